This design comes from an exercise in tuning for a short achievable clock period and few clock cycles on the open sky130 flow, not from production work.
RTL that was checked went through simulation tests only; none was proved equivalent to the original.
The runs stand in the order in which they began. Some may have run side by side, so a run need not build on the results above it, and the first need not be the original design.
Some runs may be left out. An edit can pass the tests and still lose a function that they never use.
The RTL of run 2 was laid out without a check of its function.
Power figures rest on the tool's default switching activity, not on a simulated workload.

<file path="flow/config.mk">
export PLATFORM = sky130hd
export DESIGN_NAME = SynCPU
export DESIGN_NICKNAME = SynCPU
export VERILOG_FILES = /design/flow/design.v
export SDC_FILE = /design/flow/constraint.sdc
export NUM_CORES = 4
export LEC_CHECK = 0
export CAP_MARGIN = 20
export CORE_MARGIN = 2
export CORE_UTILIZATION = 30
export SLEW_MARGIN = 20
</file>
<file path="flow/constraint.sdc">
create_clock -name core_clock -period 11.0 [get_ports {clk}]
set_input_delay 2.2000 -clock core_clock [delete_from_list [all_inputs] [get_ports {clk}]]
set_output_delay 2.2000 -clock core_clock [all_outputs]
set_load 0.01 [all_outputs]
</file>
<file path="flow/design.v">
`timescale 1ns / 1ps
module pp_register(clk, hold, q, d, rst, flush, set_data);
input clk, hold, rst, flush;
input [31:0]set_data;
input [31:0] d;
output reg [31:0] q;
always @(posedge clk or negedge rst) begin
    if (rst == 0) begin
        q <= 0;
    end else if (hold) begin
        q <= q;
    end else if (flush == 0) begin
        q <= set_data;
    end else begin
        q <= d;
    end
end 
endmodule
`timescale 1ns / 1ps
module pp_register_bit(
    input  wire clk,
    input  wire rst,
    input  wire hold,
    input  wire flush,
    input  wire d,
    input  wire set_data,
    output reg  q
);
always @(posedge clk or negedge rst) begin
    if (!rst) begin
        q <= 1'b0;
    end else if (hold) begin
        q <= q;
    end else if (!flush) begin
        q <= set_data;
    end else begin
        q <= d;
    end
end
endmodule
`timescale 1ns / 1ps
module pp_register_inst(
    input        clk,
    input        hold,
    input        rst,
    input        flush,
    input [31:0] d,
    input [31:0] rst_set_data,
    input [31:0] flush_set_data,
    output reg [31:0] q
);
always @(posedge clk or negedge rst) begin
    if (!rst) begin
        q <= rst_set_data;
    end else if (hold) begin
        q <= q;
    end else if (!flush) begin
        q <= flush_set_data;
    end else begin
        q <= d;
    end
end
endmodule
`timescale 1ns / 1ps
module reg_file (
    input wire clk_regs,     
    input wire rst,
    input wire[4:0] rs1,    
    input wire[4:0] rs2,
    input wire[31:0] din,
    input wire [4:0] rd,
    input wire reg_wrt,
    output wire[31:0] d1_temp,
    output wire[31:0] d2_temp
);
    reg[31:0] regs[0:31];
    wire raw_rs1 = reg_wrt && (rd != 5'b0) && (rd == rs1);
    wire raw_rs2 = reg_wrt && (rd != 5'b0) && (rd == rs2);
    assign d1_temp = (rs1 == 0) ? 32'b0 : (raw_rs1 ? din : regs[rs1]);
    assign d2_temp = (rs2 == 0) ? 32'b0 : (raw_rs2 ? din : regs[rs2]);
    always @(negedge rst or posedge clk_regs)begin
        if(rst==0) begin
                     regs[0]<=0;          regs[1]<=0;          regs[2]<=0;          regs[3]<=0; 
                     regs[4]<=0;          regs[5]<=0;          regs[6]<=0;          regs[7]<=0; 
                     regs[8]<=0;          regs[9]<=0;          regs[10]<=0;         regs[11]<=0; 
                     regs[12]<=0;         regs[13]<=0;         regs[14]<=0;         regs[15]<=0; 
                     regs[16]<=0;         regs[17]<=0;         regs[18]<=0;         regs[19]<=0; 
                     regs[20]<=0;         regs[21]<=0;         regs[22]<=0;         regs[23]<=0; 
                     regs[24]<=0;         regs[25]<=0;         regs[26]<=0;         regs[27]<=0; 
                     regs[28]<=0;         regs[29]<=0;         regs[30]<=0;         regs[31]<=0;  
        end
        else if(reg_wrt & (rd != 5'b0)) begin
            regs[rd] <= din;
        end
        else begin
        end
    end   
endmodule
`timescale 1ns / 1ps
module pc_reg (clk, rst, pc_br, alu_out, pc_sel, pc, hold, flush);
    input clk;  
    input rst;
    input hold;
    input flush;
    input [31:0] pc_br;   
    input [31:0] alu_out;   
    input [1:0] pc_sel;       
    reg [31:0] pc_MUX;
    output [31:0] pc;
    pp_register pc_pp(.d(pc_MUX), .q(pc), .rst(rst), .hold(hold), .flush(1'b1), .clk(clk));
    always@(*)
    begin
    case(pc_sel)
        0 : pc_MUX = pc + 4;
        1 : pc_MUX = pc_br;
        2 : pc_MUX = alu_out;
        default pc_MUX = 0;
        endcase
    end
endmodule
`timescale 1ns / 1ps
module imm_gen (input [31:0]inst,
                input [3:0]imm_sel,
                output reg[31:0]imm);
always @(*)
begin
    if (imm_sel[2:0] == 3'b000 || imm_sel[2:0] == 3'b111)
        imm = {32{1'b0}};
    else
    begin
        if (imm_sel[2:0] == 3'b101)
            imm[31:20] = inst[31:20];
        else if (imm_sel[3])
            imm[31:20] = {12{1'b0}};
        else
            imm[31:20] = {12{inst[31]}};
        if (imm_sel[2:0] == 3'b101 || imm_sel[2:0] == 3'b110)
            imm[19:12] = inst[19:12];
        else if (imm_sel[3])
        begin
            if (imm_sel[2:0] == 3'b100)
                imm[19:12] = {{7{1'b0}},inst[31]};
            else
                imm[19:12] = {8{1'b0}};
        end
        else
            imm[19:12] = {8{inst[31]}};
        if (imm_sel[2:0] == 3'b100)
            imm[11] = inst[7];
        else if (imm_sel[2:0] == 3'b101)
            imm[11] = 1'b0;
        else if (imm_sel[2:0] == 3'b110)
            imm[11] = inst[20];
        else
            imm[11] = inst[31];
        if (imm_sel[2:0] == 3'b010 || imm_sel[2:0] == 3'b101)
            imm[10:5] = {6{1'b0}};
        else
            imm[10:5] = inst[30:25];
        if (imm_sel[2:0] == 3'b101)
            imm[4:1] = {4{1'b0}};
        else if (imm_sel[2:0] == 3'b011 || imm_sel[2:0] == 3'b100)
            imm[4:1] = inst[11:8];
        else
            imm[4:1] = inst[24:21];
        if (imm_sel[2:0] == 3'b011)
            imm[0] = inst[7];
        else if (imm_sel[2:0] == 3'b001 || imm_sel[2:0] == 3'b010)
            imm[0] = inst[20];
        else
            imm[0] = 1'b0;
    end
end
endmodule
`timescale 1ns / 1ps
module alu(alu_a,
           alu_b,
           alu_ctl,
           alu_out);
    input [31:0] alu_a, alu_b;
    input [4:0] alu_ctl;
    output reg[31:0] alu_out;
    parameter
    ADD = 5'b0000_1,
    SLT = 5'b0001_0,
    SLTU = 5'b0001_1,
    AND = 5'b0010_0,
    OR = 5'b0010_1,
    XOR = 5'b0011_0,
    SLL = 5'b0011_1,
    SRL = 5'b0100_0,
    SUB = 5'b0100_1,
    SRA = 5'b0101_0,
    BEQ = 5'b0101_1,
    BNE = 5'b0110_0,
    BLT = 5'b0110_1,
    BLTU = 5'b0111_0,
    BGE = 5'b0111_1,
    BGEU = 5'b1000_0,
    LUI = 5'b1000_1,
    ADDU = 5'b1001_0;
    always@(*)
    begin
        case(alu_ctl)
            ADD: alu_out = $signed(alu_a) + $signed(alu_b);
            SLT: begin
                if ($signed(alu_a) < $signed(alu_b))
                    alu_out = 1;
                else
                    alu_out = 0;
            end
            SLTU: begin
                if ($unsigned(alu_a)<$unsigned(alu_b))
                    alu_out = 1;
                else
                    alu_out = 0;
            end
            AND: alu_out = alu_a & alu_b;
            OR: alu_out  = alu_a | alu_b;
            XOR: alu_out = alu_a ^ alu_b;
            SLL: alu_out = $unsigned(alu_a) << alu_b[4:0];
            SRL: alu_out = $unsigned(alu_a) >> alu_b[4:0];
            SUB: alu_out = $signed($signed(alu_a) - $signed(alu_b));
            SRA: alu_out = $signed(alu_a) >>> alu_b[4:0];
            BEQ: begin
                if (alu_a == alu_b)
                    alu_out = 1;
                else
                    alu_out = 0;
            end
            BNE: begin
                if (alu_a != alu_b)
                    alu_out = 1;
                else
                    alu_out = 0;
            end
            BLT: begin
                if ($signed(alu_a) < $signed(alu_b))
                    alu_out = 1;
                else
                    alu_out = 0;
            end
            BLTU: begin
                if ($unsigned(alu_a) < $unsigned(alu_b))
                    alu_out = 1;
                else
                    alu_out = 0;
            end
            BGE: begin
                if ($signed(alu_a) >= $signed(alu_b))
                    alu_out = 1;
                else
                    alu_out = 0;
            end
            BGEU: begin
                if ($unsigned(alu_a) >= $unsigned(alu_b))
                    alu_out = 1;
                else
                    alu_out = 0;
            end
            LUI: alu_out      = $signed(alu_b);
            ADDU:alu_out      = $unsigned($unsigned(alu_a) + $signed(alu_b));
            default : alu_out = 32'bxxxx_xxxx_xxxx_xxxx_xxxx_xxxx_xxxx_xxxx;
        endcase
    end
endmodule
`timescale 1ns / 1ps
module alu_mux( pc,
                d1,
                d2,
                imm,
                alu_forward,
                din,
                trim_forward,
                A_sel,
                B_sel,
                A_out,
                B_out
                );
    input  [31:0] d1, d2, imm, pc, alu_forward, din, trim_forward;
    input  [2:0] A_sel; 
    input  [2:0] B_sel;
    output reg [31:0] A_out, B_out;
    always @(*) begin
        casex(A_sel)
            3'b000: A_out = $unsigned(pc);
            3'b001: A_out = d1;
            3'b010: A_out = alu_forward;
            3'b011: A_out = din;
            3'b1xx: A_out = trim_forward;
            default: A_out = d1;
        endcase
        casex(B_sel)
            3'b000: B_out = d2;
            3'b001: B_out = imm;
            3'b010: B_out = alu_forward;
            3'b011: B_out = din;
            3'b1xx: B_out = trim_forward;
            default: B_out = d2;
        endcase
    end
endmodule
`timescale 1ns / 1ps
module top_alu(pc,
               d1,
               d2,
               imm,
               alu_forward,
               din,
               A_sel,
               B_sel,
               alu_ctl,
               alu_out,
               trim_forward);
    input [31:0] pc, d1, d2, imm, alu_forward, din, trim_forward;
    input [2:0]A_sel, B_sel;
    input [4:0] alu_ctl;
    output [31:0] alu_out;
    wire [31:0] alu_a, alu_b;
    alu_mux alu_mux(.pc(pc),.d1(d1), .d2(d2),.imm(imm), .alu_forward(alu_forward),.din(din),.A_sel(A_sel),.B_sel(B_sel),.A_out(alu_a),.B_out(alu_b), .trim_forward(trim_forward));
    alu alu(.alu_a(alu_a),.alu_b(alu_b),.alu_out(alu_out),.alu_ctl(alu_ctl));
endmodule
`timescale 1ns / 1ps
module b_adder (input [31:0]pc,
                input [31:0]imm,
                output reg[31:0]pc_br);
always @(*)
begin
    pc_br = $unsigned($unsigned(pc) + $signed(imm));
end
endmodule
`timescale 1ns / 1ps
module din_MUX(alu_out, din_sel, pc_ma, trim_out, din);
input [31:0] alu_out, pc_ma, trim_out;
input [1:0] din_sel;
output reg [31:0] din;
always@(*)
begin
    case(din_sel)
    1 : din = pc_ma + 4;
    2 : din = alu_out;
    3 : din = trim_out;
    default din = 32'bxxxx_xxxx_xxxx_xxxx_xxxx_xxxx_xxxx_xxxx;
    endcase
    end
endmodule
`timescale 1ns / 1ps
module trim_extender(trim_ctl, trim_out,trim_in);
input [2:0] trim_ctl;
input [31:0] trim_in;
output reg[31:0] trim_out;
parameter 
LW = 3'b000,
LH = 3'b001,
LB = 3'b010,
LBU = 3'b011,
LHU = 3'b100;
always@(*) begin
    case(trim_ctl)
        LW:  trim_out = trim_in;
        LH:  trim_out = {{16{trim_in[15]}}, trim_in[15:0]};
        LB:  trim_out = {{24{trim_in[7]}},  trim_in[7:0]};
        LBU: trim_out = {{24{1'b0}},        trim_in[7:0]};
        LHU: trim_out = {{16{1'b0}},        trim_in[15:0]};
        default: trim_out = 32'hxxxx_xxxx;
    endcase
end
endmodule
`timescale 1ns / 1ps
module ID_CU(op_id,imm_sel);
input [8:0] op_id;
output [3:0] imm_sel;
ControlUnit id_cu(.inst_9(op_id) , .pc_sel(), .reg_wrt(), .imm_sel(imm_sel), .A_sel(), .B_sel(), .alu_ctl(), .b_cmp(1'b0), .dm_ctl(), .trim_ctl(), .din_sel());
endmodule
module EX_CU(op_ex,A_sel,B_sel,alu_ctl, pc_sel, b_cmp);
input [8:0] op_ex;
output A_sel,B_sel;
input b_cmp;
output [4:0] alu_ctl;
output [1:0] pc_sel;
ControlUnit id_cu(.inst_9(op_ex) , .pc_sel(pc_sel), .reg_wrt(), .imm_sel(), .A_sel(A_sel), .B_sel(B_sel), .alu_ctl(alu_ctl), .b_cmp(b_cmp), .dm_ctl(), .trim_ctl(), .din_sel());
endmodule
module MA_CU(
    op_ma,
    trim_ctl,
    din_sel,
    dm_ctl,
    mem_req,
    mem_we,
    mem_re
);
input  [8:0] op_ma;
output [2:0] trim_ctl;
output [1:0] din_sel;
output [3:0] dm_ctl;
output       mem_req;
output       mem_we;
output       mem_re;
ControlUnit id_cu(
    .inst_9   (op_ma),
    .pc_sel   (),
    .reg_wrt  (),
    .imm_sel  (),
    .A_sel    (),
    .B_sel    (),
    .alu_ctl  (),
    .b_cmp    (1'b0),
    .dm_ctl   (dm_ctl),
    .trim_ctl (trim_ctl),
    .din_sel  (din_sel)
);
wire [4:0] opcode_5 = op_ma[4:0];
assign mem_re  = (opcode_5 == 5'b00000);  
assign mem_we  = (opcode_5 == 5'b01000);  
assign mem_req = mem_re | mem_we;
endmodule
module WB_CU(op_wb,reg_wrt);
input [8:0] op_wb;
output reg_wrt;
ControlUnit id_cu(.inst_9(op_wb) , .pc_sel(), .reg_wrt(reg_wrt), .imm_sel(), .A_sel(), .B_sel(), .alu_ctl(), .b_cmp(1'b0), .dm_ctl(), .trim_ctl(), .din_sel());
endmodule
module ControlUnit(inst_9 ,pc_sel,reg_wrt,imm_sel,A_sel,B_sel,alu_ctl,b_cmp,dm_ctl,trim_ctl,din_sel);
input [8:0] inst_9;
input b_cmp;
output [2:0] trim_ctl;
output [3:0] dm_ctl;
output [1:0] din_sel;
output [1:0] pc_sel;
output reg_wrt;
output [3:0] imm_sel;
output A_sel,B_sel;
output [4:0] alu_ctl;
reg [2:0] trim_ctl;
reg [3:0] dm_ctl;
reg [1:0] din_sel;
reg [1:0] pc_sel;
reg reg_wrt;
reg [3:0] imm_sel;
reg  A_sel,B_sel;
reg [4:0] alu_ctl;
parameter I_imm= 4'b0001,
IS_imm=4'b0010,
S_imm=4'b0011,
B_imm=4'b0100,
U_imm=4'b0101,
J_imm=4'b0110,
IU_imm=4'b1001;
parameter LW = 3'b000,
LH = 3'b001,
LB = 3'b010,
LBU = 3'b011,
LHU = 3'b100;
parameter ADD  = 5'b0000_1, 
SLT = 5'b0001_0, 
SLTU = 5'b0001_1,
AND = 5'b0010_0,
OR = 5'b0010_1,
XOR = 5'b0011_0,
SLL = 5'b0011_1,
SRL = 5'b0100_0,
SUB = 5'b0100_1,
SRA = 5'b0101_0,
BEQ = 5'b0101_1,
BNE = 5'b0110_0,
BLT = 5'b0110_1,
BLTU = 5'b0111_0,
BGE = 5'b0111_1,
BGEU = 5'b1000_0,
LUI = 5'b1000_1,
ADDU = 5'b10010;
wire [14:0] CU_out;
    always@(*)begin
        pc_sel=2'b0;
        reg_wrt=2'b00;
        imm_sel=4'b0000;
        A_sel=1'b0;
        B_sel=1'b0;     
        alu_ctl=5'b0000_0;
        dm_ctl=4'b0000;
        trim_ctl=3'b000;
        din_sel=2'b00;
    case(inst_9[4:0])
        5'b01100:begin
                reg_wrt=1'b1; 
                A_sel=1'b1;                                              
                B_sel=1'b0;
                din_sel=2'b10;
                case(inst_9[7:5])
                        3'b000:begin
                                case(inst_9[8])
                                1'b0:alu_ctl=ADD; 
                                1'b1:alu_ctl=SUB; 
                                endcase
                        end
                        3'b010:alu_ctl=SLT; 
                        3'b011:alu_ctl=SLTU; 
                        3'b111:alu_ctl=AND; 
                        3'b110:alu_ctl=OR; 
                        3'b100:alu_ctl=XOR; 
                        3'b001:alu_ctl=SLL; 
                        3'b101:begin
                                case(inst_9[8])
                                1'b0:alu_ctl=SRL; 
                                1'b1:alu_ctl=SRA; 
                                endcase
                        end
                endcase
                end
        5'b00100:begin  
                reg_wrt=1'b1;                                                
                A_sel=1'b1;
                B_sel=1'b1;
                din_sel=2'b10;
                 imm_sel=I_imm;
                case(inst_9[7:5])
                        3'b000:alu_ctl=ADD; 
                        3'b010:alu_ctl=SLT; 
                        3'b011:begin
                                imm_sel=I_imm;
                                alu_ctl=SLTU; 
                        end
                        3'b111:alu_ctl=AND; 
                        3'b110:alu_ctl=OR; 
                        3'b100:alu_ctl=XOR; 
                        3'b001:alu_ctl=SLL; 
                        3'b101:begin
                        case(inst_9[8])
                            1'b0:alu_ctl=SRL; 
                            1'b1:alu_ctl=SRA; 
                            default:alu_ctl=5'bXXXXX;
                            endcase
                           end 
                        default:alu_ctl=5'bXXXXX;
                endcase    
                end
        5'b00000:begin
                reg_wrt=1'b1;
                imm_sel = I_imm;
                A_sel=1'b1;
                B_sel=1'b1;
                alu_ctl=ADD;
                din_sel=2'b11;
                dm_ctl = 4'b1000;
                case(inst_9[7:5])
                3'b000:trim_ctl=LB; 
                3'b001:trim_ctl=LH; 
                3'b010:trim_ctl=LW; 
                3'b100:begin 
                        alu_ctl=ADD;
                        trim_ctl=LBU;
                end
                3'b101:begin 
                        alu_ctl=ADD;
                        trim_ctl=LHU;
                end
                endcase            
                end
        5'b01000:begin
                imm_sel = S_imm;
                A_sel = 1'b1;
                B_sel =  1'b1;
                din_sel=2'b00;
                alu_ctl = ADD;
                case(inst_9[7:5])
                3'b000:dm_ctl=4'b001; 
                3'b001:dm_ctl=4'b0011; 
                3'b010:dm_ctl=4'b1111; 
                endcase            
                end    
        5'b11000:begin
                imm_sel=B_imm;
                A_sel=1'b1;       
                B_sel=1'b0;       
                din_sel=2'b00;
                case(inst_9[7:5])
                3'b000:alu_ctl= BEQ; 
                3'b001:alu_ctl=BNE; 
                3'b100:alu_ctl=BLT; 
                3'b101:alu_ctl=BGE; 
                3'b110:alu_ctl=BLTU; 
                3'b111:alu_ctl=BGEU; 
                endcase
                case(b_cmp)
                1'b0:pc_sel=0;
                1'b1:pc_sel=1;
                endcase
                end
        5'b01101:begin
                reg_wrt=1'b1;
                imm_sel=U_imm;
                A_sel=1'bx;
                B_sel=1'b1;
                alu_ctl=LUI;
                din_sel=2'b10;
                end
        5'b00101:begin
                reg_wrt=1'b1;
                imm_sel=U_imm;
                A_sel=1'b0;    
                B_sel=1'b1;    
                alu_ctl=ADD;   
                din_sel=2'b10;
                end
        5'b11011:begin
                pc_sel=2'b10;
                reg_wrt=1'b1;
                imm_sel=J_imm;
                A_sel=1'b0;
                B_sel=1'b1;                
                din_sel=2'b01;
                alu_ctl=ADD;
                end
        5'b11001:begin
                pc_sel=2'b10;
                reg_wrt=1'b1;
                imm_sel=I_imm;
                A_sel=1'b1;
                B_sel=1'b1;
                alu_ctl=ADD;
                din_sel=2'b01;
                end
    endcase
    end  
endmodule
`timescale 1ns / 1ps
module hold_CU(dm_ack, im_ack, hold, inst_5);
input dm_ack, im_ack;  
output reg hold;
input [4:0] inst_5;  
reg buffer;
always @(*) begin
    case (inst_5)
        5'b00000,
        5'b01000: hold = ~(im_ack & dm_ack);
        default:  hold = ~im_ack;
    endcase
end
endmodule
`timescale 1ns / 1ps
module CU_forwarding(CU_A_sel, CU_B_sel, inst_EX, inst_MA, inst_WB, A_sel, B_sel);
    input   CU_A_sel;
    input   CU_B_sel;
    input   [14:0]inst_EX;
    input   [9:0]inst_MA;
    input   [9:0]inst_WB;
    output  reg[2:0]A_sel;
    output  reg[2:0]B_sel;
    parameter Rtype = 5'b01100;
    parameter Itype = 5'b00100;
    parameter LUI   = 5'b01101;
    parameter AUIPC = 5'b00101;
    parameter JAL   = 5'b11011;
    parameter JALR  = 5'b11001;
    parameter Ltype = 5'b00000;
    parameter Stype = 5'b01000;
    parameter Btype = 5'b11000;
    wire    [4:0] opcode_EX;
    wire    [4:0] opcode_MA;
    wire    [4:0] opcode_WB;
    wire    [4:0] rd_MA, rd_WB;
    wire    [4:0] rs1;
    wire    [4:0] rs2;
    assign opcode_EX = inst_EX[4:0];
    assign opcode_MA = inst_MA[4:0];
    assign opcode_WB = inst_WB[4:0];
    assign rd_MA = inst_MA[9:5];
    assign rd_WB = inst_WB[9:5];
    assign rs1 = inst_EX[9:5];
    assign rs2 = inst_EX[14:10];
wire reg_wrt_ma = (opcode_MA == Rtype) | (opcode_MA == Itype) | (opcode_MA == Ltype) |
                  (opcode_MA == LUI)   | (opcode_MA == AUIPC) | (opcode_MA == JAL)  | (opcode_MA == JALR);
wire reg_wrt_wb = (opcode_WB == Rtype) | (opcode_WB == Itype) | (opcode_WB == Ltype) |
                  (opcode_WB == LUI)   | (opcode_WB == AUIPC) | (opcode_WB == JAL)  | (opcode_WB == JALR);
always @(*) begin
    A_sel = {2'b00, CU_A_sel};
    B_sel = {2'b00, CU_B_sel};
    if ((opcode_EX == Rtype) | (opcode_EX == Itype) | (opcode_EX == Ltype) | (opcode_EX == Stype) | (opcode_EX == Btype) | (opcode_EX == JALR)) begin
        if (reg_wrt_ma && (rd_MA != 5'b0)) begin
            if (rd_MA == rs1 && CU_A_sel) begin
                if (opcode_MA == Ltype) A_sel = 3'b100;       
                else                    A_sel = 3'b010;       
            end
            if (rd_MA == rs2 && !CU_B_sel) begin
                if (opcode_MA == Ltype) B_sel = 3'b100;
                else                    B_sel = 3'b010;
            end
        end
        if (reg_wrt_wb && (rd_WB != 5'b0)) begin
            if (A_sel == {2'b00, CU_A_sel} && (rd_WB == rs1) && CU_A_sel)
                A_sel = 3'b011;  
            if (B_sel == {2'b00, CU_B_sel} && (rd_WB == rs2) && !CU_B_sel)
                B_sel = 3'b011;  
        end
    end
end
endmodule
`timescale 1ns / 1ps
module if_module(clk, rst, pc_br, alu_out, pc_sel, im_inst,im_addr, pc_id, inst_id, inst_valid_id, flush, hold);
    input clk;
    input rst, flush, hold;
    input [31:0] pc_br;     
    input [31:0] alu_out;         
    input [1:0] pc_sel;
    input [31:0] im_inst;
    wire [31:0] pc;
    output [31:0] im_addr;
    assign im_addr = pc;
    output [31:0] pc_id;
    output [31:0] inst_id;
    output        inst_valid_id;
pc_reg PC_module(
    .clk(clk),
    .rst(rst),
    .pc_br(pc_br),
    .alu_out(alu_out),
    .pc_sel(pc_sel),
    .pc(pc),
    .hold(hold),
    .flush(flush)
);
pp_register_inst inst_id_pp(
    .clk(clk),
    .hold(hold),
    .rst(rst),
    .flush(flush),
    .d(im_inst),
    .rst_set_data(32'b0000_0000_0000_000000_000_00000_0010011),
    .flush_set_data(32'b0000_0000_0000_000000_000_00000_0010011),
    .q(inst_id)
);
pp_register_bit inst_valid_id_pp(
    .clk      (clk),
    .rst      (rst),
    .hold     (hold),
    .flush    (flush),
    .d        (1'b1),
    .set_data (1'b0),
    .q        (inst_valid_id)
);
pp_register pc_id_pp(.q(pc_id), .d(pc), .set_data(32'b0), .flush(1'b1), .hold(hold), .rst(rst), .clk(clk));
endmodule
`timescale 1ns / 1ps
module id_module (clk, rst, inst_id, pc_id, inst_valid_id, din, rd, reg_wrt, inst_ex, inst_valid_ex, d1, d2, pc_ex, hold, flush, imm_sel, imm_ex,
                  d1_id, imm_id);
    input               clk;
    input               rst;
    input               hold;
    input               flush;
    input wire[31:0]    inst_id;
    input wire[31:0]    pc_id;
    input               inst_valid_id;
    input wire[31:0]    din;
    input wire[4:0]     rd;
    input               reg_wrt;
    input [3:0]         imm_sel;
    output [31:0] inst_ex;
    output        inst_valid_ex;
    output [31:0] imm_ex;
    output [31:0] d1_id;
    output [31:0] imm_id;
    wire[4:0] rs1;
    wire[4:0] rs2;
    wire[31:0] d1_temp, d2_temp;
    output [31:0] d1;
    output [31:0] d2;
    output [31:0] pc_ex;
    assign rs1 = inst_id[19:15];
    assign rs2 = inst_id[24:20];
    wire[31:0] imm;
pp_register d1_pp(.rst(rst), .clk(clk),.set_data(32'b0), .hold(hold), .flush(flush), .d(d1_temp), .q(d1));
pp_register d2_pp(.rst(rst), .clk(clk), .set_data(32'b0),.hold(hold), .flush(flush), .d(d2_temp), .q(d2));
pp_register pc_ex_pp(.rst(rst), .clk(clk), .set_data(32'b0), .hold(hold), .flush(1'b1), .d(pc_id), .q(pc_ex));
pp_register_inst inst_ex_pp(
    .clk(clk),
    .hold(hold),
    .rst(rst),
    .flush(flush),
    .d(inst_id),
    .rst_set_data(32'b0000_0000_0000_000000_000_00000_0010011),
    .flush_set_data(32'b0000_0000_0000_000000_000_00000_0010011),
    .q(inst_ex)
);
pp_register_bit inst_valid_ex_pp(
    .clk      (clk),
    .rst      (rst),
    .hold     (hold),
    .flush    (flush),
    .d        (inst_valid_id),
    .set_data (1'b0),
    .q        (inst_valid_ex)
);
pp_register imm_pp(.rst(rst), .clk(clk), .set_data(32'b0),.hold(hold), .flush(flush), .d(imm), .q(imm_ex));
reg_file registers_file(
    .clk_regs(clk),
    .rst(rst),
    .rs1(rs1),
    .rs2(rs2),
    .din(din),
    .rd(rd),
    .reg_wrt(reg_wrt),
    .d1_temp(d1_temp),
    .d2_temp(d2_temp)
);
assign d1_id  = d1_temp;
assign imm_id = imm;
imm_gen imm_gen(.inst(inst_id),
                .imm_sel(imm_sel),
                .imm(imm));
endmodule
`timescale 1ns / 1ps
module ex_module (pc_ex, d1, d2,din, inst_ex, inst_valid_ex, A_sel, B_sel, alu_ctl, clk, rst, pc_br, pc_ma, alu_out, d2_ma, inst_ma, inst_valid_ma, flush, hold,
trim_forward, imm_ex, alu_pc);
                  input [31:0]imm_ex;
                  input [31:0]pc_ex;
                  input [31:0]d1;
                  input [31:0]d2;
                  input [31:0]din;
                  input [31:0]inst_ex;
                  input        inst_valid_ex;
                  input [2:0]A_sel;
                  input [2:0]B_sel;
                  input [4:0] alu_ctl;
                  input clk;
                  input rst;
                  input flush;
                  input hold;
                  output [31:0]pc_br;
                  output [31:0]pc_ma;
                  output [31:0]alu_out;
                  output [31:0]d2_ma;
                  output [31:0]inst_ma;
                  output        inst_valid_ma;
                  input [31:0] trim_forward;
                  output [31:0] alu_pc;
wire[31:0] pc_br_temp, alu_out_temp;
assign alu_pc = alu_out_temp;
b_adder b_adder(.pc(pc_ex),
                .imm(imm_ex),
                .pc_br(pc_br_temp));
top_alu top_alu(.pc(pc_ex),
               .d1(d1),
               .d2(d2),
               .imm(imm_ex),
               .alu_forward(alu_out),
               .din(din),
               .A_sel(A_sel),
               .B_sel(B_sel),
               .alu_ctl(alu_ctl),
               .alu_out(alu_out_temp),
               .trim_forward(trim_forward));
assign pc_br = pc_br_temp;
pp_register pc_ma_pp(clk, hold, pc_ma, pc_ex, rst, 1'b1, 32'b0);  
pp_register_inst inst_ma_pp(
    .clk(clk),
    .hold(hold),
    .rst(rst),
    .flush(1'b1),
    .d(inst_ex),
    .rst_set_data(32'b0000_0000_0000_000000_000_00000_0010011),
    .flush_set_data(32'b0000_0000_0000_000000_000_00000_0010011),
    .q(inst_ma)
);
pp_register_bit inst_valid_ma_pp(
    .clk      (clk),
    .rst      (rst),
    .hold     (hold),
    .flush    (1'b1),
    .d        (inst_valid_ex),
    .set_data (1'b0),
    .q        (inst_valid_ma)
);
pp_register alu_out_pp(clk, hold, alu_out, alu_out_temp, rst, 1'b1, 32'b0);
pp_register d2_ma_pp(clk, hold, d2_ma, d2, rst, 1'b1, 32'b0);
endmodule
`timescale 1ns / 1ps
module ma_module(
    alu_out,
    pc_ma,
    inst_valid_ma,
    dm_load,
    din_sel,
    trim_ctl,
    din,
    clk,
    rst,
    inst_ma,
    inst_wb,
    pc_wb,
    inst_valid_wb,
    op_ma,
    b_cmp,
    d2_ma,
    dm_store,
    dm_addr,
    hold,
    trim_forward,
    reg_wrt_wb
);
output wire[8:0] op_ma;
output wire b_cmp;
input [31:0]alu_out, dm_load, inst_ma,d2_ma;
input [31:0] pc_ma;
input        inst_valid_ma;
input [1:0] din_sel;
input [2:0] trim_ctl;
input clk, rst, hold;
output [31:0] din; 
output [31:0] inst_wb, trim_forward;
output [31:0] pc_wb;
output        inst_valid_wb;
output wire[31:0] dm_addr, dm_store;
input             reg_wrt_wb;
wire [31:0] trim_out, din_temp;
assign b_cmp = alu_out[0];
assign op_ma = {inst_ma[30], inst_ma[14:12], inst_ma[6:2]};
wire [4:0] opcode_ma = inst_ma[6:2];
wire [4:0] rs2_ma    = inst_ma[24:20];
wire [4:0] rd_wb     = inst_wb[11:7];
wire       is_store  = (opcode_ma == 5'b01000);
wire       fwd_store_from_wb = is_store && reg_wrt_wb && (rd_wb != 5'b0) && (rd_wb == rs2_ma);
wire [1:0] byte_off = alu_out[1:0];
wire [31:0] dm_load_lane = dm_load >> (byte_off * 8);
wire [31:0] store_data_raw = fwd_store_from_wb ? din : d2_ma;
wire [31:0] store_data_lane = store_data_raw << (byte_off * 8);
assign dm_store = store_data_lane;
assign dm_addr  = alu_out;
assign trim_forward = trim_out;
wire flush;
pp_register din_pp(.d(din_temp), .q(din), .set_data(32'b0), .clk(clk), .rst(rst), .flush(1'b1), .hold(hold));
pp_register_inst inst_wb_pp(
    .clk(clk),
    .hold(hold),
    .rst(rst),
    .flush(1'b1),
    .d(inst_ma),
    .rst_set_data(32'b0000_0000_0000_000000_000_00000_0010011),
    .flush_set_data(32'b0000_0000_0000_000000_000_00000_0010011),
    .q(inst_wb)
);
pp_register_bit inst_valid_wb_pp(
    .clk      (clk),
    .rst      (rst),
    .hold     (hold),
    .flush    (1'b1),
    .d        (inst_valid_ma),
    .set_data (1'b0),
    .q        (inst_valid_wb)
);
pp_register pc_wb_pp(clk, hold, pc_wb, pc_ma, rst, 1'b1, 32'b0);
trim_extender trim_extender(.trim_ctl(trim_ctl), .trim_out(trim_out), .trim_in(dm_load_lane));
din_MUX din_MUX(.alu_out(alu_out), .din_sel(din_sel), .pc_ma(pc_ma), .trim_out(trim_out), .din(din_temp));
endmodule
`timescale 1ns / 1ps
module SynCPU(
    dm_load,
    dm_addr,
    dm_store,
    im_addr,
    im_inst,
    dm_ctl,
    mem_req,
    mem_we,
    mem_re,
    trace_valid,
    trace_pc,
    trace_inst,
    trace_rd,
    trace_rd_data,
    clk,
    rst,
    dm_ack,
    im_ack
);
input               clk, rst, dm_ack, im_ack;
input  wire [31:0]  im_inst, dm_load;
output wire [31:0]  dm_addr, dm_store, im_addr;
output wire [3:0]   dm_ctl;
output wire         trace_valid;
output wire [31:0]  trace_pc;
output wire [31:0]  trace_inst;
output wire [4:0]   trace_rd;
output wire [31:0]  trace_rd_data;
output wire         mem_req;
output wire         mem_we;
output wire         mem_re;
wire [31:0] alu_out, pc_ex, d2_ma, inst_ex, pc_br, pc_id, d1, d2, inst_id, imm_ex, trim_forward;
wire [31:0] din, inst_ma, pc_ma, inst_wb, pc_wb, alu_pc;
wire [31:0] d1_id, imm_id;
wire        hold, flush_ifid, flush_idex;            
wire inst_valid_id;
wire inst_valid_ex;
wire inst_valid_ma;
wire inst_valid_wb;
wire [4:0]  rd       = inst_wb[11:7];
wire [8:0] op_id = {inst_id[30], inst_id[14:12], inst_id[6:2]}; 
wire [3:0] imm_sel;
wire [8:0] op_ex = {inst_ex[30], inst_ex[14:12], inst_ex[6:2]}; 
wire [2:0]A_sel, B_sel;
wire [4:0] alu_ctl;
wire [8:0] op_ma = {inst_ma[30], inst_ma[14:12], inst_ma[6:2]};
wire b_cmp_ma;
wire b_cmp_ex;
wire [2:0] trim_ctl;
wire [1:0] din_sel;
wire [1:0] pc_sel;
wire [3:0] dm_ctl_raw;
wire is_jalr_ex = (inst_ex[6:2] == 5'b11001);
wire [31:0] jump_target_ex = is_jalr_ex ? (alu_pc & 32'hFFFF_FFFE) : alu_pc;
wire [1:0] pc_sel_final_raw = pc_sel;
wire [31:0] alu_out_for_pc  = jump_target_ex;
wire [1:0] pc_sel_final = pc_sel_final_raw;
wire flush_redirect = (((pc_sel_final == 2'b01) | (pc_sel_final == 2'b10)) ? 1'b0 : 1'b1);
assign flush_ifid = flush_redirect;
assign flush_idex = flush_redirect;
wire flush = flush_ifid;
wire [8:0] op_wb = {inst_wb[30], inst_wb[14:12], inst_wb[6:2]};
wire reg_wrt;
wire [4:0] inst_5 = inst_ma[6:2];
wire CU_A_sel, CU_B_sel;
if_module IF(
    .clk           (clk),
    .rst           (rst),
    .pc_br         (pc_br),
    .alu_out       (alu_out_for_pc),
    .pc_sel        (pc_sel_final),
    .im_inst       (im_inst),
    .im_addr       (im_addr),
    .pc_id         (pc_id),
    .inst_id       (inst_id),
    .inst_valid_id (inst_valid_id),
    .flush         (flush_ifid),
    .hold          (hold)
);
id_module ID(
    .clk           (clk),
    .rst           (rst),
    .inst_id       (inst_id),
    .pc_id         (pc_id),
    .inst_valid_id (inst_valid_id),
    .din           (din),
    .rd            (rd),
    .reg_wrt       (reg_wrt),
    .inst_ex       (inst_ex),
    .inst_valid_ex (inst_valid_ex),
    .d1            (d1),
    .d2            (d2),
    .pc_ex         (pc_ex),
    .flush         (flush_idex),
    .hold          (hold),
    .imm_ex        (imm_ex),
    .imm_sel       (imm_sel),
    .d1_id         (d1_id),
    .imm_id        (imm_id)
);
wire [4:0] opcode_ex_5 = inst_ex[6:2];
wire [4:0] rs2_ex      = inst_ex[24:20];
wire       is_store_ex = (opcode_ex_5 == 5'b01000);
wire [4:0] opcode_ma_5 = inst_ma[6:2];
wire [4:0] rd_ma_full  = inst_ma[11:7];
wire [4:0] rd_wb_full  = inst_wb[11:7];
wire reg_wrt_ma_full = (opcode_ma_5 == 5'b01100) | (opcode_ma_5 == 5'b00100) | (opcode_ma_5 == 5'b00000) |
                       (opcode_ma_5 == 5'b01101) | (opcode_ma_5 == 5'b00101) | (opcode_ma_5 == 5'b11011) | (opcode_ma_5 == 5'b11001);
wire fwd_store_from_ma = is_store_ex && reg_wrt_ma_full && (rd_ma_full != 5'b0) && (rd_ma_full == rs2_ex);
wire fwd_store_from_wb = is_store_ex && reg_wrt && (rd_wb_full != 5'b0) && (rd_wb_full == rs2_ex);
wire [31:0] store_data_ma = (opcode_ma_5 == 5'b00000) ? trim_forward : alu_out;
wire [31:0] d2_ex_fwd = fwd_store_from_ma ? store_data_ma : (fwd_store_from_wb ? din : d2);
ex_module EX(
    .alu_out       (alu_out),
    .d1            (d1),
    .d2            (d2_ex_fwd),
    .inst_ex       (inst_ex),
    .inst_valid_ex (inst_valid_ex),
    .A_sel         (A_sel),
    .B_sel         (B_sel),
    .alu_ctl       (alu_ctl),
    .clk           (clk),
    .rst           (rst),
    .pc_br         (pc_br),
    .pc_ma         (pc_ma),
    .pc_ex         (pc_ex),
    .d2_ma         (d2_ma),
    .inst_ma       (inst_ma),
    .inst_valid_ma (inst_valid_ma),
    .flush         (flush),
    .hold          (hold),
    .imm_ex        (imm_ex),
    .din           (din),
    .trim_forward  (trim_forward),
    .alu_pc        (alu_pc)
);
ma_module MA(
    .alu_out        (alu_out),
    .pc_ma          (pc_ma),
    .inst_valid_ma  (inst_valid_ma),
    .dm_load        (dm_load),
    .trim_ctl       (trim_ctl),
    .din            (din),
    .clk            (clk),
    .rst            (rst),
    .inst_ma        (inst_ma),
    .inst_wb        (inst_wb),
    .pc_wb          (pc_wb),
    .inst_valid_wb  (inst_valid_wb),
    .b_cmp          (b_cmp_ma),
    .d2_ma          (d2_ma),
    .dm_store       (dm_store),
    .dm_addr        (dm_addr),
    .op_ma          (op_ma),
    .din_sel        (din_sel),
    .hold           (hold),
    .trim_forward   (trim_forward),
    .reg_wrt_wb     (reg_wrt)
);
ID_CU ID_CU(
    .op_id   (op_id),
    .imm_sel (imm_sel)
);
assign b_cmp_ex = alu_pc[0];
EX_CU EX_CU(
    .op_ex   (op_ex),
    .A_sel   (CU_A_sel),
    .B_sel   (CU_B_sel),
    .alu_ctl (alu_ctl),
    .b_cmp   (b_cmp_ex),
    .pc_sel  (pc_sel)
); 
MA_CU MA_CU(
    .op_ma    (op_ma),
    .trim_ctl (trim_ctl),
    .din_sel  (din_sel),
    .dm_ctl   (dm_ctl_raw),
    .mem_req  (mem_req),
    .mem_we   (mem_we),
    .mem_re   (mem_re)
);
assign dm_ctl = mem_we ? (dm_ctl_raw << dm_addr[1:0]) : dm_ctl_raw;
WB_CU WB_CU(
    .op_wb   (op_wb),
    .reg_wrt (reg_wrt)
);
hold_CU HOLD_CU(
    .dm_ack (dm_ack),
    .im_ack (im_ack),
    .hold   (hold),
    .inst_5 (inst_5)
);
CU_forwarding CU_forwarding(
    .CU_A_sel (CU_A_sel),
    .CU_B_sel (CU_B_sel),
    .inst_EX  ({inst_ex[24:20], inst_ex[19:15], inst_ex[6:2]}),
    .inst_MA  ({inst_ma[11:7], inst_ma[6:2]}),
    .A_sel    (A_sel),
    .B_sel    (B_sel),
    .inst_WB  ({inst_wb[11:7], inst_wb[6:2]})
);
assign trace_valid   = inst_valid_wb & ~hold;
assign trace_pc      = pc_wb;
assign trace_inst    = inst_wb;
assign trace_rd      = (inst_valid_wb && reg_wrt) ? rd : 5'd0;
assign trace_rd_data = (inst_valid_wb && reg_wrt) ? din : 32'd0;
endmodule
</file>
<file path="flow/run.sh">
#!/bin/bash
# synth_recipe.tcl (not shown) runs the flow's synth.tcl, then flattens the netlist and writes it again
# the make line also repeats each setting of config.mk as NAME=value (left out here)
make -C /OpenROAD-flow-scripts/flow DESIGN_CONFIG=/design/flow/config.mk WORK_HOME=/design/flow/orfs CLKGATE_MAP_FILE= SYNTH_SCRIPT=/design/flow/synth_recipe.tcl finish
</file>
==> run notes, run 1 <==
status=no timing/DRC/antenna violations; worst min-delay path class=register to register; Post-Route Setup TNS=0 ns; Core Area=282000 um^2; IO Port Bufs=272; post-synth top area cell=dfrtp_1; Yosys reg bits=between 1000 and 1500; Fill cells=approximately 28000; min Tclk post-route=~9.4 ns; slew margin rel.=0.0803; clock sinks=~1500; initial antenna violation count=30; final hold violations=0; DRC=0; total power=between 30000 and 40000 uW; Root Driver=clkbuf_16; most frequent cells in the layout=1461 x dfrtp_1, 1183 x nand2_1, 1039 x mux2_2, 574 x a22oi_1, 418 x a21oi_1; 1st-pass router iterations=13; share of cells above drive strength 1=0.209; Post-DRT Antenna Nets=0; syn nets=8946; # H-tree levels=4; Crit path top cell by count=buf_4; commonest non-fill, non-tap cell in the layout=dfrtp_1; DR WL/cell=36.7 um; share of the synthesized area in the top cell type=0.432; Setup Skew=0.0851 ns; largest net degree at the start of global routing=224; Crit path arrival time=~10 ns; CP Launch Type=register; Area contributors post-synth=dfrtp_1 43%, mux2_2 14%, nand2_1 5.3%, a22oi_1 5.1%, clkbuf_1 3.0%; Max Cap Viol=0; Leak Pwr=approximately 0.044 uW; initial core utilization=0.301; DPL Wire Length=301000 um; hold buffer count at CTS=0; GRT Util Overall=0.313; Clock Path Buffers=3; Final period util=0.852; fin. max-slew vios=0; Synth Flop Type=dfrtp_1; total grt overflow=0; Setup WS post-layout=between 1.5 and 2 ns; CTS tree=built; Critical Path End Type=register; sequential area share after synthesis=0.435; area grow syn2layout=16.5%; clock transition at the registers of the reported paths=0.06 ns; RSZ-0062 raised after global routing=false; Mapped Area=around 85000 um^2; Via density=6.50; final setup violation count=0; max incr delay on CP=between 0.8 and 0.9 ns; global-route wire length before repair=639000 um; worst-margin pin slew=between 1 and 1.5 ns; Synth Instances=about 8700; pre-CTS setup slack=about 0.95 ns; DIE WIDTH=roughly 540 um; Num CTS Buffers=between 150 and 200; drt total wl=465000 um; IR drop worst, VDD=~0.28 mV; row cnt=around 200; nets=8960; synthesis warning total=16; DRT iter0 DRCs=13987; die footprint=between 200000 and 300000 um^2; Placed Cells=12329; num ports=273; Clock Latency Late Sink=approximately 0.89 ns; Post-synth EDFFs=0; height of the die=between 500 and 600 um; Crit path required time=roughly 12 ns; Synth cell types=99; ys async rst share=1.00; crit-path max FO=13; vias in the first global route=slightly below 80000; Peak Freq=107 MHz; Setup Fix Bufs, Post-CTS=0; crit path kind=register to register; syn avg cell area=around 9.7 um^2; RePlAce Congestion=between 1 and 1.5; PostCTS Resize Cnt=0; final non-filler cell total=between 10000 and 15000; PD cells=roughly 340 nW/um^2; Via Count=82316; CP max stage cell=nor4_1
routing by layer:
layer	up-vias	wire, um	GRT usage
met5	-	719	0.00483
met4	39	44100	0.239
met3	2110	61600	0.119
met2	6698	189000	0.444
met1	41038	169000	0.381
li1	32431	-	-
metrics by stage:
step	util	hold slack [ns]	instance area (um^2)
finish	0.351	0.449	98900
global route	0.351	0.473	98800
CTS	0.350	0.447	98600
detailed placement	0.330	0.444	92900
global placement	0.330	0.442	92900
floorplan	-	0.432	84900
synth_stat cells, drive strengths merged (9+ instances only):
cell type,n
o31ai,17
mux2,1040
nand2b,37
nor3,161
o22ai,45
o21ai,388
nor2,422
nand3,189
o21bai,31
or3,23
a22o,181
a31o,9
xnor2,97
mux2i,231
nand2,1199
buf,113
o221ai,21
dfstp,12
and3,73
o211ai,36
a211o,18
a22oi,574
a211oi,71
a21oi,419
xor2,38
a222oi,75
and2,23
clkbuf,673
a32oi,9
nor2b,22
or2,17
or4,10
nand4,170
a21o,42
o2111ai,13
inv,133
ha,134
a31oi,46
nand3b,68
nor4,52
nor3b,10
a221oi,209
o21a,19
dfrtp,1464
a221o,12
flip-flops by register name (all words and copies together), names as in the netlist, 32 cells and up:
name,cells
ID.registers_file.regs,992
MA.din_pp.q,32
ID.d1_pp.q,32
EX.d2_ma_pp.q,32
EX.pc_ma_pp.q,32
EX.alu_out_pp.q,32
IF.inst_id_pp.q,32
ID.imm_pp.q,32
MA.inst_wb_pp.q,32
ID.inst_ex_pp.q,32
IF.PC_module.pc_pp.q,32
ID.d2_pp.q,32
IF.pc_id_pp.q,32
MA.pc_wb_pp.q,32
ID.pc_ex_pp.q,32
EX.inst_ma_pp.q,32
area by class of cell:
cell class              count  area [um^2]  share of cell area
repair buffers            636         5710              0.0577
flip-flops and latches   1476        37000               0.374
multi-input cells        6344        45300               0.458
clock buffers             225         4580              0.0463
diodes                     31         77.6            0.000785
well taps                3743         4680              0.0474
clock inverters            68         1090              0.0110
inverters                 135          507             0.00513
path summary, 6_finish.rpt:
| kind | start | endpoint | slack, ns | depth (start not counted) |
|---|---|---|---|---|
| worst max register to register | ID.inst_ex_pp.q[3] | ID.imm_pp.q[17] | 1.63 | 32 |
| worst min-delay path | ID.inst_ex_pp.q[0] | EX.inst_ma_pp.q[0] | 0.45 | 2 |
| worst max-delay path | ID.inst_ex_pp.q[3] | ID.imm_pp.q[17] | 1.63 | 32 |
| min in group asynchronous | rst | IF.inst_id_pp.q[3] | 1.32 | 1 |
| max in group asynchronous | rst | ID.registers_file.regs[8][14] | 7.16 | 4 |
| worst min register to register | ID.inst_ex_pp.q[0] | EX.inst_ma_pp.q[0] | 0.45 | 2 |
power by group:
part,internal (uW),leakage (uW),switching [uW]
clock,3330,0.00273,2560
sequential,7080,0.0199,2240
combinational,5770,0.0218,12800
logic make-up after synthesis:
group,count (synthesis),synth area share
DFF,1476,0.435
adders and majority gates,137,0.0205
xor gates and xnor gates,135,0.0139
AOI/OAI and AO/OA,2311,0.191
muxes,1271,0.165
and+or+nand+nor,2490,0.133
buffers and inverters,921,0.0417
worst max-delay path, delay by kind of cell, from the launching register on:
kind                       cells  cell delay (ns)
DFF                            1             0.58
adders and majority gates      2             0.62
AOI/OAI and AO/OA             12             2.92
xor gates and xnor gates       1             0.21
and+or+nand+nor               11             3.85
buffers and inverters          6             1.08
Testbench counts, summed over its fixed seeds: cycles 35,717.
==> run 2: changes to the inputs <==
==> flow/design.v (replaced) <==
`timescale 1ns / 1ps
module reg_file (
    input  wire        clk,
    input  wire        rst,
    input  wire [4:0]  rs1,
    input  wire [4:0]  rs2,
    input  wire        we,
    input  wire [4:0]  rd,
    input  wire [31:0] din,
    output wire [31:0] d1,
    output wire [31:0] d2
);
    reg [31:0] regs [1:31];
    integer i;
    always @(posedge clk or negedge rst) begin
        if (!rst) begin
            for (i = 1; i < 32; i = i + 1) regs[i] <= 32'd0;
        end else if (we && rd != 5'd0) begin
            regs[rd] <= din;
        end
    end
    wire [31:0] r1 = (rs1 == 5'd0) ? 32'd0 : regs[rs1];
    wire [31:0] r2 = (rs2 == 5'd0) ? 32'd0 : regs[rs2];
    wire byp1 = we && (rd != 5'd0) && (rd == rs1);
    wire byp2 = we && (rd != 5'd0) && (rd == rs2);
    assign d1 = byp1 ? din : r1;
    assign d2 = byp2 ? din : r2;
endmodule
`timescale 1ns / 1ps
module SynCPU(
    dm_load,
    dm_addr,
    dm_store,
    im_addr,
    im_inst,
    dm_ctl,
    mem_req,
    mem_we,
    mem_re,
    trace_valid,
    trace_pc,
    trace_inst,
    trace_rd,
    trace_rd_data,
    clk,
    rst,
    dm_ack,
    im_ack
);
input               clk, rst, dm_ack, im_ack;
input  wire [31:0]  im_inst, dm_load;
output wire [31:0]  dm_addr, dm_store, im_addr;
output wire [3:0]   dm_ctl;
output wire         trace_valid;
output wire [31:0]  trace_pc;
output wire [31:0]  trace_inst;
output wire [4:0]   trace_rd;
output wire [31:0]  trace_rd_data;
output wire         mem_req;
output wire         mem_we;
output wire         mem_re;
localparam OP_LOAD  = 5'b00000;
localparam OP_OPIMM = 5'b00100;
localparam OP_AUIPC = 5'b00101;
localparam OP_STORE = 5'b01000;
localparam OP_OP    = 5'b01100;
localparam OP_LUI   = 5'b01101;
localparam OP_BR    = 5'b11000;
localparam OP_JALR  = 5'b11001;
localparam OP_JAL   = 5'b11011;
reg  [31:0] pc_q;
reg         v_id;
reg  [31:0] inst_id, pc_id;
reg         v_ex;
reg  [31:0] inst_ex, pc_ex;
reg  [31:0] a_ex, b_ex, sd_ex, cst_ex;
reg         fa_ma, fa_wb, fb_ma, fb_wb, fs_ma, fs_wb;
reg         add_ex, sub_ex, sll_ex, srl_ex, sra_ex, slt_ex, sltu_ex, xor_ex, or_ex, and_ex, cst_sel_ex;
reg         br_ex, jalr_ex, load_ex, store_ex, rdw_ex, pred_ex;
reg         v_ma;
reg  [31:0] inst_ma, pc_ma, res_ma, sd_ma;
reg  [3:0]  be_ma;
reg         we_ma, re_ma, rdw_ma, load_ma;
reg         v_wb;
reg  [31:0] inst_wb, pc_wb, res_wb;
reg  [4:0]  rd_wb;
wire mem_stall = (we_ma | re_ma) & ~dm_ack;
wire lu_stall;
wire ex_redirect;
wire [31:0] ex_tgt;
wire [4:0] opc_id = inst_id[6:2];
wire [2:0] f3_id  = inst_id[14:12];
wire       f7_id  = inst_id[30];
wire [4:0] rd_id  = inst_id[11:7];
wire [4:0] rs1_id = inst_id[19:15];
wire [4:0] rs2_id = inst_id[24:20];
wire id_load  = (opc_id == OP_LOAD);
wire id_opimm = (opc_id == OP_OPIMM);
wire id_auipc = (opc_id == OP_AUIPC);
wire id_store = (opc_id == OP_STORE);
wire id_op    = (opc_id == OP_OP);
wire id_lui   = (opc_id == OP_LUI);
wire id_br    = (opc_id == OP_BR);
wire id_jalr  = (opc_id == OP_JALR);
wire id_jal   = (opc_id == OP_JAL);
wire id_alu   = id_op | id_opimm;
wire id_use1 = id_load | id_opimm | id_store | id_op | id_br | id_jalr;
wire id_use2 = id_store | id_op | id_br;
wire id_rdw  = id_load | id_opimm | id_auipc | id_op | id_lui | id_jalr | id_jal;
wire [31:0] imm_i = {{20{inst_id[31]}}, inst_id[31:20]};
wire [31:0] imm_s = {{20{inst_id[31]}}, inst_id[31:25], inst_id[11:7]};
wire [31:0] imm_b = {{19{inst_id[31]}}, inst_id[31], inst_id[7], inst_id[30:25], inst_id[11:8], 1'b0};
wire [31:0] imm_u = {inst_id[31:12], 12'b0};
wire [31:0] imm_j = {{11{inst_id[31]}}, inst_id[31], inst_id[19:12], inst_id[20], inst_id[30:21], 1'b0};
wire [31:0] pcimm  = id_jal ? imm_j : (id_br ? imm_b : imm_u);
wire [31:0] tsum   = pc_id + pcimm;    
wire [31:0] pc4_id = pc_id + 32'd4;
wire pred_id = v_id & (id_jal | (id_br & inst_id[31]));
wire [31:0] rf_d1, rf_d2;
wire        rf_we = v_wb & (rd_wb != 5'd0);
reg_file RF(
    .clk (clk),
    .rst (rst),
    .rs1 (rs1_id),
    .rs2 (rs2_id),
    .we  (rf_we),
    .rd  (rd_wb),
    .din (res_wb),
    .d1  (rf_d1),
    .d2  (rf_d2)
);
wire [4:0] rd_ex = inst_ex[11:7];
wire [4:0] rd_ma = inst_ma[11:7];
wire prod_ex = v_ex & rdw_ex & (rd_ex != 5'd0);
wire prod_ma = v_ma & rdw_ma & (rd_ma != 5'd0);
wire m1_ex = prod_ex & (rd_ex == rs1_id);
wire m2_ex = prod_ex & (rd_ex == rs2_id);
wire m1_ma = prod_ma & (rd_ma == rs1_id);
wire m2_ma = prod_ma & (rd_ma == rs2_id);
assign lu_stall = v_id & load_ex & ((id_use1 & m1_ex) | (id_use2 & m2_ex));
assign im_addr = pc_q;
always @(posedge clk or negedge rst) begin
    if (!rst) begin
        pc_q <= 32'd0;
        v_id <= 1'b0;
    end else if (!mem_stall) begin
        if (ex_redirect) begin
            pc_q <= ex_tgt;
            v_id <= 1'b0;
        end else if (!lu_stall) begin
            if (pred_id)
                pc_q <= tsum;
            else if (im_ack)
                pc_q <= pc_q + 32'd4;
            v_id <= im_ack & ~pred_id;
        end
    end
end
always @(posedge clk) begin
    if (!mem_stall && !lu_stall) begin
        inst_id <= im_inst;
        pc_id   <= pc_q;
    end
end
always @(posedge clk or negedge rst) begin
    if (!rst)
        v_ex <= 1'b0;
    else if (!mem_stall)
        v_ex <= v_id & ~lu_stall & ~ex_redirect;
end
always @(posedge clk) begin
    if (!mem_stall) begin
        inst_ex  <= inst_id;
        pc_ex    <= pc_id;
        a_ex     <= rf_d1;
        b_ex     <= (id_op | id_br) ? rf_d2 : (id_store ? imm_s : imm_i);
        sd_ex    <= rf_d2;
        cst_ex   <= id_lui ? imm_u : (id_auipc ? tsum : (id_br ? (pred_id ? pc4_id : tsum) : pc4_id));
        fa_ma    <= id_use1 & m1_ex;
        fa_wb    <= id_use1 & ~m1_ex & m1_ma;
        fb_ma    <= (id_op | id_br) & m2_ex;
        fb_wb    <= (id_op | id_br) & ~m2_ex & m2_ma;
        fs_ma    <= id_store & m2_ex;
        fs_wb    <= id_store & ~m2_ex & m2_ma;
        add_ex   <= (id_op & f3_id == 3'b000 & ~f7_id) | (id_opimm & f3_id == 3'b000) | id_load | id_store;
        sub_ex   <= id_op & f3_id == 3'b000 & f7_id;
        sll_ex   <= id_alu & f3_id == 3'b001;
        slt_ex   <= id_alu & f3_id == 3'b010;
        sltu_ex  <= id_alu & f3_id == 3'b011;
        xor_ex   <= id_alu & f3_id == 3'b100;
        srl_ex   <= id_alu & f3_id == 3'b101 & ~f7_id;
        sra_ex   <= id_alu & f3_id == 3'b101 & f7_id;
        or_ex    <= id_alu & f3_id == 3'b110;
        and_ex   <= id_alu & f3_id == 3'b111;
        cst_sel_ex <= id_lui | id_auipc | id_jal | id_jalr;
        br_ex    <= id_br;
        jalr_ex  <= id_jalr;
        load_ex  <= id_load;
        store_ex <= id_store;
        rdw_ex   <= id_rdw;
        pred_ex  <= pred_id;
    end
end
wire [31:0] A  = fa_ma ? res_ma : (fa_wb ? res_wb : a_ex);
wire [31:0] B  = fb_ma ? res_ma : (fb_wb ? res_wb : b_ex);
wire [31:0] SD = fs_ma ? res_ma : (fs_wb ? res_wb : sd_ex);
wire [31:0] sum = A + B;
wire [31:0] dif = A - B;
wire        lt  = $signed(A) < $signed(B);
wire        ltu = A < B;
wire        eq  = (A == B);
wire [31:0] shl = A << B[4:0];
wire [31:0] shr = A >> B[4:0];
wire [31:0] sra = $signed(A) >>> B[4:0];
wire [31:0] res =
      ({32{add_ex}}  & sum)
    | ({32{sub_ex}}  & dif)
    | ({32{sll_ex}}  & shl)
    | ({32{srl_ex}}  & shr)
    | ({32{sra_ex}}  & sra)
    | {31'd0, (slt_ex & lt) | (sltu_ex & ltu)}
    | ({32{xor_ex}}  & (A ^ B))
    | ({32{or_ex}}   & (A | B))
    | ({32{and_ex}}  & (A & B))
    | ({32{cst_sel_ex}} & cst_ex);
wire [2:0] f3_ex = inst_ex[14:12];
reg taken;
always @(*) begin
    case (f3_ex)
        3'b000:  taken = eq;
        3'b001:  taken = ~eq;
        3'b100:  taken = lt;
        3'b101:  taken = ~lt;
        3'b110:  taken = ltu;
        default: taken = ~ltu;
    endcase
end
assign ex_redirect = v_ex & (jalr_ex | (br_ex & (taken ^ pred_ex)));
assign ex_tgt      = jalr_ex ? {sum[31:1], 1'b0} : cst_ex;
wire [1:0] lane = sum[1:0];
reg  [3:0] be_raw;
always @(*) begin
    case (f3_ex[1:0])
        2'b00:   be_raw = 4'b0001;
        2'b01:   be_raw = 4'b0011;
        default: be_raw = 4'b1111;
    endcase
end
always @(posedge clk or negedge rst) begin
    if (!rst) begin
        v_ma  <= 1'b0;
        we_ma <= 1'b0;
        re_ma <= 1'b0;
    end else if (!mem_stall) begin
        v_ma  <= v_ex;
        we_ma <= v_ex & store_ex;
        re_ma <= v_ex & load_ex;
    end
end
always @(posedge clk) begin
    if (!mem_stall) begin
        inst_ma <= inst_ex;
        pc_ma   <= pc_ex;
        res_ma  <= res;
        sd_ma   <= SD << {lane, 3'b000};
        be_ma   <= store_ex ? (be_raw << lane) : (load_ex ? 4'b1000 : 4'b0000);
        rdw_ma  <= rdw_ex;
        load_ma <= load_ex;
    end
end
assign dm_addr  = res_ma;
assign dm_store = sd_ma;
assign dm_ctl   = be_ma;
assign mem_we   = we_ma;
assign mem_re   = re_ma;
assign mem_req  = we_ma | re_ma;
wire [2:0]  f3_ma = inst_ma[14:12];
wire [31:0] ld_sh = dm_load >> {res_ma[1:0], 3'b000};
reg  [31:0] ld_val;
always @(*) begin
    case (f3_ma)
        3'b000:  ld_val = {{24{ld_sh[7]}}, ld_sh[7:0]};
        3'b001:  ld_val = {{16{ld_sh[15]}}, ld_sh[15:0]};
        3'b100:  ld_val = {24'd0, ld_sh[7:0]};
        3'b101:  ld_val = {16'd0, ld_sh[15:0]};
        default: ld_val = ld_sh;
    endcase
end
always @(posedge clk or negedge rst) begin
    if (!rst)
        v_wb <= 1'b0;
    else
        v_wb <= v_ma & ~mem_stall;
end
always @(posedge clk) begin
    if (!mem_stall) begin
        inst_wb <= inst_ma;
        pc_wb   <= pc_ma;
        res_wb  <= rdw_ma ? (load_ma ? ld_val : res_ma) : 32'd0;
        rd_wb   <= rdw_ma ? rd_ma : 5'd0;
    end
end
assign trace_valid   = v_wb;
assign trace_pc      = pc_wb;
assign trace_inst    = inst_wb;
assign trace_rd      = rd_wb;
assign trace_rd_data = res_wb;
endmodule
--- a/flow/config.mk
+++ b/flow/config.mk
@@ -7,2 +7,3 @@
 export LEC_CHECK = 0
+export ABC_CLOCK_PERIOD_IN_PS = 2000
 export CAP_MARGIN = 20
@@ -10,2 +11,3 @@
 export CORE_UTILIZATION = 30
+export SETUP_SLACK_MARGIN = 5
 export SLEW_MARGIN = 20
==> run notes, run 2 <==
DRC=0; reg-to-reg setup timing slack=5.25 ns; worst-margin pin slew=1.34 ns; Clock Path Buffers=3; PD cells=298 nW/um^2; Post-Route Setup TNS=0 ns; 1st-pass router iterations=13; IR drop worst, VDD=approximately 0.17 mV; CTS tree=built; crit-path max FO=32; commonest non-fill, non-tap cell in the layout=mux2_2; Post-synth EDFFs=a little over 500; initial antenna violation count=33; Worst R2R Start=fa_wb; Critical Path End Type=register; ys async rst share=0.667; sequential area share after synthesis=0.496; slew margin rel.=0.102; largest reg by FF count=RF.regs; clock sinks=between 1500 and 2000; min-delay src=inst_ma[16]; Num CTS Buffers=168; status=no timing/DRC/antenna violations; drt total wl=410000 um; DR WL/cell=roughly 36 um; Clock Latency Late Sink=0.88 ns; reg2reg end=res_ma[29]; syn avg cell area=between 10 and 15 um^2; CP Launch Type=register; DPL Wire Length=~260000 um; Post-synth top cells=1098 x mux2_2, 1030 x dfrtp_1, 539 x clkbuf_1; Crit path required time=between 10 and 15 ns; num ports=273; min Tclk post-route=roughly 5.8 ns; Synth cell types=about 100; global-route wire length before repair=between 500000 and 600000 um; DRT iter0 DRCs=approximately 13000; fin util=0.350; RSZ-0062 raised after global routing=false; post-synth top area cell=dfrtp_1; Leak Pwr=around 0.04 uW; most frequent cells in the layout=1098 x mux2_2, 1030 x dfrtp_1, 514 x edfxtp_1, 498 x nand2_1, 486 x a22oi_1; hold path endpoint=inst_wb[16]; GRT Util Overall=0.280; die footprint=around 280000 um^2; total grt overflow=0; Root Driver=clkbuf_16; area grow syn2layout=16.2%; Synth Flop Type=dfrtp_1; fin. max-slew vios=0; Hold Crit Depth=0; height of the die=about 530 um; syn nets=7631; clock transition at the registers of the reported paths=0.07 ns; worst reg-to-reg path cell count=14; Final period util=0.523; worst min-delay path class=register to register; Mapped Area=83200 um^2; largest net degree at the start of global routing=approximately 190; Post-DRT Antenna Nets=0; top-count cell post-synth=mux2_2; max reg flops=just under 1000; nets=~7600; total power=approximately 29000 uW; # H-tree levels=4; final setup violation count=0; DIE WIDTH=around 530 um; vias in the first global route=roughly 70000; Synth Instances=roughly 7400; initial core utilization=0.301; row cnt=around 190; Setup Skew=slightly below 0.07 ns; Via density=roughly 6.4; synthesis warning total=3; Peak Freq=174 MHz; Core Area=~280000 um^2; RePlAce Congestion=1.05; Max Cap Viol=0; Setup Fix Bufs, Post-CTS=0; share of the synthesized area in the top cell type=0.310; hold buffer count at CTS=0; share of cells above drive strength 1=0.237; Area contributors post-synth=dfrtp_1 31%, edfxtp_1 19%, mux2_2 15%, a22oi_1 4.4%, mux2i_1 2.7%; Yosys reg bits=~1500; crit path kind=register to register; final hold violations=0; Crit path arrival time=6.33 ns; Via Count=between 70000 and 80000; IO Port Bufs=between 200 and 300
[run 2: worst max-delay path, cell delays in order, from the launching register on]
cell and delay, ns:
edfxtp_1 0.34, buf_4 0.50, mux2i_1 0.16, o21ai_1 0.67, inv_1 0.10, ha_1 0.58, and4_1 0.30, nand4_1 0.13
o2111ai_1 0.55, a211oi_1 0.29, o41ai_1 0.81, a31oi_1 0.28, a221oi_1 0.29, nor2_1 0.12, or3_1 0.33
[run 2: logic make-up (layout without fill, tap and decap cells)]
group / count (synthesis) / after routing / share of synthesized area
other cells: 0 / 19 / 0
xor+xnor: 145 / 145 / 0.0155
simple gates: 1440 / 1440 / 0.0798
fa+ha+maj: 132 / 132 / 0.0201
flops: 1544 / 1544 / 0.496
compound gates: 2043 / 2043 / 0.176
buf+inv: 807 / 960 / 0.0377
mux: 1320 / 1320 / 0.176
[run 2: cell type report]
class / count / area, um^2
sequential: 1544 / 41200
timing repair buffer: 526 / 4790
tap: 3705 / 4640
clock inverter: 86 / 1170
antenna: 19 / 47.5
multi-input combinational: 5080 / 39600
fill: 27165 / 179000
inverter: 127 / 480
clock buffer: 221 / 4710
[run 2: repair_timing]
action / 4_1_cts / 5_1_grt
gates resized for setup: 0 / 4
endpoints found under the hold margin: 0 / 0
endpoints found under the setup margin: 0 / 19
[run 2: stage by stage]
stage	instances	cell area (um^2)	hold slack, ns	worst slack, ns
2_1_floorplan	7431	83200	0.400	1.14
3_3_place_gp	10974	90500	0.400	5.12
3_5_place_dp	10974	90500	0.405	5.16
4_1_cts	11281	96400	0.407	5.15
5_1_grt	11292	96600	0.424	5.02
6_report	11308	96700	0.410	5.25
[run 2: worst max-delay path by stage]
stage | slack, ns | start | cells past startpoint | to
after floorplan | 1.14 | dm_ack | 8 | pc_q[10]
after global routing | 5.02 | inst_id[5] | 17 | pc_q[31]
after detailed placement | 5.16 | res_wb[10] | 15 | pc_q[30]
after global placement | 5.12 | fb_wb | 19 | pc_q[30]
final | 5.25 | fa_wb | 14 | res_ma[29]
after CTS | 5.15 | res_wb[10] | 13 | res_ma[29]
[run 2: per-layer routing]
metal,track usage,vias to the layer above,share of wire
met5,0.00171,-,0.00043
met2,0.411,5935,0.42
met3,0.101,1821,0.13
met4,0.181,20,0.081
li1,-,28341,-
met1,0.347,36270,0.37
[run 2: where the power goes]
group	leakage (uW)	switching, uW	total, uW	internal (uW)
registers	0.0200	1610	9520	7910
clock network	0.00284	2590	6080	3490
logic	0.0174	9020	13200	4170
==> run 3: changes to the inputs <==
--- a/flow/design.v
+++ b/flow/design.v
@@ -73,2 +73,5 @@
 reg  [31:0] inst_id, pc_id;
+reg         bhit_id, bpred_id;
+reg  [29:0] ptgt_id;
+reg  [1:0]  bctr_id;
 reg         v_ex;
@@ -79,2 +82,7 @@
 reg         br_ex, jalr_ex, load_ex, store_ex, rdw_ex, pred_ex;
+reg         jal_ex, other_ex, bpred_ex, jpred_ex, bhit_ex;
+reg  [29:0] ptgt_ex;
+reg         bad_ma;
+reg  [1:0]  bctr_ex;
+reg  [31:0] bt_ex, e0_ex, e1_ex;
 reg         v_ma;
@@ -86,3 +94,3 @@
 reg  [4:0]  rd_wb;
-wire mem_stall = (we_ma | re_ma) & ~dm_ack;
+wire rep = ((we_ma | re_ma) & ~dm_ack) | bad_ma;
 wire lu_stall;
@@ -117,3 +125,6 @@
 wire [31:0] pc4_id = pc_id + 32'd4;
-wire pred_id = v_id & (id_jal | (id_br & inst_id[31]));
+wire id_redirect = v_id & ((id_jal & ~bpred_id) | (id_br & inst_id[31] & ~bhit_id));
+wire pred_id = bpred_id | id_jal | (id_br & inst_id[31] & ~bhit_id);
+wire [31:0] e0_id = {ptgt_id, 2'b00} - imm_i;
+wire [31:0] e1_id = {ptgt_id, 2'b01} - imm_i;
 wire [31:0] rf_d1, rf_d2;
@@ -141,2 +152,13 @@
 assign im_addr = pc_q;
+reg         bt_v   [0:31];
+reg  [11:0] bt_tag [0:31];
+reg  [29:0] bt_tgt [0:31];
+reg  [1:0]  bt_ctr [0:31];
+reg         bt_unc [0:31];
+wire [4:0]  b_idx  = pc_q[6:2];
+wire        b_hit  = bt_v[b_idx] & (bt_tag[b_idx] == pc_q[18:7]);
+wire        b_pred = b_hit & (bt_unc[b_idx] | bt_ctr[b_idx][1]);
+wire [29:0] b_tgt  = bt_tgt[b_idx];
+wire [1:0]  b_ctr  = bt_ctr[b_idx];
+wire [31:0] if_next = b_pred ? {b_tgt, 2'b00} : pc_q + 32'd4;
 always @(posedge clk or negedge rst) begin
@@ -145,4 +167,7 @@
         v_id <= 1'b0;
-    end else if (!mem_stall) begin
-        if (ex_redirect) begin
+    end else begin
+        if (rep) begin
+            pc_q <= pc_ma;
+            v_id <= 1'b0;
+        end else if (ex_redirect) begin
             pc_q <= ex_tgt;
@@ -150,7 +175,7 @@
         end else if (!lu_stall) begin
-            if (pred_id)
+            if (id_redirect)
                 pc_q <= tsum;
             else if (im_ack)
-                pc_q <= pc_q + 32'd4;
-            v_id <= im_ack & ~pred_id;
+                pc_q <= if_next;
+            v_id <= im_ack & ~id_redirect;
         end
@@ -159,5 +184,9 @@
 always @(posedge clk) begin
-    if (!mem_stall && !lu_stall) begin
-        inst_id <= im_inst;
-        pc_id   <= pc_q;
+    if (!lu_stall) begin
+        inst_id  <= im_inst;
+        pc_id    <= pc_q;
+        bhit_id  <= b_hit;
+        bpred_id <= b_pred;
+        ptgt_id  <= b_tgt;
+        bctr_id  <= b_ctr;
     end
@@ -167,7 +196,7 @@
         v_ex <= 1'b0;
-    else if (!mem_stall)
-        v_ex <= v_id & ~lu_stall & ~ex_redirect;
+    else
+        v_ex <= v_id & ~lu_stall & ~ex_redirect & ~rep;
 end
 always @(posedge clk) begin
-    if (!mem_stall) begin
+    begin
         inst_ex  <= inst_id;
@@ -201,2 +230,12 @@
         pred_ex  <= pred_id;
+        jal_ex   <= id_jal;
+        other_ex <= ~(id_jal | id_br | id_jalr);
+        bpred_ex <= bpred_id;
+        ptgt_ex  <= ptgt_id;
+        jpred_ex <= bpred_id & id_jalr;
+        bhit_ex  <= bhit_id;
+        bctr_ex  <= bctr_id;
+        bt_ex    <= tsum;
+        e0_ex    <= e0_id;
+        e1_ex    <= e1_id;
     end
@@ -237,4 +276,50 @@
 end
-assign ex_redirect = v_ex & (jalr_ex | (br_ex & (taken ^ pred_ex)));
+wire jalr_ok = jpred_ex & ((A == e0_ex) | (A == e1_ex));
+assign ex_redirect = v_ex & ((jalr_ex & ~jalr_ok) | (br_ex & (taken ^ pred_ex)));
 assign ex_tgt      = jalr_ex ? {sum[31:1], 1'b0} : cst_ex;
+wire bad_ex = bpred_ex & (other_ex | ((jal_ex | br_ex) & ({ptgt_ex, 2'b00} != bt_ex)));
+wire [1:0]  ctr_inc = (bhit_ex & bctr_ex != 2'b11) ? bctr_ex + 2'd1 : (bhit_ex ? 2'b11 : 2'b10);
+wire [1:0]  ctr_dec = (bctr_ex != 2'b00) ? bctr_ex - 2'd1 : 2'b00;
+reg         u_inv, u_set, u_ctr_we, u_unc;
+reg  [4:0]  u_idx;
+reg  [11:0] u_tag;
+reg  [29:0] u_tgt;
+reg  [1:0]  u_ctr;
+always @(posedge clk or negedge rst) begin
+    if (!rst) begin
+        u_inv    <= 1'b0;
+        u_set    <= 1'b0;
+        u_ctr_we <= 1'b0;
+    end else begin
+        u_inv    <= v_ex & bad_ex;
+        u_set    <= v_ex & ~bad_ex & (jal_ex | jalr_ex | (br_ex & taken));
+        u_ctr_we <= v_ex & ~bad_ex & (jal_ex | jalr_ex | (br_ex & (taken | bhit_ex)));
+    end
+end
+always @(posedge clk) begin
+    u_idx <= pc_ex[6:2];
+    u_tag <= pc_ex[18:7];
+    u_tgt <= jalr_ex ? sum[31:2] : bt_ex[31:2];
+    u_unc <= ~br_ex;
+    u_ctr <= ~br_ex ? 2'b11 : (taken ? ctr_inc : ctr_dec);
+end
+integer k;
+always @(posedge clk or negedge rst) begin
+    if (!rst) begin
+        for (k = 0; k < 32; k = k + 1) bt_v[k] <= 1'b0;
+    end else if (u_inv) begin
+        bt_v[u_idx] <= 1'b0;
+    end else if (u_set) begin
+        bt_v[u_idx] <= 1'b1;
+    end
+end
+always @(posedge clk) begin
+    if (u_set) begin
+        bt_tag[u_idx] <= u_tag;
+        bt_tgt[u_idx] <= u_tgt;
+        bt_unc[u_idx] <= u_unc;
+    end
+    if (u_ctr_we)
+        bt_ctr[u_idx] <= u_ctr;
+end
 wire [1:0] lane = sum[1:0];
@@ -251,8 +336,10 @@
         v_ma  <= 1'b0;
+        bad_ma <= 1'b0;
         we_ma <= 1'b0;
         re_ma <= 1'b0;
-    end else if (!mem_stall) begin
-        v_ma  <= v_ex;
-        we_ma <= v_ex & store_ex;
-        re_ma <= v_ex & load_ex;
+    end else begin
+        v_ma  <= v_ex & ~rep;
+        we_ma <= v_ex & ~bad_ex & store_ex & ~rep;
+        re_ma <= v_ex & ~bad_ex & load_ex & ~rep;
+        bad_ma <= v_ex & bad_ex & ~rep;
     end
@@ -260,3 +347,3 @@
 always @(posedge clk) begin
-    if (!mem_stall) begin
+    begin
         inst_ma <= inst_ex;
@@ -292,6 +379,6 @@
     else
-        v_wb <= v_ma & ~mem_stall;
+        v_wb <= v_ma & ~rep;
 end
 always @(posedge clk) begin
-    if (!mem_stall) begin
+    begin
         inst_wb <= inst_ma;
--- a/flow/config.mk
+++ b/flow/config.mk
@@ -10,3 +10,3 @@
 export CORE_MARGIN = 2
-export CORE_UTILIZATION = 30
+export CORE_UTILIZATION = 45
 export SETUP_SLACK_MARGIN = 5
==> run notes, run 3 <==
largest reg by FF count=RF.regs; ys async rst share=0.331; synthesis warning total=4; commonest non-fill, non-tap cell in the layout=edfxtp_1; total grt overflow=0; slew margin rel.=0.136; net switching power=between 10000 and 15000 uW; final non-filler cell total=15447; pre-CTS setup slack=between 3 and 4 ns; top flop regs=RF.regs x992, bt_tgt x960, bt_tag x384; initial antenna violation count=44; Clk network pwr share=0.345; Critical Path End Type=register; Int Pwr=roughly 24000 uW; reg-to-reg setup timing slack=just over 5 ns; most frequent cells in the layout=1538 x edfxtp_1, 1068 x mux2_2, 1059 x dfrtp_1, 709 x nand2_1, 595 x dfxtp_1; Yosys reg bits=approximately 3200; met2 usage=0.530; CTS tree=built; Max Cap Viol=0; RSZ-0062 raised after global routing=false; Placed Cells=about 15000; global-route wire length before repair=approximately 830000 um; fin util=0.517; Post-synth EDFFs=around 1500; Synth Instances=approximately 11000; DRC=0; max reg flops=around 990; grt peak-use layer=met2; post-synth top area cell=edfxtp_1; Synth cell types=91; PD cells=around 220 nW/um^2; hold path endpoint=inst_wb[28]; status=no timing/DRC/antenna violations; Root Driver=clkbuf_16; Flop pwr share=0.436; worst-margin pin slew=~1.3 ns; Setup WS post-layout=a little over 5 ns; IR drop worst, VDD=0.195 mV; Crit path required time=roughly 12 ns; Hold Crit Depth=0; Via density=just under 7; Setup Skew=between 0.08 and 0.09 ns; final hold violations=0; Leak Pwr=roughly 0.064 uW; Post-DRT Antenna Nets=0; hold slack final=0.320 ns; Clock Path Buffers=4; syn avg cell area=roughly 13 um^2; worst min-delay path class=register to register; initial core utilization=0.453; drt total wl=607000 um; RePlAce Congestion=about 1.0; reg2reg end=pc_q[28]; Num CTS Buffers=about 350; Core Area=approximately 320000 um^2; DPL Wire Length=about 380000 um; fin. max-slew vios=0; Mapped Area=144000 um^2; row cnt=around 210; crit path kind=register to register; sequential area share after synthesis=0.591; sw frac=0.317; met1 usage=0.485; num ports=between 200 and 300; min Tclk post-route=around 5.9 ns; vias in the first global route=roughly 100k; largest net degree at the start of global routing=161; Post-synth top cells=1538 x edfxtp_1, 1068 x mux2_2, 1066 x dfrtp_1; Synth Flop Type=edfxtp_1; Logic pwr share=0.219; Via Count=roughly 110k; share of the synthesized area in the top cell type=0.321; worst reg-to-reg path cell count=18; clock sinks=3217; top-count cell post-synth=edfxtp_1; die footprint=around 320000 um^2; Area contributors post-synth=edfxtp_1 32%, dfrtp_1 19%, dfxtp_1 8.5%, mux2_2 8.3%, mux4_2 6.0%; Post-Route Setup TNS=0 ns; 1st-pass router iterations=12; min-delay src=inst_ma[28]; area grow syn2layout=14.2%; GR Util met3=0.110; clock transition at the registers of the reported paths=0.06 ns; crit-path max FO=67; Final period util=0.540; Crit path arrival time=just under 7 ns; Worst R2R Start=fb_wb; DIE WIDTH=approximately 570 um; DR WL/cell=slightly below 40 um; Clock Latency Late Sink=between 0.9 and 1 ns; nets=approximately 11000; IO Port Bufs=between 200 and 300; # H-tree levels=5; share of cells above drive strength 1=0.232; GRT Util Overall=0.366; syn nets=approximately 11000; final setup violation count=0; Peak Freq=168 MHz; DRT iter0 DRCs=18826; CP Launch Type=register; height of the die=570 um
==> run 3: cell types whose count changed in the layout (fill, tap and decap cells not counted), moves of 47 or more <==
cell,change
nand2_1,+211
dfxtp_1,+595
o21ai_0,+123
xnor2_1,+99
nor2_1,+64
inv_1,+59
xor2_1,+60
and2_1,+47
edfxtp_1,+1024
clkbuf_16,+186
mux4_2,+383
buf_4,+90
==> run 3: worst max path at each step <==
stage	from	endpoint	slack (ns)	cells after the start
final	fb_wb	pc_q[28]	5.06	18
after global routing	res_ma[0]	pc_q[6]	4.97	20
after CTS	fa_wb	pc_q[6]	4.99	18
after detailed placement	fb_ma	pc_q[6]	3.97	19
after global placement	fb_ma	pc_q[6]	3.97	19
after floorplan	inst_ex[7]	pc_q[28]	3.28	11
==> run 3: layer usage <==
metal	wire length [um]	part of all wire	vias to the layer above
li1	-	-	41958
met1	229000	0.38	54649
met2	256000	0.42	8327
met3	75200	0.12	2340
met4	46100	0.076	33
met5	345	0.00057	-
==> run 3: critical path, stage by stage (launching register included) <==
cell	delay, ns
dfxtp_2	0.33
buf_4	0.51
mux2i_1	0.19
o21a_2	0.26
buf_4	0.31
inv_1	0.12
buf_4	0.46
ha_1	0.34
o21ai_0	0.13
o21ai_0	0.48
nand4_1	0.29
a311oi_1	0.46
o32a_1	0.38
a21bo_2	0.21
a21oi_1	0.14
xnor2_1	0.50
nand2_1	0.20
a21oi_1	0.24
o32a_1	0.20
==> run 3: cells by family (layout without fill, tap and decap cells) <==
family,Yosys count,after routing,synth area share
adders and majority gates,174,174,0.0153
muxes,1727,1727,0.163
buffers and inverters,1042,1448,0.0281
and+or+nand+nor,1921,1921,0.0619
AOI/OAI and AO/OA,2451,2451,0.122
xor gates and xnor gates,304,304,0.0185
other,0,25,0
DFF,3217,3217,0.591
==> run 3: metrics by stage <==
stage / power [uW] / instance area [um^2]
2_1_floorplan: 19500 / 144000
3_3_place_gp: 23200 / 152000
3_5_place_dp: 23300 / 152000
4_1_cts: 35300 / 164000
5_1_grt: 36300 / 164000
6_report: 35400 / 164000
==> run 3: what timing repair did <==
action,in CTS,in global routing
cloned,0,0
endpoints found under the setup margin,41,38
hold buffers,0,0
pin swaps,1,2
resized for setup,10,16
buffers inserted,2,3
==> run 3: cell type report <==
cell class              count  area (um^2)
diodes                     25         62.6
clock buffers             491        10100
clock inverters           147         1730
fillers                 26596       154000
inverters                 189          717
multi-input cells        6577        55900
flip-flops and latches   3217        85200
well taps                4180         5230
repair buffers            621         5520
==> run 3: power by group through the flow <==
stage	sequential, uW	clock [uW]	combinational, uW
floorplan	15100	0	4380
global route	15500	12700	8130
detailed placement	15600	0	7640
global placement	15600	0	7580
CTS	15400	12300	7660
finish	15400	12200	7770
Testbench counts for the RTL of run 3, summed over its fixed seeds: cycles 30,304.
==> run 4: changes to the inputs <==
--- a/flow/design.v
+++ b/flow/design.v
@@ -13,12 +13,16 @@
     reg [31:0] regs [1:31];
-    integer i;
+    reg [31:1] valid;
     always @(posedge clk or negedge rst) begin
-        if (!rst) begin
-            for (i = 1; i < 32; i = i + 1) regs[i] <= 32'd0;
-        end else if (we && rd != 5'd0) begin
+        if (!rst)
+            valid <= 31'd0;
+        else if (we && rd != 5'd0)
+            valid[rd] <= 1'b1;
+    end
+    always @(posedge clk) begin
+        if (we && rd != 5'd0)
             regs[rd] <= din;
-        end
     end
-    wire [31:0] r1 = (rs1 == 5'd0) ? 32'd0 : regs[rs1];
-    wire [31:0] r2 = (rs2 == 5'd0) ? 32'd0 : regs[rs2];
+    wire [31:0] vfull = {valid, 1'b0};
+    wire [31:0] r1 = (rs1 == 5'd0) ? 32'd0 : (regs[rs1] & {32{vfull[rs1]}});
+    wire [31:0] r2 = (rs2 == 5'd0) ? 32'd0 : (regs[rs2] & {32{vfull[rs2]}});
     wire byp1 = we && (rd != 5'd0) && (rd == rs1);
@@ -83,2 +87,3 @@
 reg         jal_ex, other_ex, bpred_ex, jpred_ex, bhit_ex;
+reg         r_eq, r_ne, r_lt, r_ge, r_ltu, r_geu, r_jn, r_jp;
 reg  [29:0] ptgt_ex;
@@ -91,2 +96,4 @@
 reg         we_ma, re_ma, rdw_ma, load_ma;
+reg  [3:0]  ls0, sg;
+reg         ls1_l1, ls1_l3, ls1_ex, hi_raw, alu_sel;
 reg         v_wb;
@@ -94,5 +101,9 @@
 reg  [4:0]  rd_wb;
-wire rep = ((we_ma | re_ma) & ~dm_ack) | bad_ma;
+wire fail_ma = ((we_ma | re_ma) & ~dm_ack) | bad_ma;
+reg  rep_q;      
+reg  fr_q;       
+wire rep = rep_q;
 wire lu_stall;
 wire ex_redirect;
+wire id_go;        
 wire [31:0] ex_tgt;
@@ -151,2 +162,3 @@
 assign lu_stall = v_id & load_ex & ((id_use1 & m1_ex) | (id_use2 & m2_ex));
+assign id_go    = v_id & ~lu_stall & ~ex_redirect & ~rep;
 assign im_addr = pc_q;
@@ -168,4 +180,4 @@
     end else begin
-        if (rep) begin
-            pc_q <= pc_ma;
+        if (rep_q) begin
+            pc_q <= pc_wb;
             v_id <= 1'b0;
@@ -174,2 +186,5 @@
             v_id <= 1'b0;
+        end else if (fr_q) begin
+            pc_q <= pc_id;
+            v_id <= 1'b0;
         end else if (!lu_stall) begin
@@ -177,3 +192,3 @@
                 pc_q <= tsum;
-            else if (im_ack)
+            else
                 pc_q <= if_next;
@@ -183,2 +198,11 @@
 end
+always @(posedge clk or negedge rst) begin
+    if (!rst) begin
+        fr_q  <= 1'b0;
+        rep_q <= 1'b0;
+    end else begin
+        fr_q  <= ~im_ack & ~rep_q & ~ex_redirect & ~fr_q & ~lu_stall & ~id_redirect;
+        rep_q <= v_ma & fail_ma & ~rep_q;
+    end
+end
 always @(posedge clk) begin
@@ -197,3 +221,24 @@
     else
-        v_ex <= v_id & ~lu_stall & ~ex_redirect & ~rep;
+        v_ex <= id_go;
+end
+always @(posedge clk or negedge rst) begin
+    if (!rst) begin
+        r_eq  <= 1'b0;
+        r_ne  <= 1'b0;
+        r_lt  <= 1'b0;
+        r_ge  <= 1'b0;
+        r_ltu <= 1'b0;
+        r_geu <= 1'b0;
+        r_jn  <= 1'b0;
+        r_jp  <= 1'b0;
+    end else begin
+        r_eq  <= id_go & id_br & ((f3_id == 3'b000 & ~pred_id) | (f3_id == 3'b001 &  pred_id));
+        r_ne  <= id_go & id_br & ((f3_id == 3'b000 &  pred_id) | (f3_id == 3'b001 & ~pred_id));
+        r_lt  <= id_go & id_br & ((f3_id == 3'b100 & ~pred_id) | (f3_id == 3'b101 &  pred_id));
+        r_ge  <= id_go & id_br & ((f3_id == 3'b100 &  pred_id) | (f3_id == 3'b101 & ~pred_id));
+        r_ltu <= id_go & id_br & ((f3_id == 3'b110 & ~pred_id) | (f3_id == 3'b111 &  pred_id));
+        r_geu <= id_go & id_br & ((f3_id == 3'b110 &  pred_id) | (f3_id == 3'b111 & ~pred_id));
+        r_jn  <= id_go & id_jalr & ~bpred_id;
+        r_jp  <= id_go & id_jalr &  bpred_id;
+    end
 end
@@ -276,4 +321,4 @@
 end
-wire jalr_ok = jpred_ex & ((A == e0_ex) | (A == e1_ex));
-assign ex_redirect = v_ex & ((jalr_ex & ~jalr_ok) | (br_ex & (taken ^ pred_ex)));
+assign ex_redirect = (r_eq & eq) | (r_ne & ~eq) | (r_lt & lt) | (r_ge & ~lt) | (r_ltu & ltu) | (r_geu & ~ltu)
+                   | r_jn | (r_jp & ~((A == e0_ex) | (A == e1_ex)));
 assign ex_tgt      = jalr_ex ? {sum[31:1], 1'b0} : cst_ex;
@@ -337,2 +382,9 @@
         bad_ma <= 1'b0;
+        ls0    <= 4'b0000;
+        ls1_l1 <= 1'b0;
+        ls1_l3 <= 1'b0;
+        ls1_ex <= 1'b0;
+        hi_raw <= 1'b0;
+        sg     <= 4'b0000;
+        alu_sel <= 1'b0;
         we_ma <= 1'b0;
@@ -344,2 +396,9 @@
         bad_ma <= v_ex & bad_ex & ~rep;
+        ls0    <= {4{v_ex & load_ex & ~rep}} & (4'b0001 << lane);
+        ls1_l1 <= (f3_ex[1] | (f3_ex[0] & ~lane[1]));
+        ls1_l3 <= f3_ex[0] & lane[1];
+        ls1_ex <= ~f3_ex[1] & ~f3_ex[0];
+        hi_raw <= f3_ex[1];
+        sg     <= f3_ex[2] ? 4'b0000 : (f3_ex[1] ? 4'b0000 : (f3_ex[0] ? (4'b0010 << lane) : (4'b0001 << lane)));
+        alu_sel <= rdw_ex & ~load_ex;
     end
@@ -360,17 +419,12 @@
 assign dm_ctl   = be_ma;
-assign mem_we   = we_ma;
-assign mem_re   = re_ma;
-assign mem_req  = we_ma | re_ma;
-wire [2:0]  f3_ma = inst_ma[14:12];
-wire [31:0] ld_sh = dm_load >> {res_ma[1:0], 3'b000};
-reg  [31:0] ld_val;
-always @(*) begin
-    case (f3_ma)
-        3'b000:  ld_val = {{24{ld_sh[7]}}, ld_sh[7:0]};
-        3'b001:  ld_val = {{16{ld_sh[15]}}, ld_sh[15:0]};
-        3'b100:  ld_val = {24'd0, ld_sh[7:0]};
-        3'b101:  ld_val = {16'd0, ld_sh[15:0]};
-        default: ld_val = ld_sh;
-    endcase
-end
+assign mem_we   = we_ma & ~rep_q;
+assign mem_re   = re_ma & ~rep_q;
+assign mem_req  = (we_ma | re_ma) & ~rep_q;
+wire        ld_is = |ls0;
+wire        ld_ext = |(sg & {dm_load[31], dm_load[23], dm_load[15], dm_load[7]});
+wire [7:0]  ld_b0 = ({8{ls0[0]}} & dm_load[7:0])   | ({8{ls0[1]}} & dm_load[15:8])
+                  | ({8{ls0[2]}} & dm_load[23:16]) | ({8{ls0[3]}} & dm_load[31:24]);
+wire [7:0]  ld_b1 = ({8{ls1_l1}} & dm_load[15:8]) | ({8{ls1_l3}} & dm_load[31:24]) | ({8{ls1_ex & ld_ext}});
+wire [15:0] ld_hi = ({16{hi_raw}} & dm_load[31:16]) | {16{~hi_raw & ld_ext}};
+wire [31:0] ld_val = {ld_hi & {16{ld_is}}, ld_b1 & {8{ld_is}}, ld_b0};
 always @(posedge clk or negedge rst) begin
@@ -379,3 +433,3 @@
     else
-        v_wb <= v_ma & ~rep;
+        v_wb <= v_ma & ~fail_ma & ~rep_q;
 end
@@ -385,3 +439,3 @@
         pc_wb   <= pc_ma;
-        res_wb  <= rdw_ma ? (load_ma ? ld_val : res_ma) : 32'd0;
+        res_wb  <= ld_val | ({32{alu_sel}} & res_ma);
         rd_wb   <= rdw_ma ? rd_ma : 5'd0;
==> flow/flow/run.sh (new file) <==
#!/bin/bash
set -euo pipefail
bash standard.sh SETUP_SLACK_MARGIN=7.5 finish > flow_make.log 2>&1
==> flow/standard.sh (new file) <==
#!/bin/bash
# synth_recipe.tcl (not shown) runs the flow's synth.tcl, then flattens the netlist and writes it again
# the make line also repeats each setting of config.mk as NAME=value (left out here)
make -C /OpenROAD-flow-scripts/flow DESIGN_CONFIG=/design/flow/config.mk WORK_HOME=/design/flow/orfs CLKGATE_MAP_FILE= SYNTH_SCRIPT=/design/flow/synth_recipe.tcl "${@:-finish}"
--- a/flow/config.mk
+++ b/flow/config.mk
@@ -11,3 +11,2 @@
 export CORE_UTILIZATION = 45
-export SETUP_SLACK_MARGIN = 5
 export SLEW_MARGIN = 20
removed: flow/run.sh
==> run notes, run 4 <==
status=no timing/DRC/antenna violations; Via Count=~96000; DRT iter0 DRCs=about 14000; share of cells above drive strength 1=0.348; post-synth top area cell=edfxtp_1; sequential area share after synthesis=0.633; M1 wire length=between 200000 and 250000 um; Post-Route Setup TNS=0 ns; Core Area=approximately 320000 um^2; drt total wl=between 500000 and 600000 um; most frequent cells in the layout=2530 x edfxtp_1, 993 x mux4_2, 609 x nand2_1, 609 x buf_4, 448 x dfxtp_1; height of the die=~570 um; DPL Wire Length=342000 um; # H-tree levels=5; crit path kind=register to register; pre-CTS setup slack=between 3 and 4 ns; top flop regs=RF.regs x992, bt_tgt x960, bt_tag x384; area grow syn2layout=22.5%; crit-path max FO=11; GRT Util Overall=0.355; clock transition at the registers of the reported paths=around 0.06 ns; syn nets=roughly 9500; Num CTS Buffers=between 300 and 400; Via density=between 6 and 7; die footprint=326000 um^2; Setup WS post-layout=~6.3 ns; Clock Path Buffers=4; top-count cell post-synth=edfxtp_1; Root Driver=clkbuf_16; Critical Path End Type=register; Fill cells=25233; Max Cap Viol=0; initial antenna violation count=54; hold buffer count at CTS=0; IR drop worst, VDD=around 0.18 mV; Post-synth top cells=2530 x edfxtp_1, 993 x mux4_2, 641 x nand2_1; Synth Instances=between 9000 and 10000; ys async rst share=0.0390; max reg flops=roughly 990; 1st-pass router iterations=6; Crit path arrival time=approximately 5.6 ns; Crit path required time=11.87 ns; fin. max-slew vios=0; Met2 Wirelength=260000 um; Mapped Area=~140000 um^2; Synth cell types=about 100; RSZ-0062 raised after global routing=true; commonest non-fill, non-tap cell in the layout=edfxtp_1; DIE WIDTH=between 500 and 600 um; initial core utilization=0.451; global-route wire length before repair=roughly 790000 um; worst min-delay path class=register to register; Leak Pwr=between 0.06 and 0.07 uW; share of the synthesized area in the top cell type=0.525; IO Port Bufs=between 200 and 300; Area contributors post-synth=edfxtp_1 53%, mux4_2 15%, dfxtp_1 8.6%, mux2i_1 2.4%, dfrtp_1 2.2%; met3 wire length=about 60000 um; vias in the first global route=93532; num ports=273; Setup Skew=about 0.061 ns; CP Launch Type=register; largest reg by FF count=RF.regs; Clock Latency Late Sink=0.96 ns; min Tclk post-route=between 4 and 5 ns; Post-synth EDFFs=about 2500; nets=10425; total grt overflow=0; clock sinks=approximately 3300; Post-DRT Antenna Nets=0; final setup violation count=0; syn avg cell area=between 15 and 20 um^2; worst-margin pin slew=around 1.3 ns; DRC=0; hold slack final=approximately 0.31 ns; Top Layer Used=met5; Synth Flop Type=edfxtp_1; final hold violations=0; Yosys reg bits=around 3300; largest net degree at the start of global routing=92; PD cells=220 nW/um^2; CTS tree=built; Final period util=0.427; DR WL/cell=between 30 and 40 um; RePlAce Congestion=0.979; synthesis warning total=3; row cnt=between 200 and 250; Peak Freq=~210 MHz; slew margin rel.=0.166
## run 4: cell types whose count changed after synthesis, sizes merged, moves of 51 or more
cell,before,now
mux2,1070,69
a22o,230,22
a222oi,69,15
a221oi,248,52
dfrtp,1066,128
edfxtp,1538,2530
clkbuf,659,375
mux2i,267,359
nand4,188,48
nand2,724,642
mux4,390,993
a22oi,443,60
nand3,135,84
nor2,438,496
## run 4: area by class of cell
type | count | area (um^2) | area share
sequential | 3278 | 92100 | 0.520
multi-input combinational | 5167 | 54500 | 0.308
timing repair buffer | 1163 | 12700 | 0.0716
clock buffer | 488 | 9860 | 0.0556
tap | 4305 | 5390 | 0.0304
clock inverter | 162 | 1570 | 0.00888
inverter | 206 | 918 | 0.00518
antenna | 36 | 90.1 | 0.000508
timing repair inverter | 7 | 62.6 | 0.000353
## run 4: final timing paths
| check | depth (start not counted) | end | slack, ns | start |
|---|---|---|---|---|
| min in group asynchronous | 1 | bt_v[6] | 1.29 | rst |
| worst min-delay path | 0 | inst_ma[17] | 0.31 | inst_ex[17] |
| worst min register to register | 0 | inst_ma[17] | 0.31 | inst_ex[17] |
| worst max register to register | 17 | pc_q[8] | 6.31 | fa_wb |
| worst max-delay path | 17 | pc_q[8] | 6.31 | fa_wb |
| max in group asynchronous | 2 | v_wb | 8.15 | rst |
## run 4: worst max-delay path: stages, from the launching register on
cell	delay [ns]
dfxtp_4	0.38
buf_12	0.16
mux2_4	0.33
mux2i_4	0.38
ha_4	0.30
or3_4	0.41
nand3b_1	0.22
nor4_4	0.24
mux2_4	0.33
a311o_1	0.28
a211oi_2	0.23
o2111ai_4	0.16
buf_12	0.19
nor3_4	0.20
buf_6	0.16
nor2b_4	0.33
o211ai_1	0.17
nand2_1	0.10
## run 4: power by group
| part | internal (uW) | switching (uW) | total, uW | leakage, uW |
|---|---|---|---|---|
| logic | 4390 | 6000 | 10400 | 0.0261 |
| clock network | 6750 | 5080 | 11800 | 0.00558 |
| registers | 15000 | 1730 | 16700 | 0.0298 |
| total | 26200 | 12800 | 39000 | 0.0615 |
## run 4: metrics by stage
stage	cells	cell area [um^2]	total power, uW	util
final	14812	177000	39000	0.553
after global routing	14792	177000	39900	0.553
after CTS	14673	175000	38400	0.546
after detailed placement	13436	153000	25100	0.477
after global placement	13435	153000	25100	0.477
after floorplan	9238	146000	21000	-
## run 4: per-layer routing
metal / GRT usage / vias to the layer above
met3: 0.0866 / 1339
met4: 0.197 / 20
li1: - / 38365
met1: 0.474 / 50034
met2: 0.534 / 5918
met5: 0 / -
## run 4: cell families (layout without fill, tap and decap cells)
group,count (synthesis),after routing,share of synthesized area
DFF,3278,3278,0.633
and+or+nand+nor,1672,1675,0.0524
adders and majority gates,183,183,0.0160
muxes,1421,1421,0.185
xor gates and xnor gates,301,301,0.0182
buffers and inverters,799,2026,0.0226
AOI/OAI and AO/OA,1584,1587,0.0720
other,0,36,0
## run 4: timing repair
action / CTS / global route
buffers inserted: 535 / 101
endpoints found under the setup margin: 684 / 413
pin swaps: 158 / 97
resized for setup: 2089 / 295
gates cloned: 52 / 1
Testbench counts for the RTL of run 4, summed over its fixed seeds: cycles 30,304.
==> run 5: changes to the inputs <==
--- a/flow/design.v
+++ b/flow/design.v
@@ -33,2 +33,31 @@
 `timescale 1ns / 1ps
+module ks_add32 (
+    input  wire [31:0] a,
+    input  wire [31:0] b,
+    input  wire        cin,
+    output wire [31:0] s,
+    output wire        cout
+);
+    wire [32*6-1:0] G, P;
+    assign G[31:0] = {a[31:1] & b[31:1], (a[0] & b[0]) | ((a[0] | b[0]) & cin)};
+    assign P[31:0] = {a[31:1] | b[31:1], 1'b0};
+    genvar l, i;
+    generate
+        for (l = 1; l <= 5; l = l + 1) begin : lv
+            for (i = 0; i < 32; i = i + 1) begin : bt
+                if (i >= (1 << (l - 1))) begin : cmb
+                    assign G[32*l + i] = G[32*(l-1) + i] | (P[32*(l-1) + i] & G[32*(l-1) + i - (1 << (l - 1))]);
+                    assign P[32*l + i] = P[32*(l-1) + i] & P[32*(l-1) + i - (1 << (l - 1))];
+                end else begin : pass
+                    assign G[32*l + i] = G[32*(l-1) + i];
+                    assign P[32*l + i] = P[32*(l-1) + i];
+                end
+            end
+        end
+    endgenerate
+    wire [32:0] c = {G[32*5 +: 32], cin};
+    assign s    = a ^ (b ^ c[31:0]);
+    assign cout = c[32];
+endmodule
+`timescale 1ns / 1ps
 module SynCPU(
@@ -80,3 +109,4 @@
 reg  [1:0]  bctr_id;
-reg         v_ex;
+reg         v_ex_q;
+wire        v_ex;       
 reg  [31:0] inst_ex, pc_ex;
@@ -86,4 +116,6 @@
 reg         br_ex, jalr_ex, load_ex, store_ex, rdw_ex, pred_ex;
-reg         jal_ex, other_ex, bpred_ex, jpred_ex, bhit_ex;
-reg         r_eq, r_ne, r_lt, r_ge, r_ltu, r_geu, r_jn, r_jp;
+reg         jal_ex, other_ex, bpred_ex, jpred_ex, bhit_ex, cst_only_ex;
+reg         r_eq_q, r_ne_q, r_lt_q, r_ge_q, r_ltu_q, r_geu_q, r_jn_q, r_jp_q;
+reg         exr_q;       
+reg  [31:0] tgt_q;           
 reg  [29:0] ptgt_ex;
@@ -95,5 +127,5 @@
 reg  [3:0]  be_ma;
-reg         we_ma, re_ma, rdw_ma, load_ma;
+reg         we_ma, re_ma, rq_ma, rdw_ma, load_ma;
 reg  [3:0]  ls0, sg;
-reg         ls1_l1, ls1_l3, ls1_ex, hi_raw, alu_sel;
+reg         ls1_l1, ls1_l3, ls1_ex, hi_raw, hi_ex, alu_sel;
 reg         v_wb;
@@ -101,3 +133,3 @@
 reg  [4:0]  rd_wb;
-wire fail_ma = ((we_ma | re_ma) & ~dm_ack) | bad_ma;
+wire fail_ma = (rq_ma & ~dm_ack) | bad_ma;
 reg  rep_q;      
@@ -105,2 +137,3 @@
 wire rep = rep_q;
+wire rep_next = v_ma & fail_ma & ~rep_q;
 wire lu_stall;
@@ -136,3 +169,5 @@
 wire [31:0] pc4_id = pc_id + 32'd4;
-wire id_redirect = v_id & ((id_jal & ~bpred_id) | (id_br & inst_id[31] & ~bhit_id));
+wire br_next  = (imm_b == 32'd4);
+wire jal_next = (imm_j == 32'd4);
+wire id_redirect = v_id & ((id_jal & ~jal_next & ~bpred_id) | (id_br & inst_id[31] & ~bhit_id));
 wire pred_id = bpred_id | id_jal | (id_br & inst_id[31] & ~bhit_id);
@@ -162,4 +197,7 @@
 assign lu_stall = v_id & load_ex & ((id_use1 & m1_ex) | (id_use2 & m2_ex));
+wire jfuse   = v_id & id_jalr & ~bpred_id & v_ex & cst_only_ex & m1_ex;
+wire [31:0] jtgt = cst_ex + imm_i;
 assign id_go    = v_id & ~lu_stall & ~ex_redirect & ~rep;
-assign im_addr = pc_q;
+wire   id_go_e  = v_id & ~lu_stall & ~rep;
+assign im_addr = exr_q ? tgt_q : pc_q;
 reg         bt_v   [0:31];
@@ -170,4 +208,12 @@
 wire [4:0]  b_idx  = pc_q[6:2];
-wire        b_hit  = bt_v[b_idx] & (bt_tag[b_idx] == pc_q[18:7]);
-wire        b_pred = b_hit & (bt_unc[b_idx] | bt_ctr[b_idx][1]);
+reg  [31:0] b_hitv, b_predv;
+integer m;
+always @(*) begin
+    for (m = 0; m < 32; m = m + 1) begin
+        b_hitv[m]  = bt_v[m] & (b_idx == m) & (bt_tag[m] == pc_q[18:7]);
+        b_predv[m] = b_hitv[m] & (bt_unc[m] | bt_ctr[m][1]);
+    end
+end
+wire        b_hit  = |b_hitv;
+wire        b_pred = |b_predv;
 wire [29:0] b_tgt  = bt_tgt[b_idx];
@@ -175,2 +221,3 @@
 wire [31:0] if_next = b_pred ? {b_tgt, 2'b00} : pc_q + 32'd4;
+wire [31:0] pc_f    = exr_q ? tgt_q : pc_q;
 always @(posedge clk or negedge rst) begin
@@ -180,18 +227,16 @@
     end else begin
-        if (rep_q) begin
+        if (rep_q)
             pc_q <= pc_wb;
-            v_id <= 1'b0;
-        end else if (ex_redirect) begin
-            pc_q <= ex_tgt;
-            v_id <= 1'b0;
-        end else if (fr_q) begin
+        else if (exr_q)
+            pc_q <= tgt_q + 32'd4;    
+        else if (fr_q)
             pc_q <= pc_id;
+        else if (!lu_stall)
+            pc_q <= id_redirect ? tsum : (jfuse ? {jtgt[31:1], 1'b0} : if_next);
+        if (rep_q | ex_redirect | fr_q)
             v_id <= 1'b0;
-        end else if (!lu_stall) begin
-            if (id_redirect)
-                pc_q <= tsum;
-            else
-                pc_q <= if_next;
-            v_id <= im_ack & ~id_redirect;
-        end
+        else if (exr_q)
+            v_id <= im_ack;           
+        else if (!lu_stall)
+            v_id <= im_ack & ~id_redirect & ~jfuse;
     end
@@ -202,5 +247,7 @@
         rep_q <= 1'b0;
+        exr_q <= 1'b0;
     end else begin
-        fr_q  <= ~im_ack & ~rep_q & ~ex_redirect & ~fr_q & ~lu_stall & ~id_redirect;
-        rep_q <= v_ma & fail_ma & ~rep_q;
+        exr_q <= ex_redirect & ~rep_q;
+        fr_q  <= ~im_ack & ~rep_q & ~ex_redirect & ~fr_q & ~lu_stall & ~id_redirect & ~jfuse;
+        rep_q <= rep_next;
     end
@@ -208,7 +255,10 @@
 always @(posedge clk) begin
+    tgt_q  <= ex_tgt;
+end
+always @(posedge clk) begin
     if (!lu_stall) begin
         inst_id  <= im_inst;
-        pc_id    <= pc_q;
-        bhit_id  <= b_hit;
-        bpred_id <= b_pred;
+        pc_id    <= pc_f;
+        bhit_id  <= b_hit & ~exr_q;
+        bpred_id <= b_pred & ~exr_q;
         ptgt_id  <= b_tgt;
@@ -219,27 +269,36 @@
     if (!rst)
-        v_ex <= 1'b0;
+        v_ex_q <= 1'b0;
     else
-        v_ex <= id_go;
+        v_ex_q <= id_go_e;
 end
+assign v_ex = v_ex_q & ~exr_q;
 always @(posedge clk or negedge rst) begin
     if (!rst) begin
-        r_eq  <= 1'b0;
-        r_ne  <= 1'b0;
-        r_lt  <= 1'b0;
-        r_ge  <= 1'b0;
-        r_ltu <= 1'b0;
-        r_geu <= 1'b0;
-        r_jn  <= 1'b0;
-        r_jp  <= 1'b0;
+        r_eq_q  <= 1'b0;
+        r_ne_q  <= 1'b0;
+        r_lt_q  <= 1'b0;
+        r_ge_q  <= 1'b0;
+        r_ltu_q <= 1'b0;
+        r_geu_q <= 1'b0;
+        r_jn_q  <= 1'b0;
+        r_jp_q  <= 1'b0;
     end else begin
-        r_eq  <= id_go & id_br & ((f3_id == 3'b000 & ~pred_id) | (f3_id == 3'b001 &  pred_id));
-        r_ne  <= id_go & id_br & ((f3_id == 3'b000 &  pred_id) | (f3_id == 3'b001 & ~pred_id));
-        r_lt  <= id_go & id_br & ((f3_id == 3'b100 & ~pred_id) | (f3_id == 3'b101 &  pred_id));
-        r_ge  <= id_go & id_br & ((f3_id == 3'b100 &  pred_id) | (f3_id == 3'b101 & ~pred_id));
-        r_ltu <= id_go & id_br & ((f3_id == 3'b110 & ~pred_id) | (f3_id == 3'b111 &  pred_id));
-        r_geu <= id_go & id_br & ((f3_id == 3'b110 &  pred_id) | (f3_id == 3'b111 & ~pred_id));
-        r_jn  <= id_go & id_jalr & ~bpred_id;
-        r_jp  <= id_go & id_jalr &  bpred_id;
+        r_eq_q  <= id_go_e & id_br & ~br_next & ((f3_id == 3'b000 & ~pred_id) | (f3_id == 3'b001 &  pred_id));
+        r_ne_q  <= id_go_e & id_br & ~br_next & ((f3_id == 3'b000 &  pred_id) | (f3_id == 3'b001 & ~pred_id));
+        r_lt_q  <= id_go_e & id_br & ~br_next & ((f3_id == 3'b100 & ~pred_id) | (f3_id == 3'b101 &  pred_id));
+        r_ge_q  <= id_go_e & id_br & ~br_next & ((f3_id == 3'b100 &  pred_id) | (f3_id == 3'b101 & ~pred_id));
+        r_ltu_q <= id_go_e & id_br & ~br_next & ((f3_id == 3'b110 & ~pred_id) | (f3_id == 3'b111 &  pred_id));
+        r_geu_q <= id_go_e & id_br & ~br_next & ((f3_id == 3'b110 &  pred_id) | (f3_id == 3'b111 & ~pred_id));
+        r_jn_q  <= id_go_e & id_jalr & ~bpred_id & ~jfuse;
+        r_jp_q  <= id_go_e & id_jalr &  bpred_id;
     end
 end
+wire r_eq  = r_eq_q  & ~exr_q;
+wire r_ne  = r_ne_q  & ~exr_q;
+wire r_lt  = r_lt_q  & ~exr_q;
+wire r_ge  = r_ge_q  & ~exr_q;
+wire r_ltu = r_ltu_q & ~exr_q;
+wire r_geu = r_geu_q & ~exr_q;
+wire r_jn  = r_jn_q  & ~exr_q;
+wire r_jp  = r_jp_q  & ~exr_q;
 always @(posedge clk) begin
@@ -276,2 +335,3 @@
         jal_ex   <= id_jal;
+        cst_only_ex <= id_lui | id_auipc;
         other_ex <= ~(id_jal | id_br | id_jalr);
@@ -290,6 +350,8 @@
 wire [31:0] SD = fs_ma ? res_ma : (fs_wb ? res_wb : sd_ex);
-wire [31:0] sum = A + B;
-wire [31:0] dif = A - B;
-wire        lt  = $signed(A) < $signed(B);
-wire        ltu = A < B;
+wire [31:0] sum, dif;
+wire        c_sum, c_dif;
+ks_add32 add_u (.a(A), .b(B),  .cin(1'b0), .s(sum), .cout(c_sum));
+ks_add32 sub_u (.a(A), .b(~B), .cin(1'b1), .s(dif), .cout(c_dif));
+wire        ltu = ~c_dif;
+wire        lt  = ltu ^ A[31] ^ B[31];
 wire        eq  = (A == B);
@@ -325,18 +387,16 @@
 wire bad_ex = bpred_ex & (other_ex | ((jal_ex | br_ex) & ({ptgt_ex, 2'b00} != bt_ex)));
-wire [1:0]  ctr_inc = (bhit_ex & bctr_ex != 2'b11) ? bctr_ex + 2'd1 : (bhit_ex ? 2'b11 : 2'b10);
-wire [1:0]  ctr_dec = (bctr_ex != 2'b00) ? bctr_ex - 2'd1 : 2'b00;
-reg         u_inv, u_set, u_ctr_we, u_unc;
+reg         u_inv, u_v, u_jmp, u_br, u_taken, u_bhit, u_unc;
+reg  [1:0]  u_bctr;
 reg  [4:0]  u_idx;
 reg  [11:0] u_tag;
-reg  [29:0] u_tgt;
-reg  [1:0]  u_ctr;
+reg  [29:0] u_sum, u_bt;
+reg         u_jalr;
+wire [29:0] u_tgt = u_jalr ? u_sum : u_bt;
 always @(posedge clk or negedge rst) begin
     if (!rst) begin
-        u_inv    <= 1'b0;
-        u_set    <= 1'b0;
-        u_ctr_we <= 1'b0;
+        u_inv <= 1'b0;
+        u_v   <= 1'b0;
     end else begin
-        u_inv    <= v_ex & bad_ex;
-        u_set    <= v_ex & ~bad_ex & (jal_ex | jalr_ex | (br_ex & taken));
-        u_ctr_we <= v_ex & ~bad_ex & (jal_ex | jalr_ex | (br_ex & (taken | bhit_ex)));
+        u_inv <= v_ex & bad_ex;
+        u_v   <= v_ex & ~bad_ex & (jal_ex | jalr_ex | br_ex);
     end
@@ -344,8 +404,19 @@
 always @(posedge clk) begin
-    u_idx <= pc_ex[6:2];
-    u_tag <= pc_ex[18:7];
-    u_tgt <= jalr_ex ? sum[31:2] : bt_ex[31:2];
-    u_unc <= ~br_ex;
-    u_ctr <= ~br_ex ? 2'b11 : (taken ? ctr_inc : ctr_dec);
-end
+    u_jmp   <= jal_ex | jalr_ex;
+    u_br    <= br_ex;
+    u_taken <= taken;
+    u_bhit  <= bhit_ex;
+    u_bctr  <= bctr_ex;
+    u_idx   <= pc_ex[6:2];
+    u_tag   <= pc_ex[18:7];
+    u_sum   <= sum[31:2];
+    u_bt    <= bt_ex[31:2];
+    u_jalr  <= jalr_ex;
+    u_unc   <= ~br_ex;
+end
+wire [1:0]  ctr_inc  = (u_bhit & u_bctr != 2'b11) ? u_bctr + 2'd1 : (u_bhit ? 2'b11 : 2'b10);
+wire [1:0]  ctr_dec  = (u_bctr != 2'b00) ? u_bctr - 2'd1 : 2'b00;
+wire        u_set    = u_v & (u_jmp | u_taken);
+wire        u_ctr_we = u_v & (u_jmp | u_taken | u_bhit);
+wire [1:0]  u_ctr    = u_jmp ? 2'b11 : (u_taken ? ctr_inc : ctr_dec);
 integer k;
@@ -387,2 +458,3 @@
         hi_raw <= 1'b0;
+        hi_ex  <= 1'b0;
         sg     <= 4'b0000;
@@ -391,13 +463,16 @@
         re_ma <= 1'b0;
+        rq_ma <= 1'b0;
     end else begin
         v_ma  <= v_ex & ~rep;
-        we_ma <= v_ex & ~bad_ex & store_ex & ~rep;
-        re_ma <= v_ex & ~bad_ex & load_ex & ~rep;
+        we_ma <= v_ex & ~bad_ex & store_ex & ~rep & ~rep_next;
+        re_ma <= v_ex & ~bad_ex & load_ex & ~rep & ~rep_next;
+        rq_ma <= v_ex & ~bad_ex & (store_ex | load_ex) & ~rep & ~rep_next;
         bad_ma <= v_ex & bad_ex & ~rep;
-        ls0    <= {4{v_ex & load_ex & ~rep}} & (4'b0001 << lane);
-        ls1_l1 <= (f3_ex[1] | (f3_ex[0] & ~lane[1]));
-        ls1_l3 <= f3_ex[0] & lane[1];
-        ls1_ex <= ~f3_ex[1] & ~f3_ex[0];
-        hi_raw <= f3_ex[1];
-        sg     <= f3_ex[2] ? 4'b0000 : (f3_ex[1] ? 4'b0000 : (f3_ex[0] ? (4'b0010 << lane) : (4'b0001 << lane)));
+        ls0    <= {4{load_ex}} & (4'b0001 << lane);
+        ls1_l1 <= load_ex & (f3_ex[1] | (f3_ex[0] & ~lane[1]));
+        ls1_l3 <= load_ex & f3_ex[0] & lane[1];
+        ls1_ex <= load_ex & ~f3_ex[1] & ~f3_ex[0];
+        hi_raw <= load_ex & f3_ex[1];
+        hi_ex  <= load_ex & ~f3_ex[1];
+        sg     <= (~load_ex | f3_ex[2] | f3_ex[1]) ? 4'b0000 : (f3_ex[0] ? (4'b0010 << lane) : (4'b0001 << lane));
         alu_sel <= rdw_ex & ~load_ex;
@@ -419,6 +494,5 @@
 assign dm_ctl   = be_ma;
-assign mem_we   = we_ma & ~rep_q;
-assign mem_re   = re_ma & ~rep_q;
-assign mem_req  = (we_ma | re_ma) & ~rep_q;
-wire        ld_is = |ls0;
+assign mem_we   = we_ma;
+assign mem_re   = re_ma;
+assign mem_req  = rq_ma;
 wire        ld_ext = |(sg & {dm_load[31], dm_load[23], dm_load[15], dm_load[7]});
@@ -427,4 +501,4 @@
 wire [7:0]  ld_b1 = ({8{ls1_l1}} & dm_load[15:8]) | ({8{ls1_l3}} & dm_load[31:24]) | ({8{ls1_ex & ld_ext}});
-wire [15:0] ld_hi = ({16{hi_raw}} & dm_load[31:16]) | {16{~hi_raw & ld_ext}};
-wire [31:0] ld_val = {ld_hi & {16{ld_is}}, ld_b1 & {8{ld_is}}, ld_b0};
+wire [15:0] ld_hi = ({16{hi_raw}} & dm_load[31:16]) | {16{hi_ex & ld_ext}};
+wire [31:0] ld_val = {ld_hi, ld_b1, ld_b0};
 always @(posedge clk or negedge rst) begin
--- a/flow/config.mk
+++ b/flow/config.mk
@@ -10,3 +10,3 @@
 export CORE_MARGIN = 2
-export CORE_UTILIZATION = 45
+export CORE_UTILIZATION = 70
 export SLEW_MARGIN = 20
==> run notes, run 5 <==
status=stopped before the end; Last stage=global routing; Tool Error=[ERROR GRT-0116] Global routing finished with congestion. Check the congestion regions in the DRC Viewer.; Post-synth EDFFs=around 2500; top-count cell post-synth=edfxtp_1; num ports=around 270; row cnt=between 150 and 200; Synth Instances=roughly 10000; share of the synthesized area in the top cell type=0.505; # H-tree levels=5; largest net degree at the start of global routing=between 70 and 80; IO Port Bufs=~270; hold buffer count at CTS=0; total grt overflow=a little over 5000; vias in the first global route=140967; clock sinks=around 3300; Synth cell types=approximately 110; sequential area share after synthesis=0.618; global-route wire length before repair=1270000 um; Mapped Area=approximately 150000 um^2; GRT Util Overall=0.843; Synth Flop Type=edfxtp_1; syn avg cell area=between 15 and 20 um^2; Clock Path Buffers=4; Yosys reg bits=around 3300; ys async rst share=0.0388; DIE WIDTH=around 470 um; syn nets=~10000; height of the die=468 um; Num CTS Buffers=340; synthesis warning total=3; Area contributors post-synth=edfxtp_1 50%, mux4_2 14%, dfxtp_1 9.1%, xnor2_1 2.9%, dfrtp_1 2.2%; pre-CTS setup slack=4.76 ns; RePlAce Congestion=between 1 and 1.5; Root Driver=clkbuf_16; Post-synth top cells=2530 x edfxtp_1, 913 x mux4_2, 687 x dfxtp_1; DPL Wire Length=388000 um; initial core utilization=0.703; post-synth top area cell=edfxtp_1
## run 5: changes by cell type after synthesis, moves of 67 or more
cell	delta
xnor2_1	+287
mux4_2	-80
xor2_1	+208
nand4_1	+95
nor2_1	+159
dfxtp_1	+67
## run 5: power groups by stage
| stage | Clock [uW] | Sequential, uW | Combinational, uW |
|---|---|---|---|
| floorplan | 0 | 16000 | 5730 |
| global placement | 0 | 16600 | 8750 |
| detailed placement | 0 | 16700 | 9350 |
| CTS | 11800 | 16300 | 11600 |
## run 5: worst min path at each step
stage,start,endpoint,slack (ns),cells after the start
floorplan,inst_ex[0],inst_ma[0],0.31,0
global placement,bctr_ex[1],u_bctr[1],0.31,0
detailed placement,inst_ex[31],inst_ma[31],0.31,0
CTS,inst_ex[30],inst_ma[30],0.31,0
## run 5: what timing repair did
action,CTS
cloned,60
buffers inserted,458
gates resized for setup,2182
pin swaps,213
setup endpoints to repair,727
## run 5: kinds of logic after synthesis
| logic type | share of synthesized area |
|---|---|
| muxes | 0.169 |
| xor gates and xnor gates | 0.0463 |
| DFF | 0.618 |
| and+or+nand+nor | 0.0604 |
| adders and majority gates | 0.0209 |
| buffers and inverters | 0.0217 |
| AOI/OAI and AO/OA | 0.0644 |
## run 5: metrics by stage
stage	total power (uW)	util	std cells	hold WS, ns	instance area [um^2]
floorplan	21700	-	9987	0.310	151000
CTS	39600	0.832	13863	0.314	178000
detailed placement	26000	0.734	12752	0.312	157000
global placement	25400	0.734	12752	0.310	157000
## run 5: layer usage
layer,global-route usage,GRT overflow
met1,0.847,457
met4,0.826,1353
met5,0.483,61
met2,0.993,2870
met3,0.696,439
Testbench counts for the RTL of run 5, summed over its fixed seeds: cycles 29,737.
==> run 6: changes to the inputs <==
--- a/flow/design.v
+++ b/flow/design.v
@@ -171,4 +171,8 @@
 wire jal_next = (imm_j == 32'd4);
-wire id_redirect = v_id & ((id_jal & ~jal_next & ~bpred_id) | (id_br & inst_id[31] & ~bhit_id));
-wire pred_id = bpred_id | id_jal | (id_br & inst_id[31] & ~bhit_id);
+wire br_same = id_br & (rs1_id == rs2_id);
+wire br_alw  = br_same & (f3_id == 3'b000 | f3_id == 3'b101 | f3_id == 3'b111);
+wire br_nev  = br_same & (f3_id == 3'b001 | f3_id == 3'b100 | f3_id == 3'b110);
+wire br_st   = id_br & (br_alw | (inst_id[31] & ~br_nev)) & (~bhit_id | br_alw);
+wire id_redirect = v_id & ((id_jal & ~jal_next & ~bpred_id) | (br_st & ~br_next & ~bpred_id));
+wire pred_id = bpred_id | id_jal | br_st;
 wire [31:0] e0_id = {ptgt_id, 2'b00} - imm_i;
--- a/flow/config.mk
+++ b/flow/config.mk
@@ -10,3 +10,3 @@
 export CORE_MARGIN = 2
-export CORE_UTILIZATION = 70
+export CORE_UTILIZATION = 60
 export SLEW_MARGIN = 20
==> run notes, run 6 <==
syn nets=between 10000 and 15000; Post-Route Setup TNS=0 ns; DIE WIDTH=between 500 and 600 um; Core Area=roughly 250000 um^2; hold slack final=roughly 0.31 ns; CP max stage cell=dfrtp_4; final hold violations=0; Area contributors post-synth=edfxtp_1 50%, mux4_2 14%, dfxtp_1 9.1%, xor2_1 2.4%, xnor2_1 2.2%; Crit path required time=8.80 ns; 1st-pass router iterations=10; clock transition at the registers of the reported paths=around 0.060 ns; CP delay by family, top=flip-flops; fin. max-slew vios=0; Peak Freq=around 220 MHz; worst min-delay path class=register to register; RePlAce Congestion=around 1.1; CP endpoint=im_addr[7]; M1 wire length=about 200000 um; WP depth=4; die footprint=between 200000 and 300000 um^2; Synth cell types=89; DPL Wire Length=between 300000 and 400000 um; DR WL/cell=between 40 and 50 um; reg2reg end=fr_q; met3 wire length=roughly 84000 um; share of the synthesized area in the top cell type=0.502; largest reg by FF count=RF.regs; post-synth top area cell=edfxtp_1; Crit path top cell by count=buf_6; ys async rst share=0.0388; Post-synth EDFFs=2530; area grow syn2layout=21.0%; GRT Util Overall=0.465; Setup Skew=0.109 ns; share of cells above drive strength 1=0.306; PD cells=221 nW/um^2; DRT iter0 DRCs=18445; reg-to-reg setup timing slack=~6.7 ns; slew margin rel.=0.214; Clock Latency Late Sink=between 1 and 1.5 ns; Leak Pwr=between 0.06 and 0.07 uW; vias in the first global route=a little over 100k; fin util=0.729; max reg flops=between 900 and 1000; worst setup path startpoint=exr_q; min Tclk post-route=4.58 ns; CP Launch Type=register; Fill cells=around 16000; Via density=between 7 and 8; mux cell area share after synthesis=0.166; initial core utilization=0.602; Via Count=roughly 110k; final setup violation count=0; Post-DRT Antenna Nets=0; Post-synth top cells=2530 x edfxtp_1, 913 x mux4_2, 688 x nor2_1; final non-filler cell total=roughly 15000; height of the die=between 500 and 600 um; Critical Path End Type=primary output; Num CTS Buffers=~350; Synth Instances=about 10000; IO Port Bufs=272; worst reg-to-reg path cell count=16; Crit path arrival time=2.38 ns; row cnt=roughly 180; Final period util=0.416; Clock Path Buffers=4; syn avg cell area=about 15 um^2; crit path kind=register to primary output; initial antenna violation count=between 60 and 70; total grt overflow=0; Buf/Inv on CP=3; CTS tree=built; Max Cap Viol=0; commonest non-fill, non-tap cell in the layout=edfxtp_1; Root Driver=clkbuf_16; max incr delay on CP=between 0.5 and 0.6 ns; clock sinks=3347; global-route wire length before repair=about 800000 um; Mapped Area=about 150000 um^2; multi-input logic area=59700 um^2; IR drop worst, VDD=around 0.23 mV; worst-margin pin slew=approximately 1.2 ns; Placed Cells=about 13000; top flop regs=RF.regs x992, bt_tgt x960, bt_tag x384; synthesis warning total=3; status=no timing/DRC/antenna violations; largest family of logic cells by synthesized area=multiplexers; Sequential Area=~93000 um^2; top-count cell post-synth=edfxtp_1; crit-path max FO=6; total power=40500 uW; most frequent cells in the layout=2530 x edfxtp_1, 913 x mux4_2, 636 x nand2_1, 589 x nor2_1, 546 x buf_4; Worst R2R Start=fb_wb; post-synthesis xor/xnor area fraction=0.0465; drt total wl=between 600000 and 700000 um; sequential area share after synthesis=0.614; # H-tree levels=5; Yosys reg bits=3347; largest net degree at the start of global routing=98; nets=roughly 11000; RSZ-0062 raised after global routing=true; critical-path cell list=buf_16 -> buf_6 -> mux2_4 -> buf_6; Synth Area in Compound Gates=0.0643; Synth Flop Type=edfxtp_1; synthesized-area fraction occupied by adder cells=0.0208; DRC=0; num ports=273; Met2 Wirelength=263000 um; Synth Area in Simple Gates=0.0662; Top Layer Used=met5
==> run 6: changes by cell type after synthesis, sizes merged, moves of 43 or more <==
cell    previous run  this run
xor2             302       418
xnor2            494       384
clkbuf           317       390
nand2            616       680
nor3              77       122
nor4              95       138
==> run 6: cells by family (layout without fill, tap and decap cells) <==
group / count (synthesis) / after routing
multiplexers: 1350 / 1350
flip-flops: 3347 / 3347
AO/OA/AOI/OAI: 1528 / 1531
XOR/XNOR: 802 / 802
other: 0 / 35
AND/OR/NAND/NOR: 2156 / 2156
adder cells (fa/ha/maj): 248 / 248
buffers and inverters: 802 / 1973
==> run 6: report_power, final <==
part | internal [uW] | total, uW | switching [uW]
clock network | 6870 | 12000 | 5120
registers | 15300 | 16500 | 1230
logic | 4530 | 12000 | 7460
==> run 6: worst min path at each step <==
| stage | slack (ns) | start | to | cells past startpoint |
|---|---|---|---|---|
| global route | 0.32 | inst_ex[6] | inst_ma[6] | 0 |
| detailed placement | 0.31 | pc_ma[24] | pc_wb[24] | 0 |
| CTS | 0.31 | inst_ex[26] | inst_ma[26] | 0 |
| global placement | 0.31 | inst_ma[22] | inst_wb[22] | 0 |
| finish | 0.31 | inst_ex[26] | inst_ma[26] | 0 |
| floorplan | 0.31 | inst_ex[0] | inst_ma[0] | 0 |
==> run 6: metrics by stage <==
| stage | setup slack (ns) | instance area [um^2] |
|---|---|---|
| floorplan | 3.87 | 153000 |
| finish | 6.42 | 183000 |
| global placement | 5.36 | 159000 |
| CTS | 6.41 | 180000 |
| global route | 6.41 | 183000 |
| detailed placement | 5.34 | 159000 |
==> run 6: final cells by class <==
class,count,share of cell area
multi-input combinational,6087,0.326
clock inverter,166,0.00934
inverter,186,0.00448
timing repair inverter,5,0.000260
timing repair buffer,1154,0.0731
clock buffer,462,0.0525
antenna,35,0.000479
sequential,3347,0.511
tap,3348,0.0229
==> run 6: worst reg2reg max path, stage by stage (launching register included) <==
cell	delay, ns
dfxtp_4	0.42
buf_12	0.13
buf_16	0.16
mux2i_2	0.35
nor2_1	0.10
a21oi_2	0.23
ha_2	0.34
nor4_2	0.31
nand4_1	0.35
nor2_4	0.27
mux2_2	0.37
a2111oi_2	0.33
o2111ai_1	0.18
a211oi_2	0.20
and3_4	0.23
o21ai_2	0.06
nor4_1	0.27
==> run 6: per-layer routing <==
layer | GRT usage | up-vias
li1 | - | 41424
met1 | 0.597 | 53632
met5 | 0 | -
met2 | 0.681 | 9814
met3 | 0.126 | 2538
met4 | 0.350 | 36
==> run 6: timing repair <==
item	in CTS	in global routing
hold buffers	0	0
gates resized for setup	2068	421
setup buffers	390	161
pin swaps	188	185
cloned	74	10
setup endpoints to repair	708	421
Testbench counts for the RTL of run 6, summed over its fixed seeds: cycles 29,649.
==> run 7: changes to the inputs <==
--- a/flow/design.v
+++ b/flow/design.v
@@ -114,2 +114,3 @@
 reg         fa_ma, fa_wb, fb_ma, fb_wb, fs_ma, fs_wb;
+reg         ga_ma, ga_wb, gb_ma, gb_wb;
 reg         add_ex, sub_ex, sll_ex, srl_ex, sra_ex, slt_ex, sltu_ex, xor_ex, or_ex, and_ex, cst_sel_ex;
@@ -319,2 +320,6 @@
         fb_wb    <= (id_op | id_br) & ~m2_ex & m2_ma;
+        ga_ma    <= id_alu & m1_ex;
+        ga_wb    <= id_alu & ~m1_ex & m1_ma;
+        gb_ma    <= id_op & m2_ex;
+        gb_wb    <= id_op & ~m2_ex & m2_ma;
         fs_ma    <= id_store & m2_ex;
@@ -353,2 +358,4 @@
 wire [31:0] B  = fb_ma ? res_ma : (fb_wb ? res_wb : b_ex);
+wire [31:0] As = ga_ma ? res_ma : (ga_wb ? res_wb : a_ex);
+wire [31:0] Bs = gb_ma ? res_ma : (gb_wb ? res_wb : b_ex);
 wire [31:0] SD = fs_ma ? res_ma : (fs_wb ? res_wb : sd_ex);
@@ -361,5 +368,5 @@
 wire        eq  = (A == B);
-wire [31:0] shl = A << B[4:0];
-wire [31:0] shr = A >> B[4:0];
-wire [31:0] sra = $signed(A) >>> B[4:0];
+wire [31:0] shl = As << Bs[4:0];
+wire [31:0] shr = As >> Bs[4:0];
+wire [31:0] sra = $signed(As) >>> Bs[4:0];
 wire [31:0] res =
@@ -371,5 +378,5 @@
     | {31'd0, (slt_ex & lt) | (sltu_ex & ltu)}
-    | ({32{xor_ex}}  & (A ^ B))
-    | ({32{or_ex}}   & (A | B))
-    | ({32{and_ex}}  & (A & B))
+    | ({32{xor_ex}}  & (As ^ Bs))
+    | ({32{or_ex}}   & (As | Bs))
+    | ({32{and_ex}}  & (As & Bs))
     | ({32{cst_sel_ex}} & cst_ex);
==> run notes, run 7 <==
status=no timing/DRC/antenna violations; largest reg by FF count=RF.regs; slew margin rel.=0.0660; Hold Crit Depth=0; Setup Skew=~0.12 ns; Post-synth top cells=2530 x edfxtp_1, 913 x mux4_2, 734 x nand2_1; Post-DRT Antenna Nets=0; DIE WIDTH=508 um; Via Count=between 100k and 150k; clock transition at the registers of the reported paths=0.07 ns; Leak Pwr=around 0.066 uW; drt total wl=673000 um; Max Cap Viol=0; share of the synthesized area in the top cell type=0.498; crit-path max FO=7; max reg flops=between 900 and 1000; most frequent cells in the layout=2530 x edfxtp_1, 913 x mux4_2, 673 x nand2_1, 634 x buf_4, 587 x nor2_1; IO Port Bufs=around 270; worst-margin pin slew=1.40 ns; Placed Cells=around 14000; final non-filler cell total=15127; Synth Flop Type=edfxtp_1; Final period util=0.418; reg-to-reg setup timing slack=between 6 and 7 ns; Yosys reg bits=approximately 3400; DRT iter0 DRCs=approximately 21000; DPL Wire Length=354000 um; Num CTS Buffers=approximately 360; final setup violation count=0; ys async rst share=0.0388; worst reg-to-reg path cell count=21; Core Area=between 200000 and 300000 um^2; min Tclk post-route=roughly 4.6 ns; sequential area share after synthesis=0.610; total grt overflow=0; Fill cells=around 15000; fin. max-slew vios=0; top flop regs=RF.regs x992, bt_tgt x960, bt_tag x384; GRT Util Overall=0.506; num ports=273; Mapped Area=between 150000 and 200000 um^2; commonest non-fill, non-tap cell in the layout=edfxtp_1; largest net degree at the start of global routing=slightly above 80; Synth cell types=~90; RePlAce Congestion=roughly 1; Post-synth EDFFs=2530; clock sinks=around 3400; CP Launch Type=register; Clock Path Buffers=4; 1st-pass router iterations=9; post-synth top area cell=edfxtp_1; initial core utilization=0.602; vias in the first global route=108397; RSZ-0062 raised after global routing=true; CTS tree=built; height of the die=approximately 500 um; IR drop worst, VDD=between 0.2 and 0.25 mV; final hold violations=0; top-count cell post-synth=edfxtp_1; nets=around 12000; initial antenna violation count=around 70; Crit path arrival time=approximately 2.4 ns; global-route wire length before repair=891000 um; syn avg cell area=between 10 and 15 um^2; Post-Route Setup TNS=0 ns; Clock Latency Late Sink=~1.0 ns; synthesis warning total=3; PD cells=around 220 nW/um^2; Peak Freq=between 200 and 250 MHz; Area contributors post-synth=edfxtp_1 50%, mux4_2 13%, dfxtp_1 9.1%, xnor2_1 2.8%, mux2i_1 2.6%; share of cells above drive strength 1=0.321; worst min-delay path class=register to register; die footprint=~260000 um^2; Synth Instances=between 10000 and 15000; Crit path required time=8.80 ns; # H-tree levels=5; syn nets=roughly 11000; row cnt=185; DR WL/cell=around 44 um; Via density=around 7.5; area grow syn2layout=22.8%; DRC=0; Root Driver=clkbuf_16; Critical Path End Type=primary output; crit path kind=register to primary output
==> run 7: cell types whose count changed after synthesis, sizes merged, moves of 29 or more <==
cell   previous run  this run
xnor2           384       496
xor2            418       308
mux2i           310       403
ha              243       302
inv             182       238
nand2           680       734
nor3            122        81
o21ai           360       400
nor4            138       105
a21oi           443       414
==> run 7: kinds of logic (layout without fill, tap and decap cells) <==
group	Yosys count	count (layout)	synth area share
DFF	3351	3351	0.610
and+or+nand+nor	2113	2117	0.0625
AOI/OAI and AO/OA	1546	1546	0.0649
muxes	1421	1421	0.169
buffers and inverters	839	2166	0.0216
xor gates and xnor gates	804	804	0.0462
adders and majority gates	307	307	0.0254
other	0	49	0
==> run 7: layer usage <==
metal,part of all wire,vias to the layer above,GRT usage
met1,0.31,55349,0.603
met2,0.43,11781,0.741
met3,0.15,3563,0.163
met5,0.00048,-,0.000185
li1,-,42155,-
met4,0.12,46,0.448
==> run 7: critical path: stages (launching register included) <==
cell     delay [ns]
dfrtp_2        0.50
buf_12         0.17
buf_12         0.12
buf_16         0.15
mux2_4         0.33
buf_6          0.13
==> run 7: final timing paths <==
path | start | endpoint
max reg2reg | fb_wb | tgt_q[30]
min in group asynchronous | rst | RF.valid[8]
max in group asynchronous | rst | pc_q[5]
min reg2reg | pc_ex[16] | u_tag[9]
max | exr_q | im_addr[30]
min | pc_ex[16] | u_tag[9]
==> run 7: report_power, final <==
group | internal, uW | switching (uW)
Clock | 6820 | 5440
Combinational | 4840 | 8090
Sequential | 15300 | 1150
Total | 27000 | 14700
==> run 7: area by class of cell <==
type | instances | area (um^2) | share of cell area
sequential | 3351 | 93500 | 0.499
timing repair inverter | 1 | 7.51 | 0.0000401
timing repair buffer | 1288 | 15100 | 0.0806
inverter | 243 | 975 | 0.00520
clock buffer | 453 | 9540 | 0.0509
tap | 3366 | 4210 | 0.0225
multi-input combinational | 6195 | 62000 | 0.331
clock inverter | 181 | 1770 | 0.00944
antenna | 49 | 123 | 0.000655
==> run 7: through the flow <==
stage / total power, uW / hold WS [ns] / area [um^2] / worst slack, ns / utilization
after floorplan: 21900 / 0.310 / 153000 / 7.13 / -
after global placement: 26000 / 0.310 / 160000 / 4.82 / 0.632
after detailed placement: 26100 / 0.312 / 160000 / 4.76 / 0.632
after CTS: 39600 / 0.259 / 183000 / 6.42 / 0.723
after global routing: 42000 / 0.269 / 187000 / 6.41 / 0.739
final: 41600 / 0.275 / 187000 / 6.40 / 0.739
==> run 7: timing repair <==
| item | CTS | global route |
|---|---|---|
| setup buffers | 489 | 156 |
| hold buffers | 0 | 0 |
| pin swaps | 202 | 248 |
| resized for setup | 2236 | 499 |
| setup endpoints to repair | 827 | 634 |
| gates cloned | 90 | 11 |
Testbench counts for the RTL of run 7, summed over its fixed seeds: cycles 29,649.
==> run 8: changes to the inputs <==
--- a/flow/config.mk
+++ b/flow/config.mk
@@ -10,3 +10,3 @@
 export CORE_MARGIN = 2
-export CORE_UTILIZATION = 60
+export CORE_UTILIZATION = 45
 export SLEW_MARGIN = 20
==> run notes, run 8 <==
die footprint=between 300000 and 400000 um^2; Fill cells=26867; initial core utilization=0.453; status=no timing/DRC/antenna violations; slew margin rel.=0.171; num ports=roughly 270; max incr delay on CP=0.57 ns; commonest non-fill, non-tap cell in the layout=edfxtp_1; worst min-delay path class=register to register; Critical Path End Type=primary output; DR WL/cell=around 38 um; CTS tree=built; row cnt=about 210; share of cells above drive strength 1=0.313; fin. max-slew vios=0; Via density=around 6.4; syn nets=approximately 11000; CP max stage cell=dfrtp_4; final setup violation count=0; nets=11750; Setup WS post-layout=roughly 6.4 ns; Clock Latency Late Sink=slightly below 1 ns; hold buffer count at CTS=0; Synth Flop Type=edfxtp_1; clock sinks=about 3400; PD cells=between 200 and 250 nW/um^2; top-count cell post-synth=edfxtp_1; Num CTS Buffers=360; vias in the first global route=about 100k; max reg flops=roughly 1000; Post-synth top cells=2530 x edfxtp_1, 913 x mux4_2, 734 x nand2_1; RePlAce Congestion=approximately 1; DIE WIDTH=roughly 590 um; Post-DRT Antenna Nets=0; crit-path max FO=7; Buf/Inv on CP=3; Final period util=0.419; global-route wire length before repair=836000 um; Mapped Area=152000 um^2; top flop regs=RF.regs x992, bt_tgt x960, bt_tag x384; 1st-pass router iterations=9; Synth Instances=between 10000 and 15000; Crit path required time=8.80 ns; pre-CTS setup slack=approximately 5.3 ns; Setup Skew=around 0.041 ns; Post-Route Setup TNS=0 ns; DRC=0; CP Launch Type=register; min Tclk post-route=~4.6 ns; area grow syn2layout=23.0%; share of the synthesized area in the top cell type=0.498; drt total wl=~600000 um; Root Driver=clkbuf_16; Post-synth EDFFs=2530; IR drop worst, VDD=0.211 mV; largest reg by FF count=RF.regs; DPL Wire Length=385000 um; Core Area=between 300000 and 400000 um^2; initial antenna violation count=38; crit path kind=register to primary output; Crit path arrival time=roughly 2.4 ns; IO Port Bufs=roughly 270; post-synth top area cell=edfxtp_1; sequential area share after synthesis=0.610; Sequential Area=about 94000 um^2; CP delay by family, top=flip-flops; worst-margin pin slew=approximately 1.2 ns; syn avg cell area=14.7 um^2; GRT Util Overall=0.353; most frequent cells in the layout=2530 x edfxtp_1, 913 x mux4_2, 708 x nand2_1, 621 x buf_4, 584 x nor2_1; synthesis warning total=3; multi-input logic area=between 60000 and 70000 um^2; clock transition at the registers of the reported paths=around 0.06 ns; critical-path cell list=buf_12 -> buf_16 -> mux2_4 -> buf_6; # H-tree levels=5; Peak Freq=roughly 220 MHz; Via Count=between 100k and 150k; Yosys reg bits=3351; fin util=0.557; height of the die=a little under 600 um; RSZ-0062 raised after global routing=true; Max Cap Viol=0; Synth cell types=92; Clock Path Buffers=4; final hold violations=0; largest net degree at the start of global routing=67; ys async rst share=0.0388; Leak Pwr=~0.065 uW; total grt overflow=0; DRT iter0 DRCs=13915; Area contributors post-synth=edfxtp_1 50%, mux4_2 13%, dfxtp_1 9.1%, xnor2_1 2.8%, mux2i_1 2.6%
[run 8: cell counts after synthesis]
No cell type changed its count.
[run 8: path summary, 6_finish.rpt]
check                             from           to  slack (ns)  depth (start not counted)
setup / recovery                 exr_q  im_addr[31]        6.39                          4
hold / removal             inst_ma[22]  inst_wb[22]        0.31                          0
setup reg to reg                 fb_wb    tgt_q[29]        6.81                         19
hold reg to reg            inst_ma[22]  inst_wb[22]        0.31                          0
max in group asynchronous          rst        exr_q        8.15                          2
min in group asynchronous          rst      bt_v[6]        1.27                          1
[run 8: area by class of cell]
class,instances,share of cell area
multi-input cells,6193,0.328
clock buffers,469,0.0537
diodes,21,0.000280
inverters,243,0.00518
flip-flops and latches,3351,0.499
repair inverters,1,0.0000400
well taps,4515,0.0301
clock inverters,184,0.00909
repair buffers,1225,0.0746
[run 8: worst register-to-register path, stage by stage (launching register included)]
cell and delay [ns]:
dfxtp_4 0.36, buf_12 0.12, buf_12 0.13, mux2i_1 0.19, nor2_1 0.07, a21oi_2 0.24, inv_2 0.12, ha_4 0.19
a2111oi_4 0.38, and4b_2 0.36, o41ai_4 0.08, buf_4 0.19, a2111oi_4 0.30, buf_6 0.17, o41ai_4 0.08, a221oi_4 0.37
o21bai_1 0.12, a21oi_2 0.20, xnor2_2 0.11, mux2_4 0.30
[run 8: routing by layer]
| metal | share of wire | global-route usage |
|---|---|---|
| met3 | 0.097 | 0.0647 |
| met4 | 0.061 | 0.177 |
| met5 | 0.00015 | 0 |
| met1 | 0.38 | 0.468 |
| met2 | 0.46 | 0.558 |
[run 8: cell families (layout without fill, tap and decap cells)]
logic type,Yosys count,in the layout,synth area share
buffers and inverters,839,2122,0.0216
muxes,1421,1421,0.169
and+or+nand+nor,2113,2115,0.0625
adders and majority gates,307,307,0.0254
DFF,3351,3351,0.610
xor gates and xnor gates,804,804,0.0462
other,0,21,0
AOI/OAI and AO/OA,1546,1546,0.0649
[run 8: what timing repair did]
action                      CTS  global route
cloned                       77             8
setup endpoints to repair   774           487
pin swaps                   183           227
hold endpoints to repair      0             0
gates resized for setup    2119           458
setup buffers               430           177
[run 8: metrics by stage]
stage | hold WS [ns] | area (um^2) | std cells | power [uW]
floorplan | 0.310 | 153000 | 10381 | 21900
global placement | 0.310 | 162000 | 14835 | 26300
detailed placement | 0.312 | 162000 | 14836 | 26400
CTS | 0.320 | 184000 | 15996 | 40000
global route | 0.321 | 188000 | 16185 | 41700
finish | 0.315 | 188000 | 16202 | 40700
[run 8: report_power, final]
| part | switching [uW] | total (uW) | internal [uW] |
|---|---|---|---|
| clock | 5200 | 12200 | 7030 |
| sequential | 1280 | 16600 | 15300 |
| combinational | 7190 | 11800 | 4650 |
==> run 9: changes to the inputs <==
==> flow/run.sh (new file) <==
#!/bin/bash
# synth_recipe.tcl (not shown) runs the flow's synth.tcl, then flattens the netlist and writes it again
# the make line also repeats each setting of config.mk as NAME=value (left out here)
make -C /OpenROAD-flow-scripts/flow DESIGN_CONFIG=/design/flow/config.mk WORK_HOME=/design/flow/orfs CLKGATE_MAP_FILE= SYNTH_SCRIPT=/design/flow/synth_recipe.tcl finish
--- a/flow/config.mk
+++ b/flow/config.mk
@@ -11,2 +11,3 @@
 export CORE_UTILIZATION = 45
+export SETUP_SLACK_MARGIN = 5
 export SLEW_MARGIN = 20
removed: flow/flow/run.sh
removed: flow/standard.sh
==> run notes, run 9 <==
die footprint=~340000 um^2; crit-path max FO=46; ys async rst share=0.0388; crit path kind=register to primary output; Synth Flop Type=edfxtp_1; Synth Instances=10381; Setup Skew=around 0.044 ns; Max Cap Viol=0; num ports=roughly 270; share of the synthesized area in the top cell type=0.498; Post-Route Setup TNS=0 ns; Fill cells=28171; final hold violations=0; total grt overflow=0; Post-synth top cells=2530 x edfxtp_1, 913 x mux4_2, 734 x nand2_1; Mapped Area=152000 um^2; Peak Freq=168 MHz; fin area=between 150000 and 200000 um^2; slew margin rel.=0.106; initial core utilization=0.453; max reg flops=around 990; PD cells=between 200 and 250 nW/um^2; clock transition at the registers of the reported paths=roughly 0.07 ns; status=no timing/DRC/antenna violations; DRC=0; Worst R2R Start=fa_ma; Critical Path End Type=primary output; Via density=around 6.4; Crit path arrival time=3.77 ns; 1st-pass router iterations=6; # H-tree levels=5; IR drop worst, VDD=0.203 mV; CTS tree=built; Root Driver=clkbuf_16; height of the die=586 um; largest net degree at the start of global routing=~120; final setup violation count=0; GRT Util Overall=0.325; Crit path required time=around 8.8 ns; DIE WIDTH=between 500 and 600 um; worst min-delay path class=register to register; area grow syn2layout=13.6%; Final period util=0.543; top flop regs=RF.regs x992, bt_tgt x960, bt_tag x384; DRT iter0 DRCs=~13000; Leak Pwr=around 0.059 uW; Synth cell types=92; sequential area share after synthesis=0.610; Area contributors post-synth=edfxtp_1 50%, mux4_2 13%, dfxtp_1 9.1%, xnor2_1 2.8%, mux2i_1 2.6%; global-route wire length before repair=778000 um; largest reg by FF count=RF.regs; syn nets=roughly 11000; hold buffer count at CTS=0; Clock Path Buffers=4; IO Port Bufs=between 200 and 300; Core Area=~340000 um^2; Num CTS Buffers=360; RePlAce Congestion=approximately 1; vias in the first global route=96586; CP Launch Type=register; clock sinks=3351; worst-margin pin slew=1.34 ns; initial antenna violation count=27; top-count cell post-synth=edfxtp_1; DPL Wire Length=approximately 380000 um; most frequent cells in the layout=2530 x edfxtp_1, 913 x mux4_2, 733 x nand2_1, 669 x dfxtp_1, 630 x nor2_1; post-synth top area cell=edfxtp_1; PostCTS Resize Cnt=0; share of cells above drive strength 1=0.184; min Tclk post-route=just under 6 ns; Post-synth EDFFs=2530; synthesis warning total=3; Yosys reg bits=roughly 3400; Post-DRT Antenna Nets=0; Area after DPL=about 160000 um^2; drt total wl=roughly 570000 um; Via Count=98914; RSZ-0062 raised after global routing=false; syn avg cell area=between 10 and 15 um^2; nets=approximately 11000; commonest non-fill, non-tap cell in the layout=edfxtp_1; min-delay src=pc_ex[13]; DR WL/cell=36.5 um; worst setup path startpoint=pc_q[3]; row cnt=213; fin. max-slew vios=0; Clock Latency Late Sink=0.97 ns; Setup Fix Bufs, Post-CTS=0
[run 9: metrics by stage]
| stage | hold slack, ns | total power (uW) | util | instances | setup WS (ns) |
|---|---|---|---|---|---|
| after global placement | 0.310 | 26100 | 0.479 | 14845 | 5.01 |
| after floorplan | 0.310 | 21800 | - | 10381 | 5.50 |
| final | 0.314 | 38300 | 0.514 | 15521 | 5.03 |
| after global routing | 0.328 | 39400 | 0.514 | 15511 | 5.01 |
| after CTS | 0.320 | 38200 | 0.514 | 15508 | 5.00 |
| after detailed placement | 0.312 | 26200 | 0.479 | 14846 | 5.03 |
[run 9: layout make-up]
type / instances / area [um^2] / area share
Multi-Input combinational cell: 6191 / 56700 / 0.328
Clock inverter: 187 / 1810 / 0.0104
Tap cell: 4515 / 5650 / 0.0326
Antenna cell: 11 / 27.5 / 0.000159
Timing Repair Buffer: 548 / 4930 / 0.0284
Clock buffer: 475 / 9970 / 0.0576
Sequential cell: 3351 / 93100 / 0.538
Inverter: 243 / 912 / 0.00527
[run 9: power breakdown]
group	switching [uW]	total, uW	internal (uW)	leakage, uW
sequential	1410	16700	15300	0.0305
clock	5210	12100	6940	0.00578
combinational	6040	9460	3410	0.0226
[run 9: cell families (layout without fill, tap and decap cells)]
| family | after synthesis | count (layout) | synth area share |
|---|---|---|---|
| XOR/XNOR | 804 | 804 | 0.0462 |
| other | 0 | 11 | 0 |
| AO/OA/AOI/OAI | 1546 | 1546 | 0.0649 |
| buffers and inverters | 839 | 1453 | 0.0216 |
| AND/OR/NAND/NOR | 2113 | 2113 | 0.0625 |
| flip-flops | 3351 | 3351 | 0.610 |
| adder cells (fa/ha/maj) | 307 | 307 | 0.0254 |
| multiplexers | 1421 | 1421 | 0.169 |
[run 9: worst max-delay path: stages, from the launching register on]
cell and delay, ns:
dfrtp_4 0.99, inv_1 0.21, o21ai_0 0.89, clkdlybuf4s50_1 0.70
[run 9: per-layer routing]
| layer | wire (um) | up-vias | global-route usage |
|---|---|---|---|
| li1 | - | 40627 | - |
| met1 | 225000 | 51507 | 0.446 |
| met2 | 261000 | 5669 | 0.511 |
| met3 | 52800 | 1101 | 0.0590 |
| met4 | 28000 | 10 | 0.139 |
| met5 | 66 | - | 0 |
[run 9: worst paths after layout]
check / cells past startpoint / endpoint / slack (ns)
max: 3 / im_addr[3] / 5.03
min: 0 / u_tag[6] / 0.31
max reg2reg: 16 / u_taken / 5.15
min reg2reg: 0 / u_tag[6] / 0.31
max in group asynchronous: 2 / pc_q[2] / 8.16
min in group asynchronous: 1 / bt_v[21] / 1.26

re-timing with driven ports:
The flow's constraints put no driver on any port. The routed layouts listed below were extracted and timed again, unchanged, in two steps. Step 1 (the two cells are an assumption about what drives the block):
set clk [get_ports {clk}]
set_driving_cell -lib_cell sky130_fd_sc_hd__clkbuf_16 $clk
set_driving_cell -lib_cell sky130_fd_sc_hd__buf_2 [delete_from_list [all_inputs] $clk]
Step 2 times the ports against the registers' clock, not the clock port: input delays grow and output delays shrink by t, the midpoint of the rising clock arrivals with the driver on. Slacks: no drivers / after step 1 / after step 2; pairs: no drivers / after step 1.
| run | shift t [ns] | setup slack, ns | hold slack, ns |
|---|---|---|---|
| run 1 | 0.935 | 1.630 / 1.630 / 0.792 | 0.449 / 0.449 / 0.449 |
| run 2 | 0.945 | 5.250 / 5.250 / 5.250 | 0.410 / 0.410 / 0.410 |
| run 3 | 1.028 | 5.063 / 5.063 / 5.063 | 0.320 / 0.320 / 0.320 |
| run 4 | 1.030 | 6.308 / 6.308 / 6.308 | 0.308 / 0.308 / 0.308 |
| run 6 | 1.069 | 6.420 / 6.318 / 6.515 | 0.308 / 0.308 / 0.308 |
| run 7 | 1.089 | 6.400 / 6.284 / 6.589 | 0.275 / 0.275 / 0.275 |
| run 8 | 1.066 | 6.391 / 6.284 / 6.499 | 0.315 / 0.315 / 0.315 |
| run 9 | 1.044 | 5.031 / 4.928 / 5.147 | 0.314 / 0.314 / 0.314 |
After both steps setup and hold are still met in every run listed. The setup slack of run 1, which loses most, moves by 0.000 ns with the drivers and by -0.838 ns with both steps. The worst setup slack also covers recovery checks on asynchronous resets.
